Source: an optimization exercise on an open RTL-to-GDS flow (aim: small area, a short achievable clock period and few clock cycles). Production flows keep margins and buffers that such runs may drop. At most, simulation tests tie the RTL to the original design; equivalence was not proved. Runs are listed by start time; runs that overlapped did not see each other's results, and the first one shown may already differ from the original design. The series may have gaps, and a smaller design here may also do less where the tests do not look. For runs 3 to 6, only the layout was checked, not whether the RTL still works. No activity file was given, so power comes from the tool's default toggle rates.

==> design.v <==
module reg_file #(
parameter  DEPTH = 4,
parameter  ADDR = 2,
parameter  WIDTH = 8)
(
input     rst,
input     clk,
input     w_en,                    
input     [ADDR-1:0]    w_addr,    
input     r1_en,                   
input     r2_en,                   
input     [ADDR-1:0]    r1_addr,   
input     [ADDR-1:0]    r2_addr,   
input     [WIDTH-1:0]   w_data,    
output    [WIDTH-1:0]   r1_data,   
output    [WIDTH-1:0]   r2_data    
);
reg [WIDTH-1:0]    rf[0:DEPTH-1];
assign  r1_data = (r1_en) ? rf[r1_addr] : {(WIDTH){1'b0}};
assign  r2_data = (r2_en) ? rf[r2_addr] : {(WIDTH){1'b0}};
always@(posedge clk or posedge rst)
begin: rf_block
  integer i;
  if(rst)
     for(i=0; i<DEPTH; i=i+1)
           rf[i] <= {(WIDTH){1'b0}};
  else if(w_en)
           rf[w_addr] <= w_data;
end
endmodule
module spu_ctrl(
input   clk,
input   rst,
input   start,                  
output  reg stop,               
input	  pco_en,		
input   [15:0] im_r_data,       
output  [7:0]  im_addr,         
output  reg im_rd,              
output  [7:0] dm_addr,          
output  reg dm_rd,              
output  reg dm_wr,              
output  reg rf_s1,
output  reg rf_s0,
output  reg [3:0] rf_w_addr,    
output  reg rf_w_wr,            
output  reg [3:0] rf_rp_addr,   
output  reg rf_rp_rd,           
output  reg [3:0] rf_rq_addr,   
output  reg rf_rq_rd,           
output  reg alu_s1,
output  reg	alu_s0,
output  [7:0] loac
);
parameter [3:0]  INIT   = 4'd0, 
                 FETCH  = 4'd1,
					  DECODE = 4'd2,
					  LOAD   = 4'd3,
					  STORE  = 4'd4,
                 ADD    = 4'd5,
					  LOAC	= 4'd6,
					  SUB		= 4'd7,
					  JMPZ	= 4'd8,
					  JUMP	= 4'd9,
                 STOP   = 4'd15;
parameter [3:0]  OP_LOAD   = 4'd0,
					  OP_STORE  = 4'd1,
                 OP_ADD    = 4'd2,
					  OP_LOAC	= 4'd3,
					  OP_SUB		= 4'd4,
					  OP_JMPZ	= 4'd5,
					  OP_JUMP	= 4'd6,
	              OP_STOP  	= 4'd15;				  
reg [7:0] pc;     
reg pc_inc;
reg pc_clr;
reg pc_jmpz;
reg pc_jump;
reg [15:0] ir;     
reg ir_ld;
reg [3:0] cs, ns;   
wire [3:0] ra, rb, rc;   
wire [3:0] op;           
wire [7:0] pco;	 
assign im_addr = pc;
assign op = ir[15:12];
assign ra = ir[11:8];
assign rb = ir[7:4];
assign rc = ir[3:0];
assign dm_addr = ir[7:0];
assign loac = ir[7:0];
assign pco = ir[7:0];
always@(posedge clk or posedge rst)
begin
	 if(rst)
		 pc <= 8'd0;
	 else if(pc_clr)
		 pc <= 8'd0;
	 else
		 case({pc_jump,pc_jmpz,pc_inc})
			3'b100:pc <= (pc + pco - 1'b1);
			3'b010:pc <= (pco_en? (pc + pco - 1'b1) : (pc));
			3'b001:pc <= (pc + 8'd1);
			default:pc <= pc;
		 endcase
end
always@(posedge clk or posedge rst)
begin
  if(rst)
     ir <= 16'd0;
  else if(ir_ld)
     ir <= im_r_data;
end
always@(posedge clk or posedge rst)
begin
  if(rst)
     cs <= INIT;
  else 
     cs <= ns;
end
always@(*)
begin
  case(cs)
  INIT:    if(start)
              ns = FETCH;
			  else
			     ns = INIT;
  FETCH:   ns = DECODE;
  DECODE:  case(op)
           OP_LOAD:  ns = LOAD;
			  OP_STORE: ns = STORE;
			  OP_ADD:   ns = ADD;
			  OP_LOAC:	ns	= LOAC;
			  OP_SUB:	ns = SUB;
			  OP_JMPZ:	ns	= JMPZ;
			  OP_JUMP:  ns = JUMP;
			  OP_STOP:  ns = STOP; 
           default:  ns = INIT;
			  endcase
  LOAD:    ns = FETCH;
  STORE:   ns = FETCH;
  ADD:     ns = FETCH;
  LOAC:	  ns = FETCH;
  SUB:	  ns = FETCH;
  JMPZ:    ns = FETCH;
  JUMP:	  ns = FETCH;
  STOP:    ns = INIT;
  default: ns = INIT;
  endcase
end
always@(*)
begin
  im_rd = 1'b0;
  pc_clr = 1'b0;
  pc_inc = 1'b0;
  pc_jmpz = 1'b0;
  pc_jump = 1'b0;
  ir_ld = 1'b0;  
  dm_rd = 1'b0;
  dm_wr = 1'b0;
  rf_s1 = 1'b0;
  rf_s0 = 1'b0;
  rf_w_addr  = 4'd0;
  rf_w_wr = 1'b0;
  rf_rp_addr = 4'd0;
  rf_rp_rd = 1'b0;  
  rf_rq_addr = 4'd0;
  rf_rq_rd = 1'b0;  
  alu_s1 = 1'b0;
  alu_s0 = 1'b0;
  stop = 1'b0; 
  case(cs)
  INIT:    begin
             pc_clr = 1'b1;  
           end
  FETCH:   begin
             im_rd  = 1'b1;
				 ir_ld  = 1'b1;
			    pc_inc = 1'b1;  
           end
  LOAD:    begin
             dm_rd = 1'b1;
			    rf_s0 = 1'b1; 
			    rf_w_addr = ra;
			    rf_w_wr = 1'b1;			  
           end
  STORE:   begin
             dm_wr = 1'b1; 
			    rf_rp_addr = ra;
			    rf_rp_rd = 1'b1;			  
           end
  ADD:     begin           
			    rf_rp_addr = rb;
			    rf_rp_rd = 1'b1;
			    rf_rq_addr = rc;
			    rf_rq_rd = 1'b1;
			    rf_w_addr = ra;
			    rf_w_wr = 1'b1;	
	          alu_s0 = 1'b1;		  
           end
  LOAC:	  begin
				 rf_s1 = 1'b1;
				 rf_w_addr = ra;
				 rf_w_wr = 1'b1;
			  end
  SUB:	  begin
				 rf_rp_addr = rb;
			    rf_rp_rd = 1'b1;
			    rf_rq_addr = rc;
			    rf_rq_rd = 1'b1;
			    rf_w_addr = ra;
			    rf_w_wr = 1'b1;	
	          alu_s1 = 1'b1;
			  end
  JMPZ:    begin
				 rf_rp_addr = ra;
				 rf_rp_rd = 1'b1;
				 pc_jmpz = 1'b1;
			  end
  JUMP:	  begin
				 pc_jump = 1'b1;
			  end
  STOP:    begin
             stop = 1'b1;  
           end
  default: begin
             im_rd = 1'b0;
             pc_clr = 1'b0;
             pc_inc = 1'b0;
				 pc_jmpz = 1'b0;
				 pc_jump = 1'b0;
             ir_ld = 1'b0;  
             dm_rd = 1'b0;
             dm_wr = 1'b0;
				 rf_s1 = 1'b0;
             rf_s0 = 1'b0;
             rf_w_addr  = 4'd0;
             rf_w_wr = 1'b0;
             rf_rp_addr = 4'd0;
             rf_rp_rd = 1'b0;  
             rf_rq_addr = 4'd0;
             rf_rq_rd = 1'b0;
				 alu_s1 = 1'b0;
             alu_s0 = 1'b0;
             stop = 1'b0;
			  end
  endcase
end
endmodule
module spu_datapath(
input clk,
input rst,
output pco_en,  
input rf_s1,
input rf_s0,
input  [3:0] rf_w_addr,   
input  rf_w_wr,           
input  [3:0] rf_rp_addr,  
input  rf_rp_rd,          
input  [3:0] rf_rq_addr,  
input  rf_rq_rd,          
input	 alu_s1,
input  alu_s0,
input	 [7:0] loac,
input  [15:0] dm_r_data,  
output [15:0] dm_w_data   
);
wire   [15:0] mux_out;
wire   [15:0] rf_rp_data;   
wire   [15:0] rf_rq_data;   
reg    [15:0] alu_out;
assign mux_out = rf_s1? loac : rf_s0? dm_r_data : alu_out;
assign dm_w_data = rf_rp_data;
assign pco_en = !rf_rp_data;
reg_file #(
 .DEPTH(16),
 .ADDR(4),
 .WIDTH(16))
rf(.rst(rst),
   .clk(clk),
   .w_en(rf_w_wr),         
   .w_addr(rf_w_addr),     
   .r1_en(rf_rp_rd),       
   .r2_en(rf_rq_rd),       
   .r1_addr(rf_rp_addr),   
   .r2_addr(rf_rq_addr),   
   .w_data(mux_out),       
   .r1_data(rf_rp_data),   
   .r2_data(rf_rq_data)    
);
always@(*)
begin
  case({alu_s1, alu_s0})
  2'd0: alu_out = rf_rp_data;
  2'd1: alu_out = rf_rp_data + rf_rq_data;
  2'd2: alu_out = rf_rp_data - rf_rq_data;
  default: alu_out = 16'd0;
  endcase
end
endmodule
module spu(
input  clk,
input  rst,
input  start,                   
output stop,                    
input   [15:0] im_r_data,       
output  [7:0]  im_addr,         
output  [7:0] dm_addr,          
output  dm_wr,                  
input  [15:0] dm_r_data,        
output [15:0] dm_w_data         
);
wire pco_en;
wire rf_s1;
wire rf_s0;
wire [3:0] rf_w_addr;    
wire rf_w_wr;            
wire [3:0] rf_rp_addr;   
wire rf_rp_rd;           
wire [3:0] rf_rq_addr;   
wire rf_rq_rd;           
wire alu_s1;
wire alu_s0;
wire [7:0] loac;
spu_ctrl c1(.clk(clk),
            .rst(rst),
            .start(start),             
            .stop(stop),               
				.pco_en(pco_en),
            .im_r_data(im_r_data),     
            .im_addr(im_addr),         
            .im_rd(),                  
            .dm_addr(dm_addr),         
            .dm_rd(),                  
            .dm_wr(dm_wr),             
            .rf_s1(rf_s1),
				.rf_s0(rf_s0),
            .rf_w_addr(rf_w_addr),     
            .rf_w_wr(rf_w_wr),         
            .rf_rp_addr(rf_rp_addr),   
            .rf_rp_rd(rf_rp_rd),       
            .rf_rq_addr(rf_rq_addr),   
            .rf_rq_rd(rf_rq_rd),       
            .alu_s1(alu_s1),
				.alu_s0(alu_s0),
				.loac(loac)
);
spu_datapath d1(.clk(clk),
                .rst(rst),
					 .pco_en(pco_en),
                .rf_s1(rf_s1),
					 .rf_s0(rf_s0),
                .rf_w_addr(rf_w_addr),       
                .rf_w_wr(rf_w_wr),           
                .rf_rp_addr(rf_rp_addr),     
                .rf_rp_rd(rf_rp_rd),         
                .rf_rq_addr(rf_rq_addr),     
                .rf_rq_rd(rf_rq_rd),         
                .alu_s1(alu_s1),
					 .alu_s0(alu_s0),
                .dm_r_data(dm_r_data),       
                .dm_w_data(dm_w_data),       
					 .loac(loac)
);
endmodule
==> run.sh <==
#!/bin/bash
# synth_recipe.tcl (not shown) runs the flow's synth.tcl, then flattens the netlist and writes it again
# the make line also repeats each setting of config.mk as NAME=value (left out here)
make -C /OpenROAD-flow-scripts/flow DESIGN_CONFIG=/design/flow/config.mk WORK_HOME=/design/flow/orfs CLKGATE_MAP_FILE= SYNTH_SCRIPT=/design/flow/synth_recipe.tcl finish
==> config.mk <==
export PLATFORM = sky130hd
export DESIGN_NAME = spu
export DESIGN_NICKNAME = spu
export VERILOG_FILES = /design/flow/design.v
export SDC_FILE = /design/flow/constraint.sdc
export NUM_CORES = 4
export LEC_CHECK = 0
export CAP_MARGIN = 20
export CORE_MARGIN = 2
export CORE_UTILIZATION = 40
export SLEW_MARGIN = 20
==> constraint.sdc <==
create_clock -name core_clock -period 8.0 [get_ports {clk}]
set_input_delay 1.6000 -clock core_clock [delete_from_list [all_inputs] [get_ports {clk}]]
set_output_delay 1.6000 -clock core_clock [all_outputs]
set_load 0.01 [all_outputs]
==> results of run 1 <==
[critical path, delay by kind of cell (launching register included)]
| family | cells | cell delay (ns) |
|---|---|---|
| and+or+nand+nor | 4 | 1.17 |
| buffers and inverters | 5 | 1.72 |
| AOI/OAI and AO/OA | 5 | 1.42 |
| adders and majority gates | 1 | 0.60 |
| DFF | 1 | 0.62 |
[state kept, by name, indices dropped and copies added (netlist names)]
name      count
c1.pc         8
c1.ir        16
c1.cs         4
d1.rf.rf    256
[power groups by stage]
stage / Sequential, mW / Clock (mW) / Combinational, mW
final: 2.88 / 1.56 / 3.80
after global routing: 2.94 / 1.64 / 4.13
after CTS: 2.83 / 1.57 / 3.69
after detailed placement: 2.85 / 0 / 3.68
after global placement: 2.85 / 0 / 3.62
after floorplan: 2.47 / 0 / 2.66
[layer usage]
metal	global-route usage	vias to the layer above
met1	0.456	8238
met3	0.0902	316
li1	-	7247
met4	0.192	0
met5	0	-
met2	0.489	1280
[per-stage QoR]
step           setup WS [ns]  utilization  cells
6_report               0.271        0.460   2544
5_1_grt              0.00451        0.460   2542
4_1_cts                0.486        0.460   2542
3_5_place_dp           0.669        0.434   2481
3_3_place_gp           0.885        0.434   2481
2_1_floorplan           1.99            -   1967
[cell families (layout without fill, tap and decap cells)]
family / Yosys count / count (layout) / synth area share
buf+inv: 229 / 265 / 0.0592
compound gates: 728 / 728 / 0.286
other cells: 0 / 2 / 0
xor+xnor: 32 / 32 / 0.0184
flops: 284 / 284 / 0.422
fa+ha+maj: 38 / 38 / 0.0291
simple gates: 642 / 642 / 0.177
mux: 14 / 14 / 0.00862
[path summary, 6_finish.rpt]
| kind | depth (start not counted) | startpoint | to | slack, ns |
|---|---|---|---|---|
| worst min register to register | 1 | c1.pc[7] | c1.pc[7] | 0.51 |
| worst max register to register | 24 | c1.cs[3] | d1.rf.rf[6][15] | 0.39 |
| worst max-delay path | 15 | c1.cs[3] | dm_w_data[9] | 0.27 |
| min in group asynchronous | 2 | rst | d1.rf.rf[4][5] | 1.37 |
| worst min-delay path | 1 | c1.pc[7] | c1.pc[7] | 0.51 |
| max in group asynchronous | 3 | rst | d1.rf.rf[14][9] | 5.42 |
[synthesized netlist by cell type, types with 17 or more instances]
cell type and n:
a21oi_1 71, dfrtp_1 284, buf_2 25, ha_1 36, nor2b_1 17, nor2_1 74, a222oi_1 38, a22oi_1 106
nor3_1 26, nand2_1 351, clkbuf_1 126, inv_1 51, nand3_1 53, and2_1 21, o22ai_1 21, o21ai_0 301
a31oi_1 33, and3_1 26, a22o_1 17, xnor2_1 23
[area by class of cell]
class	count	area, um2	share of cell area
tap	539	674	0.0351
sequential	284	7110	0.370
antenna	2	5.00	0.000260
clock inverter	15	116	0.00605
inverter	53	203	0.0105
timing repair buffer	151	1320	0.0685
multi-input combinational	1454	8820	0.459
clock buffer	46	990	0.0515
==> reports/metrics.csv, run 1 <==
metric,value,unit
max_stage_delay,0.75,ns
final_common_cell,nand2_1,
slew_viol_final,0,
power,8.23,mW
die_area,43700,um2
yosysTopAreaCell,dfrtp_1,
async_flop_share,1.00,
drt_wl_total,74.3,mm
post_cts_resized,0,
numClockSinks,284,
clk_path_buf_depth,3,
area_growth,14.2,%
synth_cell_types,94,
die_w,209,um
cts_tree,built,
yosys_warnings,4,
fmax,129,MHz
rows,75,
cts_setup_buffers,0,
outcome,no timing/DRC/antenna violations,
cap_violations,0,
worstMarginPinSlew,1.21,ns
synth.top_cell.area_share,0.422,
cp_slowest_cell,a21oi_1,
ctsHtreeMaxLevel,2,
ys_ff_latch,284,
dr.pass1.iters,12,
power.leakage,8.25,nW
grt_antenna_before_repair,1,
routed_via_density,6.71,
route.met3.wl,9.50,mm
cp_max_fo,17,
via_count,17100,
worst-endpoint-required,6.40,ns
synthFlopType,dfrtp_1,
netlist_area,16800,um2
swShare,0.467,
finalCritPeriodShare,0.966,
antenna_left,0,
core_area,41800,um2
p_per_area,428,nW/um2
grt_pass1_vias,16100,
combPwrFrac,0.461,
path_clk_slew,0.06,ns
drt_iter0_drc,2733,
start_kind,flip-flop,
rsz0062_at_grt,no,
relSlewSlack,0.193,
io_buffers,68,
gp_congestion,1.01,
syn_area_per_cell,8.56,um2
clockRootBuffer,clkbuf_16,
fin_nets,2051,
layout_common_cells,"nand2_1 (349), o21ai_0 (301), dfrtp_1 (284)",
grt_max_degree,156,
fin_skew,0.0183,ns
setup_viol,0,
synth_area_leaders,"dfrtp_1 (42%), o21ai_0 (8.9%), nand2_1 (7.8%), a22oi_1 (4.7%), clkbuf_1 (2.8%)",
seq_area_frac_synth,0.422,
route.met2.wl,30.7,mm
cts-hold-fix-buffers,0,
drive_above_1_share,0.0969,
track_usage,0.338,
wl_per_cell,29.2,um
cp_data_arrival_time,6.13,ns
period_minus_slack,7.73,ns
design_area,19200,um2
hold_class,reg -> reg,
dieHeight,209,um
place_area,18100,um2
whs,0.507,ns
setup.worst_path.end_class,primary output,
hold_violations,0,
wl_met1,29.2,mm
synth_nets,2040,
initial_core_util,0.403,
place.detailed.hpwl,50.1,mm
netSwitchingPower,3.84,mW
n_fill_cell,4066,
grt-ovfl-total,0,
cts-buffers-inserted,34,
clkPwrFrac,0.189,
top_layer_used,met4,
synth_edf_count,0,
critical_path_class,reg -> out,
crit_chain,inv_1 > nand2_1 > nor2_1 > inv_1 > ha_2 > buf_4 > or3b_1 > or4b_1 > o311ai_4 > buf_4 > a22oi_1 > o22ai_1 > a21oi_1 > a21oi_1 > clkdlybuf4s50_1,
final.setup.tns,0,ns
p_seq_frac,0.350,
vdd_drop_max,0.181,mV
design.portCount,69,
netlist_instances,1967,
grt_pass1_wl,109,mm
remaining_drc_errors,0,
clock_latency,0.55,ns
intPower,4.39,mW
Testbench counts, summed over its fixed seeds: cycles 156,537.
==> run 2, diff against run 1 <==
==> design.v (replaced) <==
module spu(
input  clk,
input  rst,
input  start,
output stop,
input   [15:0] im_r_data,
output  [7:0]  im_addr,
output  [7:0] dm_addr,
output  dm_wr,
input  [15:0] dm_r_data,
output [15:0] dm_w_data
);
localparam [3:0] OP_LOAD  = 4'd0,
                 OP_STORE = 4'd1,
                 OP_ADD   = 4'd2,
                 OP_LOAC  = 4'd3,
                 OP_SUB   = 4'd4,
                 OP_JMPZ  = 4'd5,
                 OP_JUMP  = 4'd6,
                 OP_STOP  = 4'd15;
reg  [7:0]  pc;       
reg         fv;       
reg  [15:0] ir;       
reg         vd;       
reg         stopd;    
reg  [15:0] a;        
reg  [15:0] b;        
reg         cin;      
reg  [7:0]  imme;     
reg  [3:0]  rae;      
reg         we_e;     
reg         ld_e;     
reg         lc_e;     
reg         st_e;     
reg         jz_e;     
reg  [15:0] rf [0:15];
wire [3:0]  op_f = im_r_data[15:12];
wire [3:0]  op_d = ir[15:12];
wire [16:0] sum17 = {a, 1'b1} + {b, cin};
wire [15:0] alu   = sum17[16:1];
wire [15:0] res   = ld_e ? dm_r_data : (lc_e ? {8'h00, imme} : alu);
wire        taken = jz_e & (a == 16'd0);
always @(posedge clk) begin: rf_write
  integer i;
  if (rst) begin
    for (i = 0; i < 16; i = i + 1)
      rf[i] <= 16'd0;
  end else if (we_e)
    rf[rae] <= res;
end
wire        jump_d = vd & (op_d == OP_JUMP) & ~taken;
wire        use_ra = (op_d == OP_STORE) | (op_d == OP_JMPZ);
wire [3:0]  sa     = use_ra ? ir[11:8] : ir[7:4];
wire [3:0]  sb     = ir[3:0];
wire [15:0] va     = (we_e && rae == sa) ? res : rf[sa];
wire [15:0] vb     = (we_e && rae == sb) ? res : rf[sb];
wire        sub_d  = (op_d == OP_SUB);
wire        go_d   = vd & ~taken;
always @(posedge clk) begin
  a    <= va;
  b    <= sub_d ? ~vb : vb;
  cin  <= sub_d;
  imme <= ir[7:0];
  rae  <= ir[11:8];
  ld_e <= (op_d == OP_LOAD);
  lc_e <= (op_d == OP_LOAC);
end
always @(posedge clk or posedge rst) begin
  if (rst) begin
    we_e <= 1'b0;
    st_e <= 1'b0;
    jz_e <= 1'b0;
  end else begin
    we_e <= go_d & ((op_d == OP_LOAD) | (op_d == OP_ADD) | (op_d == OP_SUB) | (op_d == OP_LOAC));
    st_e <= go_d & (op_d == OP_STORE);
    jz_e <= go_d & (op_d == OP_JMPZ);
  end
end
wire        kill_f = taken | jump_d | stopd;
wire [7:0]  pc_jz  = pc + imme - 8'd2;
wire [7:0]  pc_jp  = pc + ir[7:0] - 8'd1;
always @(posedge clk) begin
  ir <= im_r_data;
end
always @(posedge clk or posedge rst) begin
  if (rst) begin
    pc    <= 8'd0;
    fv    <= 1'b0;
    vd    <= 1'b0;
    stopd <= 1'b0;
  end else begin
    vd    <= fv & ~kill_f;
    stopd <= fv & ~kill_f & (op_f == OP_STOP);
    if (start) begin
      pc <= 8'd0;
      fv <= 1'b1;
    end else begin
      if (stopd)
        fv <= 1'b0;
      if (taken)
        pc <= pc_jz;
      else if (jump_d)
        pc <= pc_jp;
      else
        pc <= pc + 8'd1;
    end
  end
end
assign im_addr   = pc;
assign dm_addr   = imme;
assign dm_wr     = st_e;
assign dm_w_data = a;
assign stop      = stopd;
endmodule
==> run 2 against run 1 <==
  * Critical path type is now in -> reg
  * Design area increased by 5.9%
  * Largest power group is now sequential cells
  * Still clean
  * Highest routed layer is now met5
  * Worst hold slack got worse by 0.11 ns
  * Via count decreased by 19%
  * Critical path depth decreased by 10
  * Synthesized area increased by 6.6%
  * Sequential cell count increased by 49
==> reports/metrics.csv, run 2 <==
metric,value,unit,change
fin_skew,0.0182,ns,-0.0000888 ns
cp_max_fo,17,,unchanged
worst-endpoint-required,8.19,ns,+1.79 ns
synth_mux_area_frac,0.129,,+0.120
yosysTopAreaCell,edfxtp_1,,
remaining_drc_errors,0,,unchanged
p_per_area,255,nW/um2,-41%
synthAdderAreaFrac,0.0326,,+0.00349
antenna_left,0,,unchanged
final_core_util,0.460,,about the same
drive_above_1_share,0.123,,+0.0257
largest_reg_flops,256,,unchanged
crit_chain,clkdlybuf4s50_1 > nor2b_1 > nor3b_1 > nand3_1 > nand2_1,,
io_buffers,68,,unchanged
start_kind,primary input,,
dr.pass1.iters,6,,-6
path_clk_slew,0.06,ns,about the same
gp_congestion,0.954,,-5.7%
synth.top_cell.area_share,0.428,,+0.00613
grt_pass1_wl,90.1,mm,-17%
via_count,13800,,-19%
grt-ovfl-total,0,,unchanged
synth_area_leaders,"edfxtp_1 (43%), mux4_2 (11%), dfxtp_1 (7.0%), nor2_1 (6.5%), nand2_1 (5.9%)",,
synth_most_common_cell,nor2_1,,
worstMarginPinSlew,1.06,ns,-0.151 ns
setup.worst_path.end_class,flip-flop,,
syn_area_per_cell,10.9,um2,+27%
yosys.area_share.xor_xnor,0.0234,,+0.00506
cp_data_arrival_time,4.52,ns,-1.61 ns
synth_compound_area_frac,0.0828,,-0.203
layout_common_cells,"nor2_1 (312), nand2_1 (281), edfxtp_1 (256)",,
finalCritPeriodShare,0.542,,-0.424
wl_per_cell,27.1,um,-7.1%
regMostFlops,rf,,
place.detailed.hpwl,43.3,mm,-14%
fin_nets,1751,,-15%
core_area,44200,um2,+5.9%
die_w,216,um,+3.2%
ctsHtreeMaxLevel,2,,unchanged
critical_path_class,in -> reg,,
netlist_instances,1648,,-16%
area_growth,13.4,%,
cp_slowest_cell,nand2_1,,
design.portCount,69,,unchanged
grt_max_degree,66,,-58%
final_common_cell,nor2_1,,
whs,0.395,ns,-0.112 ns
relSlewSlack,0.278,,+0.0857
seq_area_frac_synth,0.518,,+0.0959
yosys.area_share.simple,0.171,,-0.00582
vdd_drop_max,0.173,mV,-4.0%
initial_core_util,0.406,,+0.00276
ys_top_cells_by_count,"nor2_1 (313), nand2_1 (281), edfxtp_1 (256)",,
track_usage,0.266,,-0.0712
dieHeight,216,um,+3.2%
clock_latency,0.56,ns,about the same
critPathTopFamily,simple AND/OR/NAND/NOR gates,,
drt_iter0_drc,1955,,-28%
crit_buf_inv,1,,-4
yosys_warnings,1,,-3
drt_wl_total,62.1,mm,-16%
power.leakage,7.82,nW,-5.2%
final.setup.tns,0,ns,unchanged
hold_class,reg -> reg,,
max_stage_delay,0.73,ns,-0.02 ns
synth_nets,1728,,-15%
setup_viol,0,,unchanged
grt_pass1_vias,13000,,-19%
synth_edf_count,256,,+256
numClockSinks,333,,+17%
post_cts_resized,0,,unchanged
synth_cell_types,76,,-19%
grt_antenna_before_repair,2,,+1
outcome,no timing/DRC/antenna violations,,
routed_via_density,6.05,,-9.9%
cap_violations,0,,unchanged
die_area,46600,um2,+6.5%
cts_tree,built,,
clockRootBuffer,clkbuf_16,,
cts-buffers-inserted,37,,+8.8%
hold_violations,0,,unchanged
async_flop_share,0.0420,,-0.958
cts-hold-fix-buffers,0,,unchanged
rows,77,,+2.7%
rsz0062_at_grt,no,,
period_minus_slack,4.33,ns,-3.39 ns
synth_top_family_by_area,simple AND/OR/NAND/NOR gates,,
fmax,231,MHz,+78%
ys_ff_latch,333,,+17%
cts_setup_buffers,0,,unchanged
clk_path_buf_depth,3,,unchanged
netlist_area,18000,um2,+6.6%
power,5.18,mW,-37%
synthFlopType,edfxtp_1,,
slew_viol_final,0,,unchanged
==> run 2: changes by cell type after synthesis, sizes merged, moves of 19 or more <==
cell    previous run  this run
a21oi             71        35
a222oi            38         0
a22oi            106         1
clkbuf           126        68
dfrtp            284        14
dfxtp              0        63
edfxtp             0       256
mux2i             10        29
mux4               0        86
nand2            352       281
nand3             53        26
nor2              74       315
o21ai            307        36
==> run 2: path summary, 6_finish.rpt <==
path	start	end	slack (ns)	cells after the start
worst min register to register	ir[5]	imme[5]	0.40	0
worst min-delay path	ir[5]	imme[5]	0.40	0
max in group asynchronous	rst	jz_e	6.06	3
worst max register to register	ir[12]	a[1]	4.07	9
worst max-delay path	rst	rf[3][15]	3.67	5
min in group asynchronous	rst	we_e	1.57	3
==> run 2: power by group <==
group          switching (mW)  internal [mW]
clock                   0.721          0.963
sequential             0.0974           1.96
combinational            1.01          0.431
==> run 2: cells by family after synthesis <==
group,Yosys count
AOI/OAI and AO/OA,206
adders and majority gates,45
muxes,119
buffers and inverters,171
DFF,333
xor gates and xnor gates,48
and+or+nand+nor,726
==> run 2: worst reg2reg max path: cells and delay by family, from the launching register on <==
kind	cells	cell delay, ns
compound gates	2	0.90
buf+inv	2	0.88
flops	1	0.48
mux	1	0.69
simple gates	4	0.87
==> run 2: through the flow <==
| step | cell area [um2] | cells | worst slack [ns] |
|---|---|---|---|
| floorplan | 18000 | 1648 | 4.64 |
| global placement | 19200 | 2224 | 3.25 |
| detailed placement | 19200 | 2224 | 3.19 |
| CTS | 20300 | 2289 | 3.75 |
| global route | 20400 | 2289 | 3.55 |
| finish | 20400 | 2290 | 3.67 |
==> run 2: layout make-up <==
| class | instances | area, um2 |
|---|---|---|
| antenna | 1 | 2.50 |
| clock buffer | 48 | 1050 |
| clock inverter | 17 | 129 |
| fill | 4056 | 23900 |
| inverter | 57 | 214 |
| multi-input combinational | 1144 | 8010 |
| sequential | 333 | 9310 |
| tap | 592 | 741 |
| timing repair buffer | 98 | 910 |
==> run 2: metal layers <==
metal  GRT usage  share of wire  vias to the layer above
met3      0.0520           0.10                      157
li1            -              -                     5993
met2       0.395           0.43                      854
met4       0.136          0.057                        2
met5           0        0.00021                        -
met1       0.372           0.41                     6843
Testbench counts for the RTL of run 2, summed over its fixed seeds: cycles 59,045.
==> run 3, diff against run 2 <==
--- a/design.v
+++ b/design.v
@@ -23,6 +23,7 @@
 reg  [15:0] ir;       
 reg         vd;       
 reg         stopd;    
+reg  [3:0]  sa;       
 reg  [15:0] a;        
 reg  [15:0] b;        
 reg         cin;      
@@ -40,17 +41,17 @@
 wire [15:0] alu   = sum17[16:1];
 wire [15:0] res   = ld_e ? dm_r_data : (lc_e ? {8'h00, imme} : alu);
 wire        taken = jz_e & (a == 16'd0);
+reg rst_q;
+always @(posedge clk)
+  rst_q <= rst;
+wire [15:0] wd = res & {16{~rst_q}};
 always @(posedge clk) begin: rf_write
   integer i;
-  if (rst) begin
-    for (i = 0; i < 16; i = i + 1)
-      rf[i] <= 16'd0;
-  end else if (we_e)
-    rf[rae] <= res;
+  for (i = 0; i < 16; i = i + 1)
+    if (rst_q | (we_e & (rae == i)))
+      rf[i] <= wd;
 end
 wire        jump_d = vd & (op_d == OP_JUMP) & ~taken;
-wire        use_ra = (op_d == OP_STORE) | (op_d == OP_JMPZ);
-wire [3:0]  sa     = use_ra ? ir[11:8] : ir[7:4];
 wire [3:0]  sb     = ir[3:0];
 wire [15:0] va     = (we_e && rae == sa) ? res : rf[sa];
 wire [15:0] vb     = (we_e && rae == sb) ? res : rf[sb];
@@ -81,6 +82,7 @@
 wire [7:0]  pc_jp  = pc + ir[7:0] - 8'd1;
 always @(posedge clk) begin
   ir <= im_r_data;
+  sa <= (op_f == OP_STORE || op_f == OP_JMPZ) ? im_r_data[11:8] : im_r_data[7:4];
 end
 always @(posedge clk or posedge rst) begin
   if (rst) begin
==> run 3 against run 2 <==
  * Still clean on timing, DRC and antenna
  * Clock skew shrank 0.0021 ns
  * Design area is 3.6% lower
  * Routed wire length grew 3.6%
  * Cell count fell by 7.1%
  * Sequential share of layout area rose by 2.3 points
  * Via count grew 0.25%
  * Critical path type is now reg -> reg
==> reports/metrics.csv, run 3 <==
metric,value,unit,change
initial_core_util,0.405,,-0.00124
fin_nets,1642,,-6.2%
design.portCount,69,,unchanged
synth_cell_types,68,,-11%
p_per_area,327,nW/um2,+28%
power.leakage,7.23,nW,-7.5%
place.detailed.hpwl,42.4,mm,-2.1%
period_minus_slack,3.62,ns,-0.719 ns
cts_setup_buffers,0,,unchanged
netlist_area,16900,um2,-5.6%
n_fill_cell,3777,,-6.9%
grt_pass1_vias,13300,,+2.4%
rsz0062_at_grt,no,,
worstMarginPinSlew,1.22,ns,+0.163 ns
die_w,210,um,-2.8%
slew_viol_final,0,,unchanged
r2r_start,ir[0],,
pre_cts_slack,4.27,ns,+1.08 ns
async_flop_share,0.0414,,-0.000622
seqCellArea,9410,um2,+1.1%
grt-ovfl-total,0,,unchanged
final.setup.tns,0,ns,unchanged
layout_common_cells,"edfxtp_1 (256), nor2_1 (107), nand2_1 (97)",,
worst_hold_startpoint,ir[9],,
relSlewSlack,0.185,,-0.0933
setup.worst_path.end_class,flip-flop,,
finalCritPeriodShare,0.452,,-0.0899
drive_above_1_share,0.111,,-0.0111
clock_latency,0.54,ns,-0.02 ns
drt_iter0_drc,2496,,+28%
cts_tree,built,,
multi_input_area,7100,um2,-11%
outcome,no timing/DRC/antenna violations,,
track_usage,0.288,,+0.0219
worst-endpoint-required,8.41,ns,+0.22 ns
ys_top_cells_by_count,"edfxtp_1 (256), nor2_1 (114), nand2_1 (97)",,
antenna_left,0,,unchanged
largest_reg_flops,256,,unchanged
grt_antenna_before_repair,1,,-1
routed_via_density,6.53,,+7.9%
hold_violations,0,,unchanged
grt_max_degree,57,,-14%
cts-hold-fix-buffers,0,,unchanged
antenna_cells,0,,-1
yosys_warnings,2,,+1
io_buffers,68,,unchanged
finalWorstSetupSlack,4.38,ns,+0.719 ns
synth_top_family_by_area,compound AO/OA/AOI/OAI gates,,
seq_area_frac_synth,0.555,,+0.0369
cp_data_arrival_time,4.03,ns,-0.49 ns
synthFlopType,edfxtp_1,,
path_clk_slew,0.06,ns,about the same
synth_most_common_cell,edfxtp_1,,
synthAdderAreaFrac,0.0346,,+0.00195
die_area,44000,um2,-5.5%
setup_viol,0,,unchanged
synth_mux_area_frac,0.0546,,-0.0744
fmax,277,MHz,+20%
drt_wl_total,64.3,mm,+3.6%
final_core_util,0.469,,+0.00836
synth_nets,1589,,-8.0%
whs,0.328,ns,-0.0679 ns
vdd_drop_max,0.120,mV,-31%
yosys.area_share.simple,0.0997,,-0.0713
netlist_instances,1509,,-8.4%
cap_violations,0,,unchanged
numClockSinks,338,,+1.5%
synth.top_cell.area_share,0.454,,+0.0256
wl_per_cell,30.3,um,+12%
core_area,41900,um2,-5.4%
synth_compound_area_frac,0.192,,+0.109
yosys.area_share.xor_xnor,0.0290,,+0.00554
cp_max_fo,54,,+37
via_count,13900,,+0.25%
syn_area_per_cell,11.2,um2,+3.0%
clk_path_buf_depth,3,,unchanged
post_cts_resized,0,,unchanged
area_growth,15.8,%,
regMostFlops,rf,,
hold_class,reg -> reg,,
cp-startpoint,ir[0],,
grt_pass1_wl,92.1,mm,+2.3%
rows,75,,-2.6%
final_common_cell,edfxtp_1,,
start_kind,flip-flop,,
power,6.41,mW,+24%
dieHeight,210,um,-2.8%
ys_ff_latch,338,,+1.5%
clockRootBuffer,clkbuf_16,,
cts-buffers-inserted,35,,-5.4%
dr.pass1.iters,6,,unchanged
ctsHtreeMaxLevel,2,,unchanged
remaining_drc_errors,0,,unchanged
synth_area_leaders,"edfxtp_1 (45%), dfxtp_1 (8.0%), mux2i_1 (3.1%), ha_1 (3.1%), a21oi_1 (2.7%)",,
synth_edf_count,256,,unchanged
gp_congestion,0.982,,+2.9%
yosysTopAreaCell,edfxtp_1,,
fin_skew,0.0160,ns,-0.00213 ns
critical_path_class,reg -> reg,,
==> run 3: metrics by stage <==
step | area [um2] | std cells
4_1_cts | 19600 | 2124
5_1_grt | 19600 | 2127
2_1_floorplan | 16900 | 1509
3_3_place_gp | 18400 | 2061
3_5_place_dp | 18400 | 2061
6_report | 19600 | 2127
==> run 3: report_power, final <==
| part | total [mW] | internal, mW | switching [mW] |
|---|---|---|---|
| sequential | 3.00 | 2.64 | 0.357 |
| clock | 1.72 | 1.01 | 0.704 |
| combinational | 1.70 | 0.615 | 1.08 |
==> run 3: per-layer routing <==
metal	vias to the layer above	track usage	routed length, um
li1	5882	-	-
met1	6642	0.372	24200
met5	-	0	18
met2	1094	0.445	28100
met3	264	0.0750	7960
met4	2	0.154	4040
==> run 3: cell type report <==
| class | instances | area share |
|---|---|---|
| Sequential cell | 338 | 0.480 |
| Multi-Input combinational cell | 1018 | 0.362 |
| Timing Repair Buffer | 113 | 0.0519 |
| Clock buffer | 42 | 0.0502 |
| Tap cell | 539 | 0.0344 |
| Clock inverter | 21 | 0.0113 |
| Inverter | 56 | 0.0107 |
==> run 3: cells by family (layout without fill, tap and decap cells) <==
| logic type | count (synthesis) | after routing |
|---|---|---|
| adder cells (fa/ha/maj) | 45 | 45 |
| XOR/XNOR | 56 | 56 |
| multiplexers | 84 | 84 |
| AND/OR/NAND/NOR | 365 | 365 |
| buffers and inverters | 153 | 232 |
| AO/OA/AOI/OAI | 468 | 468 |
| flip-flops | 338 | 338 |
==> run 3: critical path, cell delays in order, from the launching register on <==
cell	delay (ns)
dfxtp_4	0.85
buf_4	0.53
nor2b_1	0.09
buf_4	0.18
a22o_1	0.22
nand2_1	0.07
o221ai_1	0.13
a2111oi_1	0.95
o22ai_1	0.24
xor2_1	0.20
==> run 3: path summary, 6_finish.rpt <==
kind,endpoint,slack (ns),cells after the start
min reg2reg,rae[1],0.33,0
max reg2reg,b[1],4.38,9
max,b[1],4.38,9
min in group asynchronous,pc[6],1.50,2
min,rae[1],0.33,0
max in group asynchronous,pc[5],6.12,2
==> run 4, diff against run 3 <==
--- a/config.mk
+++ b/config.mk
@@ -5,7 +5,9 @@
 export SDC_FILE = /design/flow/constraint.sdc
 export NUM_CORES = 4
 export LEC_CHECK = 0
+export ABC_CLOCK_PERIOD_IN_PS = 2800
 export CAP_MARGIN = 20
 export CORE_MARGIN = 2
 export CORE_UTILIZATION = 40
+export SETUP_SLACK_MARGIN = 5
 export SLEW_MARGIN = 20
==> run 4 against run 3 <==
  * Clock skew fell by 0.0012 ns
  * Worst hold slack got worse by 0.0026 ns
  * Clock power barely moved
  * Sequential share of layout area fell by 0.88 points
  * Synthesized cell count did not move
  * Synthesized area did not move
  * Register-to-register slack improved by 0.57 ns
  * Clock-buffer cell count rose by 11
  * Non-clock buffer count rose by 15
  * Cell count rose by 0.94%
  * Fmax rose by 19%
  * Power rose by 1.1%
==> reports/metrics.csv, run 4 <==
metric,value,unit,change
seq_area_frac_synth,0.555,,unchanged
synth_most_common_cell,edfxtp_1,,
design.portCount,69,,unchanged
clock_latency,0.54,ns,about the same
hold_violations,0,,unchanged
ctsHtreeMaxLevel,2,,unchanged
setup_viol,0,,unchanged
regToRegSetupSlack,4.96,ns,+0.57 ns
vdd_drop_max,0.145,mV,+20%
grt-ovfl-total,0,,unchanged
start_kind,flip-flop,,
ff2ff_path_depth,10,,+1
track_usage,0.303,,+0.0150
cap_violations,0,,unchanged
finalCritPeriodShare,0.381,,-0.0713
design_area,20000,um2,+2.0%
p_per_area,324,nW/um2,-0.84%
outcome,no timing/DRC/antenna violations,,
dieHeight,210,um,unchanged
routed_via_density,6.67,,+2.2%
final_core_util,0.478,,+0.00939
final_common_cell,edfxtp_1,,
drt_iter0_drc,2163,,-13%
drive_above_1_share,0.143,,+0.0316
final.setup.tns,0,ns,unchanged
largest_reg_flops,256,,unchanged
cts_tree,built,,
synthFlopType,edfxtp_1,,
finalWorstSetupSlack,4.96,ns,+0.571 ns
initial_core_util,0.405,,unchanged
critPathTopFamily,compound AO/OA/AOI/OAI gates,,
die_w,210,um,unchanged
yosysTopAreaCell,edfxtp_1,,
cp_num_cells,10,,+1
synth_edf_count,256,,unchanged
crit_buf_inv,3,,+1
synth_cell_types,68,,unchanged
setup.worst_path.end_class,flip-flop,,
worstMarginPinSlew,1.27,ns,+0.0482 ns
core_area,41900,um2,unchanged
netlist_instances,1509,,unchanged
period_minus_slack,3.04,ns,-0.571 ns
slew_viol_final,0,,unchanged
hold_class,reg -> reg,,
yosys_warnings,2,,unchanged
critical_path_class,reg -> reg,,
syn_area_per_cell,11.2,um2,unchanged
cts-buffers-inserted,37,,+5.7%
via_count,14300,,+3.2%
clk_path_buf_depth,3,,unchanged
fmax,328,MHz,+19%
rows,75,,unchanged
max_stage_delay,0.51,ns,-0.44 ns
power,6.49,mW,+1.1%
grt_antenna_before_repair,0,,-1
grt_pass1_vias,13700,,+3.1%
grt_max_degree,53,,-7.0%
antenna_left,0,,unchanged
antenna_cells,0,,unchanged
gp_congestion,1.00,,+2.3%
pre_cts_slack,4.26,ns,-0.0150 ns
r2r_start,sa[0],,
area_growth,18.2,%,
grt_pass1_wl,96.4,mm,+4.7%
fin_skew,0.0149,ns,-0.00119 ns
synth.top_cell.area_share,0.454,,unchanged
worst-endpoint-required,8.43,ns,+0.02 ns
numClockSinks,338,,unchanged
worst_hold_startpoint,ir[10],,
remaining_drc_errors,0,,unchanged
path_clk_slew,0.06,ns,about the same
place.detailed.hpwl,44.2,mm,+4.3%
dr.pass1.iters,10,,+4
cp_data_arrival_time,3.47,ns,-0.56 ns
crit_chain,buf_4 > clkinvlp_4 > buf_4 > nor2_1 > a2bb2oi_1 > o221ai_1 > a221oi_1 > o221ai_2 > o21ai_0 > o21ai_0,,
whs_endpoint,rae[2],,
drt_wl_total,68.3,mm,+6.2%
async_flop_share,0.0414,,unchanged
die_area,44000,um2,unchanged
place_area,18400,um2,about the same
ys_top_cells_by_count,"edfxtp_1 (256), nor2_1 (114), nand2_1 (97)",,
regMostFlops,rf,,
power.leakage,7.46,nW,+3.2%
clockRootBuffer,clkbuf_16,,
fin_nets,1659,,+1.0%
ys_ff_latch,338,,unchanged
wl_per_cell,31.8,um,+5.2%
rsz0062_at_grt,yes,,
reg2reg_to,a[3],,
synth_nets,1589,,unchanged
cts-hold-fix-buffers,0,,unchanged
relSlewSlack,0.155,,-0.0303
min_delay_path_depth,0,,unchanged
layout_common_cells,"edfxtp_1 (256), nand2_1 (96), nor2_1 (94)",,
cp_max_fo,24,,-56%
netlist_area,16900,um2,unchanged
cp_slowest_cell,nor2_1,,
synth_area_leaders,"edfxtp_1 (45%), dfxtp_1 (8.0%), mux2i_1 (3.1%), ha_1 (3.1%), a21oi_1 (2.7%)",,
io_buffers,68,,unchanged
-- run 4: per-layer routing --
metal,track usage,up-vias,part of all wire
met5,0,-,0
met4,0.153,0,0.064
met3,0.0780,282,0.13
met2,0.464,1188,0.43
met1,0.399,6916,0.37
li1,-,5942,-
-- run 4: power breakdown --
| group | internal [mW] | switching, mW | total, mW |
|---|---|---|---|
| Combinational | 0.649 | 1.15 | 1.80 |
| Sequential | 2.64 | 0.352 | 2.99 |
| Clock | 0.981 | 0.707 | 1.69 |
| Total | 4.27 | 2.21 | 6.49 |
-- run 4: how the worst max path moves through the flow --
stage / startpoint / endpoint / slack, ns
after global routing: a[5] / rf[10][14] / 4.95
final: sa[0] / a[3] / 4.96
after global placement: b[0] / rf[12][13] / 4.38
after CTS: b[0] / rf[8][15] / 4.79
after floorplan: ir[1] / pc[7] / 5.01
after detailed placement: b[0] / rf[10][13] / 4.26
-- run 4: cells by family (layout without fill, tap and decap cells) --
group,Yosys count,count (layout),share of synthesized area
muxes,84,84,0.0546
adders and majority gates,45,45,0.0346
AOI/OAI and AO/OA,468,468,0.192
DFF,338,338,0.555
buffers and inverters,153,252,0.0357
xor gates and xnor gates,56,56,0.0290
and+or+nand+nor,365,365,0.0997
-- run 4: area by class of cell --
type                            count  area, um2
Tap cell                          539        674
Multi-Input combinational cell   1018       7260
Clock buffer                       53       1050
Clock inverter                     15        135
Timing Repair Buffer              128       1250
Sequential cell                   338       9420
Inverter                           56        226
Fill cell                        3762      21800
-- run 4: what timing repair did --
item                                   CTS  global route
gates cloned                             0             3
endpoints found under the hold margin    0             0
resized for setup                       63            37
buffers inserted                        13             3
pin swaps                                1             2
setup endpoints to repair              220           424
-- run 4: through the flow --
step                std cells  hold WS [ns]
finish                   2147         0.325
global route             2147         0.346
CTS                      2141         0.325
detailed placement       2060         0.312
global placement         2060         0.313
floorplan                1509         0.310
==> run 5, diff against run 4 <==
--- a/design.v
+++ b/design.v
@@ -28,6 +28,7 @@
 reg  [15:0] b;        
 reg         cin;      
 reg  [7:0]  imme;     
+reg  [7:0]  tgte;     
 reg  [3:0]  rae;      
 reg         we_e;     
 reg         ld_e;     
@@ -44,17 +45,28 @@
 reg rst_q;
 always @(posedge clk)
   rst_q <= rst;
-wire [15:0] wd = res & {16{~rst_q}};
+wire [15:0] wd   = res & {16{~rst_q}};
+wire [15:0] wsel = {16{rst_q}} | ({16{we_e}} & (16'd1 << rae));
 always @(posedge clk) begin: rf_write
   integer i;
   for (i = 0; i < 16; i = i + 1)
-    if (rst_q | (we_e & (rae == i)))
-      rf[i] <= wd;
+    rf[i] <= (wd & {16{wsel[i]}}) | (rf[i] & {16{~wsel[i]}});
 end
-wire        jump_d = vd & (op_d == OP_JUMP) & ~taken;
-wire [3:0]  sb     = ir[3:0];
-wire [15:0] va     = (we_e && rae == sa) ? res : rf[sa];
-wire [15:0] vb     = (we_e && rae == sb) ? res : rf[sb];
+wire [3:0]  sb  = ir[3:0];
+wire [15:0] oha = 16'd1 << sa;
+wire [15:0] ohb = 16'd1 << sb;
+reg  [15:0] rda, rdb;
+always @(*) begin: rf_read
+  integer i;
+  rda = 16'd0;
+  rdb = 16'd0;
+  for (i = 0; i < 16; i = i + 1) begin
+    rda = rda | (rf[i] & {16{oha[i]}});
+    rdb = rdb | (rf[i] & {16{ohb[i]}});
+  end
+end
+wire [15:0] va     = (we_e && rae == sa) ? res : rda;
+wire [15:0] vb     = (we_e && rae == sb) ? res : rdb;
 wire        sub_d  = (op_d == OP_SUB);
 wire        go_d   = vd & ~taken;
 always @(posedge clk) begin
@@ -62,6 +74,7 @@
   b    <= sub_d ? ~vb : vb;
   cin  <= sub_d;
   imme <= ir[7:0];
+  tgte <= pc + ir[7:0] + 8'hff;    
   rae  <= ir[11:8];
   ld_e <= (op_d == OP_LOAD);
   lc_e <= (op_d == OP_LOAC);
@@ -77,9 +90,8 @@
     jz_e <= go_d & (op_d == OP_JMPZ);
   end
 end
-wire        kill_f = taken | jump_d | stopd;
-wire [7:0]  pc_jz  = pc + imme - 8'd2;
-wire [7:0]  pc_jp  = pc + ir[7:0] - 8'd1;
+wire        kill_f = taken | stopd;
+wire        jump_f = fv & ~kill_f & (op_f == OP_JUMP);
 always @(posedge clk) begin
   ir <= im_r_data;
   sa <= (op_f == OP_STORE || op_f == OP_JMPZ) ? im_r_data[11:8] : im_r_data[7:4];
@@ -100,9 +112,9 @@
       if (stopd)
         fv <= 1'b0;
       if (taken)
-        pc <= pc_jz;
-      else if (jump_d)
-        pc <= pc_jp;
+        pc <= tgte;
+      else if (jump_f)
+        pc <= pc + im_r_data[7:0];
       else
         pc <= pc + 8'd1;
     end
==> run 5 against run 4 <==
  * Via count grew 0.88%
  * Die area grew 0.88%
  * Highest routed layer is now met5
  * Non-clock buffer count grew 2
  * Fmax shrank 9.6%
  * Still clean on timing, DRC and antenna
==> reports/metrics.csv, run 5 <==
metric,value,unit,change
outcome,no timing/DRC/antenna violations,,
synth.top_cell.area_share,0.450,,-0.00402
final.setup.tns,0,ns,unchanged
synth_area_leaders,"edfxtp_1 (45%), dfxtp_1 (8.9%), mux2i_1 (2.9%), a22oi_1 (2.6%), ha_1 (2.6%)",,
grt_pass1_wl,99.2,mm,+2.9%
slew_viol_final,0,,unchanged
rsz0062_at_grt,yes,,
synth_most_common_cell,edfxtp_1,,
start_kind,primary input,,
finalCritPeriodShare,0.421,,+0.0403
netSwitchingPower,2.18,mW,-1.6%
reg2reg_to,pc[6],,
via_count,14500,,+0.88%
initial_core_util,0.406,,+0.00179
design_area,20200,um2,+0.98%
seq_area_frac_synth,0.559,,+0.00446
layout_common_cells,"edfxtp_1 (256), nand2_1 (96), nor2_1 (85)",,
hold_violations,0,,unchanged
netlist_area,17100,um2,+0.89%
remaining_drc_errors,0,,unchanged
vdd_drop_max,0.135,mV,-6.4%
antenna_left,0,,unchanged
n_fill_cell,3705,,-1.5%
design.portCount,69,,unchanged
netlist_instances,1479,,-2.0%
routed_via_density,6.83,,+2.3%
place.detailed.hpwl,43.8,mm,-0.86%
rows,75,,unchanged
synth_cell_types,80,,+18%
dieHeight,211,um,+0.44%
fmax,297,MHz,-9.6%
whs_endpoint,rae[2],,
grt_antenna_before_repair,1,,+1
clkPwrFrac,0.277,,+0.017
fin_skew,0.0231,ns,+0.00827 ns
track_usage,0.311,,+0.00750
drt_wl_total,69.9,mm,+2.3%
setup_viol,0,,unchanged
grt_max_degree,63,,+19%
clk_path_buf_depth,3,,unchanged
relSlewSlack,0.238,,+0.0830
cp_max_fo,3,,-88%
area_growth,18.3,%,about the same
wl_per_cell,33.0,um,+3.8%
swShare,0.339,,-0.00264
combPwrFrac,0.266,,-0.012
min_delay_path_depth,0,,unchanged
synthFlopType,edfxtp_1,,
worst-endpoint-required,8.41,ns,-0.02 ns
cp_data_arrival_time,3.77,ns,+0.30 ns
clockRootBuffer,clkbuf_16,,
r2r_start,a[15],,
synth_edf_count,256,,unchanged
p_seq_frac,0.458,,-0.004
die_w,211,um,+0.44%
p_per_area,318,nW/um2,-1.8%
antenna_cells,0,,unchanged
io_buffers,68,,unchanged
die_area,44400,um2,+0.88%
drt_iter0_drc,2455,,+13%
grt_pass1_vias,13900,,+1.1%
worst_hold_startpoint,ir[10],,
gp_congestion,0.988,,-1.6%
ctsHtreeMaxLevel,2,,unchanged
dr.pass1.iters,7,,-3
fin_nets,1623,,-2.2%
hold_class,reg -> reg,,
setup.worst_path.end_class,flip-flop,,
async_flop_share,0.0405,,-0.000958
path_clk_slew,0.06,ns,about the same
intPower,4.25,mW,-0.48%
cts_tree,built,,
final_common_cell,edfxtp_1,,
power.leakage,7.36,nW,-1.4%
worstMarginPinSlew,1.14,ns,-0.127 ns
core_area,42000,um2,+0.45%
regToRegSetupSlack,4.74,ns,-0.22 ns
drive_above_1_share,0.158,,+0.0154
place_area,18500,um2,+0.61%
ys_ff_latch,346,,+2.4%
synth_nets,1552,,-2.3%
numClockSinks,346,,+2.4%
ff2ff_path_depth,15,,+5
syn_area_per_cell,11.6,um2,+2.9%
cts-buffers-inserted,38,,+2.7%
clock_latency,0.56,ns,+0.02 ns
yosysTopAreaCell,edfxtp_1,,
cts-hold-fix-buffers,0,,unchanged
critical_path_class,in -> reg,,
period_minus_slack,3.37,ns,+0.323 ns
cap_violations,0,,unchanged
ys_top_cells_by_count,"edfxtp_1 (256), nand2_1 (99), nor2_1 (98)",,
grt-ovfl-total,0,,unchanged
yosys_warnings,2,,unchanged
## run 5: changes by cell type after synthesis, sizes merged, moves of 9 or more
cell	before	now
o21ai	85	53
nand3	46	30
nor2	114	98
xor2	30	15
buf	39	51
mux2	27	39
clkbuf	58	48
inv	54	44
a32oi	19	28
## run 5: layer usage
metal,GRT usage,vias to the layer above,part of all wire
met5,0,-,0.00047
met4,0.162,4,0.059
met3,0.101,286,0.14
met2,0.460,1232,0.43
met1,0.407,7044,0.37
li1,-,5888,-
## run 5: worst max-delay path by stage
stage	end	depth (start not counted)	from
final	pc[6]	13	im_r_data[12]
after global routing	pc[6]	13	im_r_data[12]
after CTS	pc[7]	13	im_r_data[12]
after detailed placement	pc[6]	12	im_r_data[13]
after global placement	pc[6]	12	im_r_data[13]
after floorplan	pc[7]	12	im_r_data[15]
## run 5: timing repair
action	CTS	global route
gates resized for setup	95	38
setup endpoints to repair	250	190
pin swaps	16	13
setup buffers	19	7
## run 5: power groups by stage
stage          combinational [mW]  sequential [mW]  clock, mW
2_1_floorplan                1.01             2.82          0
3_3_place_gp                 1.55             2.96          0
3_5_place_dp                 1.57             2.96          0
4_1_cts                      1.60             2.92       1.79
5_1_grt                      1.81             2.98       1.86
6_report                     1.71             2.94       1.78
## run 5: stage by stage
step	hold slack (ns)	utilization	instances	worst slack, ns	power, mW
global placement	0.317	0.440	2023	3.55	4.50
finish	0.332	0.481	2117	4.63	6.43
global route	0.340	0.481	2117	4.54	6.65
floorplan	0.310	-	1479	4.35	3.83
detailed placement	0.315	0.440	2023	3.48	4.53
CTS	0.335	0.476	2110	4.56	6.31
## run 5: kinds of logic after synthesis
family          Yosys count  synth area share
buf+inv                 144            0.0352
compound gates          440             0.183
simple gates            371             0.107
xor+xnor                 45            0.0235
flops                   346             0.559
mux                      95            0.0636
fa+ha+maj                38            0.0291
## run 5: worst max-delay path: stages
cell       delay (ns)
buf_8            0.09
or2_4            0.25
a2111oi_4        0.27
nand2_1          0.16
buf_6            0.15
fa_2             0.36
nor2b_2          0.13
o21ai_2          0.07
a21boi_1         0.18
o21ai_1          0.10
and3_1           0.17
o21ai_1          0.15
a21oi_1          0.09
## run 5: area by class of cell
cell class | instances | area, um2 | area share
flip-flops and latches | 346 | 9590 | 0.475
multi-input cells | 989 | 7320 | 0.362
repair buffers | 130 | 1200 | 0.0596
clock buffers | 44 | 995 | 0.0492
well taps | 539 | 674 | 0.0334
clock inverters | 24 | 248 | 0.0123
inverters | 45 | 173 | 0.00854
==> run 6, diff against run 5 <==
--- a/design.v
+++ b/design.v
@@ -23,7 +23,11 @@
 reg  [15:0] ir;       
 reg         vd;       
 reg         stopd;    
-reg  [3:0]  sa;       
+reg  [15:0] oha;      
+reg  [15:0] ohb;      
+reg         lcd;      
+reg         fwda;     
+reg         fwdb;     
 reg  [15:0] a;        
 reg  [15:0] b;        
 reg         cin;      
@@ -32,7 +36,6 @@
 reg  [3:0]  rae;      
 reg         we_e;     
 reg         ld_e;     
-reg         lc_e;     
 reg         st_e;     
 reg         jz_e;     
 reg  [15:0] rf [0:15];
@@ -40,7 +43,7 @@
 wire [3:0]  op_d = ir[15:12];
 wire [16:0] sum17 = {a, 1'b1} + {b, cin};
 wire [15:0] alu   = sum17[16:1];
-wire [15:0] res   = ld_e ? dm_r_data : (lc_e ? {8'h00, imme} : alu);
+wire [15:0] res   = ld_e ? dm_r_data : alu;
 wire        taken = jz_e & (a == 16'd0);
 reg rst_q;
 always @(posedge clk)
@@ -52,23 +55,21 @@
   for (i = 0; i < 16; i = i + 1)
     rf[i] <= (wd & {16{wsel[i]}}) | (rf[i] & {16{~wsel[i]}});
 end
-wire [3:0]  sb  = ir[3:0];
-wire [15:0] oha = 16'd1 << sa;
-wire [15:0] ohb = 16'd1 << sb;
 reg  [15:0] rda, rdb;
 always @(*) begin: rf_read
   integer i;
-  rda = 16'd0;
+  rda = {8'h00, ir[7:0] & {8{lcd}}};
   rdb = 16'd0;
   for (i = 0; i < 16; i = i + 1) begin
     rda = rda | (rf[i] & {16{oha[i]}});
     rdb = rdb | (rf[i] & {16{ohb[i]}});
   end
 end
-wire [15:0] va     = (we_e && rae == sa) ? res : rda;
-wire [15:0] vb     = (we_e && rae == sb) ? res : rdb;
+wire [15:0] va     = fwda ? res : rda;
+wire [15:0] vb     = fwdb ? res : rdb;
 wire        sub_d  = (op_d == OP_SUB);
 wire        go_d   = vd & ~taken;
+wire        we_n   = go_d & ((op_d == OP_LOAD) | (op_d == OP_ADD) | (op_d == OP_SUB) | (op_d == OP_LOAC));
 always @(posedge clk) begin
   a    <= va;
   b    <= sub_d ? ~vb : vb;
@@ -77,7 +78,6 @@
   tgte <= pc + ir[7:0] + 8'hff;    
   rae  <= ir[11:8];
   ld_e <= (op_d == OP_LOAD);
-  lc_e <= (op_d == OP_LOAC);
 end
 always @(posedge clk or posedge rst) begin
   if (rst) begin
@@ -85,16 +85,24 @@
     st_e <= 1'b0;
     jz_e <= 1'b0;
   end else begin
-    we_e <= go_d & ((op_d == OP_LOAD) | (op_d == OP_ADD) | (op_d == OP_SUB) | (op_d == OP_LOAC));
+    we_e <= we_n;
     st_e <= go_d & (op_d == OP_STORE);
     jz_e <= go_d & (op_d == OP_JMPZ);
   end
 end
 wire        kill_f = taken | stopd;
 wire        jump_f = fv & ~kill_f & (op_f == OP_JUMP);
+wire        rd_ra_f = (op_f == OP_STORE) | (op_f == OP_JMPZ);
+wire        rd_b_f  = (op_f == OP_ADD) | (op_f == OP_SUB);
+wire        rd_a_f  = rd_ra_f | rd_b_f;
+wire [3:0]  sa_f    = rd_ra_f ? im_r_data[11:8] : im_r_data[7:4];
 always @(posedge clk) begin
   ir <= im_r_data;
-  sa <= (op_f == OP_STORE || op_f == OP_JMPZ) ? im_r_data[11:8] : im_r_data[7:4];
+  oha  <= rd_a_f ? (16'd1 << sa_f) : 16'd0;
+  ohb  <= rd_b_f ? (16'd1 << im_r_data[3:0]) : 16'd0;
+  lcd  <= (op_f == OP_LOAC);
+  fwda <= we_n & rd_a_f & (ir[11:8] == sa_f);
+  fwdb <= we_n & rd_b_f & (ir[11:8] == im_r_data[3:0]);
 end
 always @(posedge clk or posedge rst) begin
   if (rst) begin
==> run 6 against run 5 <==
  * Still clean on timing, DRC and antenna
  * Synthesized cell count fell by 14%
  * Sequential share of layout area grew 6.4 points
  * Critical path depth is 1 higher
  * Sequential power down 18%
  * Clock power increased by 7%
  * Power fell by 26%
  * Die area is 6.5% lower
  * Design area decreased by 6.5%
  * Worst hold slack better by 0.099 ns
  * Fmax down 1.6%
  * Register-to-register slack worse by 0.16 ns
  * Largest cell class unchanged
  * Largest power group unchanged
==> reports/metrics.csv, run 6 <==
metric,value,unit,change
outcome,no timing/DRC/antenna violations,,
drive_above_1_share,0.136,,-0.0220
remaining_drc_errors,0,,unchanged
cts_tree,built,,
pre_cts_slack,3.62,ns,+0.139 ns
synth_mux_area_frac,0.00628,,-0.0573
fin_skew,0.0129,ns,-0.0102 ns
whs,0.432,ns,+0.0992 ns
ys_ff_latch,376,,+8.7%
gp_congestion,0.869,,-12%
track_usage,0.271,,-0.0399
core_area,39500,um2,-5.9%
grt_antenna_before_repair,0,,-1
die_w,204,um,-3.3%
power,4.77,mW,-26%
design_area,18900,um2,-6.5%
grt_pass1_wl,81.1,mm,-18%
synth_area_leaders,"edfxtp_1 (48%), dfxtp_1 (13%), a22oi_1 (7.7%), ha_1 (2.7%), dfrtp_1 (2.2%)",,
rsz0062_at_grt,yes,,
rows,73,,-2.7%
antenna_cells,0,,unchanged
synth_most_common_cell,edfxtp_1,,
setup.worst_path.end_class,flip-flop,,
syn_area_per_cell,12.6,um2,+8.8%
drt_iter0_drc,2136,,-13%
worstMarginPinSlew,1.28,ns,+0.140 ns
relSlewSlack,0.146,,-0.0918
grt_max_degree,34,,-46%
cp_max_fo,7,,+4
setup_viol,0,,unchanged
synth_top_family_by_area,compound AO/OA/AOI/OAI gates,,
max_stage_delay,0.57,ns,+0.21 ns
seq_area_frac_synth,0.637,,+0.0776
synth_nets,1342,,-14%
vdd_drop_max,0.155,mV,+14%
drt_wl_total,56.5,mm,-19%
io_buffers,68,,unchanged
cp_data_arrival_time,3.82,ns,+0.05 ns
synth.top_cell.area_share,0.482,,+0.0321
clock_latency,0.54,ns,-0.02 ns
p_per_area,253,nW/um2,-21%
netlist_instances,1269,,-14%
via_count,12200,,-16%
place.detailed.hpwl,32.8,mm,-25%
clockRootBuffer,clkbuf_16,,
synth_compound_area_frac,0.184,,+0.00120
synthFlopType,edfxtp_1,,
netlist_area,15900,um2,-6.7%
ys_top_cells_by_count,"edfxtp_1 (256), a22oi_1 (164), dfxtp_1 (106)",,
routed_via_density,6.44,,-5.7%
dieHeight,204,um,-3.3%
die_area,41500,um2,-6.5%
power.leakage,7.12,nW,-3.2%
fin_nets,1415,,-13%
start_kind,flip-flop,,
clk_path_buf_depth,3,,unchanged
place_area,17300,um2,-6.4%
cp-startpoint,a[6],,
design.portCount,69,,unchanged
period_minus_slack,3.42,ns,+0.0555 ns
worst-endpoint-required,8.40,ns,about the same
final.setup.tns,0,ns,unchanged
synth_edf_count,256,,unchanged
finalCritPeriodShare,0.428,,+0.00693
slew_viol_final,0,,unchanged
initial_core_util,0.403,,-0.00322
area_growth,18.5,%,
worst_hold_startpoint,ir[8],,
grt-ovfl-total,0,,unchanged
n_fill_cell,3456,,-6.7%
antenna_left,0,,unchanged
yosys.area_share.simple,0.0814,,-0.0251
finalWorstSetupSlack,4.58,ns,-0.0555 ns
wl_per_cell,29.8,um,-9.8%
dr.pass1.iters,7,,unchanged
final_common_cell,edfxtp_1,,
ctsHtreeMaxLevel,2,,unchanged
cts-hold-fix-buffers,0,,unchanged
synthAdderAreaFrac,0.0312,,+0.00208
yosysTopAreaCell,edfxtp_1,,
r2r_start,a[6],,
grt_pass1_vias,11900,,-14%
cts-buffers-inserted,39,,+2.6%
yosys.area_share.xor_xnor,0.0275,,+0.00395
hold_violations,0,,unchanged
crit_chain,or4_4 > or4_4 > o2111ai_4 > or2_4 > ha_4 > inv_2 > fa_2 > nor2b_4 > o21ai_2 > a21boi_2 > o21ai_1 > and3_1 > o21ai_1 > a21oi_1,,
path_clk_slew,0.06,ns,about the same
yosys_warnings,2,,unchanged
cap_violations,0,,unchanged
cp_slowest_cell,or4_4,,
async_flop_share,0.0372,,-0.00323
critical_path_class,reg -> reg,,
synth_cell_types,59,,-26%
fmax,292,MHz,-1.6%
hold_class,reg -> reg,,
numClockSinks,376,,+8.7%
layout_common_cells,"edfxtp_1 (256), a22oi_1 (164), dfxtp_1 (97)",,
## run 6: changes by cell type in the layout (fill, tap and decap cells not counted), sizes merged, moves of 18 or more
cell,previous run,this run
nand2,100,34
a222oi,3,21
dfxtp,76,106
nand4,5,30
o21ai,53,21
mux2,39,0
and2,20,2
nor2b,22,4
a32oi,28,0
o22ai,23,3
mux2i,49,10
a22oi,59,164
a21oi,85,57
## run 6: layout make-up
cell class	count	area, um2	area share
sequential	376	10200	0.538
multi-input combinational	754	5520	0.292
clock buffer	50	1090	0.0577
timing repair buffer	117	1010	0.0536
tap	525	657	0.0347
clock inverter	20	243	0.0128
inverter	54	203	0.0107
## run 6: power breakdown
group	switching, mW	internal (mW)	leakage [nW]
Combinational	0.302	0.157	2.77
Sequential	0.117	2.30	3.69
Clock	0.764	1.13	0.653
Total	1.18	3.59	7.12
## run 6: logic make-up (layout without fill, tap and decap cells)
group,Yosys count,in the layout
AO/OA/AOI/OAI,392,392
flip-flops,376,376
adder cells (fa/ha/maj),38,38
buffers and inverters,139,241
AND/OR/NAND/NOR,264,264
multiplexers,10,10
XOR/XNOR,50,50
## run 6: stage by stage
step           cells   util
2_1_floorplan   1269      -
3_3_place_gp    1813  0.438
3_5_place_dp    1813  0.438
4_1_cts         1891  0.475
5_1_grt         1896  0.478
6_report        1896  0.478
## run 6: worst max-delay path, delay by kind of cell (launching register included)
family / cells / cell delay, ns
buffers and inverters: 1 / 0.03
AOI/OAI and AO/OA: 6 / 0.84
DFF: 1 / 0.33
adders and majority gates: 2 / 0.48
and+or+nand+nor: 5 / 1.61
## run 6: worst paths after layout
check / slack (ns) / end / depth (start not counted)
worst min register to register: 0.43 / rae[0] / 0
worst max register to register: 4.58 / pc[6] / 14
max in group asynchronous: 6.09 / pc[0] / 2
worst min-delay path: 0.43 / rae[0] / 0
min in group asynchronous: 1.47 / jz_e / 2
worst max-delay path: 4.58 / pc[6] / 14
## run 6: timing repair
action                     4_1_cts  5_1_grt
pin swaps                       16        8
resized for setup               74       25
gates cloned                     0        0
buffers inserted                 8        5
setup endpoints to repair      205      233
## run 6: routing by layer
layer	vias to the layer above	share of wire	global-route usage
met5	-	0	0
met4	0	0.065	0.146
met3	264	0.13	0.0737
met2	951	0.44	0.426
met1	5855	0.37	0.340
li1	5135	-	-
==> run 7, diff against run 6 <==
--- a/design.v
+++ b/design.v
@@ -68,6 +68,9 @@
 wire [15:0] va     = fwda ? res : rda;
 wire [15:0] vb     = fwdb ? res : rdb;
 wire        sub_d  = (op_d == OP_SUB);
+wire        jz_d   = (op_d == OP_JMPZ);
+wire [7:0]  tgt_d  = pc + ir[7:0] + 8'hff;    
+wire        taken_d = vd & jz_d & ~fwda & ~taken & (rda == 16'd0);
 wire        go_d   = vd & ~taken;
 wire        we_n   = go_d & ((op_d == OP_LOAD) | (op_d == OP_ADD) | (op_d == OP_SUB) | (op_d == OP_LOAC));
 always @(posedge clk) begin
@@ -75,7 +78,7 @@
   b    <= sub_d ? ~vb : vb;
   cin  <= sub_d;
   imme <= ir[7:0];
-  tgte <= pc + ir[7:0] + 8'hff;    
+  tgte <= tgt_d;
   rae  <= ir[11:8];
   ld_e <= (op_d == OP_LOAD);
 end
@@ -87,10 +90,33 @@
   end else begin
     we_e <= we_n;
     st_e <= go_d & (op_d == OP_STORE);
-    jz_e <= go_d & (op_d == OP_JMPZ);
+    jz_e <= go_d & jz_d & fwda;
   end
 end
-wire        kill_f = taken | stopd;
+reg  [7:0]  jt;
+always @(*) begin: jump_adder
+  reg [7:0] g, p, gg, pp, g2, p2;
+  integer i;
+  g = pc & im_r_data[7:0];
+  p = pc ^ im_r_data[7:0];
+  gg = g; pp = p;
+  for (i = 1; i < 8; i = i + 1) begin
+    g2[i] = gg[i] | (pp[i] & gg[i-1]);
+    p2[i] = pp[i] & pp[i-1];
+  end
+  g2[0] = gg[0]; p2[0] = pp[0];
+  gg = g2; pp = p2;
+  for (i = 2; i < 8; i = i + 1) begin
+    g2[i] = gg[i] | (pp[i] & gg[i-2]);
+    p2[i] = pp[i] & pp[i-2];
+  end
+  gg = g2; pp = p2;
+  for (i = 4; i < 8; i = i + 1) begin
+    g2[i] = gg[i] | (pp[i] & gg[i-4]);
+  end
+  jt = p ^ {g2[6:0], 1'b0};
+end
+wire        kill_f = taken | taken_d | stopd;
 wire        jump_f = fv & ~kill_f & (op_f == OP_JUMP);
 wire        rd_ra_f = (op_f == OP_STORE) | (op_f == OP_JMPZ);
 wire        rd_b_f  = (op_f == OP_ADD) | (op_f == OP_SUB);
@@ -119,10 +145,12 @@
     end else begin
       if (stopd)
         fv <= 1'b0;
-      if (taken)
+      if (jump_f)
+        pc <= jt;
+      else if (taken)
         pc <= tgte;
-      else if (jump_f)
-        pc <= pc + im_r_data[7:0];
+      else if (taken_d)
+        pc <= tgt_d;
       else
         pc <= pc + 8'd1;
     end
==> flow/run.sh (new file) <==
#!/bin/bash
set -uo pipefail
bash standard.sh SETUP_SLACK_MARGIN=5.6 finish > flow_make.log 2>&1
status=$?
tail -n 40 flow_make.log
exit $status
==> standard.sh (new file) <==
#!/bin/bash
# synth_recipe.tcl (not shown) runs the flow's synth.tcl, then flattens the netlist and writes it again
# the make line also repeats each setting of config.mk as NAME=value (left out here)
make -C /OpenROAD-flow-scripts/flow DESIGN_CONFIG=/design/flow/config.mk WORK_HOME=/design/flow/orfs CLKGATE_MAP_FILE= SYNTH_SCRIPT=/design/flow/synth_recipe.tcl "${@:-finish}"
--- a/config.mk
+++ b/config.mk
@@ -9,5 +9,4 @@
 export CAP_MARGIN = 20
 export CORE_MARGIN = 2
 export CORE_UTILIZATION = 40
-export SETUP_SLACK_MARGIN = 5
 export SLEW_MARGIN = 20
removed: run.sh
==> run 7 against run 6 <==
  * Still clean
  * Sequential power is essentially flat
  * Non-clock buffer count grew 121
  * Power grew 2.9%
  * Core utilization grew 5.0 points
  * Global-route usage shrank 0.43 points
  * Worst setup slack gained 0.52 ns
  * Critical path depth shrank 4
  * Design area grew 14%
  * Critical endpoint unchanged
  * Largest power group unchanged
==> reports/metrics.csv, run 7 <==
metric,value,unit,change
outcome,no timing/DRC/antenna violations,,
p_seq_frac,0.488,,-0.019
yosys.area_share.xor_xnor,0.0301,,+0.00262
final_common_cell,edfxtp_1,,
setup_viol,0,,unchanged
area_growth,30.3,%,
clk_path_buf_depth,3,,unchanged
power.leakage,8.08,nW,+14%
design.portCount,69,,unchanged
grt_max_degree,35,,+2.9%
synth.top_cell.area_share,0.463,,-0.0189
ctsHtreeMaxLevel,2,,unchanged
worstMarginPinSlew,1.16,ns,-0.115 ns
synth_most_common_cell,edfxtp_1,,
dieHeight,208,um,+2.0%
drt_iter0_drc,2424,,+13%
synth_cell_types,69,,+17%
fin_skew,0.0172,ns,+0.00424 ns
swShare,0.255,,+0.00700
hold_violations,0,,unchanged
setup.worst_path.end_class,flip-flop,,
grt_pass1_vias,12300,,+3.5%
core_area,40900,um2,+3.5%
ff2ff_path_depth,11,,-3
cp_max_fo,2,,-5
cp_data_arrival_time,3.33,ns,-0.49 ns
critical_path_class,in -> reg,,
p_per_area,227,nW/um2,-10%
cts-hold-fix-buffers,0,,unchanged
combPwrFrac,0.137,,+0.041
worst-endpoint-required,8.42,ns,+0.02 ns
cts-buffers-inserted,38,,-2.6%
ys_ff_latch,376,,unchanged
netSwitchingPower,1.25,mW,+5.8%
io_buffers,68,,unchanged
clockRootBuffer,clkbuf_16,,
via_count,13200,,+7.8%
cts_tree,built,,
initial_core_util,0.406,,+0.00232
drt_wl_total,59.9,mm,+6.1%
min_delay_path_depth,0,,unchanged
vdd_drop_max,0.127,mV,-18%
synth_mux_area_frac,0.0171,,+0.0108
numClockSinks,376,,unchanged
final.setup.tns,0,ns,unchanged
dpl.cell_count,1834,,+1.2%
rows,74,,+1.4%
ys_top_cells_by_count,"edfxtp_1 (256), dfxtp_1 (106), a22oi_1 (101)",,
track_usage,0.267,,-0.00431
synth_top_family_by_area,compound AO/OA/AOI/OAI gates,,
start_kind,primary input,,
grt-ovfl-total,0,,unchanged
relSlewSlack,0.223,,+0.0769
die_w,208,um,+2.0%
finalCritPeriodShare,0.363,,-0.0648
grt_antenna_before_repair,0,,unchanged
layout_common_cells,"edfxtp_1 (256), buf_4 (114), a22oi_1 (94)",,
layout.cells.non_filler,2033,,+7.2%
hold_class,reg -> reg,,
synth_area_leaders,"edfxtp_1 (46%), dfxtp_1 (13%), a22oi_1 (4.6%), a22o_1 (3.3%), a221oi_1 (3.2%)",,
netlist_area,16600,um2,+4.1%
syn_area_per_cell,12.9,um2,+3.0%
path_clk_slew,0.07,ns,about the same
rsz0062_at_grt,yes,,
drive_above_1_share,0.332,,+0.195
dr.pass1.iters,9,,+2
clkPwrFrac,0.375,,-0.022
antenna_left,0,,unchanged
async_flop_share,0.0372,,unchanged
synthAdderAreaFrac,0.0308,,-0.000468
yosysTopAreaCell,edfxtp_1,,
slew_viol_final,0,,unchanged
netlist_instances,1282,,+1.0%
remaining_drc_errors,0,,unchanged
yosys.area_share.simple,0.0887,,+0.00729
period_minus_slack,2.90,ns,-0.518 ns
die_area,43100,um2,+4.0%
seq_area_frac_synth,0.612,,-0.0249
intPower,3.66,mW,+1.9%
clock_latency,0.54,ns,about the same
yosys_warnings,2,,unchanged
antenna_cells,0,,unchanged
synth_edf_count,256,,unchanged
synth_compound_area_frac,0.179,,-0.00531
fin_nets,1546,,+9.3%
n_fill_cell,3326,,-3.8%
gp_congestion,0.912,,+4.9%
grt_pass1_wl,84.7,mm,+4.5%
routed_via_density,6.47,,+0.55%
cap_violations,0,,unchanged
synthFlopType,edfxtp_1,,
synth_nets,1356,,+1.0%
fmax,344,MHz,+18%
place.detailed.hpwl,34.2,mm,+4.2%
regToRegSetupSlack,5.13,ns,+0.55 ns
wl_per_cell,29.5,um,-1.1%
==> run 7: critical path: stages <==
cell,delay [ns]
buf_12,0.10
ha_4,0.15
fa_2,0.33
a21o_1,0.16
a21o_1,0.16
a21o_1,0.19
a21oi_2,0.13
xnor2_1,0.15
nor3_2,0.08
a311oi_2,0.27
==> run 7: metal layers <==
layer,GRT usage,wire length (um),vias up
met5,0,0,-
met4,0.108,2830,0
met3,0.0678,7910,230
met2,0.411,26700,1081
met1,0.360,22500,6411
li1,-,-,5437
==> run 7: power groups by stage <==
stage / combinational, mW / clock (mW) / sequential, mW
after floorplan: 0.270 / 0 / 2.39
after global placement: 0.448 / 0 / 2.43
after CTS: 0.570 / 1.86 / 2.39
after detailed placement: 0.455 / 0 / 2.43
after global routing: 0.710 / 1.93 / 2.41
final: 0.674 / 1.84 / 2.40
==> run 7: layout make-up <==
cell class,count,area [um2],area share
Clock buffer,49,1070,0.0494
Sequential cell,376,10300,0.474
Timing Repair Buffer,238,2440,0.113
Multi-Input combinational cell,777,6810,0.315
Inverter,41,160,0.00741
Clock inverter,20,221,0.0102
Tap cell,532,666,0.0308
==> run 7: path summary, 6_finish.rpt <==
| path | startpoint | to |
|---|---|---|
| min reg2reg | ir[2] | imme[2] |
| max reg2reg | b[0] | flip-flop |
| min in group asynchronous | rst | jz_e |
| min | ir[2] | imme[2] |
| max | im_r_data[0] | pc[6] |
| max in group asynchronous | rst | pc[4] |
==> run 7: metrics by stage <==
step,utilization,setup WS [ns],instance area [um2],power (mW),hold slack [ns]
finish,0.528,5.10,21600,4.91,0.404
detailed placement,0.439,3.94,18000,2.88,0.397
CTS,0.500,5.17,20500,4.82,0.409
global route,0.528,5.04,21600,5.05,0.409
global placement,0.439,3.95,18000,2.88,0.408
floorplan,-,4.77,16800,2.66,0.350
==> run 7: timing repair <==
| item | 4_1_cts | 5_1_grt |
|---|---|---|
| gates resized for setup | 361 | 116 |
| cloned | 5 | 2 |
| setup endpoints to repair | 371 | 473 |
| pin swaps | 51 | 70 |
| buffers inserted | 54 | 69 |
==> run 7: logic make-up (layout without fill, tap and decap cells) <==
| logic type | after synthesis | count (layout) |
|---|---|---|
| flip-flops | 376 | 376 |
| AO/OA/AOI/OAI | 370 | 370 |
| AND/OR/NAND/NOR | 282 | 283 |
| buffers and inverters | 130 | 348 |
| XOR/XNOR | 57 | 57 |
| multiplexers | 28 | 28 |
| adder cells (fa/ha/maj) | 39 | 39 |
Testbench counts for the RTL of run 7, summed over its fixed seeds: cycles 54,590.
==> run 8, diff against run 7 <==
==> run.sh (new file) <==
#!/bin/bash
# synth_recipe.tcl (not shown) runs the flow's synth.tcl, then flattens the netlist and writes it again
# the make line also repeats each setting of config.mk as NAME=value (left out here)
make -C /OpenROAD-flow-scripts/flow DESIGN_CONFIG=/design/flow/config.mk WORK_HOME=/design/flow/orfs CLKGATE_MAP_FILE= SYNTH_SCRIPT=/design/flow/synth_recipe.tcl finish
--- a/config.mk
+++ b/config.mk
@@ -9,4 +9,5 @@
 export CAP_MARGIN = 20
 export CORE_MARGIN = 2
 export CORE_UTILIZATION = 40
+export SETUP_SLACK_MARGIN = 5
 export SLEW_MARGIN = 20
removed: flow/run.sh
removed: standard.sh
==> run 8 against run 7 <==
  * Die area did not move
  * Sequential power barely moved
  * Sequential cell count unchanged
  * Clock-buffer cell count shrank 1
  * Register-to-register slack got worse by 0.07 ns
  * Core utilization is 5.5 points lower
  * Power decreased by 6.7%
  * Cell count shrank 5.8%
  * Critical endpoint is now pc[7]
  * Largest cell class unchanged
  * Largest power group unchanged
  * Highest routed layer unchanged
==> reports/metrics.csv, run 8 <==
metric,value,unit,change
cap_violations,0,,unchanged
synthFlopType,edfxtp_1,,
yosysTopAreaCell,edfxtp_1,,
remaining_drc_errors,0,,unchanged
antenna_left,0,,unchanged
async_flop_share,0.0372,,unchanged
fin_nets,1434,,-7.2%
drt_wl_total,57.0,mm,-4.9%
layout.cells.non_filler,1916,,-5.8%
synth.top_cell.area_share,0.463,,unchanged
core_area,40900,um2,unchanged
netlist_area,16600,um2,unchanged
intPower,3.43,mW,-6.3%
final.setup.tns,0,ns,unchanged
fin_skew,0.0156,ns,-0.00160 ns
layout_common_cells,"edfxtp_1 (256), a22oi_1 (101), dfxtp_1 (96)",,
ctsHtreeMaxLevel,2,,unchanged
relSlewSlack,0.262,,+0.0394
clk_path_buf_depth,3,,unchanged
synth_most_common_cell,edfxtp_1,,
initial_core_util,0.406,,unchanged
via_count,12300,,-6.4%
cts-buffers-inserted,37,,-2.6%
combPwrFrac,0.104,,-0.033
grt_pass1_vias,12000,,-2.5%
final_common_cell,edfxtp_1,,
p_seq_frac,0.523,,+0.035
dr.pass1.iters,7,,-2
grt-ovfl-total,0,,unchanged
cp_max_fo,8,,+6
cts-hold-fix-buffers,0,,unchanged
dpl.cell_count,1835,,+0.055%
io_buffers,68,,unchanged
antenna_cells,0,,unchanged
hold_class,reg -> reg,,
synth_edf_count,256,,unchanged
dieHeight,208,um,unchanged
die_w,208,um,unchanged
multi_input_area,6080,um2,-11%
setup_viol,0,,unchanged
rows,74,,unchanged
seq_area_frac_synth,0.612,,unchanged
fmax,330,MHz,-4.2%
clock_latency,0.54,ns,about the same
place.detailed.hpwl,34.2,mm,+0.11%
drive_above_1_share,0.157,,-0.175
period_minus_slack,3.03,ns,+0.128 ns
setup.worst_path.end_class,flip-flop,,
p_per_area,237,nW/um2,+4.2%
start_kind,primary input,,
whs,0.407,ns,+0.00243 ns
cp_data_arrival_time,3.47,ns,+0.14 ns
track_usage,0.259,,-0.00734
worst-endpoint-required,8.43,ns,about the same
path_clk_slew,0.07,ns,about the same
worstMarginPinSlew,1.10,ns,-0.0690 ns
drt_iter0_drc,2239,,-7.6%
grt_max_degree,35,,unchanged
synth_area_leaders,"edfxtp_1 (46%), dfxtp_1 (13%), a22oi_1 (4.6%), a22o_1 (3.3%), a221oi_1 (3.2%)",,
rsz0062_at_grt,yes,,
finalCritPeriodShare,0.379,,+0.0160
design.portCount,69,,unchanged
synth_nets,1356,,unchanged
netlist_instances,1282,,unchanged
yosys_warnings,2,,unchanged
wl_per_cell,29.7,um,+0.86%
critical_path_class,in -> reg,,
slew_viol_final,0,,unchanged
n_fill_cell,3623,,+8.9%
swShare,0.251,,-0.00343
cts_tree,built,,
grt_pass1_wl,81.9,mm,-3.3%
numClockSinks,376,,unchanged
power.leakage,7.23,nW,-11%
ys_ff_latch,376,,unchanged
synth_cell_types,69,,unchanged
syn_area_per_cell,12.9,um2,unchanged
clockRootBuffer,clkbuf_16,,
clkPwrFrac,0.373,,-0.002
seqCellArea,10200,um2,-0.71%
outcome,no timing/DRC/antenna violations,,
area_growth,16.6,%,
vdd_drop_max,0.120,mV,-5.4%
die_area,43100,um2,unchanged
hold_violations,0,,unchanged
grt_antenna_before_repair,0,,unchanged
netSwitchingPower,1.15,mW,-8.0%
routed_via_density,6.43,,-0.67%
ys_top_cells_by_count,"edfxtp_1 (256), dfxtp_1 (106), a22oi_1 (101)",,
gp_congestion,0.909,,-0.35%
run 8: metrics by stage:
stage | worst slack (ns) | total power, mW | utilization | cell area (um2)
finish | 4.97 | 4.58 | 0.473 | 19400
global route | 4.84 | 4.72 | 0.473 | 19400
CTS | 4.97 | 4.57 | 0.469 | 19200
detailed placement | 3.89 | 2.87 | 0.436 | 17900
global placement | 3.94 | 2.87 | 0.436 | 17900
floorplan | 4.77 | 2.65 | - | 16600
run 8: per-layer routing:
layer	vias to the layer above	track usage	routed length [um]
li1	5208	-	-
met1	6003	0.353	22000
met2	903	0.397	25100
met3	205	0.0590	6840
met4	0	0.116	2950
met5	-	0	0
run 8: power groups by stage:
stage	logic [mW]	clock network (mW)	registers (mW)
4_1_cts	0.457	1.73	2.39
2_1_floorplan	0.261	0	2.39
6_report	0.478	1.71	2.39
3_3_place_gp	0.438	0	2.43
5_1_grt	0.512	1.80	2.41
3_5_place_dp	0.444	0	2.43
run 8: what timing repair did:
action	CTS	global route
gates resized for setup	86	26
pin swaps	2	12
setup buffers	9	9
cloned	0	0
endpoints found under the setup margin	188	149
run 8: worst paths after layout:
kind                                    from  endpoint  slack (ns)  cells after the start
worst max-delay path            im_r_data[1]     pc[7]        4.97                     10
min in group asynchronous                rst      jz_e        1.51                      2
worst min register to register         ir[2]   imme[2]        0.41                      0
worst max register to register        oha[7]     pc[5]        5.06                      8
worst min-delay path                   ir[2]   imme[2]        0.41                      0
max in group asynchronous                rst     pc[4]        6.02                      2
run 8: final cells by class:
class	instances	area share
Clock buffer	48	0.0537
Clock inverter	15	0.00646
Inverter	41	0.00795
Multi-Input combinational cell	776	0.314
Sequential cell	376	0.526
Tap cell	532	0.0344
Timing Repair Buffer	128	0.0577
run 8: cells by family after synthesis:
| group | after synthesis | synth area share |
|---|---|---|
| and+or+nand+nor | 282 | 0.0887 |
| muxes | 28 | 0.0171 |
| adders and majority gates | 39 | 0.0308 |
| buffers and inverters | 130 | 0.0427 |
| AOI/OAI and AO/OA | 370 | 0.179 |
| DFF | 376 | 0.612 |
| xor gates and xnor gates | 57 | 0.0301 |
run 8: critical path, cell delays in order:
cell             delay [ns]
clkdlybuf4s15_2        0.25
ha_1                   0.31
a21o_1                 0.16
a21oi_2                0.17
nor2b_1                0.07
o21a_1                 0.20
o41ai_2                0.25
xnor2_1                0.16
nor3_1                 0.07
a311oi_2               0.23
==> run 9, diff against run 8 <==
==> flow/run.sh (new file) <==
#!/bin/bash
# Layout flow: the standard ORFS layout (standard.sh, with the standard
# synthesis unchanged), except that the port buffers are plain buf_2 cells
# rather than the delay-cell buffers the resizer picks by default (the
# platform matches cell footprints when resizing, so a delay cell can never
# become a plain buffer later). Every port still gets its own buffer.
# make's full output goes to flow_make.log; each ORFS step writes its own log
# under orfs/logs/.
set -uo pipefail
bash standard.sh "BUFFER_PORTS_ARGS=-buffer_cell sky130_fd_sc_hd__buf_2" finish > flow_make.log 2>&1
status=$?
tail -n 40 flow_make.log
exit $status
==> standard.sh (new file) <==
#!/bin/bash
# synth_recipe.tcl (not shown) runs the flow's synth.tcl, then flattens the netlist and writes it again
# the make line also repeats each setting of config.mk as NAME=value (left out here)
make -C /OpenROAD-flow-scripts/flow DESIGN_CONFIG=/design/flow/config.mk WORK_HOME=/design/flow/orfs CLKGATE_MAP_FILE= SYNTH_SCRIPT=/design/flow/synth_recipe.tcl "${@:-finish}"
removed: run.sh
==> run 9 against run 8 <==
  * Worst setup slack improved by 0.035 ns
  * Clock skew is 0.0042 ns higher
  * Worst hold slack improved by 0.0069 ns
  * Die area stayed put
  * Critical path depth fell by 1
  * Largest power group unchanged
==> reports/metrics.csv, run 9 <==
metric,value,unit,change
outcome,no timing/DRC/antenna violations,,
grt_pass1_wl,80.8,mm,-1.4%
antenna_cells,0,,unchanged
grt_pass1_vias,12000,,-0.47%
clkPwrFrac,0.395,,+0.022
critical_path_class,reg -> reg,,
cp_max_fo,3,,-5
netSwitchingPower,1.18,mW,+2.8%
die_area,43100,um2,unchanged
layout_common_cells,"edfxtp_1 (256), a22oi_1 (101), dfxtp_1 (100)",,
period_minus_slack,3.00,ns,-0.0350 ns
design_area,19200,um2,-1.0%
remaining_drc_errors,0,,unchanged
async_flop_share,0.0372,,unchanged
clock_latency,0.54,ns,about the same
grt_antenna_before_repair,2,,+2
cts_tree,built,,
hold_violations,0,,unchanged
syn_area_per_cell,12.9,um2,unchanged
grt_max_degree,35,,unchanged
track_usage,0.255,,-0.00429
via_count,12600,,+2.2%
initial_core_util,0.406,,unchanged
fin_skew,0.0198,ns,+0.00421 ns
drive_above_1_share,0.203,,+0.0467
synth_most_common_cell,edfxtp_1,,
ctsHtreeMaxLevel,2,,unchanged
p_seq_frac,0.505,,-0.018
grt-ovfl-total,0,,unchanged
setup.worst_path.end_class,flip-flop,,
cts-buffers-inserted,37,,unchanged
antenna_left,0,,unchanged
intPower,3.56,mW,+3.8%
dieHeight,208,um,unchanged
max_stage_delay,0.56,ns,+0.25 ns
synth_nets,1356,,unchanged
swShare,0.250,,-0.00172
relSlewSlack,0.146,,-0.116
rows,74,,unchanged
ys_ff_latch,376,,unchanged
cp_data_arrival_time,3.41,ns,-0.06 ns
wl_per_cell,29.8,um,+0.33%
numClockSinks,376,,unchanged
worst-endpoint-required,8.41,ns,-0.02 ns
start_kind,flip-flop,,
clockRootBuffer,clkbuf_16,,
finalCritPeriodShare,0.375,,-0.00438
path_clk_slew,0.07,ns,about the same
cp_slowest_cell,mux2i_1,,
clk_path_buf_depth,3,,unchanged
netlist_instances,1282,,unchanged
yosys_warnings,2,,unchanged
die_w,208,um,unchanged
netlist_area,16600,um2,unchanged
p_per_area,247,nW/um2,+4.6%
n_fill_cell,3585,,-1.0%
worstMarginPinSlew,1.28,ns,+0.184 ns
cap_violations,0,,unchanged
combPwrFrac,0.099,,-0.005
slew_viol_final,0,,unchanged
final.setup.tns,0,ns,unchanged
drt_iter0_drc,2138,,-4.5%
design.portCount,69,,unchanged
drt_wl_total,57.1,mm,+0.17%
final_core_util,0.468,,-0.00474
synth_cell_types,69,,unchanged
final_common_cell,edfxtp_1,,
synth.top_cell.area_share,0.463,,unchanged
fin_nets,1426,,-0.56%
hold_class,reg -> reg,,
io_buffers,68,,unchanged
synth_area_leaders,"edfxtp_1 (46%), dfxtp_1 (13%), a22oi_1 (4.6%), a22o_1 (3.3%), a221oi_1 (3.2%)",,
whs,0.414,ns,+0.00689 ns
rsz0062_at_grt,yes,,
seq_area_frac_synth,0.612,,unchanged
synthFlopType,edfxtp_1,,
routed_via_density,6.58,,+2.4%
crit_chain,ha_1 > a211oi_2 > o211ai_1 > a21oi_1 > o21bai_1 > xor2_1 > mux2i_1 > a21oi_1 > xor2_1,,
gp_congestion,0.879,,-3.3%
place_area,17500,um2,-1.8%
setup_viol,0,,unchanged
ys_top_cells_by_count,"edfxtp_1 (256), dfxtp_1 (106), a22oi_1 (101)",,
vdd_drop_max,0.150,mV,+25%
place.detailed.hpwl,34.2,mm,about the same
core_area,40900,um2,unchanged
synth_edf_count,256,,unchanged
yosysTopAreaCell,edfxtp_1,,
area_growth,15.5,%,
dr.pass1.iters,6,,-1
fmax,334,MHz,+1.2%
power.leakage,7.17,nW,-0.74%
-- run 9: cell count changes in the layout (fill, tap and decap cells not counted), moves of 3 or more --
cell and delta:
clkdlybuf4s50_1 -31, dlygate4sd2_1 -29, dfrtp_2 -4, dlymetal6s2s_1 -5
dfxtp_1 +4, dfxtp_2 -4, clkinv_1 -6, buf_4 -9
clkbuf_8 +3, buf_2 +66, dfrtp_1 +4
-- run 9: critical path: cells and delay by family (launching register included) --
| family | cells | cell delay, ns |
|---|---|---|
| AOI/OAI and AO/OA | 5 | 1.26 |
| DFF | 1 | 0.33 |
| adders and majority gates | 1 | 0.34 |
| xor gates and xnor gates | 2 | 0.36 |
| muxes | 1 | 0.56 |
-- run 9: layer usage --
layer,track usage,wire length (um)
met3,0.0728,7320
met5,0.00556,35
met4,0.122,2850
met2,0.385,25300
met1,0.338,21600
-- run 9: logic make-up after synthesis --
group                      after synthesis  synth area share
DFF                                    376             0.612
AOI/OAI and AO/OA                      370             0.179
and+or+nand+nor                        282            0.0887
buffers and inverters                  130            0.0427
xor gates and xnor gates                57            0.0301
adders and majority gates               39            0.0308
muxes                                   28            0.0171
-- run 9: stage by stage --
stage	power, mW	worst slack [ns]	std cells
floorplan	2.65	4.77	1282
global placement	2.86	4.42	1833
detailed placement	2.86	4.33	1834
CTS	4.72	4.93	1905
global route	4.87	4.99	1913
finish	4.74	5.00	1913
-- run 9: final timing paths --
path	start	end	slack, ns	depth (start not counted)
worst min register to register	ir[11]	rae[3]	0.41	0
min in group asynchronous	rst	pc[1]	1.16	2
worst max register to register	a[5]	b[8]	5.00	9
worst min-delay path	ir[11]	rae[3]	0.41	0
worst max-delay path	a[5]	b[8]	5.00	9
max in group asynchronous	rst	pc[0]	6.36	2
-- run 9: final cells by class --
type / count / area [um2] / share of cell area
Tap cell: 532 / 666 / 0.0347
Inverter: 41 / 154 / 0.00803
Sequential cell: 376 / 10200 / 0.531
Clock inverter: 16 / 199 / 0.0104
Clock buffer: 52 / 1130 / 0.0588
Timing Repair Buffer: 120 / 776 / 0.0405
Multi-Input combinational cell: 776 / 6070 / 0.317
-- run 9: power by group through the flow --
stage / combinational (mW) / sequential, mW / clock, mW
6_report: 0.471 / 2.40 / 1.87
5_1_grt: 0.502 / 2.41 / 1.96
4_1_cts: 0.440 / 2.39 / 1.89
3_5_place_dp: 0.429 / 2.43 / 0
3_3_place_gp: 0.423 / 2.43 / 0
2_1_floorplan: 0.261 / 2.39 / 0
-- run 9: what timing repair did --
item                                    CTS  global route
endpoints found under the setup margin  144           177
buffers inserted                          3             8
pin swaps                                 5            13
hold buffers                              0             0
gates cloned                              0             0
gates resized for setup                  30            29
==> run 10, diff against run 9 <==
--- a/flow/run.sh
+++ b/flow/run.sh
@@ -7,7 +7,7 @@
 # make's full output goes to flow_make.log; each ORFS step writes its own log
 # under orfs/logs/.
 set -uo pipefail
-bash standard.sh "BUFFER_PORTS_ARGS=-buffer_cell sky130_fd_sc_hd__buf_2" finish > flow_make.log 2>&1
+bash standard.sh "BUFFER_PORTS_ARGS=-buffer_cell sky130_fd_sc_hd__buf_2" SETUP_SLACK_MARGIN=5.3 finish > flow_make.log 2>&1
 status=$?
 tail -n 40 flow_make.log
 exit $status
--- a/config.mk
+++ b/config.mk
@@ -9,5 +9,4 @@
 export CAP_MARGIN = 20
 export CORE_MARGIN = 2
 export CORE_UTILIZATION = 40
-export SETUP_SLACK_MARGIN = 5
 export SLEW_MARGIN = 20
==> run 10 against run 9 <==
  * Core utilization grew 2.0 points
  * Register-to-register slack gained 0.19 ns
  * Design area grew 4.4%
  * Via count grew 0.75%
  * Worst hold slack lost 0.0013 ns
  * Non-clock buffer count grew 38
  * Sequential share of layout area shrank 2.0 points
  * Still clean
==> reports/metrics.csv, run 10 <==
metric,value,unit,change
critPathTopFamily,compound AO/OA/AOI/OAI gates,,
final_common_cell,edfxtp_1,,
cap_violations,0,,unchanged
clock_latency,0.55,ns,about the same
drive_above_1_share,0.254,,+0.0506
track_usage,0.261,,+0.00606
min_delay_path_depth,0,,unchanged
synth_cell_types,69,,unchanged
hold_class,reg -> reg,,
n_fill_cell,3534,,-1.4%
netlist_area,16600,um2,unchanged
die_w,208,um,unchanged
routed_via_density,6.50,,-1.3%
worst_hold_startpoint,ir[2],,
cts_tree,built,,
cts-hold-fix-buffers,0,,unchanged
start_kind,primary input,,
via_count,12700,,+0.75%
crit_buf_inv,1,,+1
whs_endpoint,imme[2],,
cp_max_fo,2,,-1
rsz0062_at_grt,yes,,
grt_antenna_before_repair,0,,-2
drt_iter0_drc,2106,,-1.5%
r2r_start,a[5],,
yosysTopAreaCell,edfxtp_1,,
netlist_instances,1282,,unchanged
power,4.87,mW,+2.7%
remaining_drc_errors,0,,unchanged
worstMarginPinSlew,1.32,ns,+0.0374 ns
die_area,43100,um2,unchanged
p_per_area,244,nW/um2,-1.6%
period_minus_slack,2.88,ns,-0.120 ns
design.portCount,69,,unchanged
grt_max_degree,35,,unchanged
multi_input_area,6370,um2,+4.8%
hold_violations,0,,unchanged
ys_top_cells_by_count,"edfxtp_1 (256), dfxtp_1 (106), a22oi_1 (101)",,
setup.worst_path.end_class,flip-flop,,
regToRegSetupSlack,5.19,ns,+0.19 ns
area_growth,20.5,%,
gp_congestion,0.935,,+6.4%
clockRootBuffer,clkbuf_16,,
slew_viol_final,0,,unchanged
wl_per_cell,30.0,um,+0.73%
fmax,347,MHz,+4.2%
grt_pass1_vias,12200,,+2.1%
rows,74,,unchanged
syn_area_per_cell,12.9,um2,unchanged
yosys_warnings,2,,unchanged
synthFlopType,edfxtp_1,,
io_buffers,68,,unchanged
fin_skew,0.0221,ns,+0.00228 ns
relSlewSlack,0.121,,-0.0250
seq_area_frac_synth,0.612,,unchanged
synth_area_leaders,"edfxtp_1 (46%), dfxtp_1 (13%), a22oi_1 (4.6%), a22o_1 (3.3%), a221oi_1 (3.2%)",,
cp_data_arrival_time,3.33,ns,-0.08 ns
outcome,no timing/DRC/antenna violations,,
cp_common_cell,a21o_1,,
cts-buffers-inserted,38,,+2.7%
ys_ff_latch,376,,unchanged
drt_wl_total,58.7,mm,+2.8%
finalWorstSetupSlack,5.12,ns,+0.120 ns
fin_nets,1465,,+2.7%
final.setup.tns,0,ns,unchanged
core_area,40900,um2,unchanged
critical_path_class,in -> reg,,
finalCritPeriodShare,0.360,,-0.0150
path_clk_slew,0.06,ns,about the same
synth.top_cell.area_share,0.463,,unchanged
antenna_left,0,,unchanged
ff2ff_path_depth,12,,+3
grt_pass1_wl,82.6,mm,+2.2%
setup_viol,0,,unchanged
crit_chain,buf_12 > ha_4 > fa_2 > a21o_1 > a21o_1 > a21o_1 > a21oi_2 > xnor2_2 > nor3_2 > a311oi_2,,
worst-endpoint-required,8.45,ns,+0.04 ns
place.detailed.hpwl,34.2,mm,about the same
async_flop_share,0.0372,,unchanged
final_core_util,0.489,,+0.0205
numClockSinks,376,,unchanged
pre_cts_slack,4.40,ns,+0.0608 ns
cp_slowest_cell,fa_2,,
dieHeight,208,um,unchanged
ctsHtreeMaxLevel,2,,unchanged
initial_core_util,0.406,,unchanged
synth_most_common_cell,edfxtp_1,,
vdd_drop_max,0.122,mV,-18%
grt-ovfl-total,0,,unchanged
layout_common_cells,"edfxtp_1 (256), a22oi_1 (100), dfxtp_1 (88)",,
power.leakage,7.53,nW,+4.9%
antenna_cells,0,,unchanged
dr.pass1.iters,8,,+2
synth_nets,1356,,unchanged
seqCellArea,10200,um2,+0.38%
max_stage_delay,0.39,ns,-0.17 ns
synth_edf_count,256,,unchanged
clk_path_buf_depth,3,,unchanged
## run 10: cell families after synthesis
kind of cell / Yosys count / synth area share
flip-flops: 376 / 0.612
AO/OA/AOI/OAI: 370 / 0.179
AND/OR/NAND/NOR: 282 / 0.0887
buffers and inverters: 130 / 0.0427
XOR/XNOR: 57 / 0.0301
adder cells (fa/ha/maj): 39 / 0.0308
multiplexers: 28 / 0.0171
## run 10: where the power goes
group / internal (mW) / switching (mW)
Combinational: 0.200 / 0.336
Sequential: 2.28 / 0.116
Clock: 1.19 / 0.748
Total: 3.67 / 1.20
## run 10: area by class of cell
class	instances	share of cell area
inverter	41	0.00769
timing repair buffer	158	0.0617
multi-input combinational	776	0.318
clock inverter	14	0.00938
sequential	376	0.510
tap	532	0.0333
clock buffer	56	0.0594
## run 10: worst max path at each step
stage | to | startpoint | cells past startpoint
2_1_floorplan | pc[6] | im_r_data[0] | 9
3_3_place_gp | pc[6] | im_r_data[0] | 10
3_5_place_dp | pc[6] | im_r_data[0] | 10
4_1_cts | pc[6] | im_r_data[0] | 10
5_1_grt | pc[6] | im_r_data[0] | 10
6_report | pc[6] | im_r_data[0] | 10
## run 10: stage by stage
stage / hold WS [ns] / area, um2 / instances
after global placement: 0.398 / 17500 / 1838
after global routing: 0.414 / 20000 / 1953
after floorplan: 0.350 / 16700 / 1282
after detailed placement: 0.405 / 17500 / 1838
final: 0.412 / 20000 / 1953
after CTS: 0.413 / 19400 / 1926
## run 10: what timing repair did
| item | in CTS | in global routing |
|---|---|---|
| buffers inserted | 18 | 26 |
| pin swaps | 25 | 26 |
| setup endpoints to repair | 242 | 192 |
| cloned | 0 | 1 |
| resized for setup | 84 | 69 |
## run 10: routing by layer
metal	up-vias	part of all wire	global-route usage
li1	5265	-	-
met5	-	0	0
met1	6181	0.38	0.341
met2	1017	0.45	0.406
met3	222	0.13	0.0773
met4	0	0.043	0.108
==> run 11, diff against run 10 <==
--- a/design.v
+++ b/design.v
@@ -31,8 +31,6 @@
 reg  [15:0] a;        
 reg  [15:0] b;        
 reg         cin;      
-reg  [7:0]  imme;     
-reg  [7:0]  tgte;     
 reg  [3:0]  rae;      
 reg         we_e;     
 reg         ld_e;     
@@ -69,16 +67,15 @@
 wire [15:0] vb     = fwdb ? res : rdb;
 wire        sub_d  = (op_d == OP_SUB);
 wire        jz_d   = (op_d == OP_JMPZ);
+wire        ls_d   = (op_d == OP_LOAD) | (op_d == OP_STORE);
 wire [7:0]  tgt_d  = pc + ir[7:0] + 8'hff;    
 wire        taken_d = vd & jz_d & ~fwda & ~taken & (rda == 16'd0);
 wire        go_d   = vd & ~taken;
 wire        we_n   = go_d & ((op_d == OP_LOAD) | (op_d == OP_ADD) | (op_d == OP_SUB) | (op_d == OP_LOAC));
 always @(posedge clk) begin
   a    <= va;
-  b    <= sub_d ? ~vb : vb;
+  b    <= (sub_d ? ~vb : vb) | {8'h00, (ir[7:0] & {8{ls_d}}) | (tgt_d & {8{jz_d}})};
   cin  <= sub_d;
-  imme <= ir[7:0];
-  tgte <= tgt_d;
   rae  <= ir[11:8];
   ld_e <= (op_d == OP_LOAD);
 end
@@ -148,7 +145,7 @@
       if (jump_f)
         pc <= jt;
       else if (taken)
-        pc <= tgte;
+        pc <= b[7:0];
       else if (taken_d)
         pc <= tgt_d;
       else
@@ -157,7 +154,7 @@
   end
 end
 assign im_addr   = pc;
-assign dm_addr   = imme;
+assign dm_addr   = b[7:0];
 assign dm_wr     = st_e;
 assign dm_w_data = a;
 assign stop      = stopd;
--- a/flow/run.sh
+++ b/flow/run.sh
@@ -7,7 +7,7 @@
 # make's full output goes to flow_make.log; each ORFS step writes its own log
 # under orfs/logs/.
 set -uo pipefail
-bash standard.sh "BUFFER_PORTS_ARGS=-buffer_cell sky130_fd_sc_hd__buf_2" SETUP_SLACK_MARGIN=5.3 finish > flow_make.log 2>&1
+bash standard.sh "BUFFER_PORTS_ARGS=-buffer_cell sky130_fd_sc_hd__buf_2" finish > flow_make.log 2>&1
 status=$?
 tail -n 40 flow_make.log
 exit $status
--- a/config.mk
+++ b/config.mk
@@ -5,8 +5,12 @@
 export SDC_FILE = /design/flow/constraint.sdc
 export NUM_CORES = 4
 export LEC_CHECK = 0
-export ABC_CLOCK_PERIOD_IN_PS = 2800
+export ABC_AREA = 1
 export CAP_MARGIN = 20
 export CORE_MARGIN = 2
 export CORE_UTILIZATION = 40
+export CTS_BUF_LIST = sky130_fd_sc_hd__clkbuf_8
+export CTS_CLUSTER_DIAMETER = 60
+export CTS_CLUSTER_SIZE = 16
+export SETUP_SLACK_MARGIN = 5
 export SLEW_MARGIN = 20
==> run 11 against run 10 <==
  * Still clean
  * Fmax fell by 2.5%
  * Register-to-register slack got worse by 0.12 ns
  * Sequential share of layout area rose by 1.1 points
  * Core utilization fell by 5.2 points
  * Clock skew rose by 0.036 ns
  * Largest cell class unchanged
==> reports/metrics.csv, run 11 <==
metric,value,unit,change
outcome,no timing/DRC/antenna violations,,
track_usage,0.258,,-0.00289
yosysTopAreaCell,edfxtp_1,,
cts_tree,built,,
worstMarginPinSlew,1.21,ns,-0.104 ns
cts-buffers-inserted,28,,-26%
crit_buf_inv,1,,unchanged
netlist_instances,1910,,+49%
cp_num_cells,1,,-9
netSwitchingPower,1.09,mW,-9.1%
setup_viol,0,,unchanged
swShare,0.283,,+0.0370
gp_congestion,0.925,,-1.1%
grt-ovfl-total,0,,unchanged
path_clk_slew,0.11,ns,+0.05 ns
relSlewSlack,0.191,,+0.0693
rows,76,,+2.7%
async_flop_share,0.0389,,+0.00165
p_seq_frac,0.605,,+0.113
dieHeight,213,um,+2.7%
dr.pass1.iters,6,,-2
start_kind,flip-flop,,
ff2ff_path_depth,8,,-4
final.setup.tns,0,ns,unchanged
grt_antenna_before_repair,2,,+2
p_per_area,204,nW/um2,-16%
io_buffers,68,,unchanged
seq_area_frac_synth,0.562,,-0.0501
fmax,339,MHz,-2.5%
design.portCount,69,,unchanged
yosys_warnings,2,,unchanged
syn_area_per_cell,9.17,um2,-29%
fin_skew,0.0583,ns,+0.0362 ns
intPower,2.76,mW,-25%
grt_pass1_wl,85.3,mm,+3.2%
drt_iter0_drc,1612,,-23%
fin_nets,2028,,+38%
critPathTopFamily,flip-flops,,
critical_path_class,reg -> out,,
clkPwrFrac,0.267,,-0.131
routed_via_density,5.58,,-14%
final_core_util,0.437,,-0.0517
hold_class,reg -> reg,,
synth_edf_count,256,,unchanged
synth_nets,1984,,+46%
synth_cell_types,53,,-23%
ys_top_cells_by_count,"nand2_1 (663), edfxtp_1 (256), nor2_1 (157)",,
die_w,213,um,+2.7%
grt_max_degree,27,,-23%
combPwrFrac,0.128,,+0.018
cp_slowest_cell,dfrtp_1,,
remaining_drc_errors,0,,unchanged
vdd_drop_max,0.118,mV,-3.4%
rsz0062_at_grt,yes,,
worst-endpoint-required,6.40,ns,-2.05 ns
final_common_cell,nand2_1,,
max_stage_delay,0.52,ns,+0.13 ns
netlist_area,17500,um2,+5.5%
grt_pass1_vias,13500,,+11%
slew_viol_final,0,,unchanged
power.leakage,8.11,nW,+7.8%
pre_cts_slack,4.62,ns,+0.226 ns
ctsHtreeMaxLevel,1,,-1
cp_data_arrival_time,1.35,ns,-1.98 ns
drive_above_1_share,0.102,,-0.153
core_area,43200,um2,+5.5%
synth.top_cell.area_share,0.439,,-0.0241
clockRootBuffer,clkbuf_8,,
die_area,45500,um2,+5.4%
finalCritPeriodShare,0.369,,+0.00924
hold_violations,0,,unchanged
layout_common_cells,"nand2_1 (663), edfxtp_1 (256), nor2_1 (150)",,
clk_path_buf_depth,3,,unchanged
synth_area_leaders,"edfxtp_1 (44%), nand2_1 (14%), dfxtp_1 (10%), nand3_1 (4.1%), nor2_1 (3.4%)",,
wl_per_cell,23.0,um,-24%
numClockSinks,360,,-4.3%
synth_most_common_cell,nand2_1,,
antenna_left,0,,unchanged
clock_latency,0.66,ns,+0.11 ns
min_delay_path_depth,0,,unchanged
ys_ff_latch,360,,-4.3%
place.detailed.hpwl,38.7,mm,+13%
setup.worst_path.end_class,primary output,,
cp_max_fo,5,,+3
finalWorstSetupSlack,5.05,ns,-0.0739 ns
period_minus_slack,2.95,ns,+0.0739 ns
initial_core_util,0.406,,about the same
via_count,14300,,+12%
drt_wl_total,58.7,mm,about the same
crit_chain,buf_2,,
area_growth,7.77,%,
synthFlopType,edfxtp_1,,
cap_violations,0,,unchanged
whs,0.397,ns,-0.0156 ns
cts_setup_buffers,0,,-18
run 11: worst paths after layout:
| check | startpoint | to | slack [ns] |
|---|---|---|---|
| setup / recovery | pc[2] | im_addr[2] | 5.05 |
| hold / removal | ir[8] | rae[0] | 0.40 |
| setup reg to reg | a[3] | flip-flop | 5.07 |
| hold reg to reg | ir[8] | rae[0] | 0.40 |
| max in group asynchronous | rst | pc[1] | 6.56 |
| min in group asynchronous | rst | we_e | 1.01 |
run 11: cells by family (layout without fill, tap and decap cells):
kind of cell / count (synthesis) / in the layout / synth area share
xor gates and xnor gates: 32 / 32 / 0.0160
other: 0 / 1 / 0
muxes: 1 / 1 / 0.000572
AOI/OAI and AO/OA: 225 / 225 / 0.0834
and+or+nand+nor: 1045 / 1045 / 0.249
buffers and inverters: 208 / 268 / 0.0600
adders and majority gates: 39 / 39 / 0.0292
DFF: 360 / 360 / 0.562
run 11: worst register-to-register path: stages (launching register included):
cell and delay (ns):
dfxtp_1 0.44, ha_1 0.31, a21oi_1 0.27, o21ai_0 0.18
a21oi_1 0.27, nand2_1 0.09, nand3_1 0.09, o21ai_0 0.39
nor2_2 0.61
run 11: layout make-up:
class                           count  area (um2)
Antenna cell                        1        2.50
Clock buffer                       29         399
Tap cell                          585         732
Fill cell                        4165       24300
Multi-Input combinational cell   1342        6710
Inverter                          120         450
Timing Repair Buffer              102         596
Sequential cell                   360        9840
Clock inverter                     17         138
run 11: repair_timing:
item                                    4_1_cts  5_1_grt
pin swaps                                     0        0
cloned                                        0        0
endpoints found under the setup margin       97      196
hold buffers                                  0        0
gates resized for setup                       7        5
run 11: stage by stage:
| stage | cell area, um2 | std cells | total power, mW |
|---|---|---|---|
| CTS | 18900 | 2555 | 3.85 |
| finish | 18900 | 2556 | 3.85 |
| detailed placement | 18300 | 2509 | 2.85 |
| global route | 18900 | 2556 | 4.00 |
| global placement | 18300 | 2509 | 2.84 |
| floorplan | 17500 | 1910 | 2.64 |
run 11: power by group through the flow:
| stage | combinational (mW) | sequential (mW) | clock [mW] |
|---|---|---|---|
| floorplan | 0.312 | 2.33 | 0 |
| global route | 0.543 | 2.35 | 1.11 |
| detailed placement | 0.482 | 2.37 | 0 |
| global placement | 0.474 | 2.36 | 0 |
| CTS | 0.484 | 2.33 | 1.04 |
| finish | 0.492 | 2.33 | 1.03 |
run 11: metal layers:
metal,up-vias,track usage,part of all wire
li1,6534,-,-
met1,6800,0.324,0.39
met2,746,0.439,0.47
met3,173,0.0449,0.092
met4,0,0.112,0.041
met5,-,0,0
Testbench counts for the RTL of run 11, summed over its fixed seeds: cycles 54,590.
==> run 12, diff against run 11 <==
--- a/config.mk
+++ b/config.mk
@@ -5,7 +5,7 @@
 export SDC_FILE = /design/flow/constraint.sdc
 export NUM_CORES = 4
 export LEC_CHECK = 0
-export ABC_AREA = 1
+export ABC_CLOCK_PERIOD_IN_PS = 2800
 export CAP_MARGIN = 20
 export CORE_MARGIN = 2
 export CORE_UTILIZATION = 40
==> run 12 against run 11 <==
  * Non-clock buffer count grew 30
  * Critical path depth increased by 7
  * Core utilization is 2.3 points higher
  * Sequential cell count did not move
  * Die area fell by 7.3%
  * Register-to-register slack lost 0.06 ns
  * Via count fell by 12%
  * Power up 3.5%
  * Clock-buffer cell count unchanged
  * Combinational power grew 12%
  * Worst setup slack lost 0.039 ns
  * Sequential share of layout area grew 1.6 points
  * Critical path type is now reg -> reg
==> reports/metrics.csv, run 12 <==
metric,value,unit,change
via_count,12600,,-12%
track_usage,0.268,,+0.00947
cp_max_fo,16,,+11
cts-hold-fix-buffers,0,,unchanged
drive_above_1_share,0.200,,+0.0985
finalCritPeriodShare,0.374,,+0.00486
antenna_left,0,,unchanged
synth_cell_types,64,,+21%
ys_top_cells_by_count,"edfxtp_1 (256), a22oi_1 (101), dfxtp_1 (90)",,
setup_viol,0,,unchanged
initial_core_util,0.406,,+0.000587
cts_tree,built,,
design.portCount,69,,unchanged
synth_area_leaders,"edfxtp_1 (47%), dfxtp_1 (11%), a22oi_1 (4.7%), a221oi_1 (3.8%), a22o_1 (3.5%)",,
die_w,205,um,-3.7%
met1_usage,0.337,,+0.0135
grt-ovfl-total,0,,unchanged
period_minus_slack,2.99,ns,+0.0389 ns
critical_path_class,reg -> reg,,
synth_most_common_cell,edfxtp_1,,
grt_pass1_wl,81.5,mm,-4.5%
antenna_cells,0,,-1
syn_area_per_cell,12.5,um2,+36%
dieHeight,205,um,-3.7%
rows,73,,-3.9%
drt_wl_total,57.7,mm,-1.7%
remaining_drc_errors,0,,unchanged
pre_cts_slack,4.40,ns,-0.221 ns
layout_common_cells,"edfxtp_1 (256), a22oi_1 (98), dfxtp_1 (81)",,
synth_edf_count,256,,unchanged
slew_viol_final,0,,unchanged
drt_iter0_drc,2075,,+29%
hold_violations,0,,unchanged
place.detailed.hpwl,35.2,mm,-9.1%
synthFlopType,edfxtp_1,,
gp_congestion,0.931,,+0.72%
fin_skew,0.0188,ns,-0.0395 ns
yosysTopAreaCell,edfxtp_1,,
p_per_area,217,nW/um2,+6.4%
yosys_warnings,2,,unchanged
setup.worst_path.end_class,flip-flop,,
routed_via_density,6.58,,+18%
io_buffers,68,,unchanged
final_common_cell,edfxtp_1,,
vdd_drop_max,0.102,mV,-14%
die_area,42200,um2,-7.3%
netlist_instances,1297,,-32%
numClockSinks,360,,unchanged
wl_per_cell,30.2,um,+32%
synth.top_cell.area_share,0.474,,+0.0351
async_flop_share,0.0389,,unchanged
grt_max_degree,32,,+19%
cts-buffers-inserted,29,,+3.6%
fin_nets,1436,,-29%
fmax,334,MHz,-1.3%
top_usage_layer,met2,,
gr-usage-met2,0.432,,-0.00703
grt_antenna_before_repair,0,,-2
hold_class,reg -> reg,,
ys_ff_latch,360,,unchanged
clk_path_buf_depth,3,,unchanged
relSlewSlack,0.0809,,-0.110
synth_nets,1371,,-31%
start_kind,flip-flop,,
dr.pass1.iters,9,,+3
netlist_area,16200,um2,-7.4%
clock_latency,0.65,ns,about the same
cp_data_arrival_time,3.53,ns,+2.18 ns
final.setup.tns,0,ns,unchanged
gr-usage-met3,0.0695,,+0.0247
outcome,no timing/DRC/antenna violations,,
rsz0062_at_grt,yes,,
core_area,39900,um2,-7.5%
power.leakage,6.95,nW,-14%
worst-endpoint-required,8.54,ns,+2.14 ns
grt_pass1_vias,12100,,-11%
cap_violations,0,,unchanged
seq_area_frac_synth,0.607,,+0.0450
clockRootBuffer,clkbuf_8,,
finalWorstSetupSlack,5.01,ns,-0.0389 ns
worstMarginPinSlew,1.38,ns,+0.165 ns
ctsHtreeMaxLevel,1,,unchanged
path_clk_slew,0.10,ns,about the same
area_growth,13.2,%,
## run 12: power by group
group          total [mW]  internal (mW)  switching (mW)  leakage [nW]
logic               0.550          0.187           0.363          3.03
clock network        1.09          0.449           0.638         0.364
registers            2.35           2.22           0.133          3.56
## run 12: cell type report
type,count,area (um2)
clock inverters,25,209
inverters,48,180
multi-input cells,791,6160
fillers,3548,21600
flip-flops and latches,360,9870
clock buffers,29,399
repair buffers,132,886
well taps,525,657
## run 12: logic make-up after synthesis
| family | synth area share |
|---|---|
| and+or+nand+nor | 0.0857 |
| xor gates and xnor gates | 0.0303 |
| buffers and inverters | 0.0397 |
| DFF | 0.607 |
| muxes | 0.0162 |
| AOI/OAI and AO/OA | 0.190 |
| adders and majority gates | 0.0315 |
## run 12: path summary, 6_finish.rpt
kind                            depth (start not counted)  slack (ns)    start     end
min in group asynchronous                               2        1.07      rst    jz_e
worst min-delay path                                    0        0.43   ir[11]  rae[3]
worst max-delay path                                    8        5.01  oha[12]   pc[5]
worst max register to register                          8        5.01  oha[12]   pc[5]
worst min register to register                          0        0.43   ir[11]  rae[3]
max in group asynchronous                               2        6.43      rst   pc[1]
## run 12: what timing repair did
| action | CTS | global route |
|---|---|---|
| endpoints found under the setup margin | 143 | 184 |
| pin swaps | 1 | 20 |
| resized for setup | 34 | 66 |
| gates cloned | 0 | 0 |
| setup buffers | 1 | 25 |
## run 12: metal layers
metal / vias to the layer above / share of wire
met5: - / 0
met4: 0 / 0.052
met3: 250 / 0.13
met2: 1036 / 0.45
met1: 6020 / 0.37
li1: 5268 / -
## run 12: worst max-delay path: stages (launching register included)
cell,delay [ns]
dfxtp_4,0.47
a22o_1,0.24
a221oi_1,0.21
and3_1,0.21
nand3_2,0.20
or4_4,0.62
or3_4,0.45
mux2i_1,0.14
o41ai_1,0.36
## run 12: through the flow
stage / area (um2) / power [mW] / instances / hold WS (ns) / util
floorplan: 16200 / 2.63 / 1297 / 0.373 / -
global placement: 17200 / 2.86 / 1830 / 0.411 / 0.430
detailed placement: 17200 / 2.87 / 1830 / 0.402 / 0.430
CTS: 17900 / 3.93 / 1885 / 0.419 / 0.448
global route: 18400 / 4.12 / 1910 / 0.430 / 0.460
finish: 18400 / 3.99 / 1910 / 0.427 / 0.460
==> run 13, diff against run 12 <==
--- a/config.mk
+++ b/config.mk
@@ -8,7 +8,7 @@
 export ABC_CLOCK_PERIOD_IN_PS = 2800
 export CAP_MARGIN = 20
 export CORE_MARGIN = 2
-export CORE_UTILIZATION = 40
+export CORE_UTILIZATION = 55
 export CTS_BUF_LIST = sky130_fd_sc_hd__clkbuf_8
 export CTS_CLUSTER_DIAMETER = 60
 export CTS_CLUSTER_SIZE = 16
==> run 13 against run 12 <==
  * Die area decreased by 27%
  * Largest power group unchanged
  * Synthesized area unchanged
  * Critical path depth grew 1
  * Sequential cell count is the same
  * Via count increased by 2.1%
  * Clock power fell by 4%
  * Fmax fell by 2.6%
  * Cell count decreased by 6.9%
  * Core utilization is 17 points higher
  * Still clean
==> reports/metrics.csv, run 13 <==
metric,value,unit,change
outcome,no timing/DRC/antenna violations,,
vdd_drop_max,0.195,mV,+90%
initial_core_util,0.562,,+0.156
via_count,12800,,+2.1%
remaining_drc_errors,0,,unchanged
yosys_warnings,2,,unchanged
area_growth,12.2,%,
period_minus_slack,3.07,ns,+0.0808 ns
gp_congestion,0.915,,-1.7%
synth_nets,1371,,unchanged
track_usage,0.366,,+0.0987
core_area,28900,um2,-28%
cp_data_arrival_time,3.60,ns,+0.07 ns
final.setup.tns,0,ns,unchanged
grt-ovfl-total,0,,unchanged
async_flop_share,0.0389,,unchanged
cts-hold-fix-buffers,0,,unchanged
dpl.cell_count,1695,,-7.4%
synth_compound_area_frac,0.190,,unchanged
slew_viol_final,0,,unchanged
grt_antenna_before_repair,0,,unchanged
start_kind,flip-flop,,
reg2reg_to,pc[7],,
finalCritPeriodShare,0.384,,+0.0101
finalWorstSetupSlack,4.93,ns,-0.0808 ns
pre_cts_slack,4.52,ns,+0.119 ns
antenna_cells,0,,unchanged
wl_per_cell,32.2,um,+6.6%
fmax,326,MHz,-2.6%
cap_violations,0,,unchanged
fin_skew,0.0235,ns,+0.00470 ns
crit_chain,buf_4 > a22oi_1 > nand2_1 > a221oi_1 > nand3_1 > or4_4 > or3_4 > a211o_1 > a221oi_2,,
synth_area_leaders,"edfxtp_1 (47%), dfxtp_1 (11%), a22oi_1 (4.7%), a221oi_1 (3.8%), a22o_1 (3.5%)",,
place.detailed.hpwl,35.4,mm,+0.46%
netlist_instances,1297,,unchanged
setup.worst_path.end_class,flip-flop,,
ctsHtreeMaxLevel,1,,unchanged
regToRegSetupSlack,4.93,ns,-0.08 ns
drt_wl_total,57.3,mm,-0.81%
grt_max_degree,32,,unchanged
power.leakage,6.97,nW,+0.21%
cp_max_fo,16,,unchanged
ys_top_cells_by_count,"edfxtp_1 (256), a22oi_1 (101), dfxtp_1 (90)",,
synth_top_family_by_area,compound AO/OA/AOI/OAI gates,,
synth.top_cell.area_share,0.474,,unchanged
rows,62,,-15%
cts_tree,built,,
max_stage_delay,0.51,ns,-0.11 ns
critPathTopFamily,simple AND/OR/NAND/NOR gates,,
hold_class,reg -> reg,,
whs,0.404,ns,-0.0233 ns
io_buffers,68,,unchanged
relSlewSlack,0.260,,+0.179
cp_slowest_cell,or4_4,,
die_area,30900,um2,-27%
netSwitchingPower,1.13,mW,about the same
critical_path_class,reg -> reg,,
n_fill_cell,2242,,-37%
worstMarginPinSlew,1.11,ns,-0.266 ns
synth_most_common_cell,edfxtp_1,,
design.portCount,69,,unchanged
dieHeight,176,um,-14%
drt_iter0_drc,2250,,+8.4%
worst-endpoint-required,8.53,ns,about the same
seq_area_frac_synth,0.607,,unchanged
p_per_area,216,nW/um2,-0.52%
antenna_left,0,,unchanged
synth_cell_types,64,,unchanged
p_seq_frac,0.597,,+0.008
combPwrFrac,0.136,,-0.002
syn_area_per_cell,12.5,um2,unchanged
die_w,176,um,-14%
synthFlopType,edfxtp_1,,
cts-buffers-inserted,31,,+6.9%
clock_latency,0.62,ns,-0.03 ns
drive_above_1_share,0.203,,+0.00301
path_clk_slew,0.10,ns,about the same
min_delay_path_depth,0,,unchanged
setup_viol,0,,unchanged
yosys.area_share.xor_xnor,0.0303,,unchanged
rsz0062_at_grt,yes,,
synth_edf_count,256,,unchanged
synth_mux_area_frac,0.0162,,unchanged
numClockSinks,360,,unchanged
yosys.area_share.simple,0.0857,,unchanged
fin_nets,1444,,+0.56%
clk_path_buf_depth,3,,unchanged
clkPwrFrac,0.267,,-0.006
power,3.93,mW,-1.4%
layout.cells.non_filler,1778,,-6.9%
r2r_start,oha[8],,
intPower,2.80,mW,-1.9%
netlist_area,16200,um2,unchanged
ff2ff_path_depth,9,,+1
ys_ff_latch,360,,unchanged
routed_via_density,7.22,,+9.7%
crit_buf_inv,1,,+1
layout_common_cells,"edfxtp_1 (256), a22oi_1 (99), dfxtp_1 (76)",,
clockRootBuffer,clkbuf_8,,
final_common_cell,edfxtp_1,,
worst_hold_startpoint,ir[11],,
dr.pass1.iters,7,,-2
synthAdderAreaFrac,0.0315,,unchanged
whs_endpoint,rae[3],,
grt_pass1_vias,12100,,+0.26%
grt_pass1_wl,81.5,mm,about the same
yosysTopAreaCell,edfxtp_1,,
hold_violations,0,,unchanged
swShare,0.288,,+0.00386
run 13: cell counts after synthesis:
No cell type changed its count.
run 13: metal layers:
| metal | vias up | global-route usage | part of all wire |
|---|---|---|---|
| met2 | 1183 | 0.555 | 0.43 |
| met5 | - | 0 | 0 |
| li1 | 5289 | - | - |
| met1 | 6082 | 0.485 | 0.37 |
| met4 | 0 | 0.176 | 0.063 |
| met3 | 288 | 0.110 | 0.14 |
run 13: repair_timing:
action,4_1_cts,5_1_grt
setup buffers,2,24
resized for setup,39,57
setup endpoints to repair,160,193
pin swaps,1,18
run 13: kinds of logic after synthesis:
| kind of cell | Yosys count |
|---|---|
| XOR/XNOR | 56 |
| AND/OR/NAND/NOR | 278 |
| buffers and inverters | 146 |
| AO/OA/AOI/OAI | 392 |
| flip-flops | 360 |
| multiplexers | 26 |
| adder cells (fa/ha/maj) | 39 |
run 13: through the flow:
step,util,instance area [um2]
CTS,0.616,17800
floorplan,-,16200
detailed placement,0.590,17000
finish,0.631,18200
global placement,0.590,17000
global route,0.631,18200
run 13: worst max path at each step:
stage | start | end | slack [ns] | cells after the start
global placement | b[0] | flip-flop | 4.54 | 8
floorplan | im_r_data[0] | pc[6] | 4.88 | 10
detailed placement | im_r_data[0] | pc[6] | 4.52 | 11
finish | oha[8] | pc[7] | 4.93 | 9
CTS | pc[0] | pc[7] | 5.00 | 13
global route | a[1] | b[6] | 4.93 | 9
run 13: cell type report:
class | count | area, um2 | area share
Clock buffer | 33 | 454 | 0.0250
Tap cell | 384 | 480 | 0.0264
Timing Repair Buffer | 138 | 983 | 0.0541
Sequential cell | 360 | 9870 | 0.543
Clock inverter | 24 | 144 | 0.00791
Inverter | 48 | 180 | 0.00990
Multi-Input combinational cell | 791 | 6080 | 0.334
run 13: power groups by stage:
| stage | combinational, mW | clock (mW) | sequential, mW |
|---|---|---|---|
| after floorplan | 0.302 | 0 | 2.33 |
| after global placement | 0.480 | 0 | 2.38 |
| after detailed placement | 0.485 | 0 | 2.38 |
| after CTS | 0.502 | 1.06 | 2.34 |
| after global routing | 0.576 | 1.13 | 2.36 |
| final | 0.534 | 1.05 | 2.35 |
==> run 14, diff against run 13 <==
--- a/config.mk
+++ b/config.mk
@@ -5,10 +5,9 @@
 export SDC_FILE = /design/flow/constraint.sdc
 export NUM_CORES = 4
 export LEC_CHECK = 0
-export ABC_CLOCK_PERIOD_IN_PS = 2800
 export CAP_MARGIN = 20
 export CORE_MARGIN = 2
-export CORE_UTILIZATION = 55
+export CORE_UTILIZATION = 40
 export CTS_BUF_LIST = sky130_fd_sc_hd__clkbuf_8
 export CTS_CLUSTER_DIAMETER = 60
 export CTS_CLUSTER_SIZE = 16
==> run 14 against run 13 <==
  * Via count is 2.1% lower
  * Register-to-register slack better by 0.08 ns
  * Die area up 37%
  * Clock-buffer cell count shrank 4
  * Combinational power is 3% higher
  * Critical path type unchanged
  * Critical endpoint is now pc[5]
  * Largest power group unchanged
==> reports/metrics.csv, run 14 <==
metric,value,unit,change
routed_via_density,6.58,,-8.9%
hold_class,reg -> reg,,
yosys_warnings,2,,unchanged
multi_input_area,6160,um2,+1.3%
wl_per_cell,30.2,um,-6.2%
clk_path_buf_depth,3,,unchanged
die_w,205,um,+17%
async_flop_share,0.0389,,unchanged
synth_most_common_cell,edfxtp_1,,
cp_max_fo,16,,unchanged
seqCellArea,9870,um2,about the same
cp-startpoint,oha[12],,
grt_pass1_vias,12100,,-0.26%
synthFlopType,edfxtp_1,,
gr-usage-met2,0.432,,-0.123
critical_path_class,reg -> reg,,
track_usage,0.268,,-0.0987
io_buffers,68,,unchanged
synth_edf_count,256,,unchanged
grt_antenna_before_repair,0,,unchanged
place.detailed.hpwl,35.2,mm,-0.46%
antenna_left,0,,unchanged
clockRootBuffer,clkbuf_8,,
via_count,12600,,-2.1%
top_usage_layer,met2,,
initial_core_util,0.406,,-0.156
p_per_area,217,nW/um2,+0.52%
cts-buffers-inserted,29,,-6.5%
n_fill_cell,3548,,+58%
critPathTopFamily,simple AND/OR/NAND/NOR gates,,
dieHeight,205,um,+17%
combPwrFrac,0.138,,+0.002
layout.cells.non_filler,1910,,+7.4%
netSwitchingPower,1.13,mW,about the same
grt-ovfl-total,0,,unchanged
ys_ff_latch,360,,unchanged
reg2reg_to,pc[5],,
regToRegSetupSlack,5.01,ns,+0.08 ns
numClockSinks,360,,unchanged
core_area,39900,um2,+38%
period_minus_slack,2.99,ns,-0.0808 ns
die_area,42200,um2,+37%
synth_nets,1371,,unchanged
intPower,2.85,mW,+2.0%
drive_above_1_share,0.200,,-0.00301
synth_area_leaders,"edfxtp_1 (47%), dfxtp_1 (11%), a22oi_1 (4.7%), a221oi_1 (3.8%), a22o_1 (3.5%)",,
synth_cell_types,64,,unchanged
gp_congestion,0.931,,+1.7%
swShare,0.285,,-0.00386
finalCritPeriodShare,0.374,,-0.0101
outcome,no timing/DRC/antenna violations,,
cts_tree,built,,
rows,73,,+18%
antenna_cells,0,,unchanged
syn_area_per_cell,12.5,um2,unchanged
relSlewSlack,0.0809,,-0.179
area_growth,13.2,%,
dpl.cell_count,1830,,+8.0%
gr-usage-met3,0.0695,,-0.0406
netlist_instances,1297,,unchanged
crit_chain,a22o_1 > a221oi_1 > and3_1 > nand3_2 > or4_4 > or3_4 > mux2i_1 > o41ai_1,,
synth.top_cell.area_share,0.474,,unchanged
ff2ff_path_depth,8,,-1
power.leakage,6.95,nW,-0.21%
worstMarginPinSlew,1.38,ns,+0.266 ns
fin_skew,0.0188,ns,-0.00470 ns
path_clk_slew,0.10,ns,about the same
slew_viol_final,0,,unchanged
setup_viol,0,,unchanged
r2r_start,oha[12],,
seq_area_frac_synth,0.607,,unchanged
grt_pass1_wl,81.5,mm,about the same
crit_buf_inv,0,,-1
cp_data_arrival_time,3.53,ns,-0.07 ns
whs,0.427,ns,+0.0233 ns
start_kind,flip-flop,,
netlist_area,16200,um2,unchanged
dr.pass1.iters,9,,+2
clkPwrFrac,0.273,,+0.006
fmax,334,MHz,+2.7%
final_common_cell,edfxtp_1,,
cp_num_cells,8,,-1
final_core_util,0.460,,-0.171
remaining_drc_errors,0,,unchanged
power,3.99,mW,+1.4%
ys_top_cells_by_count,"edfxtp_1 (256), a22oi_1 (101), dfxtp_1 (90)",,
grt_max_degree,32,,unchanged
max_stage_delay,0.62,ns,+0.11 ns
crit_end,pc[5],,
clock_latency,0.65,ns,+0.03 ns
drt_wl_total,57.7,mm,+0.82%
final.setup.tns,0,ns,unchanged
ctsHtreeMaxLevel,1,,unchanged
hold_violations,0,,unchanged
met1_usage,0.337,,-0.148
drt_iter0_drc,2075,,-7.8%
worst-endpoint-required,8.54,ns,about the same
design.portCount,69,,unchanged
p_seq_frac,0.589,,-0.008
fin_nets,1436,,-0.55%
layout_common_cells,"edfxtp_1 (256), a22oi_1 (98), dfxtp_1 (81)",,
cap_violations,0,,unchanged
yosysTopAreaCell,edfxtp_1,,
vdd_drop_max,0.102,mV,-47%
setup.worst_path.end_class,flip-flop,,
rsz0062_at_grt,yes,,
cp_slowest_cell,or4_4,,
run 14: how the worst min path moves through the flow:
stage | start | end | slack [ns] | depth (start not counted)
after floorplan | ir[11] | rae[3] | 0.37 | 0
after global placement | ir[11] | rae[3] | 0.41 | 0
after detailed placement | ir[11] | rae[3] | 0.40 | 0
after CTS | ir[11] | rae[3] | 0.42 | 0
after global routing | ir[10] | rae[2] | 0.43 | 0
final | ir[11] | rae[3] | 0.43 | 0
run 14: timing repair:
| action | CTS | global route |
|---|---|---|
| pin swaps | 1 | 20 |
| hold buffers | 0 | 0 |
| setup endpoints to repair | 143 | 184 |
| endpoints found under the hold margin | 0 | 0 |
| setup buffers | 1 | 25 |
| resized for setup | 34 | 66 |
run 14: power groups by stage:
stage	sequential [mW]	combinational (mW)	clock, mW
after floorplan	2.33	0.302	0
after global placement	2.38	0.477	0
after detailed placement	2.38	0.485	0
after CTS	2.34	0.499	1.09
after global routing	2.36	0.591	1.17
final	2.35	0.550	1.09
run 14: kinds of logic after synthesis:
group | Yosys count | synth area share
simple gates | 278 | 0.0857
flops | 360 | 0.607
mux | 26 | 0.0162
fa+ha+maj | 39 | 0.0315
xor+xnor | 56 | 0.0303
buf+inv | 146 | 0.0397
compound gates | 392 | 0.190
run 14: area by class of cell:
cell class,instances,share of cell area
Sequential cell,360,0.538
Multi-Input combinational cell,791,0.335
Timing Repair Buffer,132,0.0483
Tap cell,525,0.0358
Clock buffer,29,0.0217
Clock inverter,25,0.0114
Inverter,48,0.00982
run 14: per-stage QoR:
| step | setup slack [ns] | instance area, um2 |
|---|---|---|
| after floorplan | 4.88 | 16200 |
| after global placement | 4.50 | 17200 |
| after detailed placement | 4.40 | 17200 |
| after CTS | 5.00 | 17900 |
| after global routing | 4.91 | 18400 |
| final | 5.01 | 18400 |
run 14: per-layer routing:
| metal | vias to the layer above | wire, um |
|---|---|---|
| li1 | 5268 | - |
| met1 | 6020 | 21100 |
| met2 | 1036 | 26100 |
| met3 | 250 | 7600 |
| met4 | 0 | 2980 |
| met5 | - | 0 |
==> run 15, diff against run 14 <==
--- a/design.v
+++ b/design.v
@@ -69,7 +69,6 @@
 wire        jz_d   = (op_d == OP_JMPZ);
 wire        ls_d   = (op_d == OP_LOAD) | (op_d == OP_STORE);
 wire [7:0]  tgt_d  = pc + ir[7:0] + 8'hff;    
-wire        taken_d = vd & jz_d & ~fwda & ~taken & (rda == 16'd0);
 wire        go_d   = vd & ~taken;
 wire        we_n   = go_d & ((op_d == OP_LOAD) | (op_d == OP_ADD) | (op_d == OP_SUB) | (op_d == OP_LOAC));
 always @(posedge clk) begin
@@ -87,7 +86,7 @@
   end else begin
     we_e <= we_n;
     st_e <= go_d & (op_d == OP_STORE);
-    jz_e <= go_d & jz_d & fwda;
+    jz_e <= go_d & jz_d;
   end
 end
 reg  [7:0]  jt;
@@ -113,7 +112,7 @@
   end
   jt = p ^ {g2[6:0], 1'b0};
 end
-wire        kill_f = taken | taken_d | stopd;
+wire        kill_f = taken | stopd;
 wire        jump_f = fv & ~kill_f & (op_f == OP_JUMP);
 wire        rd_ra_f = (op_f == OP_STORE) | (op_f == OP_JMPZ);
 wire        rd_b_f  = (op_f == OP_ADD) | (op_f == OP_SUB);
@@ -146,8 +145,6 @@
         pc <= jt;
       else if (taken)
         pc <= b[7:0];
-      else if (taken_d)
-        pc <= tgt_d;
       else
         pc <= pc + 8'd1;
     end
--- a/config.mk
+++ b/config.mk
@@ -5,6 +5,7 @@
 export SDC_FILE = /design/flow/constraint.sdc
 export NUM_CORES = 4
 export LEC_CHECK = 0
+export ABC_CLOCK_PERIOD_IN_PS = 2800
 export CAP_MARGIN = 20
 export CORE_MARGIN = 2
 export CORE_UTILIZATION = 40
==> run 15 against run 14 <==
  * Critical path type unchanged
  * Critical endpoint is now b[9]
  * Critical path depth unchanged
  * Clock power down about 10%
  * Still clean on timing, DRC and antenna
  * Worst hold slack better by 0.0098 ns
==> reports/metrics.csv, run 15 <==
metric,value,unit,change
outcome,no timing/DRC/antenna violations,,
hold_violations,0,,unchanged
synth_edf_count,256,,unchanged
synth.top_cell.area_share,0.486,,+0.0122
async_flop_share,0.0389,,unchanged
crit_chain,fa_1 > a211oi_1 > o21ai_0 > a21boi_0 > xnor2_1 > mux2i_4 > a21oi_1 > xor2_1,,
dpl.cell_count,1792,,-2.1%
dieHeight,203,um,-1.2%
crit_buf_inv,0,,unchanged
die_area,41100,um2,-2.5%
vdd_drop_max,0.116,mV,+14%
rows,72,,-1.4%
max_stage_delay,0.49,ns,-0.13 ns
netlist_instances,1256,,-3.2%
start_kind,flip-flop,,
critical_path_class,reg -> reg,,
yosysTopAreaCell,edfxtp_1,,
rsz0062_at_grt,no,,
hold_class,reg -> reg,,
design.portCount,69,,unchanged
relSlewSlack,0.137,,+0.0563
drive_above_1_share,0.156,,-0.0444
fmax,337,MHz,+0.84%
cts-hold-fix-buffers,0,,unchanged
numClockSinks,360,,unchanged
power.leakage,6.53,nW,-6.1%
grt_pass1_vias,11900,,-1.4%
place.detailed.hpwl,33.7,mm,-4.4%
io_buffers,68,,unchanged
via_count,12200,,-2.9%
cp_slowest_cell,a21oi_1,,
synth_cell_types,67,,+4.7%
period_minus_slack,2.97,ns,-0.0250 ns
worst_hold_startpoint,ir[8],,
critPathTopFamily,compound AO/OA/AOI/OAI gates,,
grt_pass1_wl,80.8,mm,-0.81%
path_clk_slew,0.11,ns,about the same
min_delay_path_depth,0,,unchanged
setup.worst_path.end_class,flip-flop,,
yosys_warnings,2,,unchanged
regToRegSetupSlack,5.03,ns,+0.02 ns
final_core_util,0.451,,-0.00900
seq_area_frac_synth,0.623,,+0.0157
layout.cells.non_filler,1842,,-3.6%
gp_congestion,0.905,,-2.9%
wl_per_cell,30.8,um,+2.0%
whs,0.437,ns,+0.00977 ns
antenna_left,0,,unchanged
track_usage,0.272,,+0.00399
drt_iter0_drc,2167,,+4.4%
synth_area_leaders,"edfxtp_1 (49%), dfxtp_1 (11%), a22oi_1 (7.6%), ha_1 (2.9%), dfrtp_1 (2.2%)",,
fin_skew,0.0273,ns,+0.00856 ns
ys_top_cells_by_count,"edfxtp_1 (256), a22oi_1 (160), dfxtp_1 (90)",,
area_growth,10.8,%,
worst-endpoint-required,8.53,ns,about the same
ff2ff_path_depth,8,,unchanged
clockRootBuffer,clkbuf_8,,
cap_violations,0,,unchanged
fin_nets,1381,,-3.8%
die_w,203,um,-1.2%
drt_wl_total,56.8,mm,-1.6%
clock_latency,0.67,ns,+0.02 ns
cts_tree,built,,
setup_viol,0,,unchanged
final.setup.tns,0,ns,unchanged
netlist_area,15800,um2,-2.5%
design_area,17500,um2,-4.6%
grt-ovfl-total,0,,unchanged
grt_antenna_before_repair,1,,+1
place_area,16900,um2,-1.8%
routed_via_density,6.63,,+0.67%
clk_path_buf_depth,3,,unchanged
layout_common_cells,"edfxtp_1 (256), a22oi_1 (160), dfxtp_1 (89)",,
initial_core_util,0.407,,+0.000869
synth_nets,1330,,-3.0%
cts-buffers-inserted,29,,unchanged
slew_viol_final,0,,unchanged
r2r_start,b[0],,
remaining_drc_errors,0,,unchanged
final_common_cell,edfxtp_1,,
finalCritPeriodShare,0.371,,-0.00312
grt_max_degree,33,,+3.1%
core_area,38800,um2,-2.7%
syn_area_per_cell,12.6,um2,+0.67%
cp_data_arrival_time,3.49,ns,-0.04 ns
antenna_cells,0,,unchanged
reg2reg_to,b[9],,
synthFlopType,edfxtp_1,,
p_per_area,217,nW/um2,about the same
dr.pass1.iters,7,,-2
cp_max_fo,4,,-12
whs_endpoint,rae[0],,
ys_ff_latch,360,,unchanged
ctsHtreeMaxLevel,1,,unchanged
synth_most_common_cell,edfxtp_1,,
worstMarginPinSlew,1.29,ns,-0.0844 ns
[run 15: changes by cell type in the layout (fill, tap and decap cells not counted), moves of 11 or more]
cell      change
a22oi_1      +62
a22o_1       -34
a221oi_1     -32
nand3_1      +15
nor2_1       -15
xnor2_1      +13
buf_4        -12
inv_1        -11
xor2_1       -11
[run 15: worst max-delay path by stage]
stage / start / to / slack (ns) / cells past startpoint
2_1_floorplan: im_r_data[1] / pc[7] / 4.91 / 8
3_3_place_gp: im_r_data[1] / pc[7] / 4.50 / 9
3_5_place_dp: im_r_data[1] / pc[7] / 4.50 / 9
4_1_cts: b[0] / flip-flop / 5.01 / 7
5_1_grt: b[1] / flip-flop / 5.01 / 8
6_report: b[0] / b[9] / 5.03 / 8
[run 15: stage by stage]
stage               setup slack [ns]  total power [mW]
global route                    5.01              3.93
CTS                             5.01              3.78
detailed placement              4.50              2.83
global placement                4.50              2.82
finish                          5.03              3.80
floorplan                       4.91              2.61
[run 15: what timing repair did]
| item | in CTS | in global routing |
|---|---|---|
| endpoints found under the setup margin | 147 | 202 |
| gates resized for setup | 13 | 15 |
| pin swaps | 0 | 1 |
| setup buffers | 0 | 1 |
[run 15: cell families after synthesis]
kind of cell,Yosys count,share of synthesized area
muxes,12,0.00760
adders and majority gates,39,0.0323
AOI/OAI and AO/OA,405,0.195
xor gates and xnor gates,57,0.0316
buffers and inverters,139,0.0355
and+or+nand+nor,244,0.0759
DFF,360,0.623
[run 15: final cells by class]
class,instances,area [um2]
fillers,3548,21300
multi-input cells,757,5630
repair buffers,115,709
clock inverters,19,110
well taps,518,648
inverters,44,169
clock buffers,29,399
flip-flops and latches,360,9840
[run 15: power by group]
| group | switching [mW] | total [mW] | internal (mW) |
|---|---|---|---|
| Sequential | 0.127 | 2.35 | 2.22 |
| Clock | 0.634 | 0.981 | 0.347 |
| Combinational | 0.321 | 0.472 | 0.151 |
[run 15: metal layers]
metal,GRT usage,wire length [um]
met4,0.137,3400
met2,0.435,25600
met5,0.00595,0
met3,0.0803,7460
met1,0.334,20400
Testbench counts for the RTL of run 15, summed over its fixed seeds: cycles 55,329.
==> run 16, diff against run 15 <==
--- a/flow/run.sh
+++ b/flow/run.sh
@@ -7,7 +7,7 @@
 # make's full output goes to flow_make.log; each ORFS step writes its own log
 # under orfs/logs/.
 set -uo pipefail
-bash standard.sh "BUFFER_PORTS_ARGS=-buffer_cell sky130_fd_sc_hd__buf_2" finish > flow_make.log 2>&1
+bash standard.sh "BUFFER_PORTS_ARGS=-buffer_cell sky130_fd_sc_hd__buf_2" SETUP_SLACK_MARGIN=5.25 finish > flow_make.log 2>&1
 status=$?
 tail -n 40 flow_make.log
 exit $status
--- a/config.mk
+++ b/config.mk
@@ -12,5 +12,4 @@
 export CTS_BUF_LIST = sky130_fd_sc_hd__clkbuf_8
 export CTS_CLUSTER_DIAMETER = 60
 export CTS_CLUSTER_SIZE = 16
-export SETUP_SLACK_MARGIN = 5
 export SLEW_MARGIN = 20
==> run 16 against run 15 <==
  * Power grew 1.3%
  * Combinational power grew 15%
  * Worst setup slack gained 0.15 ns
  * Clock skew grew 0.011 ns
  * Clock power shrank 2.0%
  * Synthesized cell count is the same
  * Core utilization grew 1.7 points
  * Fmax grew 5.4%
  * Register-to-register slack gained 0.29 ns
  * Worst hold slack lost 0.0037 ns
  * Clock-buffer cell count grew 1
  * Global-route usage grew 0.10 points
  * Critical path type is now reg -> out
  * Largest cell class unchanged
==> reports/metrics.csv, run 16 <==
metric,value,unit,change
outcome,no timing/DRC/antenna violations,,
place_area,16900,um2,+0.39%
rsz0062_at_grt,yes,,
power.leakage,6.80,nW,+4.1%
netlist_area,15800,um2,unchanged
via_count,12400,,+1.6%
setup_viol,0,,unchanged
critPathTopFamily,flip-flops,,
path_clk_slew,0.10,ns,about the same
final_common_cell,edfxtp_1,,
antenna_left,0,,unchanged
synth_area_leaders,"edfxtp_1 (49%), dfxtp_1 (11%), a22oi_1 (7.6%), ha_1 (2.9%), dfrtp_1 (2.2%)",,
io_buffers,68,,unchanged
cts-buffers-inserted,27,,-6.9%
place.detailed.hpwl,34.2,mm,+1.5%
slew_viol_final,0,,unchanged
setup.worst_path.end_class,primary output,,
hold_class,reg -> reg,,
critical_path_class,reg -> out,,
regToRegSetupSlack,5.32,ns,+0.29 ns
cp_data_arrival_time,1.21,ns,-2.28 ns
cp_slowest_cell,dfrtp_1,,
remaining_drc_errors,0,,unchanged
synth_nets,1330,,unchanged
routed_via_density,6.61,,-0.31%
ctsHtreeMaxLevel,1,,unchanged
whs,0.433,ns,-0.00373 ns
gp_congestion,0.914,,+1.1%
cap_violations,0,,unchanged
yosysTopAreaCell,edfxtp_1,,
antenna_cells,0,,unchanged
grt_antenna_before_repair,0,,-1
p_per_area,212,nW/um2,-2.4%
synthFlopType,edfxtp_1,,
finalCritPeriodShare,0.352,,-0.0191
crit_chain,buf_2,,
max_stage_delay,0.43,ns,-0.06 ns
track_usage,0.273,,+0.00100
final.setup.tns,0,ns,unchanged
drt_wl_total,57.0,mm,+0.36%
synth_cell_types,67,,unchanged
layout_common_cells,"edfxtp_1 (256), a22oi_1 (160), buf_4 (76)",,
hold_violations,0,,unchanged
vdd_drop_max,0.0892,mV,-23%
grt-ovfl-total,0,,unchanged
grt_pass1_vias,12300,,+3.4%
synth.top_cell.area_share,0.486,,unchanged
grt_max_degree,33,,unchanged
clk_path_buf_depth,3,,unchanged
core_area,38800,um2,unchanged
fin_nets,1412,,+2.2%
dr.pass1.iters,8,,+1
n_fill_cell,3441,,-3.0%
worst-endpoint-required,6.40,ns,-2.13 ns
ys_ff_latch,360,,unchanged
die_area,41100,um2,unchanged
die_w,203,um,unchanged
cp_max_fo,2,,-2
numClockSinks,360,,unchanged
synth_edf_count,256,,unchanged
seq_area_frac_synth,0.623,,unchanged
drive_above_1_share,0.207,,+0.0512
worstMarginPinSlew,1.24,ns,-0.0560 ns
relSlewSlack,0.175,,+0.0374
period_minus_slack,2.81,ns,-0.153 ns
design_area,18200,um2,+3.8%
area_growth,14.9,%,
rows,72,,unchanged
async_flop_share,0.0389,,unchanged
wl_per_cell,30.4,um,-1.5%
crit_buf_inv,1,,+1
start_kind,flip-flop,,
netlist_instances,1256,,unchanged
syn_area_per_cell,12.6,um2,unchanged
fin_skew,0.0384,ns,+0.0110 ns
synth_most_common_cell,edfxtp_1,,
fmax,355,MHz,+5.4%
design.portCount,69,,unchanged
clock_latency,0.65,ns,-0.02 ns
drt_iter0_drc,2149,,-0.83%
ys_top_cells_by_count,"edfxtp_1 (256), a22oi_1 (160), dfxtp_1 (90)",,
clockRootBuffer,clkbuf_8,,
cts_tree,built,,
initial_core_util,0.407,,unchanged
grt_pass1_wl,81.8,mm,+1.2%
dieHeight,203,um,unchanged
yosys_warnings,2,,unchanged
==> run 16: layer usage <==
metal | track usage | up-vias | wire length (um)
met3 | 0.0621 | 247 | 6700
met4 | 0.151 | 0 | 3560
li1 | - | 5127 | -
met1 | 0.342 | 6078 | 20700
met2 | 0.437 | 948 | 26000
met5 | 0 | - | 0
==> run 16: cell type report <==
cell class | instances | area (um2) | share of cell area
flip-flops and latches | 360 | 9900 | 0.545
multi-input cells | 757 | 5770 | 0.318
repair buffers | 148 | 1170 | 0.0647
well taps | 518 | 648 | 0.0357
clock buffers | 30 | 413 | 0.0227
inverters | 44 | 169 | 0.00930
clock inverters | 20 | 90.1 | 0.00496
==> run 16: metrics by stage <==
| stage | util | setup slack [ns] | cells | power (mW) |
|---|---|---|---|---|
| floorplan | - | 4.91 | 1256 | 2.62 |
| global placement | 0.436 | 4.52 | 1793 | 2.82 |
| detailed placement | 0.436 | 4.50 | 1793 | 2.83 |
| CTS | 0.462 | 5.16 | 1868 | 3.82 |
| global route | 0.468 | 5.17 | 1877 | 3.98 |
| finish | 0.468 | 5.19 | 1877 | 3.85 |
==> run 16: repair_timing <==
action                     in CTS  in global routing
buffers inserted               25                  9
hold buffers                    0                  0
pin swaps                       2                  7
setup endpoints to repair     262                245
gates resized for setup        88                 24
==> run 16: final timing paths <==
check                      startpoint          to  depth (start not counted)
setup / recovery                pc[5]  im_addr[5]                          1
hold / removal                 ir[11]      rae[3]                          0
setup reg to reg                 b[0]        b[3]                          8
hold reg to reg                ir[11]      rae[3]                          0
max in group asynchronous         rst       pc[7]                          2
min in group asynchronous         rst          vd                          2
==> run 16: cells by family (layout without fill, tap and decap cells) <==
group                    count (synthesis)  after routing  synth area share
flip-flops                             360            360             0.623
multiplexers                            12             12           0.00760
buffers and inverters                  139            242            0.0355
XOR/XNOR                                57             57            0.0316
AND/OR/NAND/NOR                        244            244            0.0759
adder cells (fa/ha/maj)                 39             39            0.0323
AO/OA/AOI/OAI                          405            405             0.195
==> run 16: power breakdown <==
group	leakage (nW)	internal (mW)	total (mW)	switching, mW
logic	2.93	0.199	0.543	0.345
clock network	0.314	0.350	0.961	0.612
registers	3.56	2.22	2.35	0.121
==> run 17, diff against run 16 <==
--- a/flow/run.sh
+++ b/flow/run.sh
@@ -7,7 +7,7 @@
 # make's full output goes to flow_make.log; each ORFS step writes its own log
 # under orfs/logs/.
 set -uo pipefail
-bash standard.sh "BUFFER_PORTS_ARGS=-buffer_cell sky130_fd_sc_hd__buf_2" SETUP_SLACK_MARGIN=5.25 finish > flow_make.log 2>&1
+bash standard.sh "BUFFER_PORTS_ARGS=-buffer_cell sky130_fd_sc_hd__buf_2" SETUP_SLACK_MARGIN=5.6 finish > flow_make.log 2>&1
 status=$?
 tail -n 40 flow_make.log
 exit $status
==> run 17 against run 16 <==
  * Combinational power is 34% higher
  * Still clean
  * Non-clock buffer count is 69 higher
  * Cell count is 3.7% higher
  * Sequential share of layout area is 3.9 points lower
  * Power is 7.2% higher
  * Highest routed layer unchanged
  * Fmax is 0.85% higher
  * Clock power is 8% higher
  * Clock skew is 0.00081 ns higher
  * Synthesized cell count stayed put
  * Synthesized area stayed put
==> reports/metrics.csv, run 17 <==
metric,value,unit,change
async_flop_share,0.0389,,unchanged
cp_max_fo,2,,unchanged
critical_path_class,reg -> out,,
swShare,0.281,,+0.00105
crit_buf_inv,1,,unchanged
synth.top_cell.area_share,0.486,,unchanged
dr.pass1.iters,10,,+2
n_fill_cell,3227,,-6.2%
p_per_area,211,nW/um2,-0.65%
wl_per_cell,30.8,um,+1.5%
netlist_area,15800,um2,unchanged
hold_class,reg -> reg,,
synth_nets,1330,,unchanged
cts_tree,built,,
layout_common_cells,"edfxtp_1 (256), a22oi_1 (160), buf_4 (117)",,
seqCellArea,9920,um2,+0.15%
numClockSinks,360,,unchanged
worstMarginPinSlew,1.29,ns,+0.0562 ns
grt_pass1_wl,83.6,mm,+2.3%
relSlewSlack,0.137,,-0.0375
worst-endpoint-required,6.40,ns,about the same
fin_skew,0.0392,ns,+0.000815 ns
grt-ovfl-total,0,,unchanged
core_area,38800,um2,unchanged
drt_iter0_drc,2499,,+16%
grt_max_degree,33,,unchanged
synth_edf_count,256,,unchanged
seq_area_frac_synth,0.623,,unchanged
final.setup.tns,0,ns,unchanged
synthFlopType,edfxtp_1,,
die_w,203,um,unchanged
vdd_drop_max,0.132,mV,+49%
synth_cell_types,67,,unchanged
cp_data_arrival_time,1.19,ns,-0.02 ns
antenna_left,0,,unchanged
dieHeight,203,um,unchanged
initial_core_util,0.407,,unchanged
rsz0062_at_grt,yes,,
hold_violations,0,,unchanged
syn_area_per_cell,12.6,um2,unchanged
yosysTopAreaCell,edfxtp_1,,
routed_via_density,6.56,,-0.68%
cts-buffers-inserted,29,,+7.4%
place.detailed.hpwl,33.4,mm,-2.4%
crit_chain,buf_6,,
dpl.cell_count,1793,,unchanged
final_common_cell,edfxtp_1,,
yosys_warnings,2,,unchanged
design.portCount,69,,unchanged
netSwitchingPower,1.16,mW,+7.6%
path_clk_slew,0.12,ns,+0.02 ns
power.leakage,7.32,nW,+7.7%
grt_antenna_before_repair,0,,unchanged
clk_path_buf_depth,3,,unchanged
die_area,41100,um2,unchanged
slew_viol_final,0,,unchanged
remaining_drc_errors,0,,unchanged
via_count,12800,,+3.0%
setup.worst_path.end_class,primary output,,
clkPwrFrac,0.253,,+0.003
ctsHtreeMaxLevel,1,,unchanged
drt_wl_total,60.0,mm,+5.3%
gp_congestion,0.904,,-1.2%
multi_input_area,6280,um2,+8.9%
rows,72,,unchanged
drive_above_1_share,0.299,,+0.0922
fmax,358,MHz,+0.85%
intPower,2.97,mW,+7.0%
synth_area_leaders,"edfxtp_1 (49%), dfxtp_1 (11%), a22oi_1 (7.6%), ha_1 (2.9%), dfrtp_1 (2.2%)",,
layout.cells.non_filler,1946,,+3.7%
p_seq_frac,0.570,,-0.039
start_kind,flip-flop,,
grt_pass1_vias,12400,,+0.83%
cap_violations,0,,unchanged
antenna_cells,0,,unchanged
area_growth,24.0,%,
combPwrFrac,0.177,,+0.036
track_usage,0.280,,+0.00701
io_buffers,68,,unchanged
max_stage_delay,0.44,ns,about the same
cp_slowest_cell,dfrtp_2,,
clock_latency,0.65,ns,about the same
period_minus_slack,2.79,ns,-0.0236 ns
finalCritPeriodShare,0.349,,-0.00295
outcome,no timing/DRC/antenna violations,,
ys_ff_latch,360,,unchanged
ys_top_cells_by_count,"edfxtp_1 (256), a22oi_1 (160), dfxtp_1 (90)",,
clockRootBuffer,clkbuf_8,,
critPathTopFamily,flip-flops,,
fin_nets,1483,,+5.0%
netlist_instances,1256,,unchanged
synth_most_common_cell,edfxtp_1,,
cts-hold-fix-buffers,0,,unchanged
setup_viol,0,,unchanged
[run 17: cell counts after synthesis]
Identical to the previous run, type by type.
[run 17: metrics by stage]
step           power, mW  setup slack (ns)  instance area, um2  utilization  hold slack (ns)
2_1_floorplan       2.62              4.91               16000            -            0.372
3_3_place_gp        2.83              4.51               17000        0.438            0.421
5_1_grt             4.25              5.20               19600        0.505            0.425
6_report            4.13              5.21               19600        0.505            0.406
3_5_place_dp        2.84              4.53               17000        0.439            0.408
4_1_cts             4.03              5.19               19000        0.490            0.416
[run 17: logic make-up (layout without fill, tap and decap cells)]
kind of cell / after synthesis / count (layout) / synth area share
flops: 360 / 360 / 0.623
compound gates: 405 / 405 / 0.195
xor+xnor: 57 / 57 / 0.0316
mux: 12 / 12 / 0.00760
buf+inv: 139 / 311 / 0.0355
simple gates: 244 / 244 / 0.0759
fa+ha+maj: 39 / 39 / 0.0323
[run 17: final timing paths]
path	from	to	slack, ns	depth (start not counted)
worst min-delay path	ir[9]	rae[1]	0.41	0
worst max-delay path	pc[1]	im_addr[1]	5.21	1
worst max register to register	a[0]	flip-flop	5.38	12
min in group asynchronous	rst	we_e	1.07	2
max in group asynchronous	rst	pc[7]	6.48	2
worst min register to register	ir[9]	rae[1]	0.41	0
[run 17: cell type report]
type / count / share of cell area
Sequential cell: 360 / 0.506
Multi-Input combinational cell: 757 / 0.321
Timing Repair Buffer: 217 / 0.103
Tap cell: 518 / 0.0331
Clock buffer: 30 / 0.0211
Inverter: 44 / 0.00868
Clock inverter: 20 / 0.00792
[run 17: power by group through the flow]
stage | clock network, mW | logic [mW] | registers, mW
2_1_floorplan | 0 | 0.285 | 2.34
3_3_place_gp | 0 | 0.444 | 2.38
3_5_place_dp | 0 | 0.450 | 2.39
4_1_cts | 1.05 | 0.633 | 2.34
5_1_grt | 1.11 | 0.767 | 2.37
6_report | 1.04 | 0.730 | 2.35
[run 17: routing by layer]
layer | vias up | track usage | routed length (um) | share of wire
met5 | - | 0 | 0 | 0
met4 | 0 | 0.142 | 3340 | 0.056
li1 | 5270 | - | - | -
met1 | 6164 | 0.347 | 21500 | 0.36
met2 | 1060 | 0.448 | 27400 | 0.46
met3 | 275 | 0.0770 | 7760 | 0.13
[run 17: timing repair]
| action | 4_1_cts | 5_1_grt |
|---|---|---|
| pin swaps | 38 | 51 |
| resized for setup | 164 | 65 |
| endpoints found under the setup margin | 495 | 308 |
| endpoints found under the hold margin | 0 | 0 |
| cloned | 2 | 3 |
| buffers inserted | 73 | 25 |
==> run 18, diff against run 17 <==
--- a/flow/run.sh
+++ b/flow/run.sh
@@ -7,7 +7,7 @@
 # make's full output goes to flow_make.log; each ORFS step writes its own log
 # under orfs/logs/.
 set -uo pipefail
-bash standard.sh "BUFFER_PORTS_ARGS=-buffer_cell sky130_fd_sc_hd__buf_2" SETUP_SLACK_MARGIN=5.6 finish > flow_make.log 2>&1
+bash standard.sh "BUFFER_PORTS_ARGS=-buffer_cell sky130_fd_sc_hd__buf_2" SETUP_SLACK_MARGIN=5.4 finish > flow_make.log 2>&1
 status=$?
 tail -n 40 flow_make.log
 exit $status
==> run 18 against run 17 <==
  * Critical endpoint is now im_addr[3]
  * Global-route usage is 0.34 points lower
  * First-iteration DRC count down 5.3%
  * Register-to-register slack got worse by 0.05 ns
  * Critical path depth is the same
  * Still clean on timing, DRC and antenna
  * Sequential power about the same
==> reports/metrics.csv, run 18 <==
metric,value,unit,change
netlist_instances,1256,,unchanged
ys_top_cells_by_count,"edfxtp_1 (256), a22oi_1 (160), dfxtp_1 (90)",,
critical_path_class,reg -> out,,
cts_tree,built,,
die_area,41100,um2,unchanged
setup_viol,0,,unchanged
cap_violations,0,,unchanged
antenna_left,0,,unchanged
grt_max_degree,33,,unchanged
async_flop_share,0.0389,,unchanged
drive_above_1_share,0.251,,-0.0483
synth_area_leaders,"edfxtp_1 (49%), dfxtp_1 (11%), a22oi_1 (7.6%), ha_1 (2.9%), dfrtp_1 (2.2%)",,
hold_violations,0,,unchanged
seq_area_frac_synth,0.623,,unchanged
remaining_drc_errors,0,,unchanged
area_growth,19.2,%,
p_per_area,210,nW/um2,-0.24%
setup.worst_path.end_class,primary output,,
synth_nets,1330,,unchanged
track_usage,0.276,,-0.00341
hold_class,reg -> reg,,
crit_chain,buf_6,,
core_area,38800,um2,unchanged
synth_cell_types,67,,unchanged
p_seq_frac,0.592,,+0.022
grt_antenna_before_repair,0,,unchanged
synthFlopType,edfxtp_1,,
final.setup.tns,0,ns,unchanged
io_buffers,68,,unchanged
seqCellArea,9910,um2,-0.10%
die_w,203,um,unchanged
max_stage_delay,0.46,ns,+0.02 ns
path_clk_slew,0.11,ns,about the same
outcome,no timing/DRC/antenna violations,,
dieHeight,203,um,unchanged
combPwrFrac,0.162,,-0.015
relSlewSlack,0.328,,+0.191
yosysTopAreaCell,edfxtp_1,,
cts-buffers-inserted,28,,-3.4%
gp_congestion,0.922,,+2.0%
slew_viol_final,0,,unchanged
place.detailed.hpwl,33.4,mm,+0.16%
ys_ff_latch,360,,unchanged
initial_core_util,0.407,,unchanged
cp_slowest_cell,dfrtp_2,,
antenna_cells,0,,unchanged
swShare,0.280,,-0.000575
rsz0062_at_grt,yes,,
critPathTopFamily,flip-flops,,
intPower,2.85,mW,-4.0%
clockRootBuffer,clkbuf_8,,
clkPwrFrac,0.246,,-0.007
layout_common_cells,"edfxtp_1 (256), a22oi_1 (160), buf_4 (103)",,
vdd_drop_max,0.0993,mV,-25%
numClockSinks,360,,unchanged
design.portCount,69,,unchanged
routed_via_density,6.52,,-0.57%
cp_max_fo,2,,unchanged
syn_area_per_cell,12.6,um2,unchanged
period_minus_slack,2.80,ns,+0.00882 ns
synth.top_cell.area_share,0.486,,unchanged
rows,72,,unchanged
multi_input_area,5950,um2,-5.3%
ctsHtreeMaxLevel,1,,unchanged
wl_per_cell,30.4,um,-1.5%
synth_edf_count,256,,unchanged
grt-ovfl-total,0,,unchanged
worstMarginPinSlew,0.982,ns,-0.311 ns
final_common_cell,edfxtp_1,,
cp_data_arrival_time,1.20,ns,about the same
yosys_warnings,2,,unchanged
netSwitchingPower,1.11,mW,-4.3%
grt_pass1_vias,12200,,-1.8%
dr.pass1.iters,8,,-2
grt_pass1_wl,82.4,mm,-1.4%
fin_skew,0.0279,ns,-0.0113 ns
drt_wl_total,58.2,mm,-2.9%
worst-endpoint-required,6.40,ns,about the same
final_core_util,0.485,,-0.0195
start_kind,flip-flop,,
via_count,12500,,-2.0%
fin_nets,1453,,-2.0%
finalCritPeriodShare,0.350,,+0.00110
crit_buf_inv,1,,unchanged
clk_path_buf_depth,3,,unchanged
clock_latency,0.62,ns,-0.03 ns
n_fill_cell,3382,,+4.8%
fmax,357,MHz,-0.31%
netlist_area,15800,um2,unchanged
drt_iter0_drc,2366,,-5.3%
power.leakage,7.07,nW,-3.4%
synth_most_common_cell,edfxtp_1,,
run 18: cell counts after synthesis:
Identical to the previous run, type by type.
run 18: area by class of cell:
cell class,instances,area share
sequential,360,0.526
inverter,44,0.00897
clock buffer,29,0.0212
clock inverter,22,0.00624
timing repair buffer,188,0.0875
tap,518,0.0344
multi-input combinational,757,0.316
run 18: logic make-up (layout without fill, tap and decap cells):
logic type | after synthesis | after routing | synth area share
muxes | 12 | 12 | 0.00760
DFF | 360 | 360 | 0.623
AOI/OAI and AO/OA | 405 | 405 | 0.195
and+or+nand+nor | 244 | 244 | 0.0759
buffers and inverters | 139 | 283 | 0.0355
xor gates and xnor gates | 57 | 57 | 0.0316
adders and majority gates | 39 | 39 | 0.0323
run 18: worst paths after layout:
kind / cells past startpoint / startpoint / end / slack [ns]
min reg2reg: 0 / ir[11] / rae[3] / 0.44
min in group asynchronous: 2 / rst / st_e / 1.05
max in group asynchronous: 2 / rst / pc[6] / 6.53
min: 0 / ir[11] / rae[3] / 0.44
max: 1 / pc[3] / im_addr[3] / 5.20
max reg2reg: 14 / pc[0] / b[7] / 5.33
run 18: metrics by stage:
step	setup WS (ns)	std cells	hold slack [ns]	area (um2)	total power, mW
after floorplan	4.91	1256	0.372	15900	2.62
after global placement	4.52	1797	0.419	17000	2.82
after detailed placement	4.54	1798	0.418	17000	2.83
after CTS	5.20	1889	0.440	18300	3.87
after global routing	5.19	1918	0.450	18800	4.09
final	5.20	1918	0.438	18800	3.96
run 18: what timing repair did:
| action | CTS | global route |
|---|---|---|
| endpoints found under the setup margin | 271 | 275 |
| hold buffers | 0 | 0 |
| gates cloned | 0 | 1 |
| hold endpoints to repair | 0 | 0 |
| resized for setup | 123 | 48 |
| pin swaps | 17 | 36 |
| setup buffers | 40 | 28 |
run 18: per-layer routing:
metal	share of wire	track usage
met3	0.13	0.0827
met1	0.36	0.339
met4	0.058	0.125
met5	0	0
met2	0.45	0.450
run 18: power groups by stage:
| stage | sequential (mW) | combinational [mW] | clock [mW] |
|---|---|---|---|
| after detailed placement | 2.38 | 0.452 | 0 |
| after CTS | 2.34 | 0.548 | 0.982 |
| after floorplan | 2.34 | 0.280 | 0 |
| after global placement | 2.38 | 0.445 | 0 |
| final | 2.34 | 0.640 | 0.974 |
| after global routing | 2.36 | 0.682 | 1.05 |
==> run 19, diff against run 18 <==
--- a/flow/run.sh
+++ b/flow/run.sh
@@ -7,7 +7,7 @@
 # make's full output goes to flow_make.log; each ORFS step writes its own log
 # under orfs/logs/.
 set -uo pipefail
-bash standard.sh "BUFFER_PORTS_ARGS=-buffer_cell sky130_fd_sc_hd__buf_2" SETUP_SLACK_MARGIN=5.4 finish > flow_make.log 2>&1
+bash standard.sh "BUFFER_PORTS_ARGS=-buffer_cell sky130_fd_sc_hd__buf_2" SETUP_SLACK_MARGIN=5.25 finish > flow_make.log 2>&1
 status=$?
 tail -n 40 flow_make.log
 exit $status
--- a/config.mk
+++ b/config.mk
@@ -10,6 +10,6 @@
 export CORE_MARGIN = 2
 export CORE_UTILIZATION = 40
 export CTS_BUF_LIST = sky130_fd_sc_hd__clkbuf_8
-export CTS_CLUSTER_DIAMETER = 60
-export CTS_CLUSTER_SIZE = 16
+export CTS_CLUSTER_DIAMETER = 50
+export CTS_CLUSTER_SIZE = 12
 export SLEW_MARGIN = 20
==> run 19 against run 18 <==
  * Clock skew up 0.0064 ns
  * Synthesized area stayed put
  * Core utilization fell by 1.8 points
  * Critical endpoint is now im_addr[5]
  * Largest cell class unchanged
  * Clock power grew 26%
  * Synthesized cell count unchanged
  * Design area fell by 3.7%
  * Combinational power shrank 19%
  * Non-clock buffer count down 54
  * Register-to-register slack got worse by 0.07 ns
  * Routed wire length down 1.6%
  * Clock-buffer cell count is 10 higher
  * First-iteration DRC count is 12% lower
  * Still clean on timing, DRC and antenna
==> reports/metrics.csv, run 19 <==
metric,value,unit,change
place.detailed.hpwl,34.2,mm,+2.3%
clockRootBuffer,clkbuf_8,,
antenna_left,0,,unchanged
clkPwrFrac,0.301,,+0.055
setup_viol,0,,unchanged
netlist_instances,1256,,unchanged
p_per_area,225,nW/um2,+7.3%
cts_tree,built,,
power.leakage,6.81,nW,-3.6%
cap_violations,0,,unchanged
grt_max_degree,33,,unchanged
numClockSinks,360,,unchanged
outcome,no timing/DRC/antenna violations,,
netSwitchingPower,1.13,mW,+1.9%
layout_common_cells,"edfxtp_1 (256), a22oi_1 (160), dfxtp_1 (69)",,
rsz0062_at_grt,yes,,
period_minus_slack,2.77,ns,-0.0332 ns
whs,0.433,ns,-0.00407 ns
grt_pass1_wl,81.9,mm,-0.67%
cts-hold-fix-buffers,0,,unchanged
antenna_cells,0,,unchanged
min_delay_path_depth,0,,unchanged
async_flop_share,0.0389,,unchanged
swShare,0.276,,-0.00401
whs_endpoint,rae[3],,
drt_wl_total,57.3,mm,-1.6%
grt_antenna_before_repair,0,,unchanged
cp_data_arrival_time,1.17,ns,-0.03 ns
final_core_util,0.467,,-0.0178
synth_cell_types,67,,unchanged
relSlewSlack,0.151,,-0.177
design_area,18100,um2,-3.7%
gp_congestion,0.914,,-0.82%
cts-buffers-inserted,39,,+39%
fin_skew,0.0343,ns,+0.00645 ns
wl_per_cell,30.5,um,+0.49%
grt_pass1_vias,12200,,+0.46%
finalWorstSetupSlack,5.23,ns,+0.0332 ns
crit_chain,buf_2,,
max_stage_delay,0.42,ns,-0.04 ns
die_w,203,um,unchanged
critPathTopFamily,flip-flops,,
final.setup.tns,0,ns,unchanged
fmax,362,MHz,+1.2%
wl_met1,21.0,mm,+0.92%
critical_path_class,reg -> out,,
rows,72,,unchanged
seq_area_frac_synth,0.623,,unchanged
worst-endpoint-required,6.40,ns,about the same
routed_via_density,6.59,,+0.94%
via_count,12400,,-1.2%
yosysTopAreaCell,edfxtp_1,,
combPwrFrac,0.126,,-0.036
regToRegSetupSlack,5.26,ns,-0.07 ns
worstMarginPinSlew,1.27,ns,+0.290 ns
hold_class,reg -> reg,,
r2r_start,b[0],,
remaining_drc_errors,0,,unchanged
synth_area_leaders,"edfxtp_1 (49%), dfxtp_1 (11%), a22oi_1 (7.6%), ha_1 (2.9%), dfrtp_1 (2.2%)",,
synth_nets,1330,,unchanged
vdd_drop_max,0.0907,mV,-8.7%
finalCritPeriodShare,0.346,,-0.00414
drive_above_1_share,0.203,,-0.0478
fin_nets,1410,,-3.0%
syn_area_per_cell,12.6,um2,unchanged
core_area,38800,um2,unchanged
dieHeight,203,um,unchanged
setup.worst_path.end_class,primary output,,
dpl.cell_count,1793,,-0.28%
synthFlopType,edfxtp_1,,
dr.pass1.iters,8,,unchanged
route.met2.wl,25.7,mm,-2.6%
p_seq_frac,0.573,,-0.019
power,4.09,mW,+3.4%
ys_ff_latch,360,,unchanged
start_kind,flip-flop,,
path_clk_slew,0.08,ns,-0.03 ns
synth_edf_count,256,,unchanged
n_fill_cell,3455,,+2.2%
place_area,16900,um2,-0.29%
yosys_warnings,2,,unchanged
area_growth,14.8,%,
cp_slowest_cell,dfrtp_1,,
grt-ovfl-total,0,,unchanged
netlist_area,15800,um2,unchanged
seqCellArea,9870,um2,-0.33%
io_buffers,68,,unchanged
hold_violations,0,,unchanged
design.portCount,69,,unchanged
final_common_cell,edfxtp_1,,
initial_core_util,0.407,,unchanged
intPower,2.96,mW,+4.0%
clk_path_buf_depth,3,,unchanged
ctsHtreeMaxLevel,2,,+1
crit_buf_inv,1,,unchanged
ff2ff_path_depth,7,,-7
drt_iter0_drc,2093,,-12%
ys_top_cells_by_count,"edfxtp_1 (256), a22oi_1 (160), dfxtp_1 (90)",,
clock_latency,0.61,ns,about the same
top_layer_used,met4,,
multi_input_area,5750,um2,-3.3%
route.met3.wl,6.79,mm,-10%
synth_most_common_cell,edfxtp_1,,
track_usage,0.274,,-0.00203
pre_cts_slack,4.50,ns,-0.0423 ns
cp_max_fo,2,,unchanged
slew_viol_final,0,,unchanged
reg2reg_to,a[3],,
die_area,41100,um2,unchanged
worst_hold_startpoint,ir[11],,
synth.top_cell.area_share,0.486,,unchanged
layout.cells.non_filler,1878,,-2.1%
==> run 19: cell counts after synthesis <==
Identical to the previous run, type by type.
==> run 19: final cells by class <==
cell class / instances / share of cell area
clock buffer: 39 / 0.0296
tap: 518 / 0.0357
multi-input combinational: 757 / 0.317
clock inverter: 26 / 0.0114
timing repair buffer: 134 / 0.0530
sequential: 360 / 0.544
inverter: 44 / 0.00931
==> run 19: what timing repair did <==
| action | in CTS | in global routing |
|---|---|---|
| gates resized for setup | 57 | 26 |
| pin swaps | 2 | 13 |
| setup buffers | 13 | 7 |
| gates cloned | 0 | 0 |
| setup endpoints to repair | 249 | 206 |
==> run 19: worst max-delay path by stage <==
stage	from	end	slack, ns	cells after the start
floorplan	im_r_data[1]	pc[7]	4.91	8
global placement	im_r_data[1]	pc[7]	4.52	9
detailed placement	im_r_data[1]	pc[7]	4.50	9
CTS	pc[1]	im_addr[1]	5.23	1
global route	pc[5]	im_addr[5]	5.22	1
finish	pc[5]	im_addr[5]	5.23	1
==> run 19: layer usage <==
layer,global-route usage,up-vias
met5,0,-
met4,0.151,0
met3,0.0674,276
met2,0.438,990
met1,0.343,5966
li1,-,5135
==> run 19: power by group through the flow <==
stage	Combinational, mW	Sequential (mW)	Clock, mW
after global placement	0.443	2.38	0
after floorplan	0.279	2.34	0
after detailed placement	0.448	2.38	0
after global routing	0.552	2.36	1.31
after CTS	0.488	2.34	1.24
final	0.516	2.35	1.23
==> run 19: cells by family (layout without fill, tap and decap cells) <==
kind of cell	count (synthesis)	after routing	share of synthesized area
buffers and inverters	139	243	0.0355
muxes	12	12	0.00760
AOI/OAI and AO/OA	405	405	0.195
adders and majority gates	39	39	0.0323
DFF	360	360	0.623
and+or+nand+nor	244	244	0.0759
xor gates and xnor gates	57	57	0.0316
==> run 20, diff against run 19 <==
--- a/config.mk
+++ b/config.mk
@@ -9,7 +9,7 @@
 export CAP_MARGIN = 20
 export CORE_MARGIN = 2
 export CORE_UTILIZATION = 40
-export CTS_BUF_LIST = sky130_fd_sc_hd__clkbuf_8
-export CTS_CLUSTER_DIAMETER = 50
-export CTS_CLUSTER_SIZE = 12
+export CTS_BUF_LIST = sky130_fd_sc_hd__clkbuf_16
+export CTS_CLUSTER_DIAMETER = 80
+export CTS_CLUSTER_SIZE = 24
 export SLEW_MARGIN = 20
==> run 20 against run 19 <==
  * Still clean
  * Design area down 1.2%
  * Critical path depth unchanged
  * Die area unchanged
  * Fmax up 1.4%
  * Critical endpoint is now dm_w_data[7]
==> reports/metrics.csv, run 20 <==
metric,value,unit,change
routed_via_density,6.66,,+1.2%
seq_area_frac_synth,0.623,,unchanged
vdd_drop_max,0.124,mV,+37%
remaining_drc_errors,0,,unchanged
worstMarginPinSlew,1.28,ns,+0.00364 ns
worst-endpoint-required,6.40,ns,about the same
area_growth,13.5,%,
drt_iter0_drc,2111,,+0.86%
ff2ff_path_depth,8,,+1
drive_above_1_share,0.178,,-0.0250
rsz0062_at_grt,yes,,
dpl.cell_count,1793,,unchanged
grt_pass1_vias,12000,,-2.0%
fmax,367,MHz,+1.4%
design.portCount,69,,unchanged
cap_violations,0,,unchanged
grt_max_degree,33,,unchanged
yosysTopAreaCell,edfxtp_1,,
numClockSinks,360,,unchanged
drt_wl_total,56.7,mm,-1.0%
setup_viol,0,,unchanged
clockRootBuffer,clkbuf_16,,
final_common_cell,edfxtp_1,,
final.setup.tns,0,ns,unchanged
fin_nets,1394,,-1.1%
netlist_area,15800,um2,unchanged
reg2reg_to,b[10],,
critical_path_class,reg -> out,,
die_w,203,um,unchanged
start_kind,flip-flop,,
gr-usage-met2,0.430,,-0.00783
seqCellArea,9860,um2,-0.19%
gr-usage-met3,0.0644,,-0.00305
initial_core_util,0.407,,unchanged
crit_chain,buf_2,,
cp_num_cells,1,,unchanged
grt_antenna_before_repair,0,,unchanged
die_area,41100,um2,unchanged
core_area,38800,um2,unchanged
cp-startpoint,a[7],,
antenna_left,0,,unchanged
relSlewSlack,0.149,,-0.00243
crit_buf_inv,1,,unchanged
dieHeight,203,um,unchanged
multi_input_area,5760,um2,about the same
critPathTopFamily,flip-flops,,
regToRegSetupSlack,5.33,ns,+0.07 ns
ys_ff_latch,360,,unchanged
finalCritPeriodShare,0.341,,-0.00488
cts_tree,built,,
cts-hold-fix-buffers,0,,unchanged
synth_cell_types,67,,unchanged
grt_pass1_wl,81.3,mm,-0.72%
cts-buffers-inserted,19,,-51%
rows,72,,unchanged
min_delay_path_depth,0,,unchanged
ctsHtreeMaxLevel,1,,-1
path_clk_slew,0.11,ns,+0.03 ns
cp_max_fo,3,,+1
ys_top_cells_by_count,"edfxtp_1 (256), a22oi_1 (160), dfxtp_1 (90)",,
worst_hold_startpoint,ir[9],,
dr.pass1.iters,6,,-2
hold_violations,0,,unchanged
cp_slowest_cell,dfxtp_1,,
slew_viol_final,0,,unchanged
gp_congestion,0.914,,unchanged
clock_latency,0.55,ns,-0.06 ns
synthFlopType,edfxtp_1,,
max_stage_delay,0.42,ns,about the same
netlist_instances,1256,,unchanged
synth_area_leaders,"edfxtp_1 (49%), dfxtp_1 (11%), a22oi_1 (7.6%), ha_1 (2.9%), dfrtp_1 (2.2%)",,
grt-ovfl-total,0,,unchanged
via_count,12300,,-0.34%
met1_usage,0.344,,+0.00182
clk_path_buf_depth,3,,unchanged
track_usage,0.271,,-0.00327
synth_edf_count,256,,unchanged
layout_common_cells,"edfxtp_1 (256), a22oi_1 (160), dfxtp_1 (84)",,
yosys_warnings,2,,unchanged
syn_area_per_cell,12.6,um2,unchanged
hold_class,reg -> reg,,
async_flop_share,0.0389,,unchanged
place.detailed.hpwl,34.2,mm,unchanged
synth_nets,1330,,unchanged
top_usage_layer,met2,,
synth_most_common_cell,edfxtp_1,,
fin_skew,0.0223,ns,-0.0120 ns
setup.worst_path.end_class,primary output,,
layout.cells.non_filler,1850,,-1.5%
power.leakage,6.71,nW,-1.5%
p_per_area,218,nW/um2,-3.2%
antenna_cells,0,,unchanged
n_fill_cell,3464,,+0.26%
cp_data_arrival_time,1.13,ns,-0.04 ns
io_buffers,68,,unchanged
r2r_start,b[5],,
wl_per_cell,30.6,um,+0.46%
period_minus_slack,2.73,ns,-0.0391 ns
outcome,no timing/DRC/antenna violations,,
whs_endpoint,rae[1],,
synth.top_cell.area_share,0.486,,unchanged
-- run 20: cell counts after synthesis --
Identical to the previous run, type by type.
-- run 20: worst max path at each step --
stage / endpoint / slack (ns)
5_1_grt: flip-flop / 5.23
4_1_cts: im_addr[4] / 5.25
3_3_place_gp: pc[7] / 4.52
6_report: dm_w_data[7] / 5.27
3_5_place_dp: pc[7] / 4.50
2_1_floorplan: pc[7] / 4.91
-- run 20: cell type report --
class / instances / share of cell area
Clock buffer: 19 / 0.0265
Clock inverter: 14 / 0.00398
Inverter: 44 / 0.00942
Multi-Input combinational cell: 757 / 0.321
Sequential cell: 360 / 0.550
Tap cell: 518 / 0.0361
Timing Repair Buffer: 138 / 0.0533
-- run 20: stage by stage --
stage / instance area (um2) / power, mW / util / worst slack (ns) / hold slack, ns
floorplan: 15900 / 2.62 / - / 4.91 / 0.372
global placement: 16900 / 2.82 / 0.436 / 4.52 / 0.424
CTS: 17800 / 3.88 / 0.458 / 5.25 / 0.421
finish: 17900 / 3.91 / 0.462 / 5.27 / 0.423
global route: 17900 / 4.04 / 0.462 / 5.23 / 0.438
detailed placement: 16900 / 2.83 / 0.436 / 4.50 / 0.415
-- run 20: cells by family after synthesis --
| kind of cell | after synthesis | share of synthesized area |
|---|---|---|
| AO/OA/AOI/OAI | 405 | 0.195 |
| flip-flops | 360 | 0.623 |
| AND/OR/NAND/NOR | 244 | 0.0759 |
| buffers and inverters | 139 | 0.0355 |
| XOR/XNOR | 57 | 0.0316 |
| adder cells (fa/ha/maj) | 39 | 0.0323 |
| multiplexers | 12 | 0.00760 |
-- run 20: what timing repair did --
action,4_1_cts,5_1_grt
resized for setup,44,16
pin swaps,9,4
setup endpoints to repair,236,223
buffers inserted,17,7
-- run 20: per-layer routing --
| layer | vias up | part of all wire |
|---|---|---|
| met5 | - | 0 |
| met4 | 0 | 0.061 |
| met3 | 260 | 0.12 |
| met2 | 951 | 0.45 |
| met1 | 6025 | 0.37 |
| li1 | 5089 | - |
-- run 20: power by group --
part           leakage, nW  switching, mW  internal [mW]
logic                 2.86          0.338          0.179
registers             3.54          0.121           2.22
clock network        0.308          0.609          0.443
total                 6.71           1.07           2.84
==> run 21, diff against run 20 <==
--- a/flow/run.sh
+++ b/flow/run.sh
@@ -7,7 +7,7 @@
 # make's full output goes to flow_make.log; each ORFS step writes its own log
 # under orfs/logs/.
 set -uo pipefail
-bash standard.sh "BUFFER_PORTS_ARGS=-buffer_cell sky130_fd_sc_hd__buf_2" SETUP_SLACK_MARGIN=5.25 finish > flow_make.log 2>&1
+bash standard.sh "BUFFER_PORTS_ARGS=-buffer_cell sky130_fd_sc_hd__buf_2" SETUP_SLACK_MARGIN=5.35 finish > flow_make.log 2>&1
 status=$?
 tail -n 40 flow_make.log
 exit $status
==> run 21 against run 20 <==
  * Still clean on timing, DRC and antenna
  * Routed wire length increased by 0.42%
  * Sequential cell count unchanged
  * Power up 0.76%
  * Clock skew is 0.0018 ns higher
  * Worst hold slack better by 0.0029 ns
  * Design area rose by 1.8%
  * Clock power barely moved
  * Fmax shrank 0.67%
  * Critical endpoint is now im_addr[1]
==> reports/metrics.csv, run 21 <==
metric,value,unit,change
outcome,no timing/DRC/antenna violations,,
ys_ff_latch,360,,unchanged
clockRootBuffer,clkbuf_16,,
design.portCount,69,,unchanged
power,3.94,mW,+0.76%
ff2ff_path_depth,9,,+1
dr.pass1.iters,7,,+1
max_stage_delay,0.48,ns,+0.06 ns
start_kind,flip-flop,,
initial_core_util,0.407,,unchanged
grt_pass1_vias,11900,,-0.30%
path_clk_slew,0.10,ns,about the same
cap_violations,0,,unchanged
area_growth,15.5,%,
finalCritPeriodShare,0.343,,+0.00230
final_common_cell,edfxtp_1,,
n_fill_cell,3431,,-0.95%
critPathTopFamily,flip-flops,,
clkPwrFrac,0.264,,-0.005
hold_violations,0,,unchanged
cp_slowest_cell,dfrtp_2,,
layout_common_cells,"edfxtp_1 (256), a22oi_1 (160), buf_4 (70)",,
place.detailed.hpwl,33.7,mm,-1.2%
grt_antenna_before_repair,0,,unchanged
cp_max_fo,4,,+1
die_w,203,um,unchanged
worst-endpoint-required,6.40,ns,about the same
dieHeight,203,um,unchanged
layout.cells.non_filler,1856,,+0.32%
hold_class,reg -> reg,,
core_area,38800,um2,unchanged
ys_top_cells_by_count,"edfxtp_1 (256), a22oi_1 (160), dfxtp_1 (90)",,
routed_via_density,6.65,,-0.19%
wl_per_cell,30.7,um,about the same
synth_nets,1330,,unchanged
dpl.cell_count,1788,,-0.28%
antenna_left,0,,unchanged
die_area,41100,um2,unchanged
netlist_area,15800,um2,unchanged
clk_path_buf_depth,3,,unchanged
grt-ovfl-total,0,,unchanged
rsz0062_at_grt,yes,,
worstMarginPinSlew,1.27,ns,-0.00819 ns
synth.top_cell.area_share,0.486,,unchanged
syn_area_per_cell,12.6,um2,unchanged
slew_viol_final,0,,unchanged
ctsHtreeMaxLevel,1,,unchanged
synth_area_leaders,"edfxtp_1 (49%), dfxtp_1 (11%), a22oi_1 (7.6%), ha_1 (2.9%), dfrtp_1 (2.2%)",,
regToRegSetupSlack,5.42,ns,+0.09 ns
place_area,16900,um2,-0.18%
design_area,18300,um2,+1.8%
clock_latency,0.53,ns,-0.02 ns
vdd_drop_max,0.187,mV,+51%
numClockSinks,360,,unchanged
netlist_instances,1256,,unchanged
remaining_drc_errors,0,,unchanged
rows,72,,unchanged
relSlewSlack,0.154,,+0.00547
seq_area_frac_synth,0.623,,unchanged
setup_viol,0,,unchanged
antenna_cells,0,,unchanged
drive_above_1_share,0.203,,+0.0254
power.leakage,6.79,nW,+1.2%
grt_pass1_wl,81.1,mm,-0.28%
yosys_warnings,2,,unchanged
drt_iter0_drc,2070,,-1.9%
cts-hold-fix-buffers,0,,unchanged
grt_max_degree,33,,unchanged
fin_skew,0.0241,ns,+0.00180 ns
netSwitchingPower,1.07,mW,+0.20%
cp_data_arrival_time,1.14,ns,about the same
p_per_area,216,nW/um2,-1.0%
cts_tree,built,,
async_flop_share,0.0389,,unchanged
swShare,0.272,,-0.00150
yosysTopAreaCell,edfxtp_1,,
cp_num_cells,1,,unchanged
io_buffers,68,,unchanged
synth_edf_count,256,,unchanged
fin_nets,1401,,+0.50%
synth_most_common_cell,edfxtp_1,,
period_minus_slack,2.74,ns,+0.0184 ns
cts-buffers-inserted,19,,unchanged
fmax,364,MHz,-0.67%
gp_congestion,0.941,,+2.9%
setup.worst_path.end_class,primary output,,
crit_chain,buf_6,,
p_seq_frac,0.597,,-0.002
drt_wl_total,56.9,mm,+0.42%
crit_buf_inv,1,,unchanged
final_core_util,0.470,,+0.00825
min_delay_path_depth,0,,unchanged
intPower,2.87,mW,+0.97%
track_usage,0.270,,-0.000674
final.setup.tns,0,ns,unchanged
via_count,12300,,+0.14%
combPwrFrac,0.140,,+0.008
critical_path_class,reg -> out,,
synthFlopType,edfxtp_1,,
synth_cell_types,67,,unchanged
-- run 21: cell counts after synthesis --
Identical to the previous run, type by type.
-- run 21: cell families (layout without fill, tap and decap cells) --
kind of cell | after synthesis | count (layout) | share of synthesized area
flip-flops | 360 | 360 | 0.623
AND/OR/NAND/NOR | 244 | 244 | 0.0759
AO/OA/AOI/OAI | 405 | 405 | 0.195
XOR/XNOR | 57 | 57 | 0.0316
multiplexers | 12 | 12 | 0.00760
adder cells (fa/ha/maj) | 39 | 39 | 0.0323
buffers and inverters | 139 | 221 | 0.0355
-- run 21: final timing paths --
check | startpoint | endpoint
setup / recovery | pc[1] | im_addr[1]
hold / removal | ir[8] | rae[0]
setup reg to reg | b[0] | b[10]
hold reg to reg | ir[8] | rae[0]
max in group asynchronous | rst | pc[6]
min in group asynchronous | rst | vd
-- run 21: power groups by stage --
stage	Combinational [mW]	Clock (mW)	Sequential (mW)
floorplan	0.279	0	2.34
global placement	0.438	0	2.38
detailed placement	0.443	0	2.39
CTS	0.496	1.05	2.34
global route	0.587	1.11	2.36
finish	0.550	1.04	2.35
-- run 21: per-stage QoR --
step	hold slack, ns	setup slack (ns)
floorplan	0.372	4.91
global placement	0.422	4.53
detailed placement	0.415	4.50
CTS	0.425	5.24
global route	0.442	5.23
finish	0.426	5.26
-- run 21: what timing repair did --
| item | in CTS | in global routing |
|---|---|---|
| buffers inserted | 21 | 14 |
| resized for setup | 88 | 35 |
| setup endpoints to repair | 263 | 245 |
| cloned | 0 | 0 |
| pin swaps | 12 | 16 |
-- run 21: cell type report --
cell class                      count  area (um2)  share of cell area
Sequential cell                   360        9900               0.542
Clock buffer                       19         475              0.0260
Inverter                           44         166             0.00912
Tap cell                          518         648              0.0355
Timing Repair Buffer              145        1150              0.0629
Multi-Input combinational cell    757        5850               0.320
Clock inverter                     13        68.8             0.00377
-- run 21: layer usage --
| metal | wire (um) | up-vias | share of wire | GRT usage |
|---|---|---|---|---|
| met2 | 26200 | 962 | 0.46 | 0.444 |
| met3 | 6930 | 257 | 0.12 | 0.0679 |
| met4 | 3320 | 0 | 0.058 | 0.128 |
| met5 | 0 | - | 0 | 0 |
| met1 | 20400 | 6032 | 0.36 | 0.335 |
| li1 | - | 5091 | - | - |
==> run 22, diff against run 21 <==
--- a/flow/run.sh
+++ b/flow/run.sh
@@ -7,7 +7,7 @@
 # make's full output goes to flow_make.log; each ORFS step writes its own log
 # under orfs/logs/.
 set -uo pipefail
-bash standard.sh "BUFFER_PORTS_ARGS=-buffer_cell sky130_fd_sc_hd__buf_2" SETUP_SLACK_MARGIN=5.35 finish > flow_make.log 2>&1
+bash standard.sh "BUFFER_PORTS_ARGS=-buffer_cell sky130_fd_sc_hd__buf_2" SETUP_SLACK_MARGIN=5.25 finish > flow_make.log 2>&1
 status=$?
 tail -n 40 flow_make.log
 exit $status
--- a/config.mk
+++ b/config.mk
@@ -8,7 +8,7 @@
 export ABC_CLOCK_PERIOD_IN_PS = 2800
 export CAP_MARGIN = 20
 export CORE_MARGIN = 2
-export CORE_UTILIZATION = 40
+export CORE_UTILIZATION = 30
 export CTS_BUF_LIST = sky130_fd_sc_hd__clkbuf_16
 export CTS_CLUSTER_DIAMETER = 80
 export CTS_CLUSTER_SIZE = 24
==> run 22 against run 21 <==
  * Still clean
  * Combinational power is 3% lower
  * Cell count is 8.6% higher
  * Design area is 0.36% lower
  * Via count hardly changed
  * Synthesized area stayed put
  * Fmax is 1.8% lower
  * Global-route usage is 6.3 points lower
  * Synthesized cell count stayed put
  * Core utilization is 12 points lower
  * Critical endpoint unchanged
  * Largest power group unchanged
==> reports/metrics.csv, run 22 <==
metric,value,unit,change
critPathTopFamily,flip-flops,,
design.portCount,69,,unchanged
setup_viol,0,,unchanged
via_count,12300,,+0.0081%
place.detailed.hpwl,34.3,mm,+1.5%
synthFlopType,edfxtp_1,,
hold_class,reg -> reg,,
vdd_drop_max,0.135,mV,-28%
p_per_area,217,nW/um2,+0.28%
wl_met1,20.9,mm,+2.5%
regToRegSetupSlack,5.31,ns,-0.11 ns
remaining_drc_errors,0,,unchanged
numClockSinks,360,,unchanged
die_w,234,um,+15%
pre_cts_slack,4.53,ns,+0.0274 ns
grt_max_degree,33,,unchanged
cts-hold-fix-buffers,0,,unchanged
final.setup.tns,0,ns,unchanged
min_delay_path_depth,0,,unchanged
r2r_start,b[0],,
slew_viol_final,0,,unchanged
crit_buf_inv,1,,unchanged
initial_core_util,0.302,,-0.105
area_growth,15.1,%,
synth_most_common_cell,edfxtp_1,,
path_clk_slew,0.10,ns,about the same
setup.worst_path.end_class,primary output,,
die_area,54500,um2,+33%
max_stage_delay,0.49,ns,about the same
worstMarginPinSlew,1.32,ns,+0.0506 ns
hold_violations,0,,unchanged
layout_common_cells,"edfxtp_1 (256), a22oi_1 (160), dfxtp_1 (78)",,
whs_endpoint,rae[0],,
cap_violations,0,,unchanged
ctsHtreeMaxLevel,1,,unchanged
cp_max_fo,5,,+1
rsz0062_at_grt,yes,,
async_flop_share,0.0389,,unchanged
final_common_cell,edfxtp_1,,
yosys_warnings,2,,unchanged
synth.top_cell.area_share,0.486,,unchanged
track_usage,0.207,,-0.0634
cts-buffers-inserted,19,,unchanged
drive_above_1_share,0.183,,-0.0203
netlist_area,15800,um2,unchanged
critical_path_class,reg -> out,,
finalCritPeriodShare,0.349,,+0.00615
outcome,no timing/DRC/antenna violations,,
grt_antenna_before_repair,0,,unchanged
route.met3.wl,7.94,mm,+15%
whs,0.441,ns,+0.0156 ns
antenna_cells,0,,unchanged
rows,84,,+17%
drt_iter0_drc,2101,,+1.5%
seq_area_frac_synth,0.623,,unchanged
netlist_instances,1256,,unchanged
worst_hold_startpoint,ir[8],,
cp_slowest_cell,dfrtp_2,,
core_area,52300,um2,+35%
fin_skew,0.0300,ns,+0.00595 ns
antenna_left,0,,unchanged
reg2reg_to,a[3],,
period_minus_slack,2.79,ns,+0.0492 ns
gp_congestion,0.894,,-5.0%
synth_cell_types,67,,unchanged
drt_wl_total,58.0,mm,+1.9%
finalWorstSetupSlack,5.21,ns,-0.0492 ns
top_layer_used,met4,,
routed_via_density,6.12,,-7.9%
io_buffers,68,,unchanged
ff2ff_path_depth,7,,-2
wl_per_cell,28.8,um,-6.2%
yosysTopAreaCell,edfxtp_1,,
route.met2.wl,25.8,mm,-1.5%
grt_pass1_wl,82.3,mm,+1.5%
ys_ff_latch,360,,unchanged
ys_top_cells_by_count,"edfxtp_1 (256), a22oi_1 (160), dfxtp_1 (90)",,
dieHeight,234,um,+15%
worst-endpoint-required,6.40,ns,about the same
crit_chain,buf_6,,
power.leakage,6.71,nW,-1.2%
synth_area_leaders,"edfxtp_1 (49%), dfxtp_1 (11%), a22oi_1 (7.6%), ha_1 (2.9%), dfrtp_1 (2.2%)",,
fmax,358,MHz,-1.8%
cts_tree,built,,
grt-ovfl-total,0,,unchanged
clk_path_buf_depth,3,,unchanged
clockRootBuffer,clkbuf_16,,
clock_latency,0.55,ns,+0.02 ns
grt_pass1_vias,12100,,+0.98%
fin_nets,1389,,-0.86%
synth_edf_count,256,,unchanged
start_kind,flip-flop,,
cp_data_arrival_time,1.19,ns,+0.05 ns
synth_nets,1330,,unchanged
dr.pass1.iters,8,,+1
relSlewSlack,0.120,,-0.0338
syn_area_per_cell,12.6,um2,unchanged
-- run 22: cell types whose count changed in the layout (fill, tap and decap cells not counted), sizes merged --
| cell | previous run | this run |
|---|---|---|
| inv | 55 | 57 |
| clkbuf | 19 | 20 |
| buf | 145 | 132 |
-- run 22: per-layer routing --
| layer | global-route usage | vias to the layer above |
|---|---|---|
| li1 | - | 5089 |
| met1 | 0.255 | 6039 |
| met2 | 0.332 | 986 |
| met3 | 0.0603 | 229 |
| met4 | 0.0989 | 0 |
| met5 | 0 | - |
-- run 22: worst max-delay path by stage --
stage / to / slack, ns / cells past startpoint / from
detailed placement: flip-flop / 4.53 / 8 / b[0]
floorplan: pc[7] / 4.91 / 8 / im_r_data[1]
finish: im_addr[1] / 5.21 / 1 / pc[1]
global placement: pc[7] / 4.56 / 9 / im_r_data[1]
global route: a[3] / 5.16 / 7 / b[0]
CTS: im_addr[1] / 5.19 / 1 / pc[1]
-- run 22: power by group --
| part | total [mW] | leakage (nW) | switching (mW) | internal, mW |
|---|---|---|---|---|
| clock network | 1.06 | 0.313 | 0.614 | 0.445 |
| registers | 2.35 | 3.55 | 0.125 | 2.22 |
| logic | 0.532 | 2.85 | 0.348 | 0.183 |
-- run 22: cell type report --
class	count	area, um2
Clock buffer	19	475
Clock inverter	15	77.6
Fill cell	5101	34200
Inverter	44	166
Multi-Input combinational cell	757	5820
Sequential cell	360	9860
Tap cell	688	861
Timing Repair Buffer	133	927
-- run 22: metrics by stage --
step	cells	utilization	instance area [um2]	power [mW]
4_1_cts	2011	0.344	18000	3.90
3_5_place_dp	1959	0.327	17100	2.83
5_1_grt	2016	0.347	18200	4.06
2_1_floorplan	1256	-	15900	2.62
6_report	2016	0.347	18200	3.94
3_3_place_gp	1959	0.327	17100	2.82
-- run 22: cells by family after synthesis --
group | synth area share
adder cells (fa/ha/maj) | 0.0323
buffers and inverters | 0.0355
multiplexers | 0.00760
AND/OR/NAND/NOR | 0.0759
AO/OA/AOI/OAI | 0.195
XOR/XNOR | 0.0316
flip-flops | 0.623
-- run 22: timing repair --
item,in CTS,in global routing
buffers inserted,18,4
resized for setup,55,21
pin swaps,10,5
setup endpoints to repair,245,195

static timing again, ports no longer ideal:
The results above use ideal ports. As a check the final layouts listed here were re-extracted and re-timed, cells and wires unchanged.
Step 1, drivers: a clkbuf_16 drives clk and a buf_2 each remaining input, both assumed.
Step 2 also shifts input and output timing later by t, the mid clock arrival at the registers, as if the neighbouring blocks saw the same clock.
Three values: ideal ports, drivers, drivers and shift; two values: the first two.
run	shift t [ns]	setup slack, ns	worst setup path at the end	worst data-port slew with drivers (ns)	cell pins on the clock port's net
run 1	0.603	0.271 / 0.213 / 0.388	register to register	0.05	1
run 2	0.607	3.665 / 3.702 / 3.095	input to register	0.07	1
run 3	0.585	4.384 / 4.384 / 4.384	register to register	0.06	1
run 4	0.593	4.955 / 4.955 / 4.530	input to register	0.06	1
run 5	0.613	4.632 / 4.654 / 4.041	input to register	0.06	1
run 6	0.591	4.577 / 4.577 / 4.022	input to register	0.04	1
run 7	0.588	5.095 / 5.106 / 4.518	input to register	0.06	1
run 8	0.585	4.967 / 4.976 / 4.415	input to register	0.04	1
run 9	0.585	5.002 / 5.002 / 4.520	input to register	0.06	1
run 10	0.587	5.122 / 5.129 / 4.542	input to register	0.07	1
run 11	0.681	5.048 / 4.997 / 4.600	input to register	0.04	1
run 12	0.693	5.009 / 4.969 / 4.521	input to register	0.04	1
run 13	0.655	4.928 / 4.928 / 4.541	input to register	0.03	1
run 14	0.693	5.009 / 4.969 / 4.521	input to register	0.04	1
run 15	0.708	5.034 / 4.999 / 4.512	input to register	0.05	1
run 16	0.691	5.187 / 5.132 / 4.626	input to register	0.04	1
run 17	0.681	5.210 / 5.161 / 4.680	input to register	0.07	1
run 18	0.654	5.201 / 5.151 / 4.740	input to register	0.07	1
run 19	0.643	5.235 / 5.181 / 4.626	input to register	0.08	1
run 20	0.595	5.274 / 5.214 / 4.728	input to register	0.05	1
run 21	0.583	5.255 / 5.198 / 4.757	input to register	0.07	1
run 22	0.593	5.206 / 5.150 / 4.722	input to register	0.07	1
After both steps setup and hold are still met in every run listed. For run 19, which loses most, drivers alone change the setup slack by -0.054 ns; drivers and shift together by -0.609 ns.
